What follows belongs to an exercise in optimizing a design on an open flow for small area; a production flow would make more cautious choices.
At most, simulation tests tie the RTL to the original design; equivalence was not proved.
The runs stand in the order in which they began. Some may have run side by side, so a run need not build on the results above it, and the first need not be the original design.
The series may have gaps, and a smaller design here may also do less where the tests do not look.
No functional check of the RTL was part of runs 2 to 5.
Power and IR drop assume default switching activity.

**design/flow/run.sh**
```bash
#!/bin/bash
# synth_recipe.tcl (not shown) runs the flow's synth.tcl, then flattens the netlist and writes it again
# the make line also repeats each setting of config.mk as NAME=value (left out here)
make -C /OpenROAD-flow-scripts/flow DESIGN_CONFIG=/design/flow/config.mk WORK_HOME=/design/flow/orfs CLKGATE_MAP_FILE= SYNTH_SCRIPT=/design/flow/synth_recipe.tcl finish
```
**design/flow/config.mk**
```make
export PLATFORM = sky130hd
export DESIGN_NAME = tero_top
export DESIGN_NICKNAME = tero_top
export VERILOG_FILES = /design/flow/design.v
export SDC_FILE = /design/flow/constraint.sdc
export NUM_CORES = 4
export LEC_CHECK = 0
export CAP_MARGIN = 20
export CORE_MARGIN = 2
export CORE_UTILIZATION = 40
export SLEW_MARGIN = 20
```
**design/flow/constraint.sdc**
```tcl
create_clock -name core_clock -period 10.0 [get_ports {CLK}]
set_input_delay 2.0000 -clock core_clock [delete_from_list [all_inputs] [get_ports {CLK}]]
set_output_delay 2.0000 -clock core_clock [all_outputs]
set_load 0.01 [all_outputs]
```
**design/flow/design.v**
```verilog
module fifo #(
    parameter WIDTH = 8,
    parameter SIZE  = 2048,
    parameter LOG_SIZE = 11)
    (
    input  wire              CLK, RST,
    input  wire  [WIDTH-1:0] DATA_W,
    output wire  [WIDTH-1:0] DATA_R,
    input  wire              WE, RE,
    output reg               EMPTY, FULL,
    input  wire              SOFT_RST);
    reg     [WIDTH-1:0] fifo_ram [0:SIZE-1];
    reg     [WIDTH-1:0] ram_out, d_data_w;
    reg                 ram_select;
    wire                write_valid, read_valid;
    reg  [LOG_SIZE-1:0] head, tail;
    wire [LOG_SIZE-1:0] n_head, n_tail;
    reg                 near_empty, near_full;
    wire                n_empty, n_near_empty;
    wire                n_full , n_near_full;
    assign DATA_R     = (ram_select) ? ram_out : d_data_w;
    always @ (posedge CLK) begin
        if (write_valid) begin
            ram_select <= (n_head != tail);
            d_data_w   <= DATA_W;
        end else begin
            ram_select <= 1'b1;
        end
    end
    always @ (posedge CLK) begin
        ram_out <= fifo_ram[n_head];
        if (write_valid) begin
            fifo_ram[tail] <= DATA_W;
        end
    end
    assign read_valid   = RE & ~EMPTY;
    assign write_valid  = WE & ~FULL;
    assign n_head       = (read_valid)  ? head + 1'b1 : head;
    assign n_tail       = (write_valid) ? tail + 1'b1 : tail;
    assign n_empty      = ~ write_valid & (EMPTY | (read_valid & near_empty));
    assign n_full       = ~ read_valid  & (FULL  | (write_valid & near_full));
    assign n_near_empty = (n_head + 1'b1 == n_tail);
    assign n_near_full  = (n_head == n_tail + 1'b1);
    always @ (posedge CLK) begin
        if (RST) begin
            head       <= 0;
            tail       <= 0;
            EMPTY      <= 1'b1;
            FULL       <= 1'b0;
            near_empty <= 1'b0;
            near_full  <= 1'b0;
        end else if (SOFT_RST) begin
            head       <= 0;
            tail       <= 0;
            EMPTY      <= 1'b1;
            FULL       <= 1'b0;
            near_empty <= 1'b0;
            near_full  <= 1'b0;
        end else begin
            head       <= n_head;
            tail       <= n_tail;
            EMPTY      <= n_empty;
            FULL       <= n_full;
            near_empty <= n_near_empty;
            near_full  <= n_near_full;
        end
    end
endmodule
module uartsender (
    input wire        CLK, RST,
    input wire [31:0] DATA,
    input wire        WE, MODE,
    output wire       TXD, READY,
    output wire       EMPTY, FULL);
    function [7:0] px;
        input [3:0] hex;
        px = hex + ((hex >= 4'd10) ? 8'd87 : 8'd48);
    endfunction
    wire [63:0]       data_in;
    wire  [7:0]       valid_in;
    reg  [63:0]       data_reg;
    reg   [7:0]       valid_reg;
    wire  [7:0]       fifo_data_w, fifo_data_r;
    wire              fifo_we, fifo_re;
    wire              ser_busy;
    assign READY       = ~ (|valid_reg);
    assign data_in     = (MODE) ? {56'h0, DATA[7:0]} :
                         {px(DATA[ 3: 0]), px(DATA[ 7: 4]), px(DATA[11: 8]), 
                          px(DATA[15:12]), px(DATA[19:16]), px(DATA[23:20]), 
                          px(DATA[27:24]), px(DATA[31:28])};
    assign valid_in    = (MODE) ? 8'b00000001 : 8'b11111111;
    assign fifo_data_w = data_reg[7:0];
    assign fifo_we     = valid_reg[0];
    assign fifo_re     = ~ EMPTY & ~ ser_busy;
    fifo #(.WIDTH(8), .SIZE(32), .LOG_SIZE(5)) send_fifo (
        .CLK(CLK), .RST(RST), .DATA_W(fifo_data_w), .DATA_R(fifo_data_r),
        .WE(fifo_we), .RE(fifo_re), .EMPTY(EMPTY), .FULL(FULL),
        .SOFT_RST(1'b0));
    serial_send tx (
        .CLK(CLK), .RST(RST), .DATA_IN(fifo_data_r), .WE(fifo_re),
        .DATA_OUT(TXD), .BUSY(ser_busy));
    always @ (posedge CLK) begin
        if (RST) begin
            data_reg  <= 64'h0000000000000000;
            valid_reg <= 8'h00;
        end else if (READY) begin
            if (WE) begin
                data_reg  <= data_in;
                valid_reg <= valid_in;
            end
        end else begin
            if (~ FULL) begin
                data_reg  <= {8'h00, data_reg[63:8]};
                valid_reg <= {1'b0, valid_reg[7:1]};
            end
        end
    end
endmodule
module serial_send (
    input  wire       CLK, RST,
    input  wire [7:0] DATA_IN,
    input  wire       WE,
    output wire       DATA_OUT,
    output reg        BUSY);
    localparam WAIT_DIV = 33;  
    localparam WAIT_LEN = 6;
    localparam STATE_IDLE = 1'b0;
    localparam STATE_SEND = 1'b1;
    reg                state, n_state;
    reg          [9:0] data_reg, n_data_reg;
    reg [WAIT_LEN-1:0] wait_cnt, n_wait_cnt;
    reg          [3:0] bit_cnt, n_bit_cnt;
    assign DATA_OUT = data_reg[0];
    always @* begin
        BUSY       = 1'b0;
        n_state    = state;
        n_wait_cnt = wait_cnt;
        n_bit_cnt  = bit_cnt;
        n_data_reg = data_reg;
        if (state == STATE_IDLE) begin
            if (WE) begin
                n_state    = STATE_SEND;
                n_data_reg = {1'b1, DATA_IN, 1'b0};
            end
        end else if (state == STATE_SEND) begin
            BUSY       = 1'b1;
            if (wait_cnt == WAIT_DIV - 1) begin
                if (bit_cnt == 4'd9) begin
                    n_state    = STATE_IDLE;
                    n_wait_cnt = 0;
                    n_bit_cnt  = 4'd0;
                end else begin
                    n_data_reg = {1'b1, data_reg[9:1]};
                    n_wait_cnt = 0;
                    n_bit_cnt  = bit_cnt + 1'b1;
                end
            end else begin
                n_wait_cnt = wait_cnt + 1'b1;
            end
        end
    end
    always @ (posedge CLK) begin
        if (RST) begin
            state    <= STATE_IDLE;
            wait_cnt <= 0;
            bit_cnt  <= 4'd0;
            data_reg <= 10'h3ff;
        end else begin
            state    <= n_state;
            wait_cnt <= n_wait_cnt;
            bit_cnt  <= n_bit_cnt;
            data_reg <= n_data_reg;
        end
    end
endmodule
module seripara (CLK, RST, MODE, UART_READY, DIN, WE, DOUT, OE);
    input             CLK, RST;
    input       [1:0] MODE;
    input             UART_READY;
    input       [7:0] DIN;
    input             WE;
    output reg [31:0] DOUT;
    output reg        OE;
    reg           out_mode;
    reg           sat;
    wire          sat_new;
    reg    [19:0] sum;
    reg    [27:0] ssum;
    wire   [19:0] sum_new;
    wire   [27:0] ssum_new;
    wire    [7:0] data_new;
    reg     [6:0] data_reg;
    reg    [11:0] cnt;
    assign sat_new  = sat || (DIN == 8'hff);
    assign sum_new  = sum  + DIN;
    assign ssum_new = ssum + DIN * DIN;
    assign data_new = {data_reg, DIN[0]};
    always @(*) begin
        if (~MODE[0]) begin
            if (out_mode) begin
                DOUT = {4'h0, ssum};
                OE   = UART_READY;
            end else begin
                DOUT = {sat, 11'h000, sum};
                OE   = (cnt == 12'hfff && WE);
            end
        end else if (MODE[1]) begin
            DOUT = {24'h0, data_new};
            OE   = (cnt[2:0] == 3'd7 && WE);
        end else begin
            DOUT = {24'h0, DIN};
            OE   = WE;
        end
    end
    always @(posedge CLK) begin
        if (RST) begin
            out_mode <= 1'b0;
            sat      <= 1'b0;
            sum      <= 0;
            ssum     <= 0;
            data_reg <= 7'h00;
            cnt      <= 12'h000;
        end else begin
            if (~out_mode & WE) begin
                out_mode <= (~MODE[0] && cnt == 12'hfff);
                sat      <= sat_new;
                sum      <= sum_new;
                ssum     <= ssum_new;
                if (MODE != 2'b11 || DIN != 8'hff) begin
                    data_reg <= data_new;
                    cnt      <= cnt + 1'b1;
                end
            end else if (out_mode & UART_READY) begin
                sat      <= 1'b0;
                sum      <= 0;
                ssum     <= 0;
                out_mode <= 1'b0;
            end
        end
    end
endmodule
module tero_rng (CLK_100M, CTR, COUNT, OEFF_Q, CTR_BUF, OEFF_PRE, OUT, OE);
    input             CLK_100M, CTR;
    input       [8:0] COUNT;
    input             OEFF_Q;
    output reg        CTR_BUF;
    output            OEFF_PRE;
    output reg  [7:0] OUT;
    output reg        OE;
    wire       oeff_q;
    wire [8:0] count;
    reg  [7:0] count_oe;
    reg        oeff_pre;
    assign count    = COUNT;
    assign oeff_q   = OEFF_Q;
    assign OEFF_PRE = oeff_pre;
    always @(posedge CLK_100M) begin
        CTR_BUF <= CTR;
    end
    always @(posedge CLK_100M) begin
        if (count[8]) begin
            OUT <= 8'hff;
        end else begin
            OUT <= count[7:0];
        end
    end
    always @(posedge CLK_100M) begin
        if (~CTR) begin
            OE       <= 1'b0;
            count_oe <= 8'd0;
            oeff_pre <= 1'b1;
        end else begin
            OE       <= ((count_oe[1:0] == 2'd3 && oeff_q == 1'b1) || count_oe == 8'd199);
            count_oe <= count_oe + 1'b1;
            oeff_pre <= (count_oe[1:0] == 2'd3);
        end
    end
endmodule
module tero_top (CLK, RST, MODE, SW, LED, TXD,
                 TERO_COUNT, TERO_OEFF, TERO_CTR, TERO_PRE, RO_SEL);
    input        CLK, RST;
    input  [1:0] MODE;
    input  [3:0] SW;
    output [7:0] LED;
    output       TXD;
    input  [8:0] TERO_COUNT;
    input        TERO_OEFF;
    output       TERO_CTR, TERO_PRE;
    output [19:0] RO_SEL;
    reg         op_mode, sel_mode;
    reg   [1:0] out_mode;
    reg         mode_d;
    reg   [2:0] state;
    reg  [19:0] cnt;
    reg   [2:0] sel_cnt;
    reg  [19:0] ro_sel;
    wire        ctr;
    wire  [7:0] tero_out;
    wire        tero_oe;
    wire [31:0] uart_data;
    wire        uart_we;
    wire        uart_ready, uart_empty, uart_full;
    localparam STATE_MODE   = 3'd0;  
    localparam STATE_WAIT   = 3'd1;  
    localparam STATE_START  = 3'd2;  
    localparam STATE_OSC    = 3'd3;  
    localparam STATE_DRAIN  = 3'd4;  
    localparam STATE_NEXT   = 3'd5;  
    localparam STATE_FINI   = 3'd6;  
    assign ctr       = (state == STATE_OSC);
    assign LED[7]    = (sel_cnt == 3'd3);
    assign LED[6]    = (sel_cnt == 3'd2);
    assign LED[5]    = (sel_cnt == 3'd1);
    assign LED[4]    = (sel_cnt == 3'd0);
    assign LED[3:0]  = (sel_cnt == 3'd0) ? ro_sel[ 3: 0] :
                       (sel_cnt == 3'd1) ? ro_sel[ 7: 4] :
                       (sel_cnt == 3'd2) ? ro_sel[11: 8] :
                       (sel_cnt == 3'd3) ? ro_sel[15:12] : ro_sel[19:16];
    assign RO_SEL    = ro_sel;
    tero_rng   RNG (.CLK_100M(CLK), .CTR(ctr), .COUNT(TERO_COUNT), .OEFF_Q(TERO_OEFF),
                    .CTR_BUF(TERO_CTR), .OEFF_PRE(TERO_PRE), .OUT(tero_out), .OE(tero_oe));
    seripara   SP  (.CLK(CLK), .RST(RST), .MODE(out_mode), .UART_READY(uart_ready),
                    .DIN(tero_out), .WE(tero_oe), .DOUT(uart_data), .OE(uart_we));
    uartsender UART(.CLK(CLK), .RST(RST), .DATA(uart_data), .WE(uart_we),
                    .MODE(op_mode), .TXD(TXD), .READY(uart_ready), 
                    .EMPTY(uart_empty), .FULL(uart_full));
    always @(posedge CLK) begin
        if (RST) begin
            op_mode   <= 1'b0;
            out_mode  <= 2'b00;
            sel_mode  <= 1'b0;
            mode_d    <= 1'b0;
            state     <= STATE_MODE;
            cnt       <= 20'h00000;
            sel_cnt   <= 3'd0;
            ro_sel    <= 20'h00000;
        end else begin
            if (state == STATE_MODE) begin
                op_mode   <= MODE[0];  
                out_mode  <= MODE;     
                sel_mode  <= MODE[1];  
                mode_d    <= MODE[0];
                sel_cnt   <= (MODE[0]) ? 3'd0 : (MODE[1]) ? 3'd3 : 3'd4;
                state     <= (MODE[0]) ? STATE_WAIT : STATE_START;
            end else if (state == STATE_WAIT) begin
                cnt      <= cnt + 1'b1;
                if (cnt == 20'hfffff) begin
                    mode_d   <= MODE[0];
                    if (MODE[0] & ~mode_d) begin
                        if (sel_cnt == 3'd0)
                            ro_sel[19:16] <= SW;
                        else if (sel_cnt == 3'd4)
                            ro_sel[15:12] <= SW;
                        else if (sel_cnt == 3'd3)
                            ro_sel[11: 8] <= SW;
                        else if (sel_cnt == 3'd2)
                            ro_sel[ 7: 4] <= SW;
                        else
                            ro_sel[ 3: 0] <= SW;
                        sel_cnt  <= (sel_cnt != 3'd0) ? sel_cnt - 1'b1 : 3'd4;
                        state    <= (sel_cnt != 3'd1) ? STATE_WAIT     : STATE_START;
                    end
                end
            end else if (state == STATE_START) begin
                state    <= STATE_OSC;
            end else if (state == STATE_OSC) begin
                if (tero_oe) begin
                    state    <= (uart_full)            ? STATE_DRAIN :
                                (op_mode == 1'b1)      ? STATE_START :
                                (cnt[11:0] == 12'hfff) ? STATE_NEXT  : STATE_START;
                    if (cnt == 20'hfffff && op_mode == 1'd1) begin
                        sel_cnt  <= (sel_cnt != 3'd0) ? sel_cnt - 1'b1 : 3'd4;
                    end
                    cnt      <= cnt + 1'b1;
                end
            end else if (state == STATE_DRAIN) begin
                if (uart_empty) begin
                    state    <= (op_mode == 1'b1)      ? STATE_START :
                                (cnt[11:0] == 12'h000) ? STATE_NEXT  : STATE_START;
                end
            end else if (state == STATE_NEXT) begin
                if (uart_ready) begin
                    ro_sel   <= ro_sel + 1'b1;
                    state    <= (ro_sel == ((sel_mode) ? 16'hffff : 20'hfffff)) ? STATE_FINI : STATE_START;
                end
            end
        end
    end    
endmodule
```
==> impl_metrics.env, run 1 <==
export IMPL_grt_usage_pct=19.8
export IMPL_drtAntennaViolNets=0
export IMPL_crit_top_cell="fa_1"
export IMPL_path_cells="inv_1 > nor2_1 > fa_1 > fa_1 > inv_1 > fa_1 > fa_1 > inv_1 > ha_1 > o21ai_0 > o21ai_0 > a31oi_1 > a21oi_1 > xnor2_1 > ha_1 > a21o_1 > a31o_2 > a31oi_1 > or2_2 > o31ai_1"
export IMPL_fp_dieH_um=255
export IMPL_seqPwrFrac_pct=37.6
export IMPL_fin_ws_ns=3.68
export IMPL_grt_max_degree=123
export IMPL_start_util_pct=40.2
export IMPL_yosys_area_share_simple_pct=16.5
export IMPL_crit_slowest_cell="fa_1"
export IMPL_cts_buffer_depth=3
export IMPL_crit_path_end_kind="flop"
export IMPL_area_growth_pct=12.8
export IMPL_coreArea_um2=62700
export IMPL_dieArea_um2=65100
export IMPL_antenna_cells=0
export IMPL_antenna_found_initial=1
export IMPL_avgSynthCellArea_um2=10.4
export IMPL_max_freq_ghz=0.158
export IMPL_dp_hpwl_um=42700
export IMPL_syn_area_um2=25200
export IMPL_finalCritPeriodShare_pct=63.2
export IMPL_synth_area_leader_cell="edfxtp_1"
export IMPL_synth_top_family_by_area="simple AND/OR/NAND/NOR gates"
export IMPL_gp_congestion=0.878
export IMPL_clk_pin_slew_ns=0.07
export IMPL_finalClockSkew_ns=0.0327
export IMPL_synthTopCellsByArea="edfxtp_1 31%, dfxtp_1 19%, ha_1 4.4%"
export IMPL_final_nets=2565
export IMPL_crit_type="flop to flop"
export IMPL_rows=92
export IMPL_muxShareOfSynthArea_pct=5.59
export IMPL_clock_sinks=509
export IMPL_vias=18600
export IMPL_multi_input_area_um2=11600
export IMPL_largest_reg_flops=256
export IMPL_cp_max_fo=9
export IMPL_dr_first_iter_drc_count=1549
export IMPL_setup_violations=0
export IMPL_arrival_ns=6.81
export IMPL_power_density_nw_per_um2=244
export IMPL_post_cts_buffers=0
export IMPL_io_buffers=48
export IMPL_hold_viol_final=0
export IMPL_tns_ns=0
export IMPL_ys_types=80
export IMPL_async_reset_ff_share_pct=0
export IMPL_drt_first_pass_iters=5
export IMPL_slew_viol_final=0
export IMPL_htreeDepth=2
export IMPL_combinationalPowerShare_pct=31.1
export IMPL_synth_compound_area_share_pct=12.8
export IMPL_synthAdderAreaFrac_pct=6.90
export IMPL_layout_commonest_cell="nor2_1"
export IMPL_crit_buf_inv=3
export IMPL_pre_cts_ws_ns=3.81
export IMPL_wl_per_cell_um=19.4
export IMPL_leakage_nw=10.2
export IMPL_drcViolationCount=0
export IMPL_clock_latency_ns=0.64
export IMPL_postPlaceCellArea_um2=26500
export IMPL_min_path_type="flop to flop"
export IMPL_grt_overflow_total=0
export IMPL_crit_family="adder cells"
export IMPL_drive_gt1_share_pct=8.57
export IMPL_stdcell_area_um2=28500
export IMPL_post_drt_via_cell_ratio=5.59
export IMPL_fin_util_pct=45.4
export IMPL_cts_root_buf="clkbuf_16"
export IMPL_p_int_w=0.00456
export IMPL_cts_hold_buf=0
export IMPL_synthXorXnorAreaFrac_pct=3.82
export IMPL_syn_inst=2430
export IMPL_tritoncts="built"
export IMPL_ir_worst_vdd_v=0.000193
export IMPL_cts_resized=0
export IMPL_final_cell_mix="273 x nor2_1, 264 x edfxtp_1, 246 x nand2_1, 243 x dfxtp_1, 125 x a21oi_1"
export IMPL_fp_dieW_um=255
export IMPL_synth_seq_cells=509
export IMPL_cp_start_kind="flop"
export IMPL_status="timing/DRC/antenna clean"
export IMPL_switching_share_pct=34.4
export IMPL_synthesis_nets=2568
export IMPL_nFillCells=5807
export IMPL_grt_pass1_wl_um=102000
export IMPL_routed_wl_um=64300
export IMPL_synth_top_area_share_pct=31.4
export IMPL_cts_buffers=55
export IMPL_synth_seq_area_share_pct=50.9
export IMPL_period_minus_slack_ns=6.32
export IMPL_io_pins=49
export IMPL_tightest_slew_ns=1.13
export IMPL_maxCapViolCount=0
export IMPL_synth_warnings=6
export IMPL_timing_max_slew_rel_slack_pct=24.2
export IMPL_p_switching_w=0.00239
export IMPL_ys_flop_type="edfxtp_1"
export IMPL_rsz0062_at_grt="false"
export IMPL_grt_pass1_vias=18200
export IMPL_ff_latch_area_um2=12800
export IMPL_slowest_delay_ns=0.58
export IMPL_critPathRequiredTime_ns=10.49
export IMPL_clockPowerShare_pct=31.3
export IMPL_synth_edf_count=264
-- cell families after synthesis --
| group | Yosys count |
|---|---|
| xor gates and xnor gates | 107 |
| DFF | 509 |
| and+or+nand+nor | 887 |
| adders and majority gates | 120 |
| AOI/OAI and AO/OA | 486 |
| buffers and inverters | 231 |
| muxes | 90 |
-- power groups by stage --
| stage | Combinational, W | Clock, W | Sequential (W) |
|---|---|---|---|
| 6_report | 0.00216 | 0.00217 | 0.00261 |
| 5_1_grt | 0.00241 | 0.00229 | 0.00264 |
| 2_1_floorplan | 0.00160 | 0 | 0.00260 |
| 3_3_place_gp | 0.00208 | 0 | 0.00265 |
| 3_5_place_dp | 0.00213 | 0 | 0.00265 |
| 4_1_cts | 0.00215 | 0.00221 | 0.00261 |
-- worst min-delay path, stage by stage (launching register included) --
cell	delay, ns
dfxtp_1	0.31
nand2_1	0.05
a21oi_1	0.05
-- Yosys cell counts (all sizes together), types with 33 or more instances --
cell type / number
dfxtp: 245
a21oi: 127
nand4: 44
buf: 33
mux2i: 42
clkbuf: 104
a211oi: 35
edfxtp: 264
o21ai: 80
o211ai: 38
xor2: 49
ha: 88
nor2: 274
nand3: 65
xnor2: 58
nor3: 78
mux4: 40
inv: 92
nand2: 247
-- path summary, 6_finish.rpt --
check,startpoint,endpoint,slack (ns),depth (start not counted)
max,RNG.OUT[5]$_SDFF_PP1_,SP.ssum[24]$_SDFFE_PP0P_,3.68,20
min,SP.data_reg[6]$_SDFFE_PP0P_,SP.data_reg[6]$_SDFFE_PP0P_,0.46,2
max reg2reg,RNG.OUT[5]$_SDFF_PP1_,SP.ssum[24]$_SDFFE_PP0P_,3.68,20
min reg2reg,SP.data_reg[6]$_SDFFE_PP0P_,SP.data_reg[6]$_SDFFE_PP0P_,0.46,2
-- final cells by class --
cell class	count	share of cell area, %
Multi-Input combinational cell	1690	40.7
Tap cell	846	3.72
Timing Repair Buffer	77	2.46
Clock inverter	32	1.56
Sequential cell	509	45.1
Inverter	94	1.24
Clock buffer	71	5.22
-- stage by stage --
step / instances / power, W / hold slack [ns]
3_5_place_dp: 3216 / 0.00479 / 0.451
6_report: 3319 / 0.00695 / 0.459
4_1_cts: 3319 / 0.00697 / 0.459
5_1_grt: 3319 / 0.00734 / 0.489
3_3_place_gp: 3216 / 0.00473 / 0.443
2_1_floorplan: 2430 / 0.00419 / 0.432
-- metal layers --
metal | part of all wire, % | up-vias | track usage [%]
met1 | 46 | 9168 | 27.0
met3 | 4.9 | 116 | 2.68
li1 | - | 8828 | -
met5 | 0.017 | - | 0
met2 | 47 | 445 | 33.0
met4 | 2.2 | 2 | 5.56
==> run 2: changes to the inputs <==
==> design/flow/design.v (replaced) <==
module tero_top (CLK, RST, MODE, SW, LED, TXD,
                 TERO_COUNT, TERO_OEFF, TERO_CTR, TERO_PRE, RO_SEL);
    input        CLK, RST;
    input  [1:0] MODE;
    input  [3:0] SW;
    output [7:0] LED;
    output       TXD;
    input  [8:0] TERO_COUNT;
    input        TERO_OEFF;
    output       TERO_CTR, TERO_PRE;
    output [19:0] RO_SEL;
    localparam STATE_MODE   = 3'd0;
    localparam STATE_WAIT   = 3'd1;
    localparam STATE_START  = 3'd2;
    localparam STATE_OSC    = 3'd3;
    localparam STATE_DRAIN  = 3'd4;
    localparam STATE_NEXT   = 3'd5;
    localparam STATE_FINI   = 3'd6;
    reg         m0, m1;      
    reg         mode_d;
    reg   [2:0] state;
    reg  [19:0] cnt;
    reg   [2:0] sel_cnt;
    reg  [19:0] ro_sel;
    wire        ctr     = (state == STATE_OSC);
    wire        in_next = (state == STATE_NEXT);
    wire        first   = (cnt[11:0] == 12'h000);
    wire        last    = (cnt[11:0] == 12'hfff);
    reg         ctr_buf;
    reg   [7:0] din;
    reg         oe;
    reg   [7:0] coe;
    assign TERO_CTR = ctr_buf;
    assign TERO_PRE = (coe[1:0] == 2'b00);
    always @(posedge CLK) begin
        ctr_buf <= ctr;
        din     <= (TERO_COUNT[8]) ? 8'hff : TERO_COUNT[7:0];
        if (~ctr) begin
            oe  <= 1'b0;
            coe <= 8'd0;
        end else begin
            oe  <= ((coe[1:0] == 2'd3 && TERO_OEFF) || coe == 8'd199);
            coe <= coe + 1'b1;
        end
    end
    reg         sat;
    reg  [19:0] sum;
    reg  [27:0] ssum;
    reg   [6:0] pk;
    reg   [2:0] pkc;
    wire        skip = (din == 8'hff);
    always @(posedge CLK) begin
        if (oe) begin
            ssum <= ((first) ? 28'd0 : ssum) + din * din;
            if (~last) begin
                sum <= ((first) ? 20'd0 : sum) + din;
                sat <= (~first & sat) | skip;
            end
        end
    end
    always @(posedge CLK) begin
        if (RST)
            pkc <= 3'd0;
        else if (oe & ~skip)
            pkc <= pkc + 1'b1;
        if (oe & ~skip)
            pk  <= {pk[5:0], din[0]};
    end
    reg   [3:0] vc;          
    reg   [7:0] hold;
    reg   [5:0] fcnt;        
    reg         busy;
    reg   [5:0] wc;
    reg   [3:0] bc;
    wire        ready  = (vc == 4'd0);
    wire        full   = fcnt[5];
    wire        empty  = (fcnt == 6'd0);
    wire        wv     = ~ready & ~full;
    wire        rv     = ~empty & ~busy;
    wire        uwe    = (~m0) ? ((in_next) ? ready : (last & oe)) :
                         (m1)  ? (pkc == 3'd7 && oe) : oe;
    always @(posedge CLK) begin
        if (RST) begin
            vc   <= 4'd0;
            fcnt <= 6'd0;
        end else begin
            if (ready) begin
                if (uwe)
                    vc <= (m0) ? 4'd1 : 4'd8;
            end else if (~full) begin
                vc <= vc - 1'b1;
            end
            fcnt <= fcnt + wv - rv;
        end
        if (ready & uwe)
            hold <= (~m0) ? ssum[7:0] : (m1) ? {pk, din[0]} : din;
    end
    function [7:0] px;
        input [3:0] hex;
        px = hex + ((hex >= 4'd10) ? 8'd87 : 8'd48);
    endfunction
    reg   [3:0] nib;
    always @(*) begin
        case ({in_next, vc})
            5'h18:   nib = {sat, 3'b000};
            5'h15:   nib = sum[19:16];
            5'h14:   nib = sum[15:12];
            5'h13:   nib = sum[11: 8];
            5'h12:   nib = sum[ 7: 4];
            5'h11:   nib = sum[ 3: 0];
            5'h07:   nib = ssum[27:24];
            5'h06:   nib = ssum[23:20];
            5'h05:   nib = ssum[19:16];
            5'h04:   nib = ssum[15:12];
            5'h03:   nib = ssum[11: 8];
            5'h02:   nib = hold[ 7: 4];
            5'h01:   nib = hold[ 3: 0];
            default: nib = 4'h0;
        endcase
    end
    wire  [7:0] wdata = (m0) ? hold : px(nib);
    localparam N = 33;
    reg   [7:0] st [0:N-1];
    reg [N-1:0] v;
    reg [N-1:0] mv;
    wire        done = busy & (wc == 6'd32) & (bc == 4'd9);
    integer     i;
    always @(*) begin
        mv[0] = v[0] & done;
        for (i = 1; i < N; i = i + 1)
            mv[i] = v[i] & (~v[i-1] | mv[i-1]);
    end
    always @(posedge CLK) begin
        if (RST)
            v <= {N{1'b0}};
        else begin
            for (i = 0; i < N-1; i = i + 1)
                v[i] <= mv[i+1] | (v[i] & ~mv[i]);
            v[N-1] <= wv | (v[N-1] & ~mv[N-1]);
        end
        for (i = 0; i < N-1; i = i + 1)
            if (mv[i+1]) st[i] <= st[i+1];
        if (wv) st[N-1] <= wdata;
    end
    always @(posedge CLK) begin
        if (RST) begin
            busy <= 1'b0;
            wc   <= 6'd0;
            bc   <= 4'd0;
        end else if (~busy) begin
            if (rv) busy <= 1'b1;
        end else if (wc == 6'd32) begin
            wc <= 6'd0;
            if (bc == 4'd9) begin
                busy <= 1'b0;
                bc   <= 4'd0;
            end else begin
                bc   <= bc + 1'b1;
            end
        end else begin
            wc <= wc + 1'b1;
        end
    end
    wire  [7:0] s0 = st[0];
    assign TXD = ~busy | (bc == 4'd9) | ((bc != 4'd0) & s0[bc - 4'd1]);
    assign LED[7]    = (sel_cnt == 3'd3);
    assign LED[6]    = (sel_cnt == 3'd2);
    assign LED[5]    = (sel_cnt == 3'd1);
    assign LED[4]    = (sel_cnt == 3'd0);
    assign LED[3:0]  = (sel_cnt == 3'd0) ? ro_sel[ 3: 0] :
                       (sel_cnt == 3'd1) ? ro_sel[ 7: 4] :
                       (sel_cnt == 3'd2) ? ro_sel[11: 8] :
                       (sel_cnt == 3'd3) ? ro_sel[15:12] : ro_sel[19:16];
    assign RO_SEL    = ro_sel;
    always @(posedge CLK) begin
        if (RST) begin
            m0        <= 1'b0;
            m1        <= 1'b0;
            mode_d    <= 1'b0;
            state     <= STATE_MODE;
            cnt       <= 20'h00000;
            sel_cnt   <= 3'd0;
            ro_sel    <= 20'h00000;
        end else begin
            if (state == STATE_MODE) begin
                m0        <= MODE[0];
                m1        <= MODE[1];
                mode_d    <= MODE[0];
                sel_cnt   <= (MODE[0]) ? 3'd0 : (MODE[1]) ? 3'd3 : 3'd4;
                state     <= (MODE[0]) ? STATE_WAIT : STATE_START;
            end else if (state == STATE_WAIT) begin
                cnt      <= cnt + 1'b1;
                if (cnt == 20'hfffff) begin
                    mode_d   <= MODE[0];
                    if (MODE[0] & ~mode_d) begin
                        if (sel_cnt == 3'd0)
                            ro_sel[19:16] <= SW;
                        else if (sel_cnt == 3'd4)
                            ro_sel[15:12] <= SW;
                        else if (sel_cnt == 3'd3)
                            ro_sel[11: 8] <= SW;
                        else if (sel_cnt == 3'd2)
                            ro_sel[ 7: 4] <= SW;
                        else
                            ro_sel[ 3: 0] <= SW;
                        sel_cnt  <= (sel_cnt != 3'd0) ? sel_cnt - 1'b1 : 3'd4;
                        state    <= (sel_cnt != 3'd1) ? STATE_WAIT     : STATE_START;
                    end
                end
            end else if (state == STATE_START) begin
                state    <= STATE_OSC;
            end else if (state == STATE_OSC) begin
                if (oe) begin
                    state    <= (full)       ? STATE_DRAIN :
                                (m0 == 1'b1) ? STATE_START :
                                (last)       ? STATE_NEXT  : STATE_START;
                    if (cnt == 20'hfffff && m0 == 1'd1) begin
                        sel_cnt  <= (sel_cnt != 3'd0) ? sel_cnt - 1'b1 : 3'd4;
                    end
                    cnt      <= cnt + 1'b1;
                end
            end else if (state == STATE_DRAIN) begin
                if (empty) begin
                    state    <= (m0 == 1'b1) ? STATE_START :
                                (first)      ? STATE_NEXT  : STATE_START;
                end
            end else if (state == STATE_NEXT) begin
                if (ready) begin
                    ro_sel   <= ro_sel + 1'b1;
                    state    <= (ro_sel == ((m1) ? 20'h0ffff : 20'hfffff)) ? STATE_FINI : STATE_START;
                end
            end
        end
    end
endmodule
==> impl_metrics.env, run 2 <==
export IMPL_io_buffers=48
export IMPL_synth_edf_count=328
export IMPL_drtAntennaViolNets=0
export IMPL_leakage_nw=8.32
export IMPL_avgSynthCellArea_um2=12.1
export IMPL_slowest_delay_ns=0.54
export IMPL_max_freq_ghz=0.171
export IMPL_p_total_w=0.00638
export IMPL_crit_top_cell="fa_1"
export IMPL_async_reset_ff_share_pct=0
export IMPL_slew_viol_final=0
export IMPL_status="timing/DRC/antenna clean"
export IMPL_start_util_pct=40.5
export IMPL_largest_reg_flops=264
export IMPL_regMostFlops="st"
export IMPL_critPathRequiredTime_ns=10.41
export IMPL_path_cells="inv_1 > ha_1 > nor4b_1 > nand3_2 > buf_4 > and2_1 > fa_1 > fa_1 > inv_1 > fa_1 > fa_1 > inv_1 > ha_1 > o21a_1 > a21oi_2 > a211o_1 > and3_1 > or4_1 > a21oi_1"
export IMPL_tritoncts="built"
export IMPL_r2r_cells=19
export IMPL_finalCritPeriodShare_pct=58.4
export IMPL_rows=83
export IMPL_ys_types=89
export IMPL_grt_pass1_wl_um=68300
export IMPL_cts_hold_buf=0
export IMPL_syn_area_um2=20800
export IMPL_synthesis_nets=1864
export IMPL_critical_path_endpoint="ssum[22]$_DFFE_PP_"
export IMPL_cts_resized=0
export IMPL_clk_pin_slew_ns=0.06
export IMPL_synth_seq_cells=452
export IMPL_power_density_nw_per_um2=269
export IMPL_synthTopCellsByArea="edfxtp_1 47%, dfxtp_1 12%, ha_1 4.6%"
export IMPL_drt_first_pass_iters=5
export IMPL_fp_dieH_um=232
export IMPL_layout_commonest_cell="edfxtp_1"
export IMPL_area_growth_pct=13.7
export IMPL_grt_overflow_total=0
export IMPL_hold_slack_ns=0.396
export IMPL_setup_violations=0
export IMPL_postPlaceCellArea_um2=22000
export IMPL_cts_root_buf="clkbuf_16"
export IMPL_crit_family="adder cells"
export IMPL_vias=13200
export IMPL_clock_sinks=452
export IMPL_min_path_type="flop to flop"
export IMPL_post_cts_buffers=0
export IMPL_final_cell_mix="328 x edfxtp_1, 159 x nor2_1, 124 x dfxtp_1, 109 x inv_1, 107 x a21oi_1"
export IMPL_cp_start_kind="flop"
export IMPL_wl_per_cell_um=16.7
export IMPL_dr_first_iter_drc_count=944
export IMPL_ys_flop_type="edfxtp_1"
export IMPL_rsz0062_at_grt="false"
export IMPL_maxCapViolCount=0
export IMPL_final_cells=2494
export IMPL_tightest_slew_ns=1.07
export IMPL_ys_top_cells_by_count="328 x edfxtp_1, 159 x nor2_1, 124 x dfxtp_1, 109 x inv_1, 107 x a21oi_1"
export IMPL_htreeDepth=2
export IMPL_cts_buffers=49
export IMPL_drcViolationCount=0
export IMPL_synth_most_common_cell="edfxtp_1"
export IMPL_worstSetupStartpoint="cnt[0]$_SDFFE_PP0P_"
export IMPL_dp_cells=2402
export IMPL_fp_dieW_um=232
export IMPL_reg2reg_slack_ns=4.16
export IMPL_gp_congestion=0.896
export IMPL_worst_path_stages=19
export IMPL_dieArea_um2=53900
export IMPL_crit_slowest_cell="fa_1"
export IMPL_grt_usage_pct=15.7
export IMPL_timing_max_slew_rel_slack_pct=27.9
export IMPL_grt_max_degree=77
export IMPL_ir_worst_vdd_v=0.000178
export IMPL_clock_latency_ns=0.60
export IMPL_arrival_ns=6.25
export IMPL_period_minus_slack_ns=5.84
export IMPL_finalClockSkew_ns=0.0418
export IMPL_synth_area_leader_cell="edfxtp_1"
export IMPL_antenna_found_initial=3
export IMPL_crit_buf_inv=4
export IMPL_reg2reg_from="cnt[0]$_SDFFE_PP0P_"
export IMPL_dp_hpwl_um=29300
export IMPL_crit_path_end_kind="flop"
export IMPL_io_pins=49
export IMPL_grt_pass1_vias=13200
export IMPL_coreArea_um2=51400
export IMPL_r2r_end="ssum[22]$_DFFE_PP_"
export IMPL_antenna_cells=0
export IMPL_cp_max_fo=53
export IMPL_final_nets=1909
export IMPL_cts_buffer_depth=3
export IMPL_post_drt_via_cell_ratio=5.27
export IMPL_routed_wl_um=41700
export IMPL_crit_type="flop to flop"
export IMPL_tns_ns=0
export IMPL_syn_inst=1728
export IMPL_hold_viol_final=0
export IMPL_synth_top_area_share_pct=47.3
export IMPL_stdcell_area_um2=23700
export IMPL_synth_seq_area_share_pct=59.2
export IMPL_drive_gt1_share_pct=7.33
export IMPL_synth_warnings=2
run 2: cell types whose count changed in the layout (fill, tap and decap cells not counted), sizes merged, moves of 29 or more:
cell	delta
o211ai	-34
dfxtp	-121
nor3	-52
nand2	-148
edfxtp	+64
nor2	-114
mux4	-35
xnor2	-29
run 2: where the power goes:
group / internal [W] / total (W) / switching (W) / leakage [nW]
Sequential: 0.00219 / 0.00230 / 0.000112 / 3.96
Clock: 0.00114 / 0.00189 / 0.000750 / 0.846
Combinational: 0.000932 / 0.00219 / 0.00126 / 3.51
Total: 0.00426 / 0.00638 / 0.00212 / 8.32
run 2: logic make-up after synthesis:
group	synth area share, %
AO/OA/AOI/OAI	9.81
flip-flops	59.2
adder cells (fa/ha/maj)	8.60
XOR/XNOR	2.44
AND/OR/NAND/NOR	14.5
multiplexers	2.25
buffers and inverters	3.22
run 2: worst min path at each step:
| stage | startpoint | end | slack [ns] | depth (start not counted) |
|---|---|---|---|---|
| finish | st[16][2]$_DFFE_PP_ | st[15][2]$_DFFE_PP_ | 0.40 | 0 |
| global route | st[29][6]$_DFFE_PP_ | st[28][6]$_DFFE_PP_ | 0.39 | 0 |
| CTS | st[29][6]$_DFFE_PP_ | st[28][6]$_DFFE_PP_ | 0.39 | 0 |
| detailed placement | st[11][5]$_DFFE_PP_ | st[10][5]$_DFFE_PP_ | 0.40 | 0 |
| global placement | st[19][3]$_DFFE_PP_ | st[18][3]$_DFFE_PP_ | 0.40 | 0 |
| floorplan | st[1][0]$_DFFE_PP_ | st[0][0]$_DFFE_PP_ | 0.40 | 0 |
run 2: worst register-to-register path, stage by stage (launching register included):
cell     delay, ns
dfxtp_1       0.36
inv_1         0.07
ha_1          0.13
nor4b_1       0.37
nand3_2       0.12
buf_4         0.31
and2_1        0.27
fa_1          0.46
fa_1          0.54
inv_1         0.05
fa_1          0.46
fa_1          0.54
inv_1         0.04
ha_1          0.35
o21a_1        0.19
a21oi_2       0.09
a211o_1       0.36
and3_1        0.27
or4_1         0.53
a21oi_1       0.15
run 2: metrics by stage:
step / setup WS (ns) / utilization (%)
floorplan: 4.42 / -
global placement: 4.31 / 42.7
detailed placement: 4.21 / 42.7
CTS: 4.14 / 46.1
global route: 3.80 / 46.1
finish: 4.16 / 46.1
run 2: per-layer routing:
layer  track usage [%]  up-vias  wire (um)
met5                 0        -         10
met4              4.63        2       1030
met3              2.63       77       1750
met2              26.0      281      19300
met1              21.2     6420      19600
li1                  -     6373          -
run 2: cell type report:
type | instances | area (um^2)
fillers | 4611 | 27700
repair buffers | 55 | 531
clock buffers | 59 | 1290
well taps | 680 | 851
inverters | 109 | 409
flip-flops and latches | 452 | 12300
multi-input cells | 1106 | 7840
clock inverters | 33 | 433
==> run 3: changes to the inputs <==
--- a/design/flow/config.mk
+++ b/design/flow/config.mk
@@ -7,2 +7,3 @@
 export LEC_CHECK = 0
+export ABC_AREA = 1
 export CAP_MARGIN = 20
@@ -10,2 +11,3 @@
 export CORE_UTILIZATION = 40
+export CTS_BUF_LIST = sky130_fd_sc_hd__clkbuf_4
 export SLEW_MARGIN = 20
==> impl_metrics.env, run 3 <==
export IMPL_status="timing/DRC/antenna clean"
export IMPL_drt_first_pass_iters=6
export IMPL_grt_max_degree=56
export IMPL_post_cts_buffers=0
export IMPL_post_drt_via_cell_ratio=4.81
export IMPL_area_growth_pct=13.5
export IMPL_arrival_ns=7.15
export IMPL_synth_area_leader_cell="edfxtp_1"
export IMPL_vias=12900
export IMPL_max_freq_ghz=0.152
export IMPL_crit_buf_inv=5
export IMPL_slowest_delay_ns=0.54
export IMPL_io_pins=49
export IMPL_syn_inst=1791
export IMPL_gp_congestion=0.853
export IMPL_worstSetupStartpoint="cnt[0]$_SDFFE_PP0P_"
export IMPL_tritoncts="built"
export IMPL_crit_type="flop to flop"
export IMPL_maxCapViolCount=0
export IMPL_clock_latency_ns=0.82
export IMPL_ys_top_cells_by_count="328 x edfxtp_1, 323 x inv_1, 195 x nor2_1, 180 x nand2_1, 124 x dfxtp_1"
export IMPL_critPathRequiredTime_ns=10.56
export IMPL_grt_usage_pct=14.9
export IMPL_clock_sinks=452
export IMPL_ys_types=49
export IMPL_cp_start_kind="flop"
export IMPL_crit_slowest_cell="fa_1"
export IMPL_reg2reg_from="cnt[0]$_SDFFE_PP0P_"
export IMPL_tns_ns=0
export IMPL_grt_overflow_total=0
export IMPL_async_reset_ff_share_pct=0
export IMPL_min_delay_start="st[16][3]$_DFFE_PP_"
export IMPL_dp_hpwl_um=26100
export IMPL_ys_flop_type="edfxtp_1"
export IMPL_crit_top_cell="nand3_1"
export IMPL_dr_first_iter_drc_count=878
export IMPL_rows=81
export IMPL_regMostFlops="st"
export IMPL_synthTopCellsByArea="edfxtp_1 49%, dfxtp_1 12%, inv_1 6.1%"
export IMPL_coreArea_um2=49200
export IMPL_synth_seq_cells=452
export IMPL_fin_ws_ns=3.41
export IMPL_layout_commonest_cell="edfxtp_1"
export IMPL_fp_dieH_um=228
export IMPL_dieArea_um2=51800
export IMPL_grt_use_met3_pct=3.68
export IMPL_drtAntennaViolNets=0
export IMPL_syn_area_um2=20000
export IMPL_final_nets=2065
export IMPL_rsz0062_at_grt="false"
export IMPL_clk_pin_slew_ns=0.06
export IMPL_start_util_pct=40.7
export IMPL_crit_path_end_kind="flop"
export IMPL_final_cell_mix="328 x edfxtp_1, 323 x inv_1, 195 x nor2_1, 180 x nand2_1, 168 x clkbuf_4"
export IMPL_period_minus_slack_ns=6.59
export IMPL_htreeDepth=3
export IMPL_finalCritPeriodShare_pct=65.9
export IMPL_grt_busiest_layer="met2"
export IMPL_grtUsageMet2_pct=24.9
export IMPL_avgSynthCellArea_um2=11.2
export IMPL_power_density_nw_per_um2=247
export IMPL_multi_input_area_um2=6320
export IMPL_timing_max_slew_rel_slack_pct=32.4
export IMPL_ff_latch_area_um2=12300
export IMPL_tightest_slew_ns=1.01
export IMPL_hold_slack_ns=0.395
export IMPL_synth_warnings=2
export IMPL_crit_family="adder cells"
export IMPL_nFillCells=4512
export IMPL_cts_buffers=112
export IMPL_cp_max_fo=37
export IMPL_io_buffers=48
export IMPL_setup_violations=0
export IMPL_synthesis_nets=1927
export IMPL_leakage_nw=8.83
export IMPL_fin_util_pct=46.2
export IMPL_routed_wl_um=37600
export IMPL_synth_seq_area_share_pct=61.7
export IMPL_antenna_found_initial=1
export IMPL_finalClockSkew_ns=0.0327
export IMPL_met1_usage_pct=18.5
export IMPL_cts_hold_buf=0
export IMPL_drive_gt1_share_pct=11.1
export IMPL_drcViolationCount=0
export IMPL_synth_edf_count=328
export IMPL_min_path_type="flop to flop"
export IMPL_ir_worst_vdd_v=0.000141
export IMPL_grt_pass1_vias=12900
export IMPL_hold_viol_final=0
export IMPL_wl_per_cell_um=14.0
export IMPL_grt_pass1_wl_um=61600
export IMPL_slew_viol_final=0
export IMPL_cts_buffer_depth=3
export IMPL_reg2reg_slack_ns=3.41
export IMPL_cts_root_buf="clkbuf_4"
export IMPL_synth_top_area_share_pct=49.2
export IMPL_synth_most_common_cell="edfxtp_1"
export IMPL_cts_resized=0
export IMPL_largest_reg_flops=264
export IMPL_fp_dieW_um=228
export IMPL_pre_cts_ws_ns=3.42
==> run 3: cell types whose count changed in the layout (fill, tap and decap cells not counted), sizes merged, moves of 29 or more <==
cell / before / now
and2: 59 / 0
clkbuf: 59 / 168
inv: 112 / 332
mux2i: 30 / 1
nand2: 99 / 180
nor2: 160 / 204
nor2b: 30 / 0
o21ai: 58 / 104
==> run 3: per-stage QoR <==
step           area (um^2)  total power, W  cells
2_1_floorplan        20000         0.00365   1791
6_report             22700         0.00560   2686
3_5_place_dp         21200         0.00411   2479
3_3_place_gp         21200         0.00408   2479
5_1_grt              22700         0.00606   2686
4_1_cts              22700         0.00569   2685
==> run 3: cell families (layout without fill, tap and decap cells) <==
family	count (synthesis)	after routing	share of synthesized area, %
simple gates	504	504	11.5
flops	452	452	61.7
buf+inv	359	589	6.74
compound gates	299	299	8.53
fa+ha+maj	118	118	8.96
xor+xnor	58	58	2.54
mux	1	1	0.0500
other cells	0	1	0
==> run 3: final cells by class <==
cell class	count	share of cell area, %
clock buffer	168	5.55
clock inverter	38	0.871
tap	664	3.66
sequential	452	54.3
timing repair buffer	55	2.33
multi-input combinational	980	27.9
inverter	328	5.42
antenna	1	0.0110
==> run 3: worst paths after layout <==
check                                      endpoint  cells after the start
worst max-delay path             ssum[27]$_DFFE_PP_                     33
worst min-delay path            st[15][3]$_DFFE_PP_                      0
worst max register to register   ssum[27]$_DFFE_PP_                     33
worst min register to register  st[15][3]$_DFFE_PP_                      0
==> run 3: routing by layer <==
layer | up-vias | part of all wire (%)
met3 | 63 | 5.6
met5 | - | 0
met4 | 0 | 2.4
met2 | 289 | 47
met1 | 6161 | 45
li1 | 6395 | -
==> run 3: where the power goes <==
group | leakage (nW) | switching, W | internal [W]
clock | 0.876 | 0.000726 | 0.000799
combinational | 3.99 | 0.00107 | 0.000715
sequential | 3.96 | 0.0000911 | 0.00219
total | 8.83 | 0.00189 | 0.00371
==> run 4: changes to the inputs <==
--- a/design/flow/config.mk
+++ b/design/flow/config.mk
@@ -10,4 +10,5 @@
 export CORE_MARGIN = 2
-export CORE_UTILIZATION = 40
-export CTS_BUF_LIST = sky130_fd_sc_hd__clkbuf_4
+export CORE_UTILIZATION = 60
+export CTS_BUF_LIST = sky130_fd_sc_hd__clkbuf_8
+export CTS_CLUSTER_SIZE = 30
 export SLEW_MARGIN = 20
==> impl_metrics.env, run 4 <==
export IMPL_routed_wl_um=35800
export IMPL_max_freq_ghz=0.152
export IMPL_cts_buffer_depth=3
export IMPL_grt_use_met3_pct=5.08
export IMPL_drive_gt1_share_pct=7.09
export IMPL_avgSynthCellArea_um2=11.2
export IMPL_grt_overflow_total=0
export IMPL_htreeDepth=3
export IMPL_ys_flop_type="edfxtp_1"
export IMPL_grtUsageMet2_pct=35.6
export IMPL_fin_ws_ns=3.42
export IMPL_crit_slowest_cell="fa_1"
export IMPL_min_path_type="flop to flop"
export IMPL_async_reset_ff_share_pct=0
export IMPL_crit_path_end_kind="flop"
export IMPL_synth_top_area_share_pct=49.2
export IMPL_cts_resized=0
export IMPL_synthesis_nets=1927
export IMPL_drtAntennaViolNets=0
export IMPL_hold_depth=0
export IMPL_grt_max_degree=56
export IMPL_drcViolationCount=0
export IMPL_finalCritPeriodShare_pct=65.8
export IMPL_dr_first_iter_drc_count=745
export IMPL_period_minus_slack_ns=6.58
export IMPL_slew_viol_final=0
export IMPL_cts_hold_buf=0
export IMPL_r2r_cells=33
export IMPL_ir_worst_vdd_v=0.000200
export IMPL_antenna_found_initial=0
export IMPL_synth_seq_cells=452
export IMPL_drt_first_pass_iters=5
export IMPL_synth_most_common_cell="edfxtp_1"
export IMPL_status="timing/DRC/antenna clean"
export IMPL_grt_usage_pct=21.2
export IMPL_fp_dieW_um=187
export IMPL_tns_ns=0
export IMPL_wl_per_cell_um=15.0
export IMPL_io_pins=49
export IMPL_worstSetupStartpoint="cnt[0]$_SDFFE_PP0P_"
export IMPL_synth_area_leader_cell="edfxtp_1"
export IMPL_grt_pass1_vias=12500
export IMPL_synth_seq_area_share_pct=61.7
export IMPL_arrival_ns=6.96
export IMPL_min_delay_start="st[16][4]$_DFFE_PP_"
export IMPL_cp_start_kind="flop"
export IMPL_synthTopCellsByArea="edfxtp_1 49%, dfxtp_1 12%, inv_1 6.1%"
export IMPL_nFillCells=2492
export IMPL_leakage_nw=8.75
export IMPL_ys_top_cells_by_count="328 x edfxtp_1, 323 x inv_1, 195 x nor2_1, 180 x nand2_1, 124 x dfxtp_1"
export IMPL_gp_congestion=0.879
export IMPL_r2r_end="ssum[27]$_DFFE_PP_"
export IMPL_crit_top_cell="nand3_1"
export IMPL_hold_end="st[15][4]$_DFFE_PP_"
export IMPL_clock_latency_ns=0.62
export IMPL_final_nets=2028
export IMPL_vias=12500
export IMPL_dp_hpwl_um=25100
export IMPL_setup_violations=0
export IMPL_fp_dieH_um=187
export IMPL_coreArea_um2=32700
export IMPL_regMostFlops="st"
export IMPL_syn_area_um2=20000
export IMPL_reg2reg_slack_ns=3.42
export IMPL_timing_max_slew_rel_slack_pct=29.7
export IMPL_finalClockSkew_ns=0.0248
export IMPL_layout_commonest_cell="inv_1"
export IMPL_post_cts_buffers=0
export IMPL_reg2reg_from="cnt[0]$_SDFFE_PP0P_"
export IMPL_synth_edf_count=328
export IMPL_antenna_cells=0
export IMPL_io_buffers=48
export IMPL_slowest_delay_ns=0.54
export IMPL_hold_viol_final=0
export IMPL_syn_inst=1791
export IMPL_final_cell_mix="347 x inv_1, 328 x edfxtp_1, 195 x nor2_1, 180 x nand2_1, 124 x dfxtp_1"
export IMPL_crit_type="flop to flop"
export IMPL_grt_pass1_wl_um=59800
export IMPL_rows=66
export IMPL_tritoncts="built"
export IMPL_ys_types=49
export IMPL_clock_sinks=452
export IMPL_tightest_slew_ns=1.05
export IMPL_grt_busiest_layer="met2"
export IMPL_start_util_pct=61.2
export IMPL_dieArea_um2=34800
export IMPL_post_drt_via_cell_ratio=5.22
export IMPL_cts_root_buf="clkbuf_8"
export IMPL_area_growth_pct=11.7
export IMPL_cts_buffers=74
export IMPL_met1_usage_pct=27.2
export IMPL_rsz0062_at_grt="false"
export IMPL_critPathRequiredTime_ns=10.37
export IMPL_clk_pin_slew_ns=0.06
export IMPL_synth_warnings=2
export IMPL_maxCapViolCount=0
export IMPL_largest_reg_flops=264
export IMPL_pre_cts_ws_ns=3.42
export IMPL_cp_max_fo=37
export IMPL_power_density_nw_per_um2=248
-- run 4: cell type report --
class                      instances  area (um^2)  area share (%)
clock inverter                    51          265            1.19
multi-input combinational        980         6320            28.3
inverter                         328         1230            5.51
tap                              442          553            2.48
sequential                       452        12300            55.2
clock buffer                      80         1100            4.93
timing repair buffer              56          533            2.39
-- run 4: logic make-up (layout without fill, tap and decap cells) --
family | after synthesis | count (layout) | synth area share [%]
AOI/OAI and AO/OA | 299 | 299 | 8.53
xor gates and xnor gates | 58 | 58 | 2.54
adders and majority gates | 118 | 118 | 8.96
buffers and inverters | 359 | 515 | 6.74
DFF | 452 | 452 | 61.7
muxes | 1 | 1 | 0.0500
and+or+nand+nor | 504 | 504 | 11.5
-- run 4: worst max-delay path: cells and delay by family (launching register included) --
family	cells	cell delay, ns
compound gates	6	0.96
xor+xnor	1	0.17
fa+ha+maj	6	2.51
buf+inv	5	0.62
flops	1	0.35
simple gates	15	1.73
-- run 4: metal layers --
layer | vias to the layer above | part of all wire [%]
met2 | 310 | 47
li1 | 6232 | -
met3 | 62 | 6.0
met1 | 5877 | 45
met4 | 0 | 2.1
met5 | - | 0
-- run 4: through the flow --
step / area (um^2) / power (W) / std cells / util, % / hold slack [ns]
finish: 22300 / 0.00555 / 2389 / 68.3 / 0.405
global route: 22300 / 0.00599 / 2389 / 68.3 / 0.408
CTS: 22300 / 0.00561 / 2388 / 68.3 / 0.405
detailed placement: 21000 / 0.00410 / 2257 / 64.1 / 0.405
global placement: 21000 / 0.00406 / 2257 / 64.1 / 0.400
floorplan: 20000 / 0.00365 / 1791 / - / 0.400
-- run 4: power breakdown --
part           switching (W)  internal, W
combinational        0.00107     0.000714
sequential         0.0000892      0.00220
clock               0.000708     0.000770
-- run 4: worst max path at each step --
stage / to / slack [ns] / cells after the start
global route: ssum[27]$_DFFE_PP_ / 2.76 / 33
floorplan: ssum[27]$_DFFE_PP_ / 3.27 / 34
global placement: ssum[27]$_DFFE_PP_ / 3.47 / 33
detailed placement: ssum[27]$_DFFE_PP_ / 3.42 / 33
CTS: ssum[27]$_DFFE_PP_ / 3.38 / 33
finish: ssum[27]$_DFFE_PP_ / 3.42 / 33
==> run 5: changes to the inputs <==
--- a/design/flow/design.v
+++ b/design/flow/design.v
@@ -1 +1,114 @@
+module sqacc (a, x, pa, pb, y);
+    input  [27:0] a;
+    input   [7:0] x;
+    input         pa, pb;
+    output [27:0] y;
+    wire p1 = (pa & x[0]);
+    wire p2 = (pa & x[0] & x[1]) | (pb & x[1]);
+    wire p3 = (pa & x[0] & x[2]);
+    wire p4 = (pa & x[0] & x[3]) | (pb & x[2]);
+    wire p5 = (pa & x[1] & x[2]);
+    wire p6 = (pa & x[0] & x[4]) | (pb & x[1] & x[3]);
+    wire p7 = (pa & x[0] & x[5]) | (pb & x[2] & x[3]);
+    wire p8 = (pa & x[1] & x[4]) | (pb & x[3]);
+    wire p9 = (pa & x[0] & x[6]) | (pb & x[2] & x[4]);
+    wire p10 = (pa & x[1] & x[5]);
+    wire p11 = (pa & x[0] & x[7]) | (pb & x[3] & x[4]);
+    wire p12 = (pa & x[1] & x[6]) | (pb & x[4]);
+    wire p13 = (pa & x[2] & x[5]);
+    wire p14 = (pa & x[1] & x[7]) | (pb & x[3] & x[5]);
+    wire p15 = (pa & x[2] & x[6]);
+    wire p16 = (pa & x[2] & x[7]) | (pb & x[4] & x[5]);
+    wire p17 = (pa & x[3] & x[6]) | (pb & x[5]);
+    wire p18 = (pa & x[3] & x[7]) | (pb & x[4] & x[6]);
+    wire p19 = (pa & x[4] & x[7]) | (pb & x[6]);
+    wire p20 = (pa & x[5] & x[6]);
+    wire p21 = (pa & x[5] & x[7]);
+    wire p22 = (pa & x[6] & x[7]) | (pb & x[7]);
+    wire s23 = a[0] ^ p1;
+    wire c24 = a[0] & p1;
+    wire s25 = a[1] ^ c24;
+    wire c26 = a[1] & c24;
+    wire s27 = a[2] ^ p2 ^ c26;
+    wire c28 = (a[2] & p2) | (c26 & (a[2] ^ p2));
+    wire s29 = a[3] ^ p3 ^ c28;
+    wire c30 = (a[3] & p3) | (c28 & (a[3] ^ p3));
+    wire s31 = a[4] ^ p4 ^ p5;
+    wire c32 = (a[4] & p4) | (p5 & (a[4] ^ p4));
+    wire s33 = s31 ^ c30;
+    wire c34 = s31 & c30;
+    wire s35 = a[5] ^ p6 ^ c32;
+    wire c36 = (a[5] & p6) | (c32 & (a[5] ^ p6));
+    wire s37 = s35 ^ c34;
+    wire c38 = s35 & c34;
+    wire s39 = a[6] ^ p7 ^ p8;
+    wire c40 = (a[6] & p7) | (p8 & (a[6] ^ p7));
+    wire s41 = s39 ^ c36 ^ c38;
+    wire c42 = (s39 & c36) | (c38 & (s39 ^ c36));
+    wire s43 = a[7] ^ p10 ^ p9;
+    wire c44 = (a[7] & p10) | (p9 & (a[7] ^ p10));
+    wire s45 = c40 ^ s43 ^ c42;
+    wire c46 = (c40 & s43) | (c42 & (c40 ^ s43));
+    wire s47 = a[8] ^ p11 ^ p12;
+    wire c48 = (a[8] & p11) | (p12 & (a[8] ^ p11));
+    wire s49 = p13 ^ c44 ^ s47;
+    wire c50 = (p13 & c44) | (s47 & (p13 ^ c44));
+    wire s51 = s49 ^ c46;
+    wire c52 = s49 & c46;
+    wire s53 = a[9] ^ p14 ^ p15;
+    wire c54 = (a[9] & p14) | (p15 & (a[9] ^ p14));
+    wire s55 = c48 ^ s53 ^ c50;
+    wire c56 = (c48 & s53) | (c50 & (c48 ^ s53));
+    wire s57 = s55 ^ c52;
+    wire c58 = s55 & c52;
+    wire s59 = a[10] ^ p16 ^ p17;
+    wire c60 = (a[10] & p16) | (p17 & (a[10] ^ p16));
+    wire s61 = c54 ^ s59 ^ c56;
+    wire c62 = (c54 & s59) | (c56 & (c54 ^ s59));
+    wire s63 = s61 ^ c58;
+    wire c64 = s61 & c58;
+    wire s65 = a[11] ^ p18 ^ c60;
+    wire c66 = (a[11] & p18) | (c60 & (a[11] ^ p18));
+    wire s67 = s65 ^ c62 ^ c64;
+    wire c68 = (s65 & c62) | (c64 & (s65 ^ c62));
+    wire s69 = a[12] ^ p19 ^ p20;
+    wire c70 = (a[12] & p19) | (p20 & (a[12] ^ p19));
+    wire s71 = s69 ^ c66 ^ c68;
+    wire c72 = (s69 & c66) | (c68 & (s69 ^ c66));
+    wire s73 = a[13] ^ p21 ^ c70;
+    wire c74 = (a[13] & p21) | (c70 & (a[13] ^ p21));
+    wire s75 = s73 ^ c72;
+    wire c76 = s73 & c72;
+    wire s77 = a[14] ^ p22 ^ c74;
+    wire c78 = (a[14] & p22) | (c74 & (a[14] ^ p22));
+    wire s79 = s77 ^ c76;
+    wire c80 = s77 & c76;
+    wire s81 = a[15] ^ c78 ^ c80;
+    wire c82 = (a[15] & c78) | (c80 & (a[15] ^ c78));
+    wire s83 = a[16] ^ c82;
+    wire c84 = a[16] & c82;
+    wire s85 = a[17] ^ c84;
+    wire c86 = a[17] & c84;
+    wire s87 = a[18] ^ c86;
+    wire c88 = a[18] & c86;
+    wire s89 = a[19] ^ c88;
+    wire c90 = a[19] & c88;
+    wire s91 = a[20] ^ c90;
+    wire c92 = a[20] & c90;
+    wire s93 = a[21] ^ c92;
+    wire c94 = a[21] & c92;
+    wire s95 = a[22] ^ c94;
+    wire c96 = a[22] & c94;
+    wire s97 = a[23] ^ c96;
+    wire c98 = a[23] & c96;
+    wire s99 = a[24] ^ c98;
+    wire c100 = a[24] & c98;
+    wire s101 = a[25] ^ c100;
+    wire c102 = a[25] & c100;
+    wire s103 = a[26] ^ c102;
+    wire c104 = a[26] & c102;
+    wire s105 = a[27] ^ c104;
+    wire c106 = a[27] & c104;
+    assign y = {s105, s103, s101, s99, s97, s95, s93, s91, s89, s87, s85, s83, s81, s79, s75, s71, s67, s63, s57, s51, s45, s41, s37, s33, s29, s27, s25, s23};
+endmodule
 module tero_top (CLK, RST, MODE, SW, LED, TXD,
@@ -18,2 +131,40 @@
     localparam STATE_FINI   = 3'd6;
+    function [27:0] inc;             
+        input [27:0] a;
+        input        e;
+        integer      j;
+        reg          k;
+        begin
+            k = e;
+            for (j = 0; j < 28; j = j + 1) begin
+                inc[j] = a[j] ^ k;
+                k      = k & a[j];
+            end
+        end
+    endfunction
+    function [27:0] add;             
+        input [27:0] a, b;
+        integer      j;
+        reg          k;
+        begin
+            k = 1'b0;
+            for (j = 0; j < 28; j = j + 1) begin
+                add[j] = a[j] ^ b[j] ^ k;
+                k      = (a[j] & b[j]) | (k & (a[j] ^ b[j]));
+            end
+        end
+    endfunction
+    function [27:0] updn;            
+        input [27:0] a;
+        input        u, d;
+        integer      j;
+        reg          k;
+        begin
+            k = u ^ d;
+            for (j = 0; j < 28; j = j + 1) begin
+                updn[j] = a[j] ^ k;
+                k       = k & ~(a[j] ^ u);
+            end
+        end
+    endfunction
     reg         m0, m1;      
@@ -36,10 +187,6 @@
         ctr_buf <= ctr;
-        din     <= (TERO_COUNT[8]) ? 8'hff : TERO_COUNT[7:0];
-        if (~ctr) begin
-            oe  <= 1'b0;
-            coe <= 8'd0;
-        end else begin
-            oe  <= ((coe[1:0] == 2'd3 && TERO_OEFF) || coe == 8'd199);
-            coe <= coe + 1'b1;
-        end
+        if (~oe)     
+            din <= (TERO_COUNT[8]) ? 8'hff : TERO_COUNT[7:0];
+        oe  <= ctr & (coe[1:0] == 2'd3) & (TERO_OEFF | (coe[7:6] == 2'd3 & coe[2]));
+        coe <= (ctr) ? inc(coe, 1'b1) : 8'd0;
     end
@@ -51,10 +198,19 @@
     wire        skip = (din == 8'hff);
+    wire [15:0] sq_d = {1'b0, din[7], 1'b0, din[6], 1'b0, din[5], 1'b0, din[4],
+                        1'b0, din[3], 1'b0, din[2], 1'b0, din[1], 1'b0, din[0]};
+    wire [15:0] sq_0 = {7'b0, (din[0]) ? din[7:1] : 7'b0,  2'b0};
+    wire [15:0] sq_1 = {6'b0, (din[1]) ? din[7:2] : 6'b0,  4'b0};
+    wire [15:0] sq_2 = {5'b0, (din[2]) ? din[7:3] : 5'b0,  6'b0};
+    wire [15:0] sq_3 = {4'b0, (din[3]) ? din[7:4] : 4'b0,  8'b0};
+    wire [15:0] sq_4 = {3'b0, (din[4]) ? din[7:5] : 3'b0, 10'b0};
+    wire [15:0] sq_5 = {2'b0, (din[5]) ? din[7:6] : 2'b0, 12'b0};
+    wire [15:0] sq_6 = {1'b0, (din[6]) ? din[7:7] : 1'b0, 14'b0};
+    wire        en_sum = oe & ~last;
+    wire        oe_d   = ctr_buf & ~ctr;     
+    wire [27:0] ssum_n;
+    sqacc SQ (.a(ssum & {28{~(oe & first)}}), .x(din), .pa(oe), .pb(oe_d), .y(ssum_n));
     always @(posedge CLK) begin
-        if (oe) begin
-            ssum <= ((first) ? 28'd0 : ssum) + din * din;
-            if (~last) begin
-                sum <= ((first) ? 20'd0 : sum) + din;
-                sat <= (~first & sat) | skip;
-            end
-        end
+        ssum <= ssum_n;
+        sum  <= add(sum & {20{~(oe & first)}}, din & {8{en_sum}});
+        sat  <= (sat & ~(oe & first)) | (en_sum & skip);
     end
@@ -63,4 +219,4 @@
             pkc <= 3'd0;
-        else if (oe & ~skip)
-            pkc <= pkc + 1'b1;
+        else
+            pkc <= inc(pkc, oe & ~skip);
         if (oe & ~skip)
@@ -89,6 +245,6 @@
                     vc <= (m0) ? 4'd1 : 4'd8;
-            end else if (~full) begin
-                vc <= vc - 1'b1;
+            end else begin
+                vc <= updn(vc, 1'b0, ~full);
             end
-            fcnt <= fcnt + wv - rv;
+            fcnt <= updn(fcnt, wv, rv);
         end
@@ -99,3 +255,3 @@
         input [3:0] hex;
-        px = hex + ((hex >= 4'd10) ? 8'd87 : 8'd48);
+        px = (hex >= 4'd10) ? {5'b01100, hex[2:0] - 3'd1} : {4'h3, hex};
     endfunction
@@ -123,44 +279,52 @@
     reg   [7:0] st [0:N-1];
-    reg [N-1:0] v;
-    reg [N-1:0] mv;
-    wire        done = busy & (wc == 6'd32) & (bc == 4'd9);
+    reg [N-1:0] e;           
+    reg [N-1:0] fr;          
+    wire        w32  = (wc == 6'd32);
+    wire        done = busy & w32 & (bc == 4'd9);
     integer     i;
     always @(*) begin
-        mv[0] = v[0] & done;
+        fr[0] = e[0] | done;
         for (i = 1; i < N; i = i + 1)
-            mv[i] = v[i] & (~v[i-1] | mv[i-1]);
+            fr[i] = e[i] | fr[i-1];
     end
     always @(posedge CLK) begin
-        if (RST)
-            v <= {N{1'b0}};
-        else begin
-            for (i = 0; i < N-1; i = i + 1)
-                v[i] <= mv[i+1] | (v[i] & ~mv[i]);
-            v[N-1] <= wv | (v[N-1] & ~mv[N-1]);
-        end
         for (i = 0; i < N-1; i = i + 1)
-            if (mv[i+1]) st[i] <= st[i+1];
-        if (wv) st[N-1] <= wdata;
+            if (fr[i])
+                st[i] <= st[i+1];
+        if (fr[N-1])
+            st[N-1] <= wdata;
+        for (i = 0; i < N-1; i = i + 1)
+            e[i] <= RST | (e[i+1] & fr[i]);
+        e[N-1] <= RST | (~wv & fr[N-1]);
     end
     always @(posedge CLK) begin
-        if (RST) begin
+        wc <= (busy & ~w32) ? inc(wc, 1'b1) : 6'd0;
+        if (RST | done)
+            bc <= 4'd0;
+        else
+            bc <= inc(bc, busy & w32);
+        if (RST)
+            busy <= 1'b0;
+        else if (~busy)
+            busy <= rv;
+        else if (done)
             busy <= 1'b0;
-            wc   <= 6'd0;
-            bc   <= 4'd0;
-        end else if (~busy) begin
-            if (rv) busy <= 1'b1;
-        end else if (wc == 6'd32) begin
-            wc <= 6'd0;
-            if (bc == 4'd9) begin
-                busy <= 1'b0;
-                bc   <= 4'd0;
-            end else begin
-                bc   <= bc + 1'b1;
-            end
-        end else begin
-            wc <= wc + 1'b1;
-        end
     end
     wire  [7:0] s0 = st[0];
-    assign TXD = ~busy | (bc == 4'd9) | ((bc != 4'd0) & s0[bc - 4'd1]);
+    reg         txb;
+    always @(*) begin
+        case (bc)
+            4'd1:    txb = s0[0];
+            4'd2:    txb = s0[1];
+            4'd3:    txb = s0[2];
+            4'd4:    txb = s0[3];
+            4'd5:    txb = s0[4];
+            4'd6:    txb = s0[5];
+            4'd7:    txb = s0[6];
+            4'd8:    txb = s0[7];
+            4'd0:    txb = 1'b0;
+            default: txb = 1'b1;
+        endcase
+    end
+    assign TXD = ~busy | txb;
     assign LED[7]    = (sel_cnt == 3'd3);
@@ -174,2 +338,17 @@
     assign RO_SEL    = ro_sel;
+    wire        cnt_en = (state == STATE_WAIT) | (ctr & oe);
+    wire        ld     = (state == STATE_WAIT) & (cnt == 20'hfffff) & MODE[0] & ~mode_d;
+    wire [19:0] ro_inc = inc(ro_sel, in_next & ready);
+    always @(posedge CLK) begin
+        cnt <= (RST) ? 20'h00000 : inc(cnt, cnt_en);
+        if (RST)
+            ro_sel <= 20'h00000;
+        else begin
+            ro_sel[19:16] <= (ld && sel_cnt == 3'd0) ? SW : ro_inc[19:16];
+            ro_sel[15:12] <= (ld && sel_cnt == 3'd4) ? SW : ro_inc[15:12];
+            ro_sel[11: 8] <= (ld && sel_cnt == 3'd3) ? SW : ro_inc[11: 8];
+            ro_sel[ 7: 4] <= (ld && sel_cnt == 3'd2) ? SW : ro_inc[ 7: 4];
+            ro_sel[ 3: 0] <= (ld && sel_cnt == 3'd1) ? SW : ro_inc[ 3: 0];
+        end
+    end
     always @(posedge CLK) begin
@@ -180,5 +359,3 @@
             state     <= STATE_MODE;
-            cnt       <= 20'h00000;
             sel_cnt   <= 3'd0;
-            ro_sel    <= 20'h00000;
         end else begin
@@ -191,3 +368,2 @@
             end else if (state == STATE_WAIT) begin
-                cnt      <= cnt + 1'b1;
                 if (cnt == 20'hfffff) begin
@@ -195,12 +371,2 @@
                     if (MODE[0] & ~mode_d) begin
-                        if (sel_cnt == 3'd0)
-                            ro_sel[19:16] <= SW;
-                        else if (sel_cnt == 3'd4)
-                            ro_sel[15:12] <= SW;
-                        else if (sel_cnt == 3'd3)
-                            ro_sel[11: 8] <= SW;
-                        else if (sel_cnt == 3'd2)
-                            ro_sel[ 7: 4] <= SW;
-                        else
-                            ro_sel[ 3: 0] <= SW;
                         sel_cnt  <= (sel_cnt != 3'd0) ? sel_cnt - 1'b1 : 3'd4;
@@ -219,3 +385,2 @@
                     end
-                    cnt      <= cnt + 1'b1;
                 end
@@ -228,3 +393,2 @@
                 if (ready) begin
-                    ro_sel   <= ro_sel + 1'b1;
                     state    <= (ro_sel == ((m1) ? 20'h0ffff : 20'hfffff)) ? STATE_FINI : STATE_START;
==> design/flow/flow/run.sh (new file) <==
#!/bin/bash
# Own layout flow: the standard layout (standard.sh, unchanged synthesis,
# floorplan, power grid, placement, routing), with two settings changed:
#  - ports are buffered with the smallest buffer (buf_1) instead of the
#    default pick, and
#  - clock tree synthesis uses clkbuf_8 leaf clusters without dummy loads.
set -euo pipefail
export BUFFER_PORTS_ARGS="-buffer_cell sky130_fd_sc_hd__buf_1"
export CTS_ARGS="-sink_clustering_enable -repair_clock_nets -buf_list sky130_fd_sc_hd__clkbuf_8 -sink_clustering_size 15 -sink_clustering_max_diameter 50 -dont_use_dummy_load"
bash standard.sh finish > standard_flow.log 2>&1
==> design/flow/standard.sh (new file) <==
#!/bin/bash
# synth_recipe.tcl (not shown) runs the flow's synth.tcl, then flattens the netlist and writes it again
# the make line also repeats each setting of config.mk as NAME=value (left out here)
make -C /OpenROAD-flow-scripts/flow DESIGN_CONFIG=/design/flow/config.mk WORK_HOME=/design/flow/orfs CLKGATE_MAP_FILE= SYNTH_SCRIPT=/design/flow/synth_recipe.tcl "${@:-finish}"
--- a/design/flow/config.mk
+++ b/design/flow/config.mk
@@ -10,5 +10,6 @@
 export CORE_MARGIN = 2
-export CORE_UTILIZATION = 60
+export CORE_UTILIZATION = 40
 export CTS_BUF_LIST = sky130_fd_sc_hd__clkbuf_8
-export CTS_CLUSTER_SIZE = 30
+export CTS_CLUSTER_DIAMETER = 50
+export CTS_CLUSTER_SIZE = 15
 export SLEW_MARGIN = 20
removed: design/flow/run.sh
==> impl_metrics.env, run 5 <==
export IMPL_syn_area_um2=17600
export IMPL_synth_area_leader_cell="edfxtp_1"
export IMPL_wl_per_cell_um=14.1
export IMPL_tritoncts="built"
export IMPL_nFillCells=3974
export IMPL_syn_inst=1434
export IMPL_dp_hpwl_um=21000
export IMPL_status="timing/DRC/antenna clean"
export IMPL_leakage_nw=8.36
export IMPL_rsz0062_at_grt="false"
export IMPL_slowest_delay_ns=0.53
export IMPL_ys_top_cells_by_count="287 x edfxtp_1, 254 x inv_1, 182 x nand2_1, 165 x dfxtp_1, 133 x nor2_1"
export IMPL_slew_viol_final=0
export IMPL_synth_top_area_share_pct=48.8
export IMPL_htreeDepth=2
export IMPL_critPathRequiredTime_ns=10.39
export IMPL_finalClockSkew_ns=0.0974
export IMPL_maxCapViolCount=0
export IMPL_arrival_ns=8.19
export IMPL_antenna_found_initial=0
export IMPL_grt_pass1_wl_um=47800
export IMPL_synth_edf_count=287
export IMPL_ff_latch_area_um2=11900
export IMPL_grt_max_degree=52
export IMPL_final_cell_mix="287 x edfxtp_1, 253 x inv_1, 182 x nand2_1, 165 x dfxtp_1, 133 x nor2_1"
export IMPL_cp_max_fo=48
export IMPL_cts_resized=0
export IMPL_clock_sinks=452
export IMPL_fp_dieH_um=214
export IMPL_setup_violations=0
export IMPL_io_pins=49
export IMPL_grt_pass1_vias=9590
export IMPL_synth_seq_area_share_pct=67.6
export IMPL_antenna_cells=0
export IMPL_dieArea_um2=45800
export IMPL_clk_pin_slew_ns=0.09
export IMPL_routed_wl_um=29400
export IMPL_coreArea_um2=43300
export IMPL_switching_share_pct=26.6
export IMPL_dr_first_iter_drc_count=752
export IMPL_final_nets=1645
export IMPL_seqPwrFrac_pct=63.8
export IMPL_synth_warnings=2
export IMPL_clock_latency_ns=0.59
export IMPL_fp_dieW_um=214
export IMPL_io_buffers=48
export IMPL_crit_buf_inv=10
export IMPL_drcViolationCount=0
export IMPL_crit_family="adder cells"
export IMPL_crit_slowest_cell="dfxtp_1"
export IMPL_min_path_type="flop to flop"
export IMPL_vias=9839
export IMPL_finalCritPeriodShare_pct=78.0
export IMPL_drtAntennaViolNets=0
export IMPL_cts_root_buf="clkbuf_8"
export IMPL_crit_path_end_kind="flop"
export IMPL_avgSynthCellArea_um2=12.3
export IMPL_drive_gt1_share_pct=4.99
export IMPL_cts_hold_buf=0
export IMPL_cp_start_kind="flop"
export IMPL_crit_top_cell="ha_1"
export IMPL_synthesis_nets=1574
export IMPL_grt_overflow_total=0
export IMPL_cts_buffers=41
export IMPL_clockPowerShare_pct=21.6
export IMPL_multi_input_area_um2=4670
export IMPL_ys_flop_type="edfxtp_1"
export IMPL_synthTopCellsByArea="edfxtp_1 49%, dfxtp_1 19%, ha_1 6.7%"
export IMPL_post_drt_via_cell_ratio=4.71
export IMPL_rows=76
export IMPL_layout_commonest_cell="edfxtp_1"
export IMPL_period_minus_slack_ns=7.80
export IMPL_gp_congestion=0.880
export IMPL_synth_seq_cells=452
export IMPL_tightest_slew_ns=0.964
export IMPL_drt_first_pass_iters=5
export IMPL_grt_usage_pct=12.9
export IMPL_max_freq_ghz=0.128
export IMPL_p_switching_w=0.00112
export IMPL_start_util_pct=40.8
export IMPL_tns_ns=0
export IMPL_ir_worst_vdd_v=0.000112
export IMPL_area_growth_pct=7.99
export IMPL_cts_buffer_depth=3
export IMPL_fin_util_pct=44.0
export IMPL_synth_most_common_cell="edfxtp_1"
export IMPL_crit_type="flop to flop"
export IMPL_async_reset_ff_share_pct=0
export IMPL_power_density_nw_per_um2=220
export IMPL_largest_reg_flops=264
export IMPL_p_int_w=0.00308
export IMPL_ys_types=42
export IMPL_combinationalPowerShare_pct=14.6
export IMPL_hold_viol_final=0
export IMPL_timing_max_slew_rel_slack_pct=35.7
export IMPL_regMostFlops="st"
export IMPL_post_cts_buffers=0
-- run 5: stage by stage --
step	hold WS, ns	setup WS (ns)	cells	cell area, um^2	total power [W]
CTS	0.336	2.14	2088	19100	0.00426
finish	0.348	2.20	2088	19100	0.00420
global placement	0.401	2.45	2047	18500	0.00331
detailed placement	0.405	2.27	2047	18500	0.00334
floorplan	0.400	2.68	1434	17600	0.00310
global route	0.347	1.70	2088	19100	0.00447
-- run 5: power by group through the flow --
stage / clock network [W] / logic [W] / registers, W
after global routing: 0.00103 / 0.000720 / 0.00272
after global placement: 0 / 0.000603 / 0.00271
after detailed placement: 0 / 0.000616 / 0.00272
final: 0.000907 / 0.000614 / 0.00268
after floorplan: 0 / 0.000461 / 0.00264
after CTS: 0.000958 / 0.000620 / 0.00268
-- run 5: final cells by class --
type | count | share of cell area (%)
multi-input combinational | 702 | 24.5
tap | 585 | 3.84
sequential | 452 | 62.6
timing repair buffer | 50 | 1.03
inverter | 258 | 5.08
clock buffer | 41 | 2.96
-- run 5: final timing paths --
check	from	to	slack [ns]	depth (start not counted)
worst max register to register	oe$_DFF_P_	ssum[27]$_DFF_P_	2.20	40
worst min-delay path	st[29][3]$_DFFE_PP_	st[28][3]$_DFFE_PP_	0.35	0
worst min register to register	st[29][3]$_DFFE_PP_	st[28][3]$_DFFE_PP_	0.35	0
worst max-delay path	oe$_DFF_P_	ssum[27]$_DFF_P_	2.20	40
-- run 5: kinds of logic (layout without fill, tap and decap cells) --
family	count (synthesis)	in the layout	synth area share [%]
AO/OA/AOI/OAI	175	175	5.81
XOR/XNOR	12	12	0.596
adder cells (fa/ha/maj)	122	122	9.84
buffers and inverters	280	349	5.96
flip-flops	452	452	67.6
AND/OR/NAND/NOR	393	393	10.2
-- run 5: per-layer routing --
layer  up-vias  GRT usage, %  part of all wire (%)
li1       4906             -                     -
met1      4683          16.7                    45
met2       193          21.6                    48
met3        57          2.62                   4.9
met4         0          4.08                   2.2
met5         -             0                     0
-- run 5: worst reg2reg max path, delay by kind of cell, from the launching register on --
kind          cells  cell delay [ns]
fa+ha+maj        27             5.58
simple gates      2             0.36
xor+xnor          1             0.12
flops             1             0.53
buf+inv          10             1.05
==> run 6: changes to the inputs <==
--- a/design/flow/design.v
+++ b/design/flow/design.v
@@ -178,3 +178,13 @@
     wire        first   = (cnt[11:0] == 12'h000);
-    wire        last    = (cnt[11:0] == 12'hfff);
+    wire        cnt_en  = (state == STATE_WAIT) | (ctr & oe);
+    wire [20:0] ck;
+    assign ck[0] = cnt_en;
+    genvar g;
+    generate
+        for (g = 0; g < 20; g = g + 1) begin : cnt_carry
+            assign ck[g+1] = ck[g] & cnt[g];
+        end
+    endgenerate
+    wire        last_e  = ck[12];    
+    wire        all1_e  = ck[20];
     reg         ctr_buf;
@@ -207,3 +217,3 @@
     wire [15:0] sq_6 = {1'b0, (din[6]) ? din[7:7] : 1'b0, 14'b0};
-    wire        en_sum = oe & ~last;
+    wire        en_sum = oe & ~last_e;
     wire        oe_d   = ctr_buf & ~ctr;     
@@ -235,3 +245,3 @@
     wire        rv     = ~empty & ~busy;
-    wire        uwe    = (~m0) ? ((in_next) ? ready : (last & oe)) :
+    wire        uwe    = (~m0) ? ((in_next) ? ready : last_e) :
                          (m1)  ? (pkc == 3'd7 && oe) : oe;
@@ -285,3 +295,3 @@
     always @(*) begin
-        fr[0] = e[0] | done;
+        fr[0] = e[0] | done | (empty & ~busy);    
         for (i = 1; i < N; i = i + 1)
@@ -296,4 +306,4 @@
         for (i = 0; i < N-1; i = i + 1)
-            e[i] <= RST | (e[i+1] & fr[i]);
-        e[N-1] <= RST | (~wv & fr[N-1]);
+            e[i] <= e[i+1] & fr[i];
+        e[N-1] <= ~wv & fr[N-1];
     end
@@ -338,7 +348,13 @@
     assign RO_SEL    = ro_sel;
-    wire        cnt_en = (state == STATE_WAIT) | (ctr & oe);
-    wire        ld     = (state == STATE_WAIT) & (cnt == 20'hfffff) & MODE[0] & ~mode_d;
-    wire [19:0] ro_inc = inc(ro_sel, in_next & ready);
+    wire        ld     = (state == STATE_WAIT) & all1_e & MODE[0] & ~mode_d;
+    wire [20:0] rk;
+    assign rk[0] = in_next & ready;
+    generate
+        for (g = 0; g < 20; g = g + 1) begin : ro_carry
+            assign rk[g+1] = rk[g] & ro_sel[g];
+        end
+    endgenerate
+    wire [19:0] ro_inc = ro_sel ^ rk[19:0];
     always @(posedge CLK) begin
-        cnt <= (RST) ? 20'h00000 : inc(cnt, cnt_en);
+        cnt <= (RST) ? 20'h00000 : cnt ^ ck[19:0];
         if (RST)
@@ -368,3 +384,3 @@
             end else if (state == STATE_WAIT) begin
-                if (cnt == 20'hfffff) begin
+                if (all1_e) begin
                     mode_d   <= MODE[0];
@@ -381,4 +397,4 @@
                                 (m0 == 1'b1) ? STATE_START :
-                                (last)       ? STATE_NEXT  : STATE_START;
-                    if (cnt == 20'hfffff && m0 == 1'd1) begin
+                                (last_e)     ? STATE_NEXT  : STATE_START;
+                    if (all1_e && m0 == 1'd1) begin
                         sel_cnt  <= (sel_cnt != 3'd0) ? sel_cnt - 1'b1 : 3'd4;
@@ -393,3 +409,3 @@
                 if (ready) begin
-                    state    <= (ro_sel == ((m1) ? 20'h0ffff : 20'hfffff)) ? STATE_FINI : STATE_START;
+                    state    <= ((m1) ? rk[16] : rk[20]) ? STATE_FINI : STATE_START;
                 end
==> design/flow/run.sh (new file) <==
#!/bin/bash
# synth_recipe.tcl (not shown) runs the flow's synth.tcl, then flattens the netlist and writes it again
# the make line also repeats each setting of config.mk as NAME=value (left out here)
make -C /OpenROAD-flow-scripts/flow DESIGN_CONFIG=/design/flow/config.mk WORK_HOME=/design/flow/orfs CLKGATE_MAP_FILE= SYNTH_SCRIPT=/design/flow/synth_recipe.tcl finish
removed: design/flow/flow/run.sh
removed: design/flow/standard.sh
==> impl_metrics.env, run 6 <==
export IMPL_power_density_nw_per_um2=283
export IMPL_met2WireLength_um=13500
export IMPL_finalClockSkew_ns=0.0465
export IMPL_fin_ws_ns=1.70
export IMPL_crit_top_cell="ha_1"
export IMPL_grt_max_degree=49
export IMPL_grt_overflow_total=0
export IMPL_cts_hold_buf=0
export IMPL_synth_edf_count=287
export IMPL_crit_family="adder cells"
export IMPL_cts_root_buf="clkbuf_8"
export IMPL_wl_met1_um=13300
export IMPL_drive_gt1_share_pct=6.57
export IMPL_reg2reg_slack_ns=1.70
export IMPL_antenna_found_initial=0
export IMPL_cp_max_fo=15
export IMPL_clk_pin_slew_ns=0.10
export IMPL_synth_top_area_share_pct=49.2
export IMPL_maxCapViolCount=0
export IMPL_status="timing/DRC/antenna clean"
export IMPL_top_layer="met4"
export IMPL_fp_dieW_um=213
export IMPL_synthTopCellsByArea="edfxtp_1 49%, dfxtp_1 19%, ha_1 6.9%"
export IMPL_cts_buffers=42
export IMPL_dp_cells=2030
export IMPL_start_util_pct=40.6
export IMPL_crit_buf_inv=3
export IMPL_grt_pass1_vias=9571
export IMPL_dieArea_um2=45500
export IMPL_clock_latency_ns=0.61
export IMPL_avgSynthCellArea_um2=12.4
export IMPL_critPathRequiredTime_ns=10.49
export IMPL_slowest_delay_ns=0.51
export IMPL_largest_reg_flops=264
export IMPL_synth_seq_area_share_pct=68.0
export IMPL_cp_start_kind="flop"
export IMPL_post_cts_buffers=0
export IMPL_crit_slowest_cell="clkinv_1"
export IMPL_tightest_slew_ns=0.831
export IMPL_htreeDepth=2
export IMPL_coreArea_um2=43200
export IMPL_synthesis_nets=1554
export IMPL_finalCritPeriodShare_pct=83.0
export IMPL_gp_congestion=0.858
export IMPL_synth_seq_cells=452
export IMPL_grt_usage_pct=13.2
export IMPL_arrival_ns=8.80
export IMPL_clock_sinks=452
export IMPL_p_total_w=0.00554
export IMPL_ys_flop_type="edfxtp_1"
export IMPL_ys_top_cells_by_count="287 x edfxtp_1, 238 x inv_1, 177 x nor2_1, 171 x nand2_1, 165 x dfxtp_1"
export IMPL_final_nets=1631
export IMPL_io_pins=49
export IMPL_vias=9655
export IMPL_slew_viol_final=0
export IMPL_final_cell_mix="287 x edfxtp_1, 253 x inv_1, 177 x nor2_1, 171 x nand2_1, 165 x dfxtp_1"
export IMPL_final_cells=2108
export IMPL_ys_types=41
export IMPL_pre_cts_ws_ns=1.69
export IMPL_hold_slack_ns=0.398
export IMPL_ir_worst_vdd_v=0.000197
export IMPL_synth_most_common_cell="edfxtp_1"
export IMPL_leakage_nw=8.32
export IMPL_grt_pass1_wl_um=47300
export IMPL_syn_inst=1412
export IMPL_drcViolationCount=0
export IMPL_drt_first_pass_iters=6
export IMPL_regMostFlops="st"
export IMPL_wl_per_cell_um=13.7
export IMPL_max_freq_ghz=0.120
export IMPL_synth_warnings=2
export IMPL_antenna_cells=0
export IMPL_dr_first_iter_drc_count=524
export IMPL_layout_commonest_cell="edfxtp_1"
export IMPL_cts_buffer_depth=3
export IMPL_hold_viol_final=0
export IMPL_tns_ns=0
export IMPL_min_path_type="flop to flop"
export IMPL_tritoncts="built"
export IMPL_rsz0062_at_grt="false"
export IMPL_area_growth_pct=11.8
export IMPL_wl_met3_um=1490
export IMPL_crit_type="flop to flop"
export IMPL_rows=76
export IMPL_syn_area_um2=17500
export IMPL_cts_resized=0
export IMPL_post_drt_via_cell_ratio=4.58
export IMPL_drtAntennaViolNets=0
export IMPL_timing_max_slew_rel_slack_pct=44.4
export IMPL_synth_area_leader_cell="edfxtp_1"
export IMPL_fp_dieH_um=213
export IMPL_io_buffers=48
export IMPL_async_reset_ff_share_pct=0
export IMPL_crit_path_end_kind="flop"
export IMPL_period_minus_slack_ns=8.30
export IMPL_setup_violations=0
export IMPL_nFillCells=3927
export IMPL_dp_hpwl_um=20800
export IMPL_routed_wl_um=29000
==> run 6: cell count changes after synthesis, moves of 4 or more <==
cell      before  now
nand4_1       14    6
o22ai_1       15   11
a311o_1        0    4
a21oi_1       32   23
nor2_1       133  177
nor3_1        10   15
nand3_1       15   25
o21ai_0       87   58
and2_2         0    7
a211oi_1       5    1
inv_1        254  238
nand2_1      182  171
==> run 6: report_power, final <==
group          total [W]  internal [W]  switching (W)
registers        0.00322       0.00300       0.000220
clock network    0.00115      0.000517       0.000634
logic            0.00117      0.000325       0.000846
total            0.00554       0.00384        0.00170
==> run 6: path summary, 6_finish.rpt <==
kind / from / end / cells after the start
setup reg to reg: oe$_DFF_P_ / sum[19]$_DFF_P_ / 37
hold reg to reg: st[6][0]$_DFFE_PP_ / st[5][0]$_DFFE_PP_ / 0
setup / recovery: oe$_DFF_P_ / sum[19]$_DFF_P_ / 37
hold / removal: st[6][0]$_DFFE_PP_ / st[5][0]$_DFFE_PP_ / 0
==> run 6: worst reg2reg max path, delay by kind of cell (launching register included) <==
kind | cells | cell delay, ns
AO/OA/AOI/OAI | 1 | 0.34
XOR/XNOR | 1 | 0.12
adder cells (fa/ha/maj) | 31 | 6.58
buffers and inverters | 3 | 0.63
flip-flops | 1 | 0.45
AND/OR/NAND/NOR | 1 | 0.08
==> run 6: logic make-up (layout without fill, tap and decap cells) <==
family / count (synthesis) / after routing / share of synthesized area, %
and+or+nand+nor: 441 / 441 / 11.5
adders and majority gates: 124 / 124 / 10.1
AOI/OAI and AO/OA: 123 / 123 / 4.22
xor gates and xnor gates: 13 / 13 / 0.650
buffers and inverters: 259 / 370 / 5.55
DFF: 452 / 452 / 68.0
==> run 6: layout make-up <==
cell class                 count  area (um^2)  area share (%)
timing repair buffer          51          503            2.57
sequential                   452        11900            60.9
clock buffer                  45          619            3.16
tap                          585          732            3.74
inverter                     241          905            4.62
multi-input combinational    701         4630            23.6
clock inverter                33          274            1.40
==> run 6: metrics by stage <==
stage / instance area, um^2 / utilization [%]
after floorplan: 17500 / -
after global placement: 18700 / 43.3
after detailed placement: 18700 / 43.3
after CTS: 19600 / 45.4
after global routing: 19600 / 45.4
final: 19600 / 45.4
==> run 6: routing by layer <==
layer | up-vias | global-route usage [%]
li1 | 4848 | -
met5 | - | 0
met2 | 149 | 22.1
met1 | 4619 | 16.8
met3 | 39 | 3.18
met4 | 0 | 4.81
==> run 7: changes to the inputs <==
==> design/flow/flow/run.sh (new file) <==
#!/bin/bash
# Own layout flow: the standard layout (standard.sh, unchanged synthesis,
# floorplan, power grid, placement, routing), with two settings changed:
#  - ports are buffered with the smallest buffer (buf_1) instead of the
#    default pick, and
#  - clock tree synthesis uses clkbuf_8 leaf clusters without dummy loads.
set -euo pipefail
export BUFFER_PORTS_ARGS="-buffer_cell sky130_fd_sc_hd__buf_1"
export CTS_ARGS="-sink_clustering_enable -repair_clock_nets -buf_list sky130_fd_sc_hd__clkbuf_8 -sink_clustering_size 15 -sink_clustering_max_diameter 50 -dont_use_dummy_load"
bash standard.sh finish > standard_flow.log 2>&1
==> design/flow/standard.sh (new file) <==
#!/bin/bash
# synth_recipe.tcl (not shown) runs the flow's synth.tcl, then flattens the netlist and writes it again
# the make line also repeats each setting of config.mk as NAME=value (left out here)
make -C /OpenROAD-flow-scripts/flow DESIGN_CONFIG=/design/flow/config.mk WORK_HOME=/design/flow/orfs CLKGATE_MAP_FILE= SYNTH_SCRIPT=/design/flow/synth_recipe.tcl "${@:-finish}"
removed: design/flow/run.sh
==> impl_metrics.env, run 7 <==
export IMPL_synth_most_common_cell="edfxtp_1"
export IMPL_hold_viol_final=0
export IMPL_synth_top_area_share_pct=49.2
export IMPL_fin_util_pct=43.9
export IMPL_top_layer="met4"
export IMPL_crit_top_cell="ha_1"
export IMPL_cts_buffer_depth=3
export IMPL_start_util_pct=40.6
export IMPL_crit_slowest_cell="clkinv_1"
export IMPL_final_nets=1631
export IMPL_wl_per_cell_um=13.7
export IMPL_rsz0062_at_grt="false"
export IMPL_tightest_slew_ns=0.881
export IMPL_worstSetupStartpoint="oe$_DFF_P_"
export IMPL_synthesis_nets=1554
export IMPL_reg2reg_from="oe$_DFF_P_"
export IMPL_leakage_nw=8.00
export IMPL_dr_first_iter_drc_count=486
export IMPL_rows=76
export IMPL_gp_congestion=0.849
export IMPL_crit_type="flop to flop"
export IMPL_cts_buffers=42
export IMPL_htreeDepth=2
export IMPL_critPathRequiredTime_ns=10.41
export IMPL_layout_commonest_cell="edfxtp_1"
export IMPL_final_cells=2072
export IMPL_syn_inst=1412
export IMPL_cts_resized=0
export IMPL_ys_top_cells_by_count="287 x edfxtp_1, 238 x inv_1, 177 x nor2_1, 171 x nand2_1, 165 x dfxtp_1"
export IMPL_met2WireLength_um=13300
export IMPL_hold_slack_ns=0.329
export IMPL_dieArea_um2=45500
export IMPL_r2r_cells=37
export IMPL_io_pins=49
export IMPL_period_minus_slack_ns=8.30
export IMPL_drt_first_pass_iters=5
export IMPL_grt_max_degree=49
export IMPL_dp_hpwl_um=20400
export IMPL_coreArea_um2=43200
export IMPL_critical_path_endpoint="sum[19]$_DFF_P_"
export IMPL_synth_warnings=2
export IMPL_cts_hold_buf=0
export IMPL_synthTopCellsByArea="edfxtp_1 49%, dfxtp_1 19%, ha_1 6.9%"
export IMPL_synth_seq_area_share_pct=68.0
export IMPL_ys_flop_type="edfxtp_1"
export IMPL_clock_latency_ns=0.60
export IMPL_area_growth_pct=8.25
export IMPL_p_int_w=0.00367
export IMPL_routed_wl_um=28300
export IMPL_min_path_type="flop to flop"
export IMPL_combinationalPowerShare_pct=21.5
export IMPL_final_cell_mix="287 x edfxtp_1, 238 x inv_1, 177 x nor2_1, 171 x nand2_1, 165 x dfxtp_1"
export IMPL_setup_violations=0
export IMPL_synth_seq_cells=452
export IMPL_cts_root_buf="clkbuf_8"
export IMPL_wl_met3_um=1390
export IMPL_ys_types=41
export IMPL_clock_sinks=452
export IMPL_drive_gt1_share_pct=5.51
export IMPL_grt_usage_pct=12.9
export IMPL_io_buffers=48
export IMPL_largest_reg_flops=264
export IMPL_status="timing/DRC/antenna clean"
export IMPL_synth_edf_count=287
export IMPL_async_reset_ff_share_pct=0
export IMPL_finalCritPeriodShare_pct=83.0
export IMPL_regMostFlops="st"
export IMPL_wl_met1_um=13000
export IMPL_power_density_nw_per_um2=278
export IMPL_vias=9589
export IMPL_clockPowerShare_pct=17.5
export IMPL_grt_pass1_vias=9750
export IMPL_reg2reg_slack_ns=1.70
export IMPL_finalClockSkew_ns=0.107
export IMPL_nFillCells=4028
export IMPL_p_total_w=0.00527
export IMPL_slowest_delay_ns=0.49
export IMPL_crit_path_end_kind="flop"
export IMPL_tns_ns=0
export IMPL_antenna_found_initial=0
export IMPL_post_cts_buffers=0
export IMPL_slew_viol_final=0
export IMPL_drcViolationCount=0
export IMPL_antenna_cells=0
export IMPL_p_switching_w=0.00161
export IMPL_drtAntennaViolNets=0
export IMPL_dp_cells=2030
export IMPL_clk_pin_slew_ns=0.09
export IMPL_seqPwrFrac_pct=61.0
export IMPL_synth_area_leader_cell="edfxtp_1"
export IMPL_ir_worst_vdd_v=0.000188
export IMPL_maxCapViolCount=0
export IMPL_tritoncts="built"
export IMPL_avgSynthCellArea_um2=12.4
export IMPL_r2r_end="sum[19]$_DFF_P_"
export IMPL_timing_max_slew_rel_slack_pct=41.0
export IMPL_fp_dieW_um=213
export IMPL_syn_area_um2=17500
export IMPL_fp_dieH_um=213
export IMPL_max_freq_ghz=0.120
export IMPL_cp_max_fo=15
export IMPL_grt_overflow_total=0
export IMPL_grt_pass1_wl_um=47000
export IMPL_cp_start_kind="flop"
export IMPL_arrival_ns=8.71
export IMPL_post_drt_via_cell_ratio=4.63
export IMPL_switching_share_pct=30.5
==> run 7: cell counts after synthesis <==
No cell type changed its count.
==> run 7: power groups by stage <==
stage          combinational (W)  clock (W)  sequential (W)
6_report                 0.00113   0.000925         0.00322
5_1_grt                  0.00131    0.00104         0.00328
2_1_floorplan           0.000876          0         0.00315
4_1_cts                  0.00116   0.000974         0.00323
3_3_place_gp             0.00112          0         0.00325
3_5_place_dp             0.00115          0         0.00326
==> run 7: metrics by stage <==
stage / setup WS, ns / cell area [um^2]
final: 1.70 / 19000
after detailed placement: 1.69 / 18400
after CTS: 1.63 / 19000
after floorplan: 2.43 / 17500
after global routing: 1.10 / 19000
after global placement: 1.89 / 18400
==> run 7: how the worst min path moves through the flow <==
stage	start	slack, ns	depth (start not counted)	end
after global routing	st[6][0]$_DFFE_PP_	0.33	0	st[5][0]$_DFFE_PP_
final	st[6][0]$_DFFE_PP_	0.33	0	st[5][0]$_DFFE_PP_
after global placement	st[16][0]$_DFFE_PP_	0.40	0	st[15][0]$_DFFE_PP_
after floorplan	st[1][0]$_DFFE_PP_	0.40	0	st[0][0]$_DFFE_PP_
after detailed placement	st[12][1]$_DFFE_PP_	0.40	0	st[11][1]$_DFFE_PP_
after CTS	st[13][2]$_DFFE_PP_	0.32	0	st[12][2]$_DFFE_PP_
==> run 7: critical path, delay by kind of cell, from the launching register on <==
kind                       cells  cell delay [ns]
AOI/OAI and AO/OA              1             0.33
xor gates and xnor gates       1             0.12
adders and majority gates     31             6.57
buffers and inverters          3             0.61
DFF                            1             0.45
and+or+nand+nor                1             0.08
==> run 7: area by class of cell <==
class	count	area [um^2]	area share [%]
Clock buffer	42	578	3.05
Inverter	241	905	4.77
Timing Repair Buffer	51	203	1.07
Tap cell	585	732	3.86
Multi-Input combinational cell	701	4630	24.4
Sequential cell	452	11900	62.8
==> run 7: kinds of logic after synthesis <==
group                    synth area share (%)
XOR/XNOR                                0.650
adder cells (fa/ha/maj)                  10.1
AO/OA/AOI/OAI                            4.22
flip-flops                               68.0
buffers and inverters                    5.55
AND/OR/NAND/NOR                          11.5
==> run 7: per-layer routing <==
layer | vias to the layer above | global-route usage [%]
li1 | 4803 | -
met1 | 4579 | 16.8
met2 | 164 | 21.6
met3 | 43 | 2.94
met4 | 0 | 3.78
met5 | - | 0
==> run 8: changes to the inputs <==
--- a/design/flow/flow/run.sh
+++ b/design/flow/flow/run.sh
@@ -8,3 +8,3 @@
 export BUFFER_PORTS_ARGS="-buffer_cell sky130_fd_sc_hd__buf_1"
-export CTS_ARGS="-sink_clustering_enable -repair_clock_nets -buf_list sky130_fd_sc_hd__clkbuf_8 -sink_clustering_size 15 -sink_clustering_max_diameter 50 -dont_use_dummy_load"
+export CTS_ARGS="-sink_clustering_enable -repair_clock_nets -buf_list sky130_fd_sc_hd__clkbuf_8 -sink_clustering_size 18 -sink_clustering_max_diameter 60 -dont_use_dummy_load"
 bash standard.sh finish > standard_flow.log 2>&1
--- a/design/flow/config.mk
+++ b/design/flow/config.mk
@@ -10,6 +10,3 @@
 export CORE_MARGIN = 2
-export CORE_UTILIZATION = 40
-export CTS_BUF_LIST = sky130_fd_sc_hd__clkbuf_8
-export CTS_CLUSTER_DIAMETER = 50
-export CTS_CLUSTER_SIZE = 15
+export CORE_UTILIZATION = 70
 export SLEW_MARGIN = 20
==> impl_metrics.env, run 8 <==
export IMPL_crit_top_cell="ha_1"
export IMPL_synth_area_leader_cell="edfxtp_1"
export IMPL_nFillCells=1598
export IMPL_drt_first_pass_iters=8
export IMPL_layout_commonest_cell="edfxtp_1"
export IMPL_hold_viol_final=0
export IMPL_clock_latency_ns=0.61
export IMPL_finalClockSkew_ns=0.0405
export IMPL_ys_types=41
export IMPL_drcViolationCount=0
export IMPL_io_pins=49
export IMPL_slowest_delay_ns=0.45
export IMPL_max_freq_ghz=0.121
export IMPL_gp_congestion=0.907
export IMPL_leakage_nw=7.91
export IMPL_crit_slowest_cell="dfxtp_1"
export IMPL_fp_dieW_um=162
export IMPL_crit_path_end_kind="flop"
export IMPL_r2r_cells=37
export IMPL_cts_root_buf="clkbuf_8"
export IMPL_min_delay_start="st[28][1]$_DFFE_PP_"
export IMPL_grt_max_degree=49
export IMPL_dr_first_iter_drc_count=743
export IMPL_synth_most_common_cell="edfxtp_1"
export IMPL_rsz0062_at_grt="false"
export IMPL_stdcell_area_um2=18500
export IMPL_antenna_cells=0
export IMPL_grt_overflow_total=0
export IMPL_setup_violations=0
export IMPL_coreArea_um2=24500
export IMPL_post_cts_buffers=0
export IMPL_async_reset_ff_share_pct=0
export IMPL_finalCritPeriodShare_pct=82.5
export IMPL_synth_top_area_share_pct=49.2
export IMPL_synth_seq_area_share_pct=68.0
export IMPL_cts_buffers=30
export IMPL_hold_end="st[27][1]$_DFFE_PP_"
export IMPL_wl_per_cell_um=15.7
export IMPL_vias=9648
export IMPL_met2WireLength_um=13500
export IMPL_synth_seq_cells=452
export IMPL_drtAntennaViolNets=0
export IMPL_multi_input_area_um2=4630
export IMPL_avgSynthCellArea_um2=12.4
export IMPL_reg2reg_slack_ns=1.75
export IMPL_tightest_slew_ns=0.795
export IMPL_dp_cells=1770
export IMPL_fin_ws_ns=1.75
export IMPL_cts_buffer_depth=3
export IMPL_synthTopCellsByArea="edfxtp_1 49%, dfxtp_1 19%, ha_1 6.9%"
export IMPL_post_drt_via_cell_ratio=5.36
export IMPL_ys_flop_type="edfxtp_1"
export IMPL_tritoncts="built"
export IMPL_maxCapViolCount=0
export IMPL_postPlaceCellArea_um2=18100
export IMPL_antenna_found_initial=0
export IMPL_timing_max_slew_rel_slack_pct=46.8
export IMPL_cts_resized=0
export IMPL_routed_wl_um=28300
export IMPL_power_density_nw_per_um2=279
export IMPL_synth_warnings=2
export IMPL_synthesis_nets=1554
export IMPL_min_path_type="flop to flop"
export IMPL_drive_gt1_share_pct=4.81
export IMPL_arrival_ns=8.71
export IMPL_largest_reg_flops=264
export IMPL_status="timing/DRC/antenna clean"
export IMPL_slew_viol_final=0
export IMPL_ff_latch_area_um2=11900
export IMPL_syn_area_um2=17500
export IMPL_grt_pass1_vias=9557
export IMPL_fp_dieH_um=162
export IMPL_ir_worst_vdd_v=0.000258
export IMPL_pre_cts_ws_ns=1.77
export IMPL_grt_pass1_wl_um=46400
export IMPL_dp_hpwl_um=20800
export IMPL_hold_depth=0
export IMPL_syn_inst=1412
export IMPL_rows=57
export IMPL_regMostFlops="st"
export IMPL_htreeDepth=1
export IMPL_wl_met1_um=12700
export IMPL_ys_top_cells_by_count="287 x edfxtp_1, 238 x inv_1, 177 x nor2_1, 171 x nand2_1, 165 x dfxtp_1"
export IMPL_top_layer="met4"
export IMPL_final_nets=1620
export IMPL_crit_type="flop to flop"
export IMPL_hold_slack_ns=0.422
export IMPL_cp_start_kind="flop"
export IMPL_clk_pin_slew_ns=0.11
export IMPL_clock_sinks=452
export IMPL_cp_max_fo=15
export IMPL_io_buffers=48
export IMPL_r2r_end="sum[19]$_DFF_P_"
export IMPL_period_minus_slack_ns=8.25
export IMPL_final_cells=1800
export IMPL_tns_ns=0
export IMPL_area_growth_pct=5.48
export IMPL_final_cell_mix="287 x edfxtp_1, 238 x inv_1, 177 x nor2_1, 171 x nand2_1, 165 x dfxtp_1"
export IMPL_reg2reg_from="oe$_DFF_P_"
export IMPL_synth_edf_count=287
export IMPL_grt_usage_pct=22.3
export IMPL_start_util_pct=71.6
export IMPL_critPathRequiredTime_ns=10.47
export IMPL_cts_hold_buf=0
export IMPL_wl_met3_um=1530
export IMPL_dieArea_um2=26300
run 8: cell counts after synthesis:
Identical to the previous run, type by type.
run 8: how the worst max path moves through the flow:
stage | from | end | slack (ns)
finish | oe$_DFF_P_ | sum[19]$_DFF_P_ | 1.75
detailed placement | oe$_DFF_P_ | sum[19]$_DFF_P_ | 1.77
CTS | oe$_DFF_P_ | sum[19]$_DFF_P_ | 1.69
floorplan | state[1]$_SDFFE_PP0P_ | sum[19]$_DFF_P_ | 2.43
global route | oe$_DFF_P_ | sum[19]$_DFF_P_ | 1.17
global placement | oe$_DFF_P_ | sum[19]$_DFF_P_ | 1.99
run 8: kinds of logic (layout without fill, tap and decap cells):
| family | after synthesis | in the layout | share of synthesized area (%) |
|---|---|---|---|
| flip-flops | 452 | 452 | 68.0 |
| adder cells (fa/ha/maj) | 124 | 124 | 10.1 |
| XOR/XNOR | 13 | 13 | 0.650 |
| AND/OR/NAND/NOR | 441 | 441 | 11.5 |
| AO/OA/AOI/OAI | 123 | 123 | 4.22 |
| buffers and inverters | 259 | 323 | 5.55 |
run 8: final cells by class:
type / count / share of cell area, %
sequential: 452 / 64.5
multi-input combinational: 701 / 25.0
inverter: 241 / 4.89
clock buffer: 30 / 2.23
tap: 324 / 2.19
timing repair buffer: 52 / 1.14
run 8: critical path: cells and delay by family (launching register included):
| family | cells | cell delay, ns |
|---|---|---|
| AO/OA/AOI/OAI | 1 | 0.31 |
| XOR/XNOR | 1 | 0.12 |
| adder cells (fa/ha/maj) | 31 | 6.60 |
| buffers and inverters | 3 | 0.55 |
| flip-flops | 1 | 0.45 |
| AND/OR/NAND/NOR | 1 | 0.09 |
run 8: power by group:
| part | switching, W | leakage [nW] | total [W] | internal (W) |
|---|---|---|---|---|
| Clock | 0.000497 | 0.216 | 0.000764 | 0.000268 |
| Combinational | 0.000852 | 3.59 | 0.00115 | 0.000299 |
| Sequential | 0.000245 | 4.11 | 0.00324 | 0.00300 |
| Total | 0.00159 | 7.91 | 0.00516 | 0.00357 |
run 8: metal layers:
metal	vias up	track usage (%)
li1	4776	-
met1	4619	31.2
met2	214	38.0
met3	39	3.42
met4	0	4.59
met5	-	0
run 8: through the flow:
stage          utilization [%]  power (W)
6_report                  75.6    0.00516
2_1_floorplan                -    0.00403
3_5_place_dp              73.9    0.00445
3_3_place_gp              73.9    0.00436
4_1_cts                   75.6    0.00522
5_1_grt                   75.6    0.00548
==> run 9: changes to the inputs <==
--- a/design/flow/design.v
+++ b/design/flow/design.v
@@ -205,3 +205,2 @@
     reg  [27:0] ssum;
-    reg   [6:0] pk;
     reg   [2:0] pkc;
@@ -231,4 +230,2 @@
             pkc <= inc(pkc, oe & ~skip);
-        if (oe & ~skip)
-            pk  <= {pk[5:0], din[0]};
     end
@@ -245,2 +242,6 @@
     wire        rv     = ~empty & ~busy;
+    reg         q;
+    wire        m11    = m0 & m1;
+    wire        pk_sh  = m11 & oe & ~q & (~skip | (pkc == 3'd7));
+    wire        pk_q   = m11 & oe & q;
     wire        uwe    = (~m0) ? ((in_next) ? ready : last_e) :
@@ -260,4 +261,12 @@
         end
-        if (ready & uwe)
-            hold <= (~m0) ? ssum[7:0] : (m1) ? {pk, din[0]} : din;
+        if (ready & uwe & ~m11)
+            hold <= (~m0) ? ssum[7:0] : din;
+        else if (pk_sh)
+            hold <= {hold[6:0], din[0]};
+        else if (pk_q)
+            hold[0] <= din[0];
+        if (RST)
+            q <= 1'b0;
+        else if (m11 & oe)
+            q <= skip & (pkc == 3'd7);
     end
==> impl_metrics.env, run 9 <==
export IMPL_status="timing/DRC/antenna clean"
export IMPL_drive_gt1_share_pct=4.84
export IMPL_synth_seq_area_share_pct=67.6
export IMPL_rsz0062_at_grt="false"
export IMPL_crit_type="flop to flop"
export IMPL_slowest_delay_ns=0.43
export IMPL_final_cell_mix="280 x edfxtp_1, 245 x inv_1, 166 x dfxtp_1, 162 x nand2_1, 162 x nor2_1"
export IMPL_io_buffers=48
export IMPL_cts_root_buf="clkbuf_8"
export IMPL_grt_usage_pct=21.8
export IMPL_regMostFlops="st"
export IMPL_drtAntennaViolNets=0
export IMPL_largest_reg_flops=264
export IMPL_wl_per_cell_um=15.5
export IMPL_avgSynthCellArea_um2=12.3
export IMPL_critical_path_endpoint="sum[19]$_DFF_P_"
export IMPL_drt_first_pass_iters=5
export IMPL_arrival_ns=8.70
export IMPL_hold_viol_final=0
export IMPL_ys_top_cells_by_count="280 x edfxtp_1, 245 x inv_1, 166 x dfxtp_1, 162 x nand2_1, 162 x nor2_1"
export IMPL_ys_flop_type="edfxtp_1"
export IMPL_crit_path_end_kind="flop"
export IMPL_crit_slowest_cell="fa_1"
export IMPL_cp_max_fo=9
export IMPL_cts_buffer_depth=3
export IMPL_gp_congestion=0.901
export IMPL_synth_area_leader_cell="edfxtp_1"
export IMPL_antenna_found_initial=0
export IMPL_synth_warnings=2
export IMPL_cp_start_kind="flop"
export IMPL_dieArea_um2=26100
export IMPL_max_freq_ghz=0.122
export IMPL_power_density_nw_per_um2=278
export IMPL_tns_ns=0
export IMPL_synth_seq_cells=446
export IMPL_post_cts_buffers=0
export IMPL_synth_top_area_share_pct=48.4
export IMPL_grt_overflow_total=0
export IMPL_critPathRequiredTime_ns=10.48
export IMPL_leakage_nw=7.89
export IMPL_crit_top_cell="ha_1"
export IMPL_nFillCells=1597
export IMPL_post_drt_via_cell_ratio=5.32
export IMPL_antenna_cells=0
export IMPL_fp_dieH_um=162
export IMPL_clk_pin_slew_ns=0.10
export IMPL_drcViolationCount=0
export IMPL_finalClockSkew_ns=0.0519
export IMPL_grt_pass1_vias=9448
export IMPL_area_growth_pct=5.43
export IMPL_routed_wl_um=27800
export IMPL_tritoncts="built"
export IMPL_r2r_end="sum[19]$_DFF_P_"
export IMPL_grt_max_degree=49
export IMPL_setup_violations=0
export IMPL_cts_hold_buf=0
export IMPL_start_util_pct=71.4
export IMPL_synthTopCellsByArea="edfxtp_1 48%, dfxtp_1 19%, ha_1 6.9%"
export IMPL_finalCritPeriodShare_pct=82.2
export IMPL_async_reset_ff_share_pct=0
export IMPL_r2r_cells=40
export IMPL_dr_first_iter_drc_count=682
export IMPL_cts_buffers=30
export IMPL_timing_max_slew_rel_slack_pct=42.4
export IMPL_vias=9530
export IMPL_pre_cts_ws_ns=1.75
export IMPL_reg2reg_slack_ns=1.78
export IMPL_syn_area_um2=17400
export IMPL_period_minus_slack_ns=8.22
export IMPL_final_nets=1612
export IMPL_dp_hpwl_um=20600
export IMPL_slew_viol_final=0
export IMPL_postPlaceCellArea_um2=17900
export IMPL_ys_types=40
export IMPL_io_pins=49
export IMPL_htreeDepth=1
export IMPL_min_delay_start="st[13][3]$_DFFE_PP_"
export IMPL_synth_most_common_cell="edfxtp_1"
export IMPL_synthesis_nets=1549
export IMPL_cts_resized=0
export IMPL_rows=57
export IMPL_grt_pass1_wl_um=45300
export IMPL_fin_ws_ns=1.78
export IMPL_stdcell_area_um2=18300
export IMPL_syn_inst=1407
export IMPL_synth_edf_count=280
export IMPL_clock_latency_ns=0.59
export IMPL_ir_worst_vdd_v=0.000190
export IMPL_min_path_type="flop to flop"
export IMPL_clock_sinks=446
export IMPL_layout_commonest_cell="edfxtp_1"
export IMPL_reg2reg_from="state[0]$_SDFFE_PP0P_"
export IMPL_maxCapViolCount=0
export IMPL_worstSetupStartpoint="state[0]$_SDFFE_PP0P_"
export IMPL_tightest_slew_ns=0.863
export IMPL_fp_dieW_um=162
export IMPL_coreArea_um2=24300
run 9: worst min-delay path by stage:
stage	end	slack [ns]	depth (start not counted)
after global placement	st[27][1]$_DFFE_PP_	0.40	0
after floorplan	st[0][0]$_DFFE_PP_	0.40	0
final	st[12][3]$_DFFE_PP_	0.42	0
after global routing	st[22][6]$_DFFE_PP_	0.43	0
after detailed placement	st[14][7]$_DFFE_PP_	0.40	0
after CTS	st[19][0]$_DFFE_PP_	0.42	0
run 9: logic make-up (layout without fill, tap and decap cells):
kind of cell / count (synthesis) / count (layout) / synth area share (%)
simple gates: 423 / 423 / 11.2
buf+inv: 266 / 327 / 5.75
fa+ha+maj: 124 / 124 / 10.1
xor+xnor: 10 / 10 / 0.504
mux: 2 / 2 / 0.115
compound gates: 136 / 136 / 4.71
flops: 446 / 446 / 67.6
run 9: through the flow:
step	hold slack [ns]	util, %	std cells	power (W)
floorplan	0.400	-	1407	0.00400
global placement	0.400	73.6	1762	0.00431
finish	0.422	75.3	1792	0.00509
detailed placement	0.405	73.6	1762	0.00440
global route	0.429	75.3	1792	0.00541
CTS	0.423	75.3	1792	0.00516
run 9: final cells by class:
class / instances / area, um^2 / share of cell area, %
inverters: 247 / 927 / 5.06
repair buffers: 50 / 195 / 1.07
well taps: 324 / 405 / 2.21
clock buffers: 30 / 413 / 2.26
multi-input cells: 695 / 4640 / 25.3
flip-flops and latches: 446 / 11700 / 64.1
run 9: power by group:
part / total [W] / leakage [nW] / switching, W / internal (W)
Combinational: 0.00112 / 3.63 / 0.000840 / 0.000277
Sequential: 0.00322 / 4.05 / 0.000237 / 0.00298
Clock: 0.000753 / 0.216 / 0.000485 / 0.000268
run 9: routing by layer:
layer / GRT usage, % / wire, um / up-vias
met5: 0 / 0 / -
met4: 5.48 / 642 / 0
met3: 2.80 / 1270 / 43
met2: 38.5 / 13800 / 165
met1: 29.1 / 12000 / 4558
li1: - / - / 4764
run 9: critical path, delay by kind of cell, from the launching register on:
kind	cells	cell delay, ns
XOR/XNOR	1	0.12
adder cells (fa/ha/maj)	31	6.72
buffers and inverters	4	0.30
AND/OR/NAND/NOR	4	0.65
flip-flops	1	0.35
==> run 10: changes to the inputs <==
--- a/design/flow/design.v
+++ b/design/flow/design.v
@@ -1,5 +1,5 @@
-module sqacc (a, x, pa, pb, y);
+module sqacc (a, x, pa, pb, pc, y);
     input  [27:0] a;
     input   [7:0] x;
-    input         pa, pb;
+    input         pa, pb, pc;
     output [27:0] y;
@@ -8,106 +8,91 @@
     wire p3 = (pa & x[0] & x[2]);
-    wire p4 = (pa & x[0] & x[3]) | (pb & x[2]);
-    wire p5 = (pa & x[1] & x[2]);
-    wire p6 = (pa & x[0] & x[4]) | (pb & x[1] & x[3]);
-    wire p7 = (pa & x[0] & x[5]) | (pb & x[2] & x[3]);
-    wire p8 = (pa & x[1] & x[4]) | (pb & x[3]);
-    wire p9 = (pa & x[0] & x[6]) | (pb & x[2] & x[4]);
-    wire p10 = (pa & x[1] & x[5]);
-    wire p11 = (pa & x[0] & x[7]) | (pb & x[3] & x[4]);
-    wire p12 = (pa & x[1] & x[6]) | (pb & x[4]);
-    wire p13 = (pa & x[2] & x[5]);
-    wire p14 = (pa & x[1] & x[7]) | (pb & x[3] & x[5]);
-    wire p15 = (pa & x[2] & x[6]);
-    wire p16 = (pa & x[2] & x[7]) | (pb & x[4] & x[5]);
-    wire p17 = (pa & x[3] & x[6]) | (pb & x[5]);
-    wire p18 = (pa & x[3] & x[7]) | (pb & x[4] & x[6]);
-    wire p19 = (pa & x[4] & x[7]) | (pb & x[6]);
-    wire p20 = (pa & x[5] & x[6]);
-    wire p21 = (pa & x[5] & x[7]);
-    wire p22 = (pa & x[6] & x[7]) | (pb & x[7]);
-    wire s23 = a[0] ^ p1;
-    wire c24 = a[0] & p1;
-    wire s25 = a[1] ^ c24;
-    wire c26 = a[1] & c24;
-    wire s27 = a[2] ^ p2 ^ c26;
-    wire c28 = (a[2] & p2) | (c26 & (a[2] ^ p2));
-    wire s29 = a[3] ^ p3 ^ c28;
-    wire c30 = (a[3] & p3) | (c28 & (a[3] ^ p3));
-    wire s31 = a[4] ^ p4 ^ p5;
-    wire c32 = (a[4] & p4) | (p5 & (a[4] ^ p4));
-    wire s33 = s31 ^ c30;
-    wire c34 = s31 & c30;
-    wire s35 = a[5] ^ p6 ^ c32;
-    wire c36 = (a[5] & p6) | (c32 & (a[5] ^ p6));
-    wire s37 = s35 ^ c34;
-    wire c38 = s35 & c34;
-    wire s39 = a[6] ^ p7 ^ p8;
-    wire c40 = (a[6] & p7) | (p8 & (a[6] ^ p7));
-    wire s41 = s39 ^ c36 ^ c38;
-    wire c42 = (s39 & c36) | (c38 & (s39 ^ c36));
-    wire s43 = a[7] ^ p10 ^ p9;
-    wire c44 = (a[7] & p10) | (p9 & (a[7] ^ p10));
-    wire s45 = c40 ^ s43 ^ c42;
-    wire c46 = (c40 & s43) | (c42 & (c40 ^ s43));
-    wire s47 = a[8] ^ p11 ^ p12;
-    wire c48 = (a[8] & p11) | (p12 & (a[8] ^ p11));
-    wire s49 = p13 ^ c44 ^ s47;
-    wire c50 = (p13 & c44) | (s47 & (p13 ^ c44));
-    wire s51 = s49 ^ c46;
-    wire c52 = s49 & c46;
-    wire s53 = a[9] ^ p14 ^ p15;
-    wire c54 = (a[9] & p14) | (p15 & (a[9] ^ p14));
-    wire s55 = c48 ^ s53 ^ c50;
-    wire c56 = (c48 & s53) | (c50 & (c48 ^ s53));
-    wire s57 = s55 ^ c52;
-    wire c58 = s55 & c52;
-    wire s59 = a[10] ^ p16 ^ p17;
-    wire c60 = (a[10] & p16) | (p17 & (a[10] ^ p16));
-    wire s61 = c54 ^ s59 ^ c56;
-    wire c62 = (c54 & s59) | (c56 & (c54 ^ s59));
-    wire s63 = s61 ^ c58;
-    wire c64 = s61 & c58;
-    wire s65 = a[11] ^ p18 ^ c60;
-    wire c66 = (a[11] & p18) | (c60 & (a[11] ^ p18));
-    wire s67 = s65 ^ c62 ^ c64;
-    wire c68 = (s65 & c62) | (c64 & (s65 ^ c62));
-    wire s69 = a[12] ^ p19 ^ p20;
-    wire c70 = (a[12] & p19) | (p20 & (a[12] ^ p19));
-    wire s71 = s69 ^ c66 ^ c68;
-    wire c72 = (s69 & c66) | (c68 & (s69 ^ c66));
-    wire s73 = a[13] ^ p21 ^ c70;
-    wire c74 = (a[13] & p21) | (c70 & (a[13] ^ p21));
-    wire s75 = s73 ^ c72;
-    wire c76 = s73 & c72;
-    wire s77 = a[14] ^ p22 ^ c74;
-    wire c78 = (a[14] & p22) | (c74 & (a[14] ^ p22));
-    wire s79 = s77 ^ c76;
-    wire c80 = s77 & c76;
-    wire s81 = a[15] ^ c78 ^ c80;
-    wire c82 = (a[15] & c78) | (c80 & (a[15] ^ c78));
-    wire s83 = a[16] ^ c82;
-    wire c84 = a[16] & c82;
-    wire s85 = a[17] ^ c84;
-    wire c86 = a[17] & c84;
-    wire s87 = a[18] ^ c86;
-    wire c88 = a[18] & c86;
-    wire s89 = a[19] ^ c88;
-    wire c90 = a[19] & c88;
-    wire s91 = a[20] ^ c90;
-    wire c92 = a[20] & c90;
-    wire s93 = a[21] ^ c92;
-    wire c94 = a[21] & c92;
-    wire s95 = a[22] ^ c94;
-    wire c96 = a[22] & c94;
-    wire s97 = a[23] ^ c96;
-    wire c98 = a[23] & c96;
-    wire s99 = a[24] ^ c98;
-    wire c100 = a[24] & c98;
-    wire s101 = a[25] ^ c100;
-    wire c102 = a[25] & c100;
-    wire s103 = a[26] ^ c102;
-    wire c104 = a[26] & c102;
-    wire s105 = a[27] ^ c104;
-    wire c106 = a[27] & c104;
-    assign y = {s105, s103, s101, s99, s97, s95, s93, s91, s89, s87, s85, s83, s81, s79, s75, s71, s67, s63, s57, s51, s45, s41, s37, s33, s29, s27, s25, s23};
+    wire p4 = (pa & x[0] & x[3]) | (pb & x[1] & x[2]) | (pc & x[2]);
+    wire p5 = (pa & x[0] & x[4]) | (pb & x[1] & x[3]);
+    wire p6 = (pa & x[0] & x[5]) | (pb & x[2] & x[3]);
+    wire p7 = (pa & x[1] & x[4]) | (pb & x[3]);
+    wire p8 = (pa & x[0] & x[6]) | (pb & x[1] & x[5]) | (pc & x[2] & x[4]);
+    wire p9 = (pa & x[0] & x[7]) | (pb & x[2] & x[5]) | (pc & x[4]);
+    wire p10 = (pa & x[1] & x[6]) | (pb & x[3] & x[4]);
+    wire p11 = (pa & x[1] & x[7]) | (pb & x[2] & x[6]) | (pc & x[3] & x[5]);
+    wire p12 = (pa & x[2] & x[7]) | (pb & x[4] & x[5]);
+    wire p13 = (pa & x[3] & x[6]) | (pb & x[5]);
+    wire p14 = (pa & x[3] & x[7]) | (pb & x[4] & x[6]);
+    wire p15 = (pa & x[4] & x[7]) | (pb & x[5] & x[6]) | (pc & x[6]);
+    wire p16 = (pa & x[5] & x[7]);
+    wire p17 = (pa & x[6] & x[7]) | (pb & x[7]);
+    wire s18 = a[0] ^ p1;
+    wire c19 = a[0] & p1;
+    wire s20 = a[1] ^ c19;
+    wire c21 = a[1] & c19;
+    wire s22 = a[2] ^ p2 ^ c21;
+    wire c23 = (a[2] & p2) | (c21 & (a[2] ^ p2));
+    wire s24 = a[3] ^ p3 ^ c23;
+    wire c25 = (a[3] & p3) | (c23 & (a[3] ^ p3));
+    wire s26 = a[4] ^ p4 ^ c25;
+    wire c27 = (a[4] & p4) | (c25 & (a[4] ^ p4));
+    wire s28 = a[5] ^ p5 ^ c27;
+    wire c29 = (a[5] & p5) | (c27 & (a[5] ^ p5));
+    wire s30 = a[6] ^ p6 ^ p7;
+    wire c31 = (a[6] & p6) | (p7 & (a[6] ^ p6));
+    wire s32 = s30 ^ c29;
+    wire c33 = s30 & c29;
+    wire s34 = a[7] ^ p8 ^ c31;
+    wire c35 = (a[7] & p8) | (c31 & (a[7] ^ p8));
+    wire s36 = s34 ^ c33;
+    wire c37 = s34 & c33;
+    wire s38 = a[8] ^ p10 ^ p9;
+    wire c39 = (a[8] & p10) | (p9 & (a[8] ^ p10));
+    wire s40 = s38 ^ c35 ^ c37;
+    wire c41 = (s38 & c35) | (c37 & (s38 ^ c35));
+    wire s42 = a[9] ^ p11 ^ c39;
+    wire c43 = (a[9] & p11) | (c39 & (a[9] ^ p11));
+    wire s44 = s42 ^ c41;
+    wire c45 = s42 & c41;
+    wire s46 = a[10] ^ p12 ^ p13;
+    wire c47 = (a[10] & p12) | (p13 & (a[10] ^ p12));
+    wire s48 = s46 ^ c43 ^ c45;
+    wire c49 = (s46 & c43) | (c45 & (s46 ^ c43));
+    wire s50 = a[11] ^ p14 ^ c47;
+    wire c51 = (a[11] & p14) | (c47 & (a[11] ^ p14));
+    wire s52 = s50 ^ c49;
+    wire c53 = s50 & c49;
+    wire s54 = a[12] ^ p15 ^ c51;
+    wire c55 = (a[12] & p15) | (c51 & (a[12] ^ p15));
+    wire s56 = s54 ^ c53;
+    wire c57 = s54 & c53;
+    wire s58 = a[13] ^ p16 ^ c55;
+    wire c59 = (a[13] & p16) | (c55 & (a[13] ^ p16));
+    wire s60 = s58 ^ c57;
+    wire c61 = s58 & c57;
+    wire s62 = a[14] ^ p17 ^ c59;
+    wire c63 = (a[14] & p17) | (c59 & (a[14] ^ p17));
+    wire s64 = s62 ^ c61;
+    wire c65 = s62 & c61;
+    wire s66 = a[15] ^ c63 ^ c65;
+    wire c67 = (a[15] & c63) | (c65 & (a[15] ^ c63));
+    wire s68 = a[16] ^ c67;
+    wire c69 = a[16] & c67;
+    wire s70 = a[17] ^ c69;
+    wire c71 = a[17] & c69;
+    wire s72 = a[18] ^ c71;
+    wire c73 = a[18] & c71;
+    wire s74 = a[19] ^ c73;
+    wire c75 = a[19] & c73;
+    wire s76 = a[20] ^ c75;
+    wire c77 = a[20] & c75;
+    wire s78 = a[21] ^ c77;
+    wire c79 = a[21] & c77;
+    wire s80 = a[22] ^ c79;
+    wire c81 = a[22] & c79;
+    wire s82 = a[23] ^ c81;
+    wire c83 = a[23] & c81;
+    wire s84 = a[24] ^ c83;
+    wire c85 = a[24] & c83;
+    wire s86 = a[25] ^ c85;
+    wire c87 = a[25] & c85;
+    wire s88 = a[26] ^ c87;
+    wire c89 = a[26] & c87;
+    wire s90 = a[27] ^ c89;
+    wire c91 = a[27] & c89;
+    assign y = {s90, s88, s86, s84, s82, s80, s78, s76, s74, s72, s70, s68, s66, s64, s60, s56, s52, s48, s44, s40, s36, s32, s28, s26, s24, s22, s20, s18};
 endmodule
@@ -190,2 +175,4 @@
     reg         ctr_buf;
+    reg         oe_d2;
+    wire        oe_d   = ctr_buf & ~ctr;     
     reg   [7:0] din;
@@ -197,3 +184,4 @@
         ctr_buf <= ctr;
-        if (~oe)     
+        oe_d2   <= oe_d;
+        if (~oe & ~oe_d)     
             din <= (TERO_COUNT[8]) ? 8'hff : TERO_COUNT[7:0];
@@ -217,5 +205,4 @@
     wire        en_sum = oe & ~last_e;
-    wire        oe_d   = ctr_buf & ~ctr;     
     wire [27:0] ssum_n;
-    sqacc SQ (.a(ssum & {28{~(oe & first)}}), .x(din), .pa(oe), .pb(oe_d), .y(ssum_n));
+    sqacc SQ (.a(ssum & {28{~(oe & first)}}), .x(din), .pa(oe), .pb(oe_d), .pc(oe_d2), .y(ssum_n));
     always @(posedge CLK) begin
==> impl_metrics.env, run 10 <==
export IMPL_dr_first_iter_drc_count=785
export IMPL_area_growth_pct=5.76
export IMPL_coreArea_um2=24300
export IMPL_rows=57
export IMPL_layout_commonest_cell="edfxtp_1"
export IMPL_period_minus_slack_ns=8.01
export IMPL_finalClockSkew_ns=0.0578
export IMPL_tightest_slew_ns=0.925
export IMPL_drcViolationCount=0
export IMPL_status="timing/DRC/antenna clean"
export IMPL_cp_start_kind="flop"
export IMPL_power_density_nw_per_um2=294
export IMPL_cts_resized=0
export IMPL_post_drt_via_cell_ratio=5.35
export IMPL_hold_slack_ns=0.415
export IMPL_crit_path_end_kind="flop"
export IMPL_fp_dieH_um=161
export IMPL_ys_types=43
export IMPL_antenna_cells=0
export IMPL_drive_gt1_share_pct=5.05
export IMPL_grt_overflow_total=0
export IMPL_leakage_nw=7.85
export IMPL_dieArea_um2=26000
export IMPL_synth_area_leader_cell="edfxtp_1"
export IMPL_reg2reg_slack_ns=1.99
export IMPL_drtAntennaViolNets=0
export IMPL_hold_viol_final=0
export IMPL_crit_slowest_cell="dfxtp_1"
export IMPL_synthesis_nets=1536
export IMPL_avgSynthCellArea_um2=12.4
export IMPL_crit_type="flop to flop"
export IMPL_grt_max_degree=49
export IMPL_wl_per_cell_um=15.6
export IMPL_synth_warnings=2
export IMPL_fp_dieW_um=161
export IMPL_arrival_ns=8.40
export IMPL_ir_worst_vdd_v=0.000316
export IMPL_cts_root_buf="clkbuf_8"
export IMPL_synth_top_area_share_pct=48.6
export IMPL_antenna_found_initial=0
export IMPL_cts_buffers=34
export IMPL_tritoncts="built"
export IMPL_final_cells=1788
export IMPL_dp_cells=1754
export IMPL_routed_wl_um=28000
export IMPL_async_reset_ff_share_pct=0
export IMPL_ys_top_cells_by_count="280 x edfxtp_1, 243 x inv_1, 167 x dfxtp_1, 164 x nor2_1, 152 x nand2_1"
export IMPL_rsz0062_at_grt="false"
export IMPL_gp_congestion=0.928
export IMPL_regMostFlops="st"
export IMPL_io_pins=49
export IMPL_synth_edf_count=280
export IMPL_synth_seq_cells=447
export IMPL_maxCapViolCount=0
export IMPL_synthTopCellsByArea="edfxtp_1 49%, dfxtp_1 19%, ha_1 6.9%"
export IMPL_grt_pass1_wl_um=45200
export IMPL_htreeDepth=2
export IMPL_nFillCells=1613
export IMPL_critPathRequiredTime_ns=10.39
export IMPL_grt_usage_pct=22.0
export IMPL_stdcell_area_um2=18300
export IMPL_slowest_delay_ns=0.52
export IMPL_final_cell_mix="280 x edfxtp_1, 243 x inv_1, 167 x dfxtp_1, 164 x nor2_1, 152 x nand2_1"
export IMPL_timing_max_slew_rel_slack_pct=38.3
export IMPL_postPlaceCellArea_um2=17800
export IMPL_tns_ns=0
export IMPL_start_util_pct=71.2
export IMPL_grt_pass1_vias=9188
export IMPL_io_buffers=48
export IMPL_vias=9568
export IMPL_synth_most_common_cell="edfxtp_1"
export IMPL_ys_flop_type="edfxtp_1"
export IMPL_min_path_type="flop to flop"
export IMPL_cp_max_fo=9
export IMPL_cts_hold_buf=0
export IMPL_drt_first_pass_iters=6
export IMPL_cts_buffer_depth=3
export IMPL_clk_pin_slew_ns=0.10
export IMPL_crit_top_cell="ha_1"
export IMPL_clock_sinks=447
export IMPL_syn_area_um2=17300
export IMPL_post_cts_buffers=0
export IMPL_finalCritPeriodShare_pct=80.1
export IMPL_clock_latency_ns=0.55
export IMPL_dp_hpwl_um=20100
export IMPL_syn_inst=1399
export IMPL_max_freq_ghz=0.125
export IMPL_slew_viol_final=0
export IMPL_final_nets=1603
export IMPL_setup_violations=0
export IMPL_synth_seq_area_share_pct=67.9
export IMPL_largest_reg_flops=264
[run 10: power breakdown]
| group | switching [W] | leakage, nW | internal (W) |
|---|---|---|---|
| Combinational | 0.000973 | 3.55 | 0.000299 |
| Sequential | 0.000250 | 4.06 | 0.00306 |
| Clock | 0.000503 | 0.244 | 0.000307 |
[run 10: cell type report]
class                   instances  area (um^2)  area share, %
clock buffers                  34          468           2.56
inverters                     245          920           5.02
multi-input cells             688         4570           25.0
flip-flops and latches        447        11800           64.2
well taps                     324          405           2.21
repair buffers                 50          195           1.07
[run 10: per-stage QoR]
step / power, W / worst slack, ns / util (%)
after floorplan: 0.00418 / 2.54 / -
after global placement: 0.00454 / 2.20 / 73.4
after detailed placement: 0.00463 / 2.02 / 73.4
after CTS: 0.00544 / 1.96 / 75.3
after global routing: 0.00571 / 1.49 / 75.3
final: 0.00539 / 1.99 / 75.3
[run 10: critical path, delay by kind of cell, from the launching register on]
family                   cells  cell delay, ns
AND/OR/NAND/NOR              1            0.09
AO/OA/AOI/OAI                1            0.21
adder cells (fa/ha/maj)     31            6.62
flip-flops                   1            0.52
buffers and inverters        3            0.34
XOR/XNOR                     1            0.12
[run 10: cell families after synthesis]
group                      synth area share [%]
DFF                                        67.9
and+or+nand+nor                            11.2
buffers and inverters                      5.72
AOI/OAI and AO/OA                          5.01
adders and majority gates                  9.60
xor gates and xnor gates                  0.506
muxes                                     0.116
[run 10: path summary, 6_finish.rpt]
check / cells past startpoint / start / end
hold / removal: 0 / st[10][3]$_DFFE_PP_ / st[9][3]$_DFFE_PP_
hold reg to reg: 0 / st[10][3]$_DFFE_PP_ / st[9][3]$_DFFE_PP_
setup reg to reg: 37 / oe$_DFF_P_ / sum[19]$_DFF_P_
setup / recovery: 37 / oe$_DFF_P_ / sum[19]$_DFF_P_
[run 10: metal layers]
layer,vias up,global-route usage [%],wire [um]
met5,-,0,0
met4,0,5.88,601
met3,44,3.83,1500
met2,218,36.2,13300
met1,4527,30.9,12600
li1,4779,-,-
==> run 11: changes to the inputs <==
--- a/design/flow/design.v
+++ b/design/flow/design.v
@@ -290,6 +290,17 @@
     integer     i;
+    wire        fr0 = e[0] | done | (empty & ~busy);   
+    reg   [8:0] gp;          
     always @(*) begin
-        fr[0] = e[0] | done | (empty & ~busy);    
-        for (i = 1; i < N; i = i + 1)
-            fr[i] = e[i] | fr[i-1];
+        gp[0] = fr0;
+        for (i = 1; i < 9; i = i + 1)
+            gp[i] = gp[i-1] | e[4*i-3] | e[4*i-2] | e[4*i-1] | e[4*i];
+        for (i = 0; i < N; i = i + 1)
+            if (i % 4 == 0)
+                fr[i] = gp[i/4];
+            else if (i % 4 == 1)
+                fr[i] = gp[i/4] | e[i];
+            else if (i % 4 == 2)
+                fr[i] = gp[i/4] | e[i-1] | e[i];
+            else
+                fr[i] = gp[i/4] | e[i-2] | e[i-1] | e[i];
     end
==> design/flow/flow/run.sh (replaced) <==
#!/bin/bash
# Own layout flow: the standard layout (standard.sh, unchanged synthesis,
# floorplan, power grid, placement, routing), with these settings changed:
#  - ports are buffered with the smallest buffer (buf_1) instead of the
#    default pick, and
#  - clock tree synthesis uses clkbuf_8 leaf clusters without dummy loads, and
#  - after global routing, gates off the critical paths are downsized
#    (ORFS RECOVER_POWER).
set -euo pipefail
export BUFFER_PORTS_ARGS="-buffer_cell sky130_fd_sc_hd__buf_1"
export CTS_ARGS="-sink_clustering_enable -repair_clock_nets -buf_list sky130_fd_sc_hd__clkbuf_8 -sink_clustering_size 18 -sink_clustering_max_diameter 60 -dont_use_dummy_load"
export RECOVER_POWER=100
bash standard.sh finish > standard_flow.log 2>&1
==> impl_metrics.env, run 11 <==
export IMPL_final_nets=1600
export IMPL_timing_max_slew_rel_slack_pct=-31.2
export IMPL_crit_path_end_kind="flop"
export IMPL_crit_top_cell="ha_1"
export IMPL_drcViolationCount=0
export IMPL_ys_top_cells_by_count="280 x edfxtp_1, 240 x inv_1, 167 x dfxtp_1, 161 x nand2_1, 161 x nor2_1"
export IMPL_reg2reg_slack_ns=1.58
export IMPL_grt_max_degree=49
export IMPL_drt_first_pass_iters=7
export IMPL_clockPowerShare_pct=14.3
export IMPL_layout_commonest_cell="edfxtp_1"
export IMPL_muxShareOfSynthArea_pct=0.116
export IMPL_cp_max_fo=48
export IMPL_htreeDepth=1
export IMPL_hold_viol_final=0
export IMPL_p_int_w=0.00362
export IMPL_stdcell_area_um2=18100
export IMPL_synthXorXnorAreaFrac_pct=0.506
export IMPL_synth_most_common_cell="edfxtp_1"
export IMPL_dieArea_um2=26000
export IMPL_cp_start_kind="flop"
export IMPL_drive_gt1_share_pct=3.63
export IMPL_cts_hold_buf=0
export IMPL_wl_per_cell_um=15.9
export IMPL_synth_compound_area_share_pct=4.75
export IMPL_finalClockSkew_ns=0.0506
export IMPL_power_density_nw_per_um2=295
export IMPL_violations="max-capacitance violations, max-slew violations"
export IMPL_leakage_nw=7.76
export IMPL_synthTopCellsByArea="edfxtp_1 49%, dfxtp_1 19%, ha_1 6.9%"
export IMPL_fp_dieH_um=161
export IMPL_synth_edf_count=280
export IMPL_ys_flop_type="edfxtp_1"
export IMPL_async_reset_ff_share_pct=0
export IMPL_antenna_found_initial=1
export IMPL_synth_seq_area_share_pct=67.9
export IMPL_dp_hpwl_um=20700
export IMPL_hold_slack_ns=0.415
export IMPL_area_growth_pct=4.59
export IMPL_regMostFlops="st"
export IMPL_min_path_type="flop to flop"
export IMPL_post_cts_buffers=0
export IMPL_tritoncts="built"
export IMPL_ir_worst_vdd_v=0.000244
export IMPL_switching_share_pct=32.3
export IMPL_largest_reg_flops=264
export IMPL_nFillCells=1638
export IMPL_cts_resized=0
export IMPL_start_util_pct=71.1
export IMPL_rsz0062_at_grt="false"
export IMPL_io_pins=49
export IMPL_fin_util_pct=74.4
export IMPL_crit_slowest_cell="clkbuf_1"
export IMPL_avgSynthCellArea_um2=12.4
export IMPL_slew_viol_final=86
export IMPL_crit_buf_inv=6
export IMPL_synthAdderAreaFrac_pct=9.61
export IMPL_maxCapViolCount=2
export IMPL_cts_buffer_depth=3
export IMPL_setup_violations=0
export IMPL_seqPwrFrac_pct=62.3
export IMPL_period_minus_slack_ns=8.42
export IMPL_postPlaceCellArea_um2=17800
export IMPL_clk_pin_slew_ns=0.10
export IMPL_crit_family="adder cells"
export IMPL_synth_warnings=2
export IMPL_p_switching_w=0.00173
export IMPL_combinationalPowerShare_pct=23.4
export IMPL_yosys_area_share_simple_pct=11.4
export IMPL_grt_usage_pct=22.2
export IMPL_tightest_slew_ns=1.97
export IMPL_max_freq_ghz=0.119
export IMPL_synth_seq_cells=447
export IMPL_dr_first_iter_drc_count=737
export IMPL_coreArea_um2=24300
export IMPL_clock_latency_ns=0.60
export IMPL_routed_wl_um=28300
export IMPL_slowest_delay_ns=0.76
export IMPL_synth_top_area_share_pct=48.6
export IMPL_critPathRequiredTime_ns=10.47
export IMPL_syn_inst=1399
export IMPL_p_total_w=0.00534
export IMPL_crit_type="flop to flop"
export IMPL_tns_ns=0
export IMPL_grt_pass1_vias=9223
export IMPL_syn_area_um2=17300
export IMPL_synth_top_family_by_area="simple AND/OR/NAND/NOR gates"
export IMPL_drtAntennaViolNets=0
export IMPL_final_cell_mix="280 x edfxtp_1, 240 x inv_1, 170 x nor2_1, 167 x dfxtp_1, 161 x nand2_1"
export IMPL_grt_overflow_total=0
export IMPL_arrival_ns=8.89
export IMPL_synth_area_leader_cell="edfxtp_1"
export IMPL_status="complete, but fails checks"
export IMPL_grt_pass1_wl_um=45300
export IMPL_ys_types=43
export IMPL_rows=57
export IMPL_fp_dieW_um=161
export IMPL_io_buffers=48
export IMPL_clock_sinks=447
export IMPL_post_drt_via_cell_ratio=5.36
export IMPL_gp_congestion=0.900
export IMPL_vias=9565
export IMPL_finalCritPeriodShare_pct=84.2
export IMPL_cts_root_buf="clkbuf_8"
export IMPL_synthesis_nets=1536
export IMPL_cts_buffers=30
[run 11: cells by family after synthesis]
logic type               Yosys count
flip-flops                       447
AND/OR/NAND/NOR                  428
buffers and inverters            260
AO/OA/AOI/OAI                    133
adder cells (fa/ha/maj)          119
XOR/XNOR                          10
multiplexers                       2
[run 11: cell type report]
| class | count | area (um^2) | area share [%] |
|---|---|---|---|
| inverter | 242 | 908 | 5.02 |
| multi-input combinational | 692 | 4420 | 24.4 |
| sequential | 447 | 11800 | 65.0 |
| antenna | 1 | 2.50 | 0.0138 |
| tap | 324 | 405 | 2.24 |
| timing repair buffer | 50 | 188 | 1.04 |
| clock buffer | 30 | 413 | 2.28 |
[run 11: power by group through the flow]
stage	clock, W	sequential, W	combinational (W)
floorplan	0	0.00322	0.000995
global placement	0	0.00332	0.00127
detailed placement	0	0.00336	0.00133
CTS	0.000792	0.00333	0.00133
global route	0.000854	0.00338	0.00144
finish	0.000764	0.00332	0.00125
[run 11: worst paths after layout]
kind / depth (start not counted) / start / end
setup / recovery: 36 / oe$_DFF_P_ / ssum[27]$_DFF_P_
hold / removal: 0 / st[32][7]$_SDFFCE_PN0P_ / st[31][7]$_DFFE_PP_
setup reg to reg: 36 / oe$_DFF_P_ / ssum[27]$_DFF_P_
hold reg to reg: 0 / st[32][7]$_SDFFCE_PN0P_ / st[31][7]$_DFFE_PP_
[run 11: routing by layer]
layer | vias to the layer above | GRT usage [%] | part of all wire [%] | wire length [um]
li1 | 4771 | - | - | -
met1 | 4552 | 30.0 | 44 | 12300
met2 | 209 | 38.6 | 49 | 14000
met3 | 33 | 3.90 | 5.9 | 1660
met4 | 0 | 4.02 | 1.2 | 349
met5 | - | 0 | 0 | 0
[run 11: stage by stage]
step | worst slack (ns) | instances
2_1_floorplan | 2.32 | 1399
3_3_place_gp | 1.90 | 1755
3_5_place_dp | 1.61 | 1755
4_1_cts | 1.60 | 1785
5_1_grt | 0.642 | 1785
6_report | 1.58 | 1786
==> run 12: changes to the inputs <==
==> design/flow/flow/run.sh (replaced) <==
#!/bin/bash
# Own layout flow: the standard layout (standard.sh: unchanged synthesis,
# floorplan, power grid, placement, routing), with these changes:
#  - ports are buffered with the smallest buffer (buf_1) instead of the
#    default pick,
#  - clock tree synthesis uses clkbuf_8 leaf clusters without dummy loads, and
#  - after the floorplan, gates that synthesis sized up are put back to drive
#    strength 1 (flow/downsize.tcl); placement's repair_design and the timing
#    repair after CTS size up again where needed.
set -euo pipefail
export BUFFER_PORTS_ARGS="-buffer_cell sky130_fd_sc_hd__buf_1"
export CTS_ARGS="-sink_clustering_enable -repair_clock_nets -buf_list sky130_fd_sc_hd__clkbuf_8 -sink_clustering_size 18 -sink_clustering_max_diameter 60 -dont_use_dummy_load"
bash standard.sh floorplan > standard_floorplan.log 2>&1
RES=$PWD/orfs/results/$FLOW_PLATFORM/tero_top/base openroad -no_init -exit flow/downsize.tcl > downsize.log 2>&1
bash standard.sh finish > standard_flow.log 2>&1
==> design/flow/flow/downsize.tcl (new file) <==
# Swap the combinational cells that synthesis sized up (drive 2, 4, 8) back to
# drive 1 before placement; placement's repair_design and the later timing
# repair size up again wherever slew, capacitance or timing need it.
set P /OpenROAD-flow-scripts/flow/platforms/sky130hd
read_lef $P/lef/sky130_fd_sc_hd.tlef
read_lef $P/lef/sky130_fd_sc_hd_merged.lef
read_liberty $P/lib/sky130_fd_sc_hd__tt_025C_1v80.lib
set R $::env(RES)
read_db $R/2_floorplan.odb
set db [ord::get_db]
set n 0
foreach inst [[[$db getChip] getBlock] getInsts] {
  set m [[$inst getMaster] getName]
  if {[regexp {^(sky130_fd_sc_hd__(nand|nor|and|or|inv|a|o|xor|xnor|mux|maj|buf)[0-9a-z_]*?)_([248])$} $m -> base]} {
    if {[string match "*clkbuf*" $m] || [string match "*dly*" $m]} { continue }
    set nm [$db findMaster ${base}_1]
    if {$nm != "NULL" && $nm != ""} {
      $inst swapMaster $nm
      incr n
    }
  }
}
puts "downsized $n cells"
write_db $R/2_floorplan.odb
==> impl_metrics.env, run 12 <==
export IMPL_clock_latency_ns=0.61
export IMPL_synthesis_nets=1536
export IMPL_antenna_found_initial=0
export IMPL_htreeDepth=1
export IMPL_routed_wl_um=28200
export IMPL_clk_pin_slew_ns=0.10
export IMPL_period_minus_slack_ns=8.52
export IMPL_layout_commonest_cell="edfxtp_1"
export IMPL_top_layer="met4"
export IMPL_ys_types=43
export IMPL_drive_gt1_share_pct=2.19
export IMPL_wl_per_cell_um=15.8
export IMPL_drt_first_pass_iters=5
export IMPL_synth_top_area_share_pct=48.6
export IMPL_rsz0062_at_grt="false"
export IMPL_vias=9580
export IMPL_crit_buf_inv=2
export IMPL_timing_max_slew_rel_slack_pct=40.5
export IMPL_clock_sinks=447
export IMPL_slowest_delay_ns=0.50
export IMPL_synth_warnings=2
export IMPL_dp_cells=1755
export IMPL_gp_congestion=0.881
export IMPL_power_density_nw_per_um2=294
export IMPL_pre_cts_ws_ns=1.26
export IMPL_final_cells=1785
export IMPL_synthTopCellsByArea="edfxtp_1 49%, dfxtp_1 19%, ha_1 6.9%"
export IMPL_wl_met3_um=1400
export IMPL_cts_root_buf="clkbuf_8"
export IMPL_crit_slowest_cell="nand4_1"
export IMPL_crit_family="simple AND/OR/NAND/NOR gates"
export IMPL_finalClockSkew_ns=0.0367
export IMPL_grt_max_degree=49
export IMPL_cp_max_fo=10
export IMPL_syn_area_um2=17300
export IMPL_post_drt_via_cell_ratio=5.37
export IMPL_grt_overflow_total=0
export IMPL_post_cts_buffers=0
export IMPL_slew_viol_final=0
export IMPL_cts_resized=0
export IMPL_cts_hold_buf=0
export IMPL_io_pins=49
export IMPL_cp_start_kind="flop"
export IMPL_coreArea_um2=24300
export IMPL_regMostFlops="st"
export IMPL_tightest_slew_ns=0.881
export IMPL_leakage_nw=7.75
export IMPL_drcViolationCount=0
export IMPL_avgSynthCellArea_um2=12.4
export IMPL_async_reset_ff_share_pct=0
export IMPL_io_buffers=48
export IMPL_rows=57
export IMPL_grt_pass1_vias=9495
export IMPL_tritoncts="built"
export IMPL_hold_viol_final=0
export IMPL_path_cells="inv_1 > ha_1 > nand4_1 > nor2_1 > nor2_1 > nand4_1 > nor2_1 > nand4_1 > nor2_1 > nand4_1 > nor2_1 > nand4_1 > nor2_1 > nand4_1 > nor2_1 > nand4_1 > nor2_1 > nand4_1 > nor2_1 > nand4_1 > nor2_1 > inv_1"
export IMPL_fin_ws_ns=1.48
export IMPL_grt_usage_pct=22.3
export IMPL_cts_buffer_depth=3
export IMPL_critPathRequiredTime_ns=10.30
export IMPL_hold_slack_ns=0.406
export IMPL_maxCapViolCount=0
export IMPL_met2WireLength_um=13400
export IMPL_dieArea_um2=26000
export IMPL_final_cell_mix="280 x edfxtp_1, 240 x inv_1, 172 x nor2_1, 167 x dfxtp_1, 162 x nand2_1"
export IMPL_antenna_cells=0
export IMPL_crit_path_end_kind="flop"
export IMPL_status="timing/DRC/antenna clean"
export IMPL_synth_area_leader_cell="edfxtp_1"
export IMPL_syn_inst=1399
export IMPL_start_util_pct=71.1
export IMPL_fp_dieH_um=161
export IMPL_arrival_ns=8.83
export IMPL_cts_buffers=30
export IMPL_crit_top_cell="nor2_1"
export IMPL_final_nets=1600
export IMPL_tns_ns=0
export IMPL_drtAntennaViolNets=0
export IMPL_synth_seq_area_share_pct=67.9
export IMPL_ys_flop_type="edfxtp_1"
export IMPL_fp_dieW_um=161
export IMPL_setup_violations=0
export IMPL_ir_worst_vdd_v=0.000274
export IMPL_ys_top_cells_by_count="280 x edfxtp_1, 240 x inv_1, 167 x dfxtp_1, 161 x nand2_1, 161 x nor2_1"
export IMPL_max_freq_ghz=0.117
export IMPL_area_growth_pct=4.28
export IMPL_synth_most_common_cell="edfxtp_1"
export IMPL_dp_hpwl_um=20500
export IMPL_grt_pass1_wl_um=46000
export IMPL_finalCritPeriodShare_pct=85.2
export IMPL_synth_seq_cells=447
export IMPL_min_path_type="flop to flop"
export IMPL_dr_first_iter_drc_count=839
export IMPL_crit_type="flop to flop"
export IMPL_largest_reg_flops=264
export IMPL_synth_edf_count=280
export IMPL_wl_met1_um=12700
export IMPL_reg2reg_slack_ns=1.48
export IMPL_nFillCells=1627
## run 12: cell count changes in the layout (fill, tap and decap cells not counted), moves of 3 or more
cell,previous run,this run
and2_1,0,7
and2_2,7,0
clkbuf_1,3,0
nand4_1,11,14
or2_1,0,10
or2_2,10,0
## run 12: worst register-to-register path, cell delays in order, from the launching register on
cell and delay [ns]:
dfxtp_1 0.38, inv_1 0.06, ha_1 0.21, nand4_1 0.13, nor2_1 0.07, nor2_1 0.24
nand4_1 0.48, nor2_1 0.42, nand4_1 0.50, nor2_1 0.42, nand4_1 0.48, nor2_1 0.42
nand4_1 0.46, nor2_1 0.42, nand4_1 0.47, nor2_1 0.44, nand4_1 0.47, nor2_1 0.42
nand4_1 0.44, nor2_1 0.38, nand4_1 0.45, nor2_1 0.28, inv_1 0.19
## run 12: report_power, final
| group | total (W) | internal, W | switching, W |
|---|---|---|---|
| sequential | 0.00333 | 0.00307 | 0.000258 |
| combinational | 0.00122 | 0.000263 | 0.000953 |
| clock | 0.000767 | 0.000268 | 0.000498 |
| total | 0.00531 | 0.00360 | 0.00171 |
## run 12: kinds of logic after synthesis
| kind of cell | Yosys count | share of synthesized area, % |
|---|---|---|
| flip-flops | 447 | 67.9 |
| AND/OR/NAND/NOR | 428 | 11.4 |
| buffers and inverters | 260 | 5.64 |
| AO/OA/AOI/OAI | 133 | 4.75 |
| adder cells (fa/ha/maj) | 119 | 9.61 |
| XOR/XNOR | 10 | 0.506 |
| multiplexers | 2 | 0.116 |
## run 12: through the flow
stage	utilization (%)	area, um^2	total power [W]
after detailed placement	72.5	17600	0.00460
after CTS	74.2	18000	0.00536
final	74.2	18000	0.00531
after global routing	74.2	18000	0.00564
after floorplan	-	17300	0.00422
after global placement	72.5	17600	0.00449
## run 12: area by class of cell
| type | instances | area (um^2) | area share, % |
|---|---|---|---|
| multi-input cells | 692 | 4360 | 24.2 |
| well taps | 324 | 405 | 2.25 |
| clock buffers | 30 | 413 | 2.29 |
| repair buffers | 50 | 195 | 1.08 |
| flip-flops and latches | 447 | 11800 | 65.1 |
| inverters | 242 | 908 | 5.04 |
## run 12: path summary, 6_finish.rpt
path,depth (start not counted),end,startpoint
max reg2reg,22,st[32][4]$_DFFE_PP_,wc[0]$_SDFF_PN0_
min reg2reg,0,st[31][3]$_DFFE_PP_,st[32][3]$_DFFE_PP_
max,22,st[32][4]$_DFFE_PP_,wc[0]$_SDFF_PN0_
min,0,st[31][3]$_DFFE_PP_,st[32][3]$_DFFE_PP_
## run 12: metal layers
layer,vias up,global-route usage [%]
met1,4536,30.9
met4,0,6.09
met5,-,0
met2,226,37.6
met3,58,3.44
li1,4760,-
==> run 13: changes to the inputs <==
==> design/flow/flow/run.sh (replaced) <==
#!/bin/bash
# Own layout flow: the standard layout (standard.sh: unchanged synthesis,
# floorplan, power grid, placement, routing), with these changes:
#  - after the floorplan, the combinational logic is re-mapped for area by
#    OpenROAD's restructure and setup-repaired with a margin
#    (flow/restructure.tcl; it maps onto a copy of the liberty file without
#    the platform's don't-use cells, made by flow/filter_lib.py; registers are
#    left as synthesis made them),
#  - ports are buffered with the smallest buffer (buf_1) instead of the
#    default pick, and
#  - clock tree synthesis uses clkbuf_8 leaf clusters without dummy loads.
set -euo pipefail
export BUFFER_PORTS_ARGS="-buffer_cell sky130_fd_sc_hd__buf_1"
export CTS_ARGS="-sink_clustering_enable -repair_clock_nets -buf_list sky130_fd_sc_hd__clkbuf_8 -sink_clustering_size 18 -sink_clustering_max_diameter 60 -dont_use_dummy_load"
bash standard.sh floorplan > standard_floorplan.log 2>&1
python3 flow/filter_lib.py "$FLOW_HOME/platforms/sky130hd/lib/sky130_fd_sc_hd__tt_025C_1v80.lib" restructure.lib > filter_lib.log 2>&1
RMP_LIB=$PWD/restructure.lib RES=$PWD/orfs/results/$FLOW_PLATFORM/tero_top/base \
  openroad -no_init -exit flow/restructure.tcl > restructure.log 2>&1
bash standard.sh finish > standard_flow.log 2>&1
==> design/flow/flow/filter_lib.py (new file) <==
#!/usr/bin/env python3
"""Write a copy of a liberty file without the cells the platform marks don't-use
(lpflow_*, probe*), for restructure's ABC mapping."""
import re, sys
src, dst = sys.argv[1], sys.argv[2]
t = open(src).read()
out, i = [], 0
pat = re.compile(r'\n(\s*)cell\s*\(\s*"?(\w+)"?\s*\)\s*\{')
while True:
    m = pat.search(t, i)
    if not m:
        out.append(t[i:])
        break
    name = m.group(2)
    if "lpflow" in name or "probe" in name:
        out.append(t[i:m.start()])
        depth, j = 0, m.end() - 1
        while True:
            c = t[j]
            if c == '{':
                depth += 1
            elif c == '}':
                depth -= 1
                if depth == 0:
                    break
            j += 1
        i = j + 1
    else:
        out.append(t[i:m.end()])
        i = m.end()
open(dst, "w").write("".join(out))
==> design/flow/flow/restructure.tcl (new file) <==
# Area recovery on the synthesized logic before placement: OpenROAD's
# restructure (ABC area mapping of the combinational logic; registers are not
# touched), then setup repair with a margin so that placement and routing
# start from a netlist that meets timing.
set P /OpenROAD-flow-scripts/flow/platforms/sky130hd
read_lef $P/lef/sky130_fd_sc_hd.tlef
read_lef $P/lef/sky130_fd_sc_hd_merged.lef
read_liberty $P/lib/sky130_fd_sc_hd__tt_025C_1v80.lib
set R $::env(RES)
read_db $R/2_floorplan.odb
read_sdc $R/2_floorplan.sdc
source $P/setRC.tcl
set_dont_use {sky130_fd_sc_hd__probe_p_8 sky130_fd_sc_hd__probec_p_8 sky130_fd_sc_hd__lpflow_*}
puts "area before [rsz::design_area]"
report_worst_slack
file mkdir rmp_work
restructure -liberty_file $::env(RMP_LIB) -target area \
  -tielo_port sky130_fd_sc_hd__conb_1/LO -tiehi_port sky130_fd_sc_hd__conb_1/HI \
  -work_dir rmp_work -abc_logfile restructure_abc.log
puts "area after restructure [rsz::design_area]"
report_worst_slack
repair_timing -setup -setup_margin 1.5
puts "area after repair [rsz::design_area]"
report_worst_slack
write_db $R/2_floorplan.odb
removed: design/flow/flow/downsize.tcl
==> impl_metrics.env, run 13 <==
export IMPL_antenna_cells=0
export IMPL_async_reset_ff_share_pct=0
export IMPL_crit_slowest_cell="dfxtp_1"
export IMPL_fp_dieH_um=161
export IMPL_reg2reg_from="wc[4]$_SDFF_PN0_"
export IMPL_clock_sinks=447
export IMPL_layout_commonest_cell="edfxtp_1"
export IMPL_grt_usage_pct=23.2
export IMPL_synthTopCellsByArea="edfxtp_1 49%, dfxtp_1 19%, ha_1 6.9%"
export IMPL_regMostFlops="st"
export IMPL_io_pins=49
export IMPL_antenna_found_initial=0
export IMPL_min_path_type="flop to flop"
export IMPL_wl_per_cell_um=16.4
export IMPL_grt_pass1_vias=9682
export IMPL_grt_overflow_total=0
export IMPL_ff_latch_area_um2=11800
export IMPL_setup_violations=0
export IMPL_crit_type="flop to flop"
export IMPL_final_nets=1495
export IMPL_gp_congestion=0.896
export IMPL_coreArea_um2=24300
export IMPL_multi_input_area_um2=4310
export IMPL_power_density_nw_per_um2=290
export IMPL_io_buffers=48
export IMPL_worstSetupStartpoint="wc[4]$_SDFF_PN0_"
export IMPL_grt_pass1_wl_um=47800
export IMPL_postPlaceCellArea_um2=17200
export IMPL_synth_seq_area_share_pct=67.9
export IMPL_drtAntennaViolNets=0
export IMPL_stdcell_area_um2=17800
export IMPL_tightest_slew_ns=0.876
export IMPL_maxCapViolCount=0
export IMPL_vias=10300
export IMPL_cts_root_buf="clkbuf_8"
export IMPL_clock_latency_ns=0.56
export IMPL_synth_warnings=2
export IMPL_drt_first_pass_iters=7
export IMPL_synthesis_nets=1536
export IMPL_crit_top_cell="inv_2"
export IMPL_dp_cells=1763
export IMPL_drive_gt1_share_pct=7.53
export IMPL_crit_path_end_kind="flop"
export IMPL_synth_edf_count=280
export IMPL_fp_dieW_um=161
export IMPL_tritoncts="built"
export IMPL_leakage_nw=6.11
export IMPL_cts_buffer_depth=3
export IMPL_ys_flop_type="edfxtp_1"
export IMPL_dr_first_iter_drc_count=890
export IMPL_largest_reg_flops=264
export IMPL_dieArea_um2=26000
export IMPL_dp_hpwl_um=20800
export IMPL_synth_seq_cells=447
export IMPL_start_util_pct=71.1
export IMPL_finalCritPeriodShare_pct=90.1
export IMPL_finalClockSkew_ns=0.0606
export IMPL_cp_max_fo=9
export IMPL_status="timing/DRC/antenna clean"
export IMPL_area_growth_pct=2.96
export IMPL_arrival_ns=9.30
export IMPL_slew_viol_final=0
export IMPL_htreeDepth=2
export IMPL_final_cell_mix="280 x edfxtp_1, 172 x nor2_1, 166 x dfxtp_1, 130 x clkinv_1, 74 x nand2_1"
export IMPL_ys_types=43
export IMPL_max_freq_ghz=0.111
export IMPL_nFillCells=1653
export IMPL_ir_worst_vdd_v=0.000273
export IMPL_post_drt_via_cell_ratio=5.74
export IMPL_routed_wl_um=29500
export IMPL_syn_inst=1399
export IMPL_tns_ns=0
export IMPL_synth_area_leader_cell="edfxtp_1"
export IMPL_synth_most_common_cell="edfxtp_1"
export IMPL_clk_pin_slew_ns=0.11
export IMPL_timing_max_slew_rel_slack_pct=40.1
export IMPL_hold_viol_final=0
export IMPL_critPathRequiredTime_ns=10.30
export IMPL_grt_max_degree=58
export IMPL_syn_area_um2=17300
export IMPL_rows=57
export IMPL_final_cells=1799
export IMPL_avgSynthCellArea_um2=12.4
export IMPL_cp_start_kind="flop"
export IMPL_period_minus_slack_ns=9.01
export IMPL_slowest_delay_ns=0.32
export IMPL_synth_top_area_share_pct=48.6
export IMPL_ys_top_cells_by_count="280 x edfxtp_1, 240 x inv_1, 167 x dfxtp_1, 161 x nand2_1, 161 x nor2_1"
export IMPL_drcViolationCount=0
export IMPL_min_delay_start="st[4][2]$_DFFE_PP_"
export IMPL_cts_buffers=35
==> run 13: cells by family (layout without fill, tap and decap cells) <==
group	Yosys count	count (layout)	synth area share [%]
multiplexers	2	0	0.116
adder cells (fa/ha/maj)	119	0	9.61
XOR/XNOR	10	9	0.506
buffers and inverters	260	254	5.64
AO/OA/AOI/OAI	133	280	4.75
flip-flops	447	447	67.9
AND/OR/NAND/NOR	428	485	11.4
==> run 13: what timing repair did <==
action                                  4_1_cts  5_1_grt
setup buffers                                 0        1
hold buffers                                  0        0
resized for setup                             5       21
endpoints found under the setup margin       17       35
==> run 13: area by class of cell <==
class | count | area share, %
flip-flops and latches | 447 | 66.0
repair buffers | 56 | 1.36
multi-input cells | 774 | 24.2
well taps | 324 | 2.28
clock buffers | 35 | 2.70
inverters | 163 | 3.49
==> run 13: through the flow <==
| stage | power, W | hold WS, ns | setup slack, ns | util [%] |
|---|---|---|---|---|
| final | 0.00516 | 0.407 | 0.994 | 73.2 |
| after detailed placement | 0.00433 | 0.405 | -0.280 | 70.9 |
| after global placement | 0.00426 | 0.401 | 0.596 | 70.9 |
| after floorplan | 0.00422 | 0.400 | 2.32 | - |
| after CTS | 0.00517 | 0.406 | 0.0234 | 72.9 |
| after global routing | 0.00545 | 0.412 | -0.0218 | 73.2 |
==> run 13: worst paths after layout <==
kind                            slack, ns  cells past startpoint                  end
worst max-delay path                 0.99                     72  st[32][1]$_DFFE_PP_
worst max register to register       0.99                     72  st[32][1]$_DFFE_PP_
worst min-delay path                 0.41                      0   st[3][2]$_DFFE_PP_
worst min register to register       0.41                      0   st[3][2]$_DFFE_PP_
==> run 13: per-layer routing <==
| metal | GRT usage [%] | vias up | part of all wire, % |
|---|---|---|---|
| li1 | - | 5126 | - |
| met1 | 33.5 | 4895 | 47 |
| met2 | 37.4 | 248 | 46 |
| met3 | 3.11 | 53 | 4.9 |
| met4 | 7.43 | 0 | 2.4 |
| met5 | 0 | - | 0 |
==> run 13: power breakdown <==
| group | switching (W) | internal, W | leakage [nW] | total [W] |
|---|---|---|---|---|
| logic | 0.000779 | 0.000288 | 1.88 | 0.00107 |
| clock network | 0.000514 | 0.000316 | 0.252 | 0.000830 |
| registers | 0.000285 | 0.00298 | 3.98 | 0.00327 |
==> run 13: worst max-delay path, delay by kind of cell, from the launching register on <==
family	cells	cell delay (ns)
and+or+nand+nor	38	4.79
buffers and inverters	34	3.66
DFF	1	0.32

## what the ideal ports hide
How much do the figures lean on ideal ports? The routed layouts below were timed once more, with nothing changed but the port constraints. Step 1 sets driving cells, clkbuf_16 on the clock port and buf_2 on the other inputs (assumed; they add their load-dependent delay and slew). Step 2 times the ports against the registers' clock, not the clock port: input delays grow and output delays shrink by t, the midpoint of the rising clock arrivals with the driver on. Three values: no drivers, after step 1, after step 2; two values: the first two.
| run | t (ns) | setup WS [ns] | latest minus earliest clock arrival (ns) |
|---|---|---|---|
| run 1 | 0.688 | 3.682 / 3.682 / 3.682 | 0.034 / 0.035 |
| run 2 | 0.640 | 4.162 / 4.162 / 4.162 | 0.044 / 0.044 |
| run 3 | 0.851 | 3.414 / 3.414 / 3.414 | 0.038 / 0.037 |
| run 4 | 0.659 | 3.416 / 3.416 / 3.416 | 0.028 / 0.027 |
| run 5 | 0.595 | 2.200 / 2.200 / 2.200 | 0.098 / 0.098 |
| run 6 | 0.641 | 1.696 / 1.696 / 1.696 | 0.052 / 0.052 |
| run 7 | 0.596 | 1.696 / 1.696 / 1.696 | 0.108 / 0.108 |
| run 8 | 0.629 | 1.755 / 1.755 / 1.755 | 0.042 / 0.042 |
| run 9 | 0.608 | 1.781 / 1.781 / 1.781 | 0.052 / 0.052 |
| run 10 | 0.566 | 1.987 / 1.987 / 1.987 | 0.062 / 0.062 |
| run 11 | 0.615 | 1.580 / 1.580 / 1.580 | 0.051 / 0.050 |
| run 12 | 0.639 | 1.476 / 1.476 / 1.476 | 0.037 / 0.036 |
| run 13 | 0.571 | 0.994 / 0.994 / 0.994 | 0.061 / 0.060 |
